From an optimization exercise on the open Yosys and OpenROAD flow, aimed at small area; shortcuts taken in it are not production practice.
Only simulation tests tie the RTL to the original design; equivalence was not proved.
Runs are listed by start time; runs that overlapped did not see each other's results, and the first one shown may already differ from the original design.
Not every run is shown, and edits may drop behaviour that the tests do not exercise.
In runs 7 to 14 the design's own scripts or RTL, not TritonCTS, make the clock network.
The flow treats the clock pin as an ideal source. Dropping or thinning the clock tree relies on that and would not hold on a real chip.

### flow/config.mk
export PLATFORM = sky130hd
export DESIGN_NAME = top_module_project
export DESIGN_NICKNAME = top_module_project
export VERILOG_FILES = /design/flow/design.v
export SDC_FILE = /design/flow/constraint.sdc
export NUM_CORES = 4
export LEC_CHECK = 0
export CAP_MARGIN = 20
export CORE_MARGIN = 2
export CORE_UTILIZATION = 40
export SLEW_MARGIN = 20
### flow/constraint.sdc
create_clock -name core_clock -period 6.0 [get_ports {clk}]
set_input_delay 1.2000 -clock core_clock [delete_from_list [all_inputs] [get_ports {clk}]]
set_output_delay 1.2000 -clock core_clock [all_outputs]
set_load 0.01 [all_outputs]
### flow/design.v
`timescale 1ns / 1ps
module baud_rate_gen #(parameter integer BAUD_RATE = 9600 ,
                      parameter integer CLK_FREQ = 50_000_000)(clk,reset,baud_tick);
input wire clk ,reset ;
output reg baud_tick ;
localparam integer BAUD_COUNT = (CLK_FREQ / (BAUD_RATE));
reg [$clog2(BAUD_COUNT) - 1 : 0 ]baud_cntr ;
always @(posedge clk or posedge reset)begin
   if(reset) begin
     baud_cntr  <= 1'b0 ;
     baud_tick <= 1'b0 ;
   end 
   else if(baud_cntr == BAUD_COUNT - 1)begin
     baud_cntr <= 1'b0 ;
     baud_tick <= 1'b1 ;
   end
   else begin
    baud_tick <= 1'b0 ;
    baud_cntr <= baud_cntr + 1 ;
   end
end
endmodule
`timescale 1ns / 1ps
module uart_rx #(parameter integer DATA = 8)(clk,reset,rx_in,rx_data,rx_valid,parity_error);
input wire clk ,reset , rx_in ;
output reg [DATA-1 : 0]rx_data ;
output reg rx_valid ,parity_error ;
wire baud_tick ;
baud_rate_gen tick_generator(.clk(clk), .reset(reset), .baud_tick(baud_tick));
reg [$clog2(DATA) : 0]bit_cnt ;
reg [DATA-1 : 0]shift_register ;
reg [2:0]state ;
reg parity_check ;
localparam integer IDLE = 3'b000 ,
                   START = 3'b001 ,
                   DATA_STATE = 3'b010 ,
                   PARITY_STATE = 3'b100 ,
                   STOP = 3'b101 ;
always @(posedge clk or posedge reset)
begin
     if(reset)begin
        state <= IDLE ;
        parity_error <= 1'b0 ;
        rx_valid <= 1'b0 ;
        bit_cnt <= 0 ;
        shift_register <= 0 ;
     end
     else begin 
          rx_valid <= 1'b0 ;
          case(state)
            IDLE : begin
                     if(rx_in == 1'b0) 
                          state <= START ;
                   end   
            START : begin 
                      if(baud_tick)begin
                        if(rx_in == 1'b0)begin
                           bit_cnt <= 1'b0 ;
                           parity_check <= 1'b0 ;
                           parity_error <= 1'b0 ;
                           state <= DATA_STATE ;
                        end
                        else 
                           state <= IDLE ;
                      end                    
                    end
            DATA_STATE : begin
                           if(baud_tick)begin
                             shift_register <= {rx_in,shift_register[DATA-1 : 1]} ;
                             parity_check <= parity_check ^ rx_in ;
                             if(bit_cnt == DATA-1)begin
                                bit_cnt <= 0 ;
                                state <= PARITY_STATE ;
                             end
                             else begin
                                bit_cnt <= bit_cnt + 1 ;
                             end
                           end
                         end
            PARITY_STATE : begin
                            if(baud_tick)begin
                            state <= STOP ;
                              if(parity_check != rx_in)
                                parity_error <= 1'b1 ;
                            end
                          end 
            STOP : begin
                     if(baud_tick)begin
                       if(rx_in == 1)begin
                          rx_data <= shift_register ;
                          rx_valid <= 1'b1 ;
                       end 
                       state <= IDLE ;
                     end  
                   end       
          endcase
     end
end
endmodule
`timescale 1ns / 1ps
module uart_tx #(parameter integer DATA = 8)(clk,reset,tx_data,tx_start,tx_out,tx_busy);
input wire clk ,reset,tx_start ;
input wire [DATA - 1 : 0 ]tx_data ;
output reg tx_out ,tx_busy ;
wire baud_tick  ;
reg parity_bit ;
reg [$clog2(DATA) : 0 ]bit_cnt  ;
reg [DATA-1:0]shift_register ;
reg [2:0]state    ;
baud_rate_gen tick_generator(.clk(clk), .reset(reset), .baud_tick(baud_tick));
localparam IDLE  =  3'b000  ,
           START =  3'b001  ,
           DATA_STATE  =  3'b010 ,
           PARITY_STATE = 3'b011 ,
           STOP  =  3'b100  ;
always @(posedge clk or posedge reset)
begin
     if(reset)begin
       state <= IDLE   ;
       tx_busy <= 1'b0 ;
       tx_out <= 1'b1  ;
       bit_cnt <= 0    ;
       shift_register <= 0;  
       parity_bit <= 0;  
     end
     else  begin
     if(state == IDLE && tx_start) begin
       tx_busy <= 1'b1 ;
       shift_register <= tx_data ;
       parity_bit <= ^tx_data ;
       bit_cnt <= 0   ;
       state <= START ;
     end
     else if(baud_tick)begin
       case(state)
         IDLE : begin
                tx_out <= 1'b1  ;
                tx_busy <= 1'b0 ;
                end
         START : begin
                   tx_out  <= 1'b0 ;
                   state   <=  DATA_STATE ;
                 end       
        DATA_STATE : begin
                       tx_out <= shift_register[0] ;
                       shift_register <= shift_register >> 1 ;
                       if(bit_cnt == DATA - 1)begin
                         state   <= PARITY_STATE ;
                         bit_cnt <= 1'b0 ;
                       end
                       else begin
                        bit_cnt <= bit_cnt + 1 ;
                       end
                     end
        PARITY_STATE : begin
                       tx_out <= parity_bit ;
                       state  <= STOP ;
                       end
        STOP : begin
                tx_out <= 1'b1  ;
                tx_busy <= 1'b1 ;
                state <= IDLE   ;
               end
       endcase
     end
     end
end
endmodule
`timescale 1ns / 1ps
module digit_lock(
    input clk,
    input reset,
    input [7:0] rx_data,
    input rx_done,
    output reg auth
);
reg [1:0]  count;
reg [31:0] entered;
always @(posedge clk or posedge reset) begin
    if (reset) begin
        auth    <= 0;
        count   <= 0;
        entered <= 0;
    end
    else if (rx_done && auth == 0) begin
        entered <= {entered[23:0], rx_data};
        count   <= count + 1;
        if (count == 3) begin
            if ({entered[23:0], rx_data} == "1416")
                auth <= 1;
            count <= 0;
        end
    end
end
endmodule
`timescale 1ns / 1ps
module alu #(parameter integer WIDTH = 8)(a,b,alu_sel,result,           
                                          carry,zero,overflow,
                                          remainder,quotient,
                                          div_by_zero );     
input wire [WIDTH-1 : 0]a,b ;
input wire [3 : 0 ]alu_sel ;
output reg [WIDTH-1 : 0]result ;
output reg [WIDTH-1 : 0]remainder ;
output reg [WIDTH-1 : 0]quotient ;
output reg div_by_zero ;
output reg carry,overflow ;
output wire zero ;
reg [WIDTH : 0 ]temp_storage ;
localparam integer MULTIPLE_TEMP_WIDTH = 2 * WIDTH ;
reg [MULTIPLE_TEMP_WIDTH-1 : 0]temp_multiple_storage ;
always @(*)begin
  result = 0 ;
  carry = 0 ;
  overflow = 0 ;
  temp_storage = 0 ;
  remainder = 0 ;
  quotient = 0 ;
  div_by_zero = 0;
  temp_multiple_storage = 0 ;
  case(alu_sel)
    4'b0000 : begin  
             temp_storage = a+b ;
             result = temp_storage[WIDTH-1 : 0] ;
             carry = temp_storage[WIDTH] ;
             overflow = carry ;
             end
    4'b0001 : begin  
             temp_storage = a-b ;
             result = temp_storage[WIDTH-1 : 0]; 
             carry = temp_storage[WIDTH] ;
             overflow = ~carry ;
             end
    4'b0010 : begin  
             temp_multiple_storage = a*b ;
             result = temp_multiple_storage[WIDTH-1 : 0] ;
             overflow = | temp_multiple_storage[MULTIPLE_TEMP_WIDTH-1 : WIDTH];
             end
    4'b0011 : begin  
             if (b == 0) begin
               div_by_zero = 1;
             end
             else begin
               quotient  = a / b ;
               remainder = a % b ;
             end
             end
    4'b0100 : result = a & b ;  
    4'b0101 : result = a | b ;  
    4'b0110 : result = a ^ b ;  
    4'b0111 : result = ~a ;  
    4'b1000 : result = a << 1 ;  
    4'b1001 : result = a >> 1 ;  
    default : result = 0 ;
  endcase
end
assign zero = (result == 0 ) ;
endmodule
`timescale 1ns / 1ps
module top_module_project(clk, reset,rx_in, tx_out,auth_out,tx_busy_out);
input  wire clk         ;
input  wire reset       ;
input  wire rx_in       ;
output wire tx_out      ;
output wire auth_out    ;     
output wire tx_busy_out ;
    wire [7:0] rx_data;
    wire rx_valid;
    wire parity_error;
    wire auth;
    reg  [7:0] alu_a, alu_b;
    reg  [3:0] alu_sel;
    wire [7:0] alu_result;
    wire carry, zero, overflow;
    wire [7:0] remainder, quotient;
    wire div_by_zero;
    reg  [7:0] tx_data;
    reg  tx_start;
    wire tx_busy;
    reg [2:0] state;
localparam WAIT_PASS = 3'd0,
           GET_A     = 3'd1,
           GET_B     = 3'd2,
           GET_OP    = 3'd3,
           SEND_RES  = 3'd4;
    uart_rx uart_rx_inst (
        .clk(clk),
        .reset(reset),
        .rx_in(rx_in),
        .rx_data(rx_data),
        .rx_valid(rx_valid),
        .parity_error(parity_error)
    );
    digit_lock lock_inst (
        .clk(clk),
        .reset(reset),
        .rx_data(rx_data),
        .rx_done(rx_valid),
        .auth(auth)
    );
    alu alu_inst (
        .a(alu_a),
        .b(alu_b),
        .alu_sel(alu_sel),
        .result(alu_result),
        .carry(carry),
        .zero(zero),
        .overflow(overflow),
        .remainder(remainder),
        .quotient(quotient),
        .div_by_zero(div_by_zero)
    );
    uart_tx uart_tx_inst (
        .clk(clk),
        .reset(reset),
        .tx_data(tx_data),
        .tx_start(tx_start),
        .tx_out(tx_out),
        .tx_busy(tx_busy)
    );
    always @(posedge clk or posedge reset) begin
        if (reset) begin
            state <= WAIT_PASS;
            alu_a <= 0;
            alu_b <= 0;
            alu_sel <= 0;
            tx_data <= 0;
            tx_start <= 0;
        end else begin
            tx_start <= 0;  
            case (state)
                WAIT_PASS: begin
                    if (auth)
                        state <= GET_A;
                end
                GET_A: begin
                    if (rx_valid) begin
                        alu_a <= rx_data;
                        state <= GET_B;
                    end
                end
                GET_B: begin
                    if (rx_valid) begin
                        alu_b <= rx_data;
                        state <= GET_OP;
                    end
                end
                GET_OP: begin
                    if (rx_valid) begin
                        alu_sel <= rx_data[3:0];
                        state <= SEND_RES;
                    end
                end
                SEND_RES: begin
                    if (!tx_busy) begin
                        tx_data <= alu_result;
                        tx_start <= 1;
                        state <= GET_A;   
                    end
                end
            endcase
        end
    end
    assign auth_out    = auth;
    assign tx_busy_out = tx_busy;
endmodule
### flow/run.sh
#!/bin/bash
# synth_recipe.tcl (not shown) runs the flow's synth.tcl, then flattens the netlist and writes it again
# the make line also repeats each setting of config.mk as NAME=value (left out here)
make -C /OpenROAD-flow-scripts/flow DESIGN_CONFIG=/design/flow/config.mk WORK_HOME=/design/flow/orfs CLKGATE_MAP_FILE= SYNTH_SCRIPT=/design/flow/synth_recipe.tcl finish
==> summary.txt, run 1 <==
GRT
  • Pin count of the biggest net entering global routing: ~80
  • First-pass GRT wire length: around 27,000 microns
  • Total GRT Usage: 0.172
  • Vias in the first global route: 5,351
  • Initial antenna violation count: 0
  • Gr ovfl total: 0

Yosys
  • Number of flops mapped to enable cells by yosys: 8
  • Top FF cell, synth: dfrtp_1
  • Cells after synthesis: between 700 and 800
  • Count leader, synth: dfrtp_1
  • Cell variety after synth: just under 60
  • Synth top area cells: dfrtp_1, ha_1, mux2_2
  • Mean post-synth cell area: between 10 and 15 sq um
  • Net Count, Synth: around 800
  • Synth warnings: 6
  • Post-synth top area share: 0.402
  • Ys async rst share: 0.938
  • Biggest area consumer among synthesized cells: dfrtp_1
  • Top cells by count, synth: dfrtp_1, nand2_1, nor2_1
  • Seq cells post-synth: roughly 130
  • Syn Std Cell Area: 7470 sq um
  • Post-synthesis sequential area ratio: 0.438

CTS
  • CTS Hold Bufs: 0
  • Post_cts resized: 0
  • Setup Buffers After CTS: 0
  • CTS H-Tree Depth: 4
  • Reg clk slew, reported paths: 0.07 ns
  • Worst skew pair latency: between 0.4 and 0.5 ns
  • Root Driver: clkbuf_16
  • CTS tree: built
  • Clock Sinks: roughly 130
  • Num CTS Buffers: 17
  • Maximum clock path buffer count: 2

Setup path
  • Data arrival, critical path: roughly 4.4 ns
  • Crit. End Element: register
  • Setup CP Type: register to register
  • Startpoint types: register
  • Worst Path Required: 6.28 ns
  • CP max FO: 9

Place
  • Placer congestion estimate: approximately 0.91
  • Input/output buffers: 5
  • Hpwl dp: roughly 12,000 microns

Route
  • Post-route ant nets: 0
  • Number of remaining DRC errors: 0
  • Initial detailed-routing violation count: 401
  • Total wire length: about 16,000 microns
  • WL/cell: ~16 microns
  • DR vias: approximately 5,300
  • Pre-antenna DRT Iters: 5
  • Drt via density: about 5.4

Floorplan
  • Die area: 19,800 sq um
  • Die W: around 140 microns
  • Initial core utilization: 0.412
  • CORE AREA: approximately 18,000 sq um
  • FP Rows: 49
  • IO Pins: 6
  • Die Y: 141 microns

Timing
  • Final setup violation count: 0
  • Final clock skew: 0.00986 ns
  • Max Slew Vio Count: 0
  • RSZ-0062 raised after global routing: no
  • Highest Clock Rate: 244 MHz
  • Sum of negative setup slack: 0 ns
  • Worst Tran Pin Value: roughly 1.1 ns
  • Final period demand of the worst path: ~4 ns
  • Final hold violations: 0
  • Final critical-path share of the clock period: 0.684
  • Worst rel slew slack: 0.278

Final layout
  • Layout Nets: about 800
  • Layout cells sized above 1: 0.123
  • Syn-to-layout area delta: 11.6%
  • # fillers: between 1,500 and 2,000
  • Antenna Cells: 0

Run
  • Max-cap check violation count: 0

Hold path
  • HP Class: register to register

Status
  • Status: complete, no violations
## sequential cells by signal, indices dropped and copies added (netlist names), 4 cells and up
name / count
uart_rx_inst.bit_cnt: 4
uart_rx_inst.tick_generator.baud_cntr: 13
lock_inst.entered: 24
uart_tx_inst.bit_cnt: 4
uart_rx_inst.shift_register: 8
tx_data: 8
uart_tx_inst.tick_generator.baud_cntr: 13
alu_sel: 4
alu_b: 8
alu_a: 8
uart_rx_inst.rx_data: 8
uart_tx_inst.shift_register: 8
## per-layer routing
| layer | global-route usage | share of wire | up-vias |
|---|---|---|---|
| met2 | 0.281 | 0.48 | 84 |
| met4 | 0.0589 | 0.016 | 0 |
| li1 | - | - | 2541 |
| met3 | 0.0275 | 0.032 | 20 |
| met1 | 0.234 | 0.48 | 2621 |
| met5 | 0 | 0 | - |
## cell type report
| class | instances | area (sq um) | area share |
|---|---|---|---|
| clock buffers | 19 | 453 | 0.0543 |
| clock inverters | 13 | 168 | 0.0201 |
| inverters | 52 | 198 | 0.0237 |
| multi-input cells | 530 | 3870 | 0.464 |
| flip-flops and latches | 129 | 3270 | 0.392 |
| well taps | 229 | 287 | 0.0344 |
| repair buffers | 11 | 95.1 | 0.0114 |
## worst max-delay path, stage by stage, from the launching register on
cell,delay [ns]
dfrtp_1,0.46
clkinv_1,0.31
nor2_1,0.21
ha_1,0.20
fa_1,0.40
ha_1,0.29
inv_1,0.05
fa_1,0.52
inv_1,0.06
fa_1,0.47
a21o_1,0.19
a21oi_1,0.19
xnor2_1,0.16
xnor2_1,0.12
a221oi_2,0.26
a21oi_1,0.07
## worst paths after layout
kind	from	end	slack, ns	cells past startpoint
hold reg to reg	uart_rx_inst.shift_register[0]	uart_rx_inst.rx_data[0]	0.45	0
min in group asynchronous	reset	uart_rx_inst.shift_register[6]	1.38	2
setup reg to reg	alu_a[0]	tx_data[7]	1.90	15
hold / removal	uart_rx_inst.shift_register[0]	uart_rx_inst.rx_data[0]	0.45	0
setup / recovery	alu_a[0]	tx_data[7]	1.90	15
max in group asynchronous	reset	alu_a[2]	3.51	3
## cells by family after synthesis
kind of cell,after synthesis,share of synthesized area
AO/OA/AOI/OAI,117,0.0953
flip-flops,129,0.438
AND/OR/NAND/NOR,233,0.152
buffers and inverters,77,0.0451
XOR/XNOR,61,0.0715
multiplexers,61,0.0885
adder cells (fa/ha/maj),58,0.110
## cells in the final DEF, fill, tap and decap left out, types with 4 or more instances in the layout
| cell type | synthesis | routed |
|---|---|---|
| dfrtp_1 | 120 | 120 |
| nand2_1 | 78 | 78 |
| nor2_1 | 72 | 72 |
| inv_1 | 48 | 47 |
| ha_1 | 45 | 45 |
| xnor2_1 | 41 | 41 |
| mux2_2 | 40 | 40 |
| a21oi_1 | 30 | 30 |
| o21ai_0 | 25 | 25 |
| o21ai_1 | 22 | 22 |
| mux2i_1 | 21 | 21 |
| nand3_1 | 20 | 20 |
| xor2_1 | 20 | 20 |
| clkbuf_16 | 0 | 17 |
| fa_1 | 13 | 13 |
| nand2b_1 | 10 | 10 |
| nor3_1 | 8 | 8 |
| edfxtp_1 | 8 | 8 |
| a21o_1 | 6 | 6 |
| nor2b_1 | 6 | 6 |
| buf_4 | 1 | 6 |
| nor3b_1 | 5 | 5 |
| o22ai_1 | 5 | 5 |
| nand4_1 | 5 | 5 |
| inv_6 | 0 | 5 |
| clkdlybuf4s50_1 | 0 | 5 |
| nor4_1 | 4 | 4 |
| a31oi_1 | 4 | 4 |
| nor4bb_1 | 4 | 4 |
## stage by stage
stage | cell area, sq um | utilization | hold WS, ns | worst slack (ns) | std cells
after floorplan | 7470 | - | 0.421 | 1.59 | 736
final | 8340 | 0.459 | 0.447 | 1.90 | 983
after CTS | 8340 | 0.459 | 0.448 | 1.91 | 983
after detailed placement | 7720 | 0.425 | 0.433 | 1.91 | 951
after global placement | 7720 | 0.425 | 0.432 | 2.01 | 951
after global routing | 8340 | 0.459 | 0.459 | 1.61 | 983
Power of run 1 is not shown: the default activity estimate is doubtful for this run.
==> run 2, diff against run 1 <==
==> flow/design.v (replaced) <==
`timescale 1ns / 1ps
module top_module_project(clk, reset, rx_in, tx_out, auth_out, tx_busy_out);
input  wire clk;
input  wire reset;
input  wire rx_in;
output wire tx_out;
output wire auth_out;
output wire tx_busy_out;
    reg [12:0] n;
    wire tick = n[12] & n[10] & n[6] & n[4] & n[3];
    always @(posedge clk or posedge reset)
        if (reset) n <= 13'd0;
        else       n <= tick ? 13'd1 : n + 13'd1;
    localparam R_PAR = 4'b1000, R_STOP = 4'b1001, R_VALID = 4'b1010,
               R_IDLE = 4'b1011, R_START = 4'b1111;
    reg [3:0] rs;
    wire rx_valid = (rs == R_VALID);
    wire rx_bit   = tick & ~rs[3];           
    always @(posedge clk or posedge reset)
        if (reset) rs <= R_IDLE;
        else case (rs)
            R_IDLE, R_VALID: rs <= rx_in ? R_IDLE : R_START;
            R_START: if (tick) rs <= rx_in ? R_IDLE : 4'b0000;
            R_STOP:  if (tick) rs <= rx_in ? R_VALID : R_IDLE;
            default: if (tick) rs <= rs + 4'd1;
        endcase
    reg        auth;
    reg  [1:0] cnt;
    reg        m;                            
    reg  [7:0] A, r;
    reg  [3:0] op;
    wire [7:0] ch = (cnt == 2'd1) ? 8'h34 : (cnt == 2'd3) ? 8'h36 : 8'h31;
    wire       eq = (A == ch);
    localparam T_PAR = 4'b1000, T_TAIL = 4'b1001, T_IDLE = 4'b1010,
               T_START = 4'b1110, T_SB = 4'b1111;
    reg [3:0] ts;
    wire pending = (ts == T_START);
    wire trig    = auth & (cnt == 2'd3) & n[0];    
    always @(posedge clk or posedge reset)
        if (reset) begin
            auth <= 1'b0;
            cnt  <= 2'd0;
        end else begin
            if (rx_valid | trig) cnt <= cnt + 2'd1;
            if (rx_valid & ~auth & (cnt == 2'd3)) auth <= m & eq;
        end
    always @(posedge clk)
        if (rx_valid & ~auth)
            m <= eq & ((cnt == 2'd0) | m);
    wire       win  = pending & (n[12:8] == 5'd0);
    wire       proc = win & n[7] & ~n[3];
    wire [2:0] j    = n[2:0];
    wire [2:0] s    = n[6:4];
    wire       at_i = (j == ~s);
    wire       lastp = (s == 3'd7);
    wire       a = A[0];
    wire       b = r[0];
    reg        c, f;
    wire       mul = (op == 4'd2);
    wire       sub = (op == 4'd1);
    wire       y   = a & (f | ~mul);
    wire       ys  = y ^ sub;
    wire       fa_s = b ^ y ^ c;
    wire       fa_c = (ys & b) | (ys & c) | (b & c);
    reg        out, c_n;
    always @* begin
        out = 1'b0;
        c_n = 1'b0;
        if (mul) begin
            out = at_i ? (a & b) : fa_s;
            c_n = at_i ? 1'b0 : fa_c;
        end else if (!lastp) begin
            out = b;
        end else case (op)
            4'd0, 4'd1: begin out = fa_s; c_n = fa_c; end
            4'd4: out = a & b;
            4'd5: out = a | b;
            4'd6: out = a ^ b;
            4'd7: out = ~a;
            4'd8: begin out = c; c_n = a; end
            4'd9: out = (j != 3'd7) & A[1];
            default: out = 1'b0;
        endcase
    end
    always @(posedge clk) begin
        c <= proc & (j != 3'd7) & c_n;
        f <= proc & (j != 3'd7) & (at_i ? b : f);
    end
    wire a_rx  = rx_bit & (~auth | (cnt == 2'd0));
    wire a_rot = trig | proc | (win & (n[3:0] == 4'd8));
    always @(posedge clk)
        if (a_rx | a_rot) A <= {a_rot ? A[0] : rx_in, A[7:1]};
    wire tx_sh = tick & ~ts[3] & (ts[2:0] != 3'd7);
    wire r_rx  = rx_bit & auth & (cnt == 2'd1);
    always @(posedge clk)
        if (proc | tx_sh | r_rx) r <= {proc ? out : rx_in, r[7:1]};
    always @(posedge clk)
        if (rx_bit & auth & (cnt == 2'd2) & ~rs[2]) op <= {rx_in, op[3:1]};
    reg p;
    always @(posedge clk or posedge reset)
        if (reset)                   ts <= T_IDLE;
        else if (trig)               ts <= T_START;
        else if (tick & (ts != T_IDLE)) ts <= ts + 4'd1;
    always @(posedge clk)
        if (tick) p <= (ts == T_SB) ? 1'b0 : ts[3] ? p : (p ^ r[0]);
    assign tx_out      = (ts == T_SB) ? 1'b0 : ~ts[3] ? r[0] : (ts == T_PAR) ? p : 1'b1;
    assign tx_busy_out = (ts != T_IDLE);
    assign auth_out    = auth;
endmodule
==> summary.txt, run 2 <==
Place
  • Placed cell area: 2730 sq um (was 7720 sq um)
  • Hpwl dp: 3430 microns (was 11,600 microns)
  • Input/output buffers: 5 (unchanged)
  • Post-Place Worst Slack: 3.20 ns (was 1.91 ns)
  • Placer congestion estimate: 0.753 (was 0.912)

Yosys
  • Main combinational cell family by area after synthesis: simple AND/OR/NAND/NOR gates (unchanged)
  • Post-Synth Simple-Gate Area: 0.172 (was 0.152)
  • Post-synthesis mux area share: 0.0201 (was 0.0885)
  • Cells after synthesis: 250 (was 736)
  • Number of flops mapped to enable cells by yosys: 22 (was 8)
  • Cell variety after synth: 52 (was 59)
  • Biggest area consumer among synthesized cells: edfxtp_1 (was dfrtp_1)
  • Syn Std Cell Area: 2610 sq um (was 7470 sq um)
  • Synthesized-area fraction occupied by xor and xnor cells: 0.0637 (was 0.0715)
  • Seq cells post-synth: 48 (was 129)
  • Ys async rst share: 0.500 (was 0.938)
  • Top FF cell, synth: edfxtp_1 (was dfrtp_1)
  • Synth top area cells: edfxtp_1, dfrtp_1, ha_1 (was dfrtp_1, ha_1, mux2_2)
  • Net Count, Synth: 269 (was 797)
  • Adder-cell share of the synthesized area: 0.0805 (was 0.110)
  • Synth warnings: 1 (was 6)
  • Post-synth top area share: 0.253 (was 0.402)
  • Compound-gate portion of the synthesized area: 0.123 (was 0.0953)
  • Mean post-synth cell area: 10.5 sq um (was 10.1 sq um)
  • Top cells by count, synth: edfxtp_1, nor2_1, dfrtp_1, inv_1, nand2_1 (was dfrtp_1, nand2_1, nor2_1)
  • Post-synthesis sequential area ratio: 0.500 (was 0.438)

Setup path
  • Crit path depth: 4 (was 15)
  • Setup CP Type: register to output port (was register to register)
  • Slowest cell on crit path: dfstp_2 (was fa_1)
  • Reg2reg start: n[10] (was alu_a[0])
  • Data arrival, critical path: 1.94 ns (was 4.39 ns)
  • Startpoint types: register (unchanged)
  • CP Buf/Inv Count: 1 (was 3)
  • CP startpoint: ts[1] (was alu_a[0])
  • Worst Path Required: 4.80 ns (was 6.28 ns)
  • Worst-path cell chain: ha_1 > nand2_1 > or2_2 > clkdlybuf4s50_1 (was clkinv_1 > nor2_1 > ha_1 > fa_1 > ha_1 > inv_1 > fa_1 > inv_1 > fa_1 > a21o_1 > a21oi_1 > xnor2_1 > xnor2_1 > a221oi_2 > a21oi_1)
  • Crit path max-delay family: flip-flops (was adder cells)
  • Worst reg2reg setup slack: 3.71 ns (was 1.90 ns)
  • CP max FO: 5 (was 9)
  • Critical Path Max Stage Delay: 0.58 ns (was 0.52 ns)
  • Worst reg2reg path endpoint: A[3] (was tx_data[7])
  • Crit. End Element: output port (was register)
  • Worst R2R Path Depth: 4 (was 15)
  • Setup crit end: tx_busy_out (was tx_data[7])

CTS
  • Reg clk slew, reported paths: 0.08 ns (was 0.07 ns)
  • Worst skew pair latency: 0.29 ns (was 0.43 ns)
  • CTS H-Tree Depth: 2 (was 4)
  • Root Driver: clkbuf_8 (was clkbuf_16)
  • CTS tree: built (unchanged)
  • Maximum clock path buffer count: 2 (unchanged)
  • CTS Hold Bufs: 0 (unchanged)
  • Post_cts resized: 0 (unchanged)
  • Clock Sinks: 48 (was 129)
  • Num CTS Buffers: 5 (was 17)
  • Setup Buffers After CTS: 0 (unchanged)

Timing
  • Worst rel slew slack: 0.259 (was 0.278)
  • Final hold violations: 0 (unchanged)
  • Highest Clock Rate: 319 MHz (was 244 MHz)
  • Sum of negative setup slack: 0 ns (unchanged)
  • Final clock skew: 0.00318 ns (was 0.00986 ns)
  • Final Worst Setup Slack: 2.86 ns (was 1.90 ns)
  • Worst Tran Pin Value: 1.10 ns (was 1.07 ns)
  • Final period demand of the worst path: 3.14 ns (was 4.10 ns)
  • Max Slew Vio Count: 0 (unchanged)
  • Final setup violation count: 0 (unchanged)
  • RSZ-0062 raised after global routing: no (unchanged)
  • Final critical-path share of the clock period: 0.523 (was 0.684)

Route
  • Number of remaining DRC errors: 0 (unchanged)
  • Total wire length: 4720 microns (was 16,000 microns)
  • Drt via density: 5.35 (was 5.36)
  • Pre-antenna DRT Iters: 4 (was 5)
  • Initial detailed-routing violation count: 83 (was 401)
  • DR vias: 1,787 (was 5,266)
  • WL/cell: 14.1 microns (was 16.3 microns)
  • Post-route ant nets: 0 (unchanged)

Hold path
  • Hold-critical path depth: 0 (unchanged)
  • HP Class: register to register (unchanged)

Final layout
  • Max reg flops: 13 (was 24)
  • Antenna Cells: 0 (unchanged)
  • Largest Register: n (was lock_inst.entered)
  • Biggest regs: n: 13 flops, A: 8 flops, r: 8 flops (was lock_inst.entered: 24 flops, uart_rx_inst.tick_generator.baud_cntr: 13 flops, uart_tx_inst.tick_generator.baud_cntr: 13 flops)
  • Most frequent cells in the layout: edfxtp_1, nor2_1, inv_1, dfrtp_1, nand2_1 (was dfrtp_1, nand2_1, nor2_1)
  • Design area: 2840 sq um (was 8340 sq um)
  • Layout Nets: 275 (was 802)
  • Syn-to-layout area delta: 8.62% (was 11.6%)
  • Layout cells sized above 1: 0.0778 (was 0.123)

GRT
  • Gr ovfl total: 0 (unchanged)
  • Total GRT Usage: 0.147 (was 0.172)
  • First-pass GRT wire length: 8510 microns (was 26,900 microns)
  • Vias in the first global route: 1,775 (was 5,351)
  • Initial antenna violation count: 0 (unchanged)
  • Pin count of the biggest net entering global routing: 25 (was 78)

Floorplan
  • Die area: 7190 sq um (was 19,800 sq um)
  • CORE AREA: 6350 sq um (was 18,100 sq um)
  • FP Rows: 29 (was 49)
  • Initial core utilization: 0.411 (was 0.412)
  • Die Y: 84.8 microns (was 141 microns)
  • Die W: 84.8 microns (was 141 microns)
  • IO Pins: 6 (unchanged)

Status
  • Status: complete, no violations (unchanged)

Run
  • Max-cap check violation count: 0 (unchanged)
-- run 2: worst min path at each step --
stage	from	endpoint	slack, ns
after global placement	r[5]	r[4]	0.41
final	r[7]	r[6]	0.42
after global routing	r[7]	r[6]	0.43
after detailed placement	r[7]	r[6]	0.41
after floorplan	r[1]	r[0]	0.40
after CTS	r[7]	r[6]	0.43
-- run 2: final cells by class --
class / instances / area (sq um)
timing repair buffer: 6 / 77.6
inverter: 20 / 75.1
clock buffer: 7 / 76.3
fill: 583 / 3510
sequential: 48 / 1310
clock inverter: 1 / 5.00
tap: 77 / 96.3
multi-input combinational: 175 / 1200
-- run 2: logic make-up (layout without fill, tap and decap cells) --
family / after synthesis / after routing
adder cells (fa/ha/maj): 17 / 17
flip-flops: 48 / 48
multiplexers: 4 / 4
XOR/XNOR: 19 / 19
AND/OR/NAND/NOR: 85 / 85
AO/OA/AOI/OAI: 50 / 50
buffers and inverters: 27 / 34
-- run 2: per-layer routing --
layer,up-vias,track usage,part of all wire
li1,904,-,-
met1,856,0.209,0.50
met2,22,0.225,0.45
met3,5,0.0340,0.030
met4,0,0.0433,0.012
met5,-,0,0
-- run 2: stage by stage --
step	hold slack (ns)	utilization	instances
3_3_place_gp	0.405	0.430	325
2_1_floorplan	0.400	-	250
4_1_cts	0.427	0.443	333
5_1_grt	0.429	0.447	334
6_report	0.425	0.447	334
3_5_place_dp	0.407	0.430	325
Power of run 2 is not shown: the default activity estimate is doubtful for this run.
==> run 3, diff against run 2 <==
--- a/flow/config.mk
+++ b/flow/config.mk
@@ -9,3 +9,5 @@
 export CORE_MARGIN = 2
 export CORE_UTILIZATION = 40
+export CTS_CLUSTER_DIAMETER = 300
+export CTS_CLUSTER_SIZE = 60
 export SLEW_MARGIN = 20
==> summary.txt, run 3 <==
Setup path
  • Worst reg2reg path endpoint: A[3] (unchanged)
  • Worst Path Required: 4.80 ns (about the same)
  • Worst reg2reg setup slack: 3.71 ns (about the same)
  • Critical Path Max Stage Delay: 0.58 ns (about the same)
  • CP startpoint: ts[1] (unchanged)
  • Worst-path cell chain: ha_1 > nand2_1 > or2_2 > clkdlybuf4s50_1 (unchanged)
  • CP max FO: 5 (unchanged)
  • Data arrival, critical path: 1.94 ns (about the same)
  • Worst R2R Path Depth: 4 (unchanged)
  • Startpoint types: register (unchanged)
  • Crit. End Element: output port (unchanged)
  • Setup CP Type: register to output port (unchanged)
  • Reg2reg start: n[10] (unchanged)
  • Slowest cell on crit path: dfstp_2 (unchanged)

Final layout
  • Most frequent cells in the layout: edfxtp_1, nor2_1, inv_1, dfrtp_1, nand2_1 (unchanged)
  • Layout cells sized above 1: 0.0778 (unchanged)
  • Cell Count, Final, Fillers Out: 334 (unchanged)
  • Layout Utilization: 0.447 (unchanged)
  • Syn-to-layout area delta: 8.62% (unchanged)
  • Antenna Cells: 0 (unchanged)
  • Largest Register: n (unchanged)
  • Biggest regs: n: 13 flops, A: 8 flops, r: 8 flops (unchanged)
  • Max reg flops: 13 (unchanged)
  • Layout Nets: 275 (unchanged)

Timing
  • Worst rel slew slack: 0.259 (unchanged)
  • Worst Tran Pin Value: 1.10 ns (unchanged)
  • Highest Clock Rate: 319 MHz (unchanged)
  • Max Slew Vio Count: 0 (unchanged)
  • Sum of negative setup slack: 0 ns (unchanged)
  • Final hold violations: 0 (unchanged)
  • Final critical-path share of the clock period: 0.523 (unchanged)
  • Final period demand of the worst path: 3.14 ns (unchanged)
  • Final clock skew: 0.00318 ns (unchanged)
  • Final setup violation count: 0 (unchanged)
  • RSZ-0062 raised after global routing: no (unchanged)
  • Hold WS: 0.425 ns (unchanged)

CTS
  • Worst skew pair latency: 0.29 ns (about the same)
  • Clock Sinks: 48 (unchanged)
  • Maximum clock path buffer count: 2 (unchanged)
  • CTS H-Tree Depth: 2 (unchanged)
  • CTS tree: built (unchanged)
  • Root Driver: clkbuf_8 (unchanged)
  • Reg clk slew, reported paths: 0.08 ns (about the same)
  • Post_cts resized: 0 (unchanged)
  • Setup Buffers After CTS: 0 (unchanged)
  • Num CTS Buffers: 5 (unchanged)
  • CTS Hold Bufs: 0 (unchanged)

Floorplan
  • Die area: 7190 sq um (unchanged)
  • Die W: 84.8 microns (unchanged)
  • Initial core utilization: 0.411 (unchanged)
  • Die Y: 84.8 microns (unchanged)
  • IO Pins: 6 (unchanged)
  • CORE AREA: 6350 sq um (unchanged)
  • FP Rows: 29 (unchanged)

Yosys
  • Mean post-synth cell area: 10.5 sq um (unchanged)
  • Net Count, Synth: 269 (unchanged)
  • Top FF cell, synth: edfxtp_1 (unchanged)
  • Post-synth top area share: 0.253 (unchanged)
  • Post-synthesis sequential area ratio: 0.500 (unchanged)
  • Top cells by count, synth: edfxtp_1, nor2_1, dfrtp_1, inv_1, nand2_1 (unchanged)
  • Number of flops mapped to enable cells by yosys: 22 (unchanged)
  • Ys async rst share: 0.500 (unchanged)
  • Cells after synthesis: 250 (unchanged)
  • Cell variety after synth: 52 (unchanged)
  • Biggest area consumer among synthesized cells: edfxtp_1 (unchanged)
  • Seq cells post-synth: 48 (unchanged)
  • Syn Std Cell Area: 2610 sq um (unchanged)
  • Synth warnings: 1 (unchanged)
  • Synth top area cells: edfxtp_1, dfrtp_1, ha_1 (unchanged)

Route
  • Total wire length: 4720 microns (unchanged)
  • WL/cell: 14.1 microns (unchanged)
  • DR vias: 1,787 (unchanged)
  • Pre-antenna DRT Iters: 4 (unchanged)
  • Number of remaining DRC errors: 0 (unchanged)
  • Drt via density: 5.35 (unchanged)
  • Initial detailed-routing violation count: 83 (unchanged)
  • Post-route ant nets: 0 (unchanged)

Place
  • Inst Count DP: 325 (unchanged)
  • Input/output buffers: 5 (unchanged)
  • Placer congestion estimate: 0.753 (unchanged)
  • Hpwl dp: 3430 microns (unchanged)

GRT
  • Pin count of the biggest net entering global routing: 25 (unchanged)
  • Total GRT Usage: 0.147 (unchanged)
  • Gr ovfl total: 0 (unchanged)
  • First-pass GRT wire length: 8510 microns (unchanged)
  • Vias in the first global route: 1,775 (unchanged)
  • Initial antenna violation count: 0 (unchanged)

Hold path
  • Hold path endpoint: r[6] (unchanged)
  • HP Class: register to register (unchanged)
  • HP Start: r[7] (unchanged)
  • Hold-critical path depth: 0 (unchanged)

Status
  • Status: complete, no violations (unchanged)

Run
  • Max-cap check violation count: 0 (unchanged)
[run 3: cell counts in the layout (fill, tap and decap cells not counted)]
No cell type changed its count.
[run 3: worst max path at each step]
stage / cells past startpoint / endpoint / slack [ns]
after floorplan: 3 / tx_busy_out / 3.63
after global placement: 4 / tx_busy_out / 3.23
after detailed placement: 4 / tx_busy_out / 3.20
after CTS: 4 / tx_busy_out / 2.85
after global routing: 4 / tx_busy_out / 2.76
final: 4 / tx_busy_out / 2.86
[run 3: routing by layer]
| layer | vias up | routed length (microns) | global-route usage |
|---|---|---|---|
| met4 | 0 | 58 | 0.0433 |
| met2 | 22 | 2140 | 0.225 |
| li1 | 904 | - | - |
| met1 | 856 | 2380 | 0.209 |
| met3 | 5 | 143 | 0.0340 |
| met5 | - | 0 | 0 |
[run 3: critical path: cells and delay by family (launching register included)]
kind / cells / cell delay [ns]
simple gates: 2 / 0.43
buf+inv: 1 / 0.48
fa+ha+maj: 1 / 0.15
flops: 1 / 0.58
[run 3: kinds of logic after synthesis]
group	after synthesis	synth area share
compound gates	50	0.123
xor+xnor	19	0.0637
fa+ha+maj	17	0.0805
buf+inv	27	0.0402
flops	48	0.500
mux	4	0.0201
simple gates	85	0.172
[run 3: area by class of cell]
| type | instances | area [sq um] |
|---|---|---|
| clock buffer | 7 | 76.3 |
| clock inverter | 1 | 5.00 |
| tap | 77 | 96.3 |
| multi-input combinational | 175 | 1200 |
| sequential | 48 | 1310 |
| inverter | 20 | 75.1 |
| timing repair buffer | 6 | 77.6 |
| fill | 583 | 3510 |
[run 3: stage by stage]
| stage | setup WS [ns] | cell area (sq um) |
|---|---|---|
| 2_1_floorplan | 3.63 | 2610 |
| 3_3_place_gp | 3.23 | 2730 |
| 3_5_place_dp | 3.20 | 2730 |
| 4_1_cts | 2.85 | 2810 |
| 5_1_grt | 2.76 | 2840 |
| 6_report | 2.86 | 2840 |
Power of run 3 is not shown: the default activity estimate is doubtful for this run.
==> run 4, diff against run 3 <==
--- a/flow/config.mk
+++ b/flow/config.mk
@@ -6,8 +6,8 @@
 export NUM_CORES = 4
 export LEC_CHECK = 0
-export CAP_MARGIN = 20
+export CAP_MARGIN = 0
 export CORE_MARGIN = 2
-export CORE_UTILIZATION = 40
+export CORE_UTILIZATION = 70
 export CTS_CLUSTER_DIAMETER = 300
 export CTS_CLUSTER_SIZE = 60
-export SLEW_MARGIN = 20
+export SLEW_MARGIN = 0
==> summary.txt, run 4 <==
GRT
  • Vias in the first global route: 1,849 (was 1,775)
  • Pin count of the biggest net entering global routing: 25 (unchanged)
  • First-pass GRT wire length: 8550 microns (was 8510 microns)
  • Total GRT Usage: 0.269 (was 0.147)
  • Gr ovfl total: 0 (unchanged)
  • Initial antenna violation count: 0 (unchanged)

Final layout
  • Largest Register: n (unchanged)
  • Layout Nets: 274 (was 275)
  • # fillers: 246 (was 583)
  • Multi-input logic area: 1200 sq um (unchanged)
  • Antenna Cells: 0 (unchanged)
  • Biggest regs: n: 13 flops, A: 8 flops, r: 8 flops (unchanged)
  • Max reg flops: 13 (unchanged)
  • Most frequent cells in the layout: edfxtp_1, nor2_1, inv_1, dfrtp_1, nand2_1 (unchanged)
  • Layout Utilization: 0.771 (was 0.447)
  • Syn-to-layout area delta: 7.18% (was 8.62%)
  • Reg area: 1310 sq um (unchanged)
  • Layout cells sized above 1: 0.0781 (was 0.0778)
  • Cell Count, Final, Fillers Out: 304 (was 334)

Yosys
  • Post-synthesis sequential area ratio: 0.500 (unchanged)
  • Synth top area cells: edfxtp_1, dfrtp_1, ha_1 (unchanged)
  • Top FF cell, synth: edfxtp_1 (unchanged)
  • Cells after synthesis: 250 (unchanged)
  • Net Count, Synth: 269 (unchanged)
  • Biggest area consumer among synthesized cells: edfxtp_1 (unchanged)
  • Cell variety after synth: 52 (unchanged)
  • Syn Std Cell Area: 2610 sq um (unchanged)
  • Top cells by count, synth: edfxtp_1, nor2_1, dfrtp_1, inv_1, nand2_1 (unchanged)
  • Number of flops mapped to enable cells by yosys: 22 (unchanged)
  • Post-synth top area share: 0.253 (unchanged)
  • Ys async rst share: 0.500 (unchanged)
  • Synth warnings: 1 (unchanged)
  • Seq cells post-synth: 48 (unchanged)
  • Mean post-synth cell area: 10.5 sq um (unchanged)

Place
  • Input/output buffers: 5 (unchanged)
  • Hpwl dp: 3490 microns (was 3430 microns)
  • Placer congestion estimate: 0.908 (was 0.753)
  • Inst Count DP: 296 (was 325)

Timing
  • Final critical-path share of the clock period: 0.522 (was 0.523)
  • Final hold violations: 0 (unchanged)
  • Highest Clock Rate: 319 MHz (about the same)
  • RSZ-0062 raised after global routing: no (unchanged)
  • Sum of negative setup slack: 0 ns (unchanged)
  • Final clock skew: 0.00694 ns (was 0.00318 ns)
  • Worst rel slew slack: 0.247 (was 0.259)
  • Final setup violation count: 0 (unchanged)
  • Final period demand of the worst path: 3.13 ns (was 3.14 ns)
  • Worst Tran Pin Value: 1.12 ns (was 1.10 ns)
  • Max Slew Vio Count: 0 (unchanged)
  • Hold WS: 0.431 ns (was 0.425 ns)

Hold path
  • HP Start: r[5] (was r[7])
  • HP Class: register to register (unchanged)

Setup path
  • Startpoint types: register (unchanged)
  • CP max FO: 5 (unchanged)
  • Worst Path Required: 4.80 ns (about the same)
  • Reg2reg start: n[3] (was n[10])
  • CP startpoint: ts[1] (unchanged)
  • Crit. End Element: output port (unchanged)
  • Data arrival, critical path: 1.93 ns (was 1.94 ns)
  • Setup CP Type: register to output port (unchanged)

Route
  • Total met2 wirelength after detailed routing: 2440 microns (was 2140 microns)
  • Number of remaining DRC errors: 0 (unchanged)
  • WL/cell: 16.6 microns (was 14.1 microns)
  • Pre-antenna DRT Iters: 4 (unchanged)
  • Wl on met1: 2260 microns (was 2380 microns)
  • Total wire length: 5050 microns (was 4720 microns)
  • Routed wl met3: 228 microns (was 143 microns)
  • Drt via density: 6.14 (was 5.35)
  • DR vias: 1,867 (was 1,787)
  • Top sig layer: met4 (unchanged)
  • Post-route ant nets: 0 (unchanged)
  • Initial detailed-routing violation count: 254 (was 83)

Floorplan
  • IO Pins: 6 (unchanged)
  • Die W: 65.1 microns (was 84.8 microns)
  • CORE AREA: 3630 sq um (was 6350 sq um)
  • Initial core utilization: 0.719 (was 0.411)
  • Die Y: 65.1 microns (was 84.8 microns)
  • Die area: 4240 sq um (was 7190 sq um)
  • FP Rows: 22 (was 29)

CTS
  • Worst skew pair latency: 0.31 ns (was 0.29 ns)
  • Reg clk slew, reported paths: 0.08 ns (about the same)
  • CTS tree: built (unchanged)
  • Clock Sinks: 48 (unchanged)
  • CTS Hold Bufs: 0 (unchanged)
  • Root Driver: clkbuf_8 (unchanged)
  • Maximum clock path buffer count: 2 (unchanged)
  • Setup Buffers After CTS: 0 (unchanged)
  • Num CTS Buffers: 5 (unchanged)
  • CTS H-Tree Depth: 2 (unchanged)
  • Post_cts resized: 0 (unchanged)

Status
  • Status: complete, no violations (unchanged)

Run
  • Max-cap check violation count: 0 (unchanged)
## run 4: logic make-up (layout without fill, tap and decap cells)
family          after synthesis  after routing  synth area share
flops                        48             48             0.500
xor+xnor                     19             19            0.0637
simple gates                 85             85             0.172
compound gates               50             50             0.123
fa+ha+maj                    17             17            0.0805
buf+inv                      27             33            0.0402
mux                           4              4            0.0201
## run 4: layout make-up
class                      count  area share
timing repair buffer           5      0.0179
sequential                    48       0.467
clock inverter                 2      0.0125
clock buffer                   6      0.0259
multi-input combinational    175       0.429
inverter                      20      0.0268
tap                           48      0.0214
## run 4: final timing paths
check | slack, ns | depth (start not counted) | end
max | 2.87 | 4 | tx_busy_out
min | 0.43 | 0 | r[4]
max reg2reg | 3.66 | 3 | A[0]
min reg2reg | 0.43 | 0 | r[4]
max in group asynchronous | 4.04 | 2 | n[1]
min in group asynchronous | 1.39 | 2 | auth
## run 4: per-layer routing
layer,GRT usage,vias up
met5,0,-
met4,0.135,0
met3,0.0599,14
met2,0.439,61
met1,0.340,890
li1,-,902
## run 4: stage by stage
step / instance area, sq um / setup slack (ns)
after floorplan: 2610 / 3.63
after global placement: 2690 / 3.24
after detailed placement: 2690 / 3.21
after CTS: 2800 / 2.86
after global routing: 2800 / 2.78
final: 2800 / 2.87
## run 4: worst max-delay path, stage by stage (launching register included)
cell	delay [ns]
dfstp_2	0.57
ha_1	0.16
nand2_1	0.11
or2_2	0.31
clkdlybuf4s50_1	0.48
Power of run 4 is not shown: the default activity estimate is doubtful for this run.
==> run 5, diff against run 4 <==
--- a/flow/design.v
+++ b/flow/design.v
@@ -29,5 +29,6 @@
     reg        m;                            
     reg  [7:0] A, r;
-    reg  [3:0] op;
+    reg        o2, o3;                       
+    reg        p;                            
     wire [7:0] ch = (cnt == 2'd1) ? 8'h34 : (cnt == 2'd3) ? 8'h36 : 8'h31;
     wire       eq = (A == ch);
@@ -45,7 +46,10 @@
             if (rx_valid & ~auth & (cnt == 2'd3)) auth <= m & eq;
         end
+    wire op_sh = rx_bit & auth & (cnt == 2'd2) & ~rs[2];
     always @(posedge clk)
         if (rx_valid & ~auth)
             m <= eq & ((cnt == 2'd0) | m);
+        else if (op_sh)
+            m <= p;
     wire       win  = pending & (n[12:8] == 5'd0);
     wire       proc = win & n[7] & ~n[3];
@@ -57,4 +61,5 @@
     wire       b = r[0];
     reg        c, f;
+    wire [3:0] op  = {o3, o2, p, m};
     wire       mul = (op == 4'd2);
     wire       sub = (op == 4'd1);
@@ -96,6 +101,5 @@
         if (proc | tx_sh | r_rx) r <= {proc ? out : rx_in, r[7:1]};
     always @(posedge clk)
-        if (rx_bit & auth & (cnt == 2'd2) & ~rs[2]) op <= {rx_in, op[3:1]};
-    reg p;
+        if (op_sh) {o3, o2} <= {rx_in, o3};
     always @(posedge clk or posedge reset)
         if (reset)                   ts <= T_IDLE;
@@ -103,5 +107,6 @@
         else if (tick & (ts != T_IDLE)) ts <= ts + 4'd1;
     always @(posedge clk)
-        if (tick) p <= (ts == T_SB) ? 1'b0 : ts[3] ? p : (p ^ r[0]);
+        if (op_sh) p <= o2;
+        else if (tick) p <= (ts == T_SB) ? 1'b0 : ts[3] ? p : (p ^ r[0]);
     assign tx_out      = (ts == T_SB) ? 1'b0 : ~ts[3] ? r[0] : (ts == T_PAR) ? p : 1'b1;
     assign tx_busy_out = (ts != T_IDLE);
==> flow/config.mk (replaced) <==
export PLATFORM = sky130hd
export DESIGN_NAME = top_module_project
export DESIGN_NICKNAME = top_module_project
export VERILOG_FILES = /design/flow/design.v
export SDC_FILE = /design/flow/constraint.sdc
export NUM_CORES = 4
export LEC_CHECK = 0
export CAP_MARGIN = 20
export CORE_MARGIN = 2
export CORE_UTILIZATION = 40
export SLEW_MARGIN = 20
==> summary.txt, run 5 <==
Timing
  • Final clock skew: 0.0119 ns (was 0.00694 ns)
  • Worst Tran Pin Value: 0.763 ns (was 1.12 ns)
  • Highest Clock Rate: 320 MHz (was 319 MHz)
  • Sum of negative setup slack: 0 ns (unchanged)
  • Worst rel slew slack: 0.487 (was 0.247)
  • Final critical-path share of the clock period: 0.521 (was 0.522)
  • Final hold violations: 0 (unchanged)
  • RSZ-0062 raised after global routing: no (unchanged)
  • Final period demand of the worst path: 3.12 ns (was 3.13 ns)
  • Final setup violation count: 0 (unchanged)
  • Max Slew Vio Count: 0 (unchanged)

Final layout
  • # fillers: 596 (was 246)
  • Commonest non-fill, non-tap cell in the layout: edfxtp_1
  • Most frequent cells in the layout: edfxtp_1, dfrtp_1, nand2_1 (was edfxtp_1, nor2_1, inv_1, dfrtp_1, nand2_1)
  • Layout cells sized above 1: 0.0843 (was 0.0781)
  • Antenna Cells: 0 (unchanged)
  • Largest Register: n (unchanged)
  • Multi-input logic area: 1220 sq um (was 1200 sq um)
  • Reg area: 1250 sq um (was 1310 sq um)
  • Syn-to-layout area delta: 8.26% (was 7.18%)
  • Max reg flops: 13 (unchanged)
  • Layout Nets: 267 (was 274)
  • Biggest regs: n: 13 flops, A: 8 flops, r: 8 flops (unchanged)

Setup path
  • Crit. End Element: output port (unchanged)
  • Crit path top cell by count: inv_1
  • Startpoint types: register (unchanged)
  • Reg2reg start: n[10] (was n[3])
  • Data arrival, critical path: 1.92 ns (was 1.93 ns)
  • Setup CP Type: register to output port (unchanged)
  • Crit path depth: 6 (was 4)
  • Slowest cell on crit path: clkdlybuf4s50_1 (was dfstp_2)
  • Crit path max-delay family: buffers and inverters (was flip-flops)
  • Worst reg2reg path endpoint: r[5] (was A[0])
  • CP max FO: 4 (was 5)
  • Worst-path cell chain: inv_1 > ha_1 > inv_1 > o311ai_0 > o21ai_0 > clkdlybuf4s50_1 (was ha_1 > nand2_1 > or2_2 > clkdlybuf4s50_1)
  • Critical Path Max Stage Delay: 0.51 ns (was 0.57 ns)
  • Setup crit end: tx_out (was tx_busy_out)
  • Worst R2R Path Depth: 3 (unchanged)
  • Worst reg2reg setup slack: 3.74 ns (was 3.66 ns)
  • Worst Path Required: 4.80 ns (about the same)
  • CP startpoint: ts[0] (was ts[1])
  • CP Buf/Inv Count: 3 (was 1)

Yosys
  • Net Count, Synth: 263 (was 269)
  • Biggest area consumer among synthesized cells: edfxtp_1 (unchanged)
  • Post-synth top area share: 0.234 (was 0.253)
  • Mean post-synth cell area: 10.5 sq um (about the same)
  • Cell variety after synth: 52 (unchanged)
  • Number of flops mapped to enable cells by yosys: 20 (was 22)
  • Cells after synthesis: 244 (was 250)
  • Seq cells post-synth: 46 (was 48)
  • Count leader, synth: edfxtp_1
  • Top cells by count, synth: edfxtp_1, dfrtp_1, nand2_1 (was edfxtp_1, nor2_1, dfrtp_1, inv_1, nand2_1)
  • Syn Std Cell Area: 2560 sq um (was 2610 sq um)
  • Ys async rst share: 0.522 (was 0.500)
  • Top FF cell, synth: edfxtp_1 (unchanged)
  • Synth top area cells: edfxtp_1, dfrtp_1, ha_1 (unchanged)
  • Synth warnings: 1 (unchanged)
  • Post-synthesis sequential area ratio: 0.487 (was 0.500)

Route
  • WL/cell: 14.3 microns (was 16.6 microns)
  • Number of remaining DRC errors: 0 (unchanged)
  • Initial detailed-routing violation count: 82 (was 254)
  • DR vias: 1,760 (was 1,867)
  • Drt via density: 5.40 (was 6.14)
  • Total wire length: 4660 microns (was 5050 microns)
  • Post-route ant nets: 0 (unchanged)
  • Pre-antenna DRT Iters: 4 (unchanged)

Place
  • Hpwl dp: 3310 microns (was 3490 microns)
  • Placer congestion estimate: 0.808 (was 0.908)
  • Input/output buffers: 5 (unchanged)

CTS
  • Setup Buffers After CTS: 0 (unchanged)
  • Root Driver: clkbuf_8 (unchanged)
  • Clock Sinks: 46 (was 48)
  • CTS tree: built (unchanged)
  • Worst skew pair latency: 0.30 ns (was 0.31 ns)
  • Num CTS Buffers: 5 (unchanged)
  • Post_cts resized: 0 (unchanged)
  • CTS H-Tree Depth: 2 (unchanged)
  • Maximum clock path buffer count: 2 (unchanged)
  • Reg clk slew, reported paths: 0.08 ns (about the same)
  • CTS Hold Bufs: 0 (unchanged)

GRT
  • Vias in the first global route: 1,656 (was 1,849)
  • Gr ovfl total: 0 (unchanged)
  • First-pass GRT wire length: 8130 microns (was 8550 microns)
  • Initial antenna violation count: 0 (unchanged)
  • Total GRT Usage: 0.143 (was 0.269)
  • Pin count of the biggest net entering global routing: 25 (unchanged)

Floorplan
  • Die Y: 84.0 microns (was 65.1 microns)
  • Die area: 7060 sq um (was 4240 sq um)
  • IO Pins: 6 (unchanged)
  • Die W: 84.0 microns (was 65.1 microns)
  • Initial core utilization: 0.408 (was 0.719)
  • CORE AREA: 6280 sq um (was 3630 sq um)
  • FP Rows: 29 (was 22)

Run
  • Max-cap check violation count: 0 (unchanged)

Status
  • Status: complete, no violations (unchanged)

Hold path
  • HP Class: register to register (unchanged)
## run 5: worst min-delay path by stage
stage	slack, ns	cells after the start	endpoint	startpoint
floorplan	0.40	0	r[0]	r[1]
global placement	0.40	0	r[6]	r[7]
detailed placement	0.41	0	r[2]	r[3]
CTS	0.43	0	r[4]	r[5]
global route	0.43	0	r[6]	r[7]
finish	0.42	0	r[4]	r[5]
## run 5: per-layer routing
| layer | vias up | GRT usage | wire length, microns |
|---|---|---|---|
| met5 | - | 0 | 0 |
| met4 | 0 | 0.0499 | 46 |
| met3 | 5 | 0.0307 | 109 |
| met2 | 23 | 0.214 | 2130 |
| met1 | 845 | 0.205 | 2370 |
| li1 | 887 | - | - |
## run 5: logic make-up (layout without fill, tap and decap cells)
family                   after synthesis  count (layout)  share of synthesized area
XOR/XNOR                              20              20                     0.0684
multiplexers                           9               9                     0.0366
AND/OR/NAND/NOR                       78              78                      0.169
buffers and inverters                 26              31                     0.0391
adder cells (fa/ha/maj)               16              16                     0.0782
AO/OA/AOI/OAI                         49              49                      0.122
flip-flops                            46              46                      0.487
## run 5: layout make-up
type / count / area share
clock buffers: 6 / 0.0262
clock inverters: 2 / 0.00316
inverters: 17 / 0.0230
multi-input cells: 172 / 0.440
flip-flops and latches: 46 / 0.450
well taps: 77 / 0.0347
repair buffers: 6 / 0.0235
## run 5: metrics by stage
step | utilization | cell area (sq um) | std cells | setup WS (ns) | hold WS, ns
CTS | 0.439 | 2760 | 325 | 2.87 | 0.425
detailed placement | 0.426 | 2680 | 317 | 3.23 | 0.406
global route | 0.442 | 2770 | 326 | 2.60 | 0.431
floorplan | - | 2560 | 244 | 3.70 | 0.400
global placement | 0.426 | 2670 | 317 | 3.22 | 0.403
finish | 0.442 | 2770 | 326 | 2.88 | 0.423
Power of run 5 is not shown: the default activity estimate is doubtful for this run.
==> run 6, diff against run 5 <==
==> flow/flow/run.sh (new file) <==
#!/bin/bash
# The standard layout (standard.sh), with an area-oriented synthesis mapping:
# ABC runs flow/abc_area.script, and adders are left to ABC instead of being
# mapped to half/full-adder cells first. Registers and their names are unchanged.
set -euo pipefail
W=$(pwd)
rm -rf "$W/scripts_area"
cp -r "$FLOW_HOME/scripts" "$W/scripts_area"
cp "$W/flow/abc_area.script" "$W/scripts_area/abc_area.script"
SCRIPTS_DIR="$W/scripts_area" ABC_AREA=1 ADDER_MAP_FILE= bash standard.sh synth > synth.log 2>&1
bash standard.sh > layout.log 2>&1
==> flow/flow/abc_area.script (new file) <==
strash
&get -n
&fraig -x
&put
scorr
dc2
strash
&get -n
&dch -f
&nf -a
&put
==> flow/standard.sh (new file) <==
#!/bin/bash
# synth_recipe.tcl (not shown) runs the flow's synth.tcl, then flattens the netlist and writes it again
# the make line also repeats each setting of config.mk as NAME=value (left out here)
make -C /OpenROAD-flow-scripts/flow DESIGN_CONFIG=/design/flow/config.mk WORK_HOME=/design/flow/orfs CLKGATE_MAP_FILE= SYNTH_SCRIPT=/design/flow/synth_recipe.tcl "${@:-finish}"
removed: flow/run.sh
==> summary.txt, run 6 <==
Setup path
  • Reg2reg start: m (was n[10])
  • Crit. End Element: output port (unchanged)
  • Worst reg2reg path endpoint: r[7] (was r[5])
  • Crit path max-delay family: flip-flops (was buffers and inverters)
  • Worst Path Required: 4.80 ns (about the same)
  • Startpoint types: register (unchanged)
  • CP max FO: 6 (was 4)
  • Setup CP Type: register to output port (unchanged)
  • Worst reg2reg setup slack: 3.72 ns (was 3.74 ns)
  • Data arrival, critical path: 1.72 ns (was 1.92 ns)
  • Critical Path Max Stage Delay: 0.57 ns (was 0.51 ns)
  • Slowest cell on crit path: dfstp_2 (was clkdlybuf4s50_1)
  • CP Buf/Inv Count: 1 (was 3)
  • Worst R2R Path Depth: 6 (was 3)
  • Worst-path cell chain: nand3_1 > nand2_1 > o22ai_1 > clkdlybuf4s50_1 (was inv_1 > ha_1 > inv_1 > o311ai_0 > o21ai_0 > clkdlybuf4s50_1)

Floorplan
  • Die W: 77.6 microns (was 84.0 microns)
  • IO Pins: 6 (unchanged)
  • Die Y: 77.6 microns (was 84.0 microns)
  • CORE AREA: 5170 sq um (was 6280 sq um)
  • FP Rows: 26 (was 29)
  • Initial core utilization: 0.419 (was 0.408)
  • Die area: 6030 sq um (was 7060 sq um)

Hold path
  • Hold-critical path depth: 0 (unchanged)
  • Hold path endpoint: r[3] (was r[4])
  • HP Class: register to register (unchanged)
  • HP Start: r[4] (was r[5])

Place
  • Input/output buffers: 5 (unchanged)
  • Placer congestion estimate: 0.785 (was 0.808)
  • Hpwl dp: 3070 microns (was 3310 microns)
  • Post-Place Worst Slack: 3.41 ns (was 3.23 ns)

Timing
  • Final hold violations: 0 (unchanged)
  • Sum of negative setup slack: 0 ns (unchanged)
  • Final Worst Setup Slack: 3.08 ns (was 2.88 ns)
  • Final period demand of the worst path: 2.92 ns (was 3.12 ns)
  • Highest Clock Rate: 343 MHz (was 320 MHz)
  • Max Slew Vio Count: 0 (unchanged)
  • Worst rel slew slack: 0.425 (was 0.487)
  • Final clock skew: 0.00787 ns (was 0.0119 ns)
  • Final critical-path share of the clock period: 0.486 (was 0.521)
  • RSZ-0062 raised after global routing: no (unchanged)
  • Final setup violation count: 0 (unchanged)
  • Worst Tran Pin Value: 0.857 ns (was 0.763 ns)

CTS
  • Num CTS Buffers: 5 (unchanged)
  • Maximum clock path buffer count: 2 (unchanged)
  • CTS H-Tree Depth: 2 (unchanged)
  • Worst skew pair latency: 0.30 ns (about the same)
  • CTS Hold Bufs: 0 (unchanged)
  • CTS tree: built (unchanged)
  • Root Driver: clkbuf_8 (unchanged)
  • Post_cts resized: 0 (unchanged)
  • Clock Sinks: 46 (unchanged)
  • Setup Buffers After CTS: 0 (unchanged)
  • Reg clk slew, reported paths: 0.08 ns (about the same)

Yosys
  • Mean post-synth cell area: 10.4 sq um (was 10.5 sq um)
  • Net Count, Synth: 212 (was 263)
  • Cells after synthesis: 209 (was 244)
  • Seq cells post-synth: 46 (unchanged)
  • Cell variety after synth: 38 (was 52)
  • Number of flops mapped to enable cells by yosys: 20 (unchanged)
  • Syn Std Cell Area: 2170 sq um (was 2560 sq um)
  • Synth warnings: 1 (unchanged)
  • Top cells by count, synth: edfxtp_1, nor2_1, a21oi_1, dfrtp_1, o21ai_0 (was edfxtp_1, dfrtp_1, nand2_1)
  • Synth top area cells: edfxtp_1, dfrtp_1, dfstp_2 (was edfxtp_1, dfrtp_1, ha_1)
  • Post-synthesis sequential area ratio: 0.575 (was 0.487)
  • Biggest area consumer among synthesized cells: edfxtp_1 (unchanged)
  • Top FF cell, synth: edfxtp_1 (unchanged)
  • Post-synth top area share: 0.277 (was 0.234)
  • Ys async rst share: 0.522 (unchanged)

Route
  • Drt via density: 5.50 (was 5.40)
  • Wl on met1: 2300 microns (was 2370 microns)
  • Number of remaining DRC errors: 0 (unchanged)
  • Total wire length: 4410 microns (was 4660 microns)
  • Post-route ant nets: 0 (unchanged)
  • DR vias: 1,605 (was 1,760)
  • Routed wl met3: 89 microns (was 109 microns)
  • Initial detailed-routing violation count: 52 (was 82)
  • WL/cell: 15.1 microns (was 14.3 microns)
  • Total met2 wirelength after detailed routing: 1920 microns (was 2130 microns)
  • Top sig layer: met4 (unchanged)
  • Pre-antenna DRT Iters: 4 (unchanged)

Final layout
  • Layout cells sized above 1: 0.0541 (was 0.0843)
  • Most frequent cells in the layout: edfxtp_1, nor2_1, a21oi_1, o21ai_0, dfrtp_1 (was edfxtp_1, dfrtp_1, nand2_1)
  • Syn-to-layout area delta: 11.5% (was 8.26%)
  • Max reg flops: 13 (unchanged)
  • Layout Nets: 224 (was 267)
  • Largest Register: n (unchanged)
  • Antenna Cells: 0 (unchanged)
  • Biggest regs: n: 13 flops, A: 8 flops, r: 8 flops (unchanged)
  • Layout Utilization: 0.468 (was 0.442)

Run
  • Max-cap check violation count: 0 (unchanged)

GRT
  • Gr ovfl total: 0 (unchanged)
  • Total GRT Usage: 0.160 (was 0.143)
  • Vias in the first global route: 1,523 (was 1,656)
  • First-pass GRT wire length: 7520 microns (was 8130 microns)
  • Initial antenna violation count: 0 (unchanged)
  • Pin count of the biggest net entering global routing: 25 (unchanged)

Status
  • Status: complete, no violations (unchanged)
## run 6: worst max-delay path by stage
stage / start / end / slack, ns / cells after the start
3_5_place_dp: ts[1] / tx_out / 3.41 / 4
5_1_grt: ts[1] / tx_out / 2.97 / 4
2_1_floorplan: ts[1] / tx_out / 3.93 / 3
3_3_place_gp: ts[1] / tx_out / 3.44 / 4
6_report: ts[1] / tx_out / 3.08 / 4
4_1_cts: ts[1] / tx_out / 3.07 / 4
## run 6: layout make-up
class,instances,area (sq um)
Tap cell,70,87.6
Inverter,8,30.0
Clock buffer,8,111
Fill cell,496,2750
Multi-Input combinational cell,155,892
Timing Repair Buffer,5,50.0
Sequential cell,46,1250
## run 6: stage by stage
step,std cells,cell area (sq um),hold slack [ns]
after floorplan,209,2170,0.400
after detailed placement,284,2310,0.411
after CTS,292,2420,0.430
final,292,2420,0.429
after global placement,284,2310,0.407
after global routing,292,2420,0.444
## run 6: kinds of logic (layout without fill, tap and decap cells)
| group | Yosys count | in the layout | synth area share |
|---|---|---|---|
| buffers and inverters | 8 | 21 | 0.0138 |
| DFF | 46 | 46 | 0.575 |
| and+or+nand+nor | 89 | 89 | 0.218 |
| muxes | 1 | 1 | 0.00461 |
| AOI/OAI and AO/OA | 56 | 56 | 0.152 |
| xor gates and xnor gates | 9 | 9 | 0.0363 |
## run 6: routing by layer
layer / vias up / GRT usage
met5: - / 0
met3: 9 / 0.0326
li1: 806 / -
met2: 14 / 0.234
met4: 0 / 0.0696
met1: 776 / 0.230
Power of run 6 is not shown: the default activity estimate is doubtful for this run.
==> run 7, diff against run 6 <==
==> flow/flow/run.sh (replaced) <==
#!/bin/bash
# The standard layout (standard.sh) with three changes, all made through a
# copy of the ORFS scripts folder:
#  - synthesis: ABC maps with the area script flow/abc_area.script, and adders are
#    left to ABC rather than mapped to adder cells first (registers are unchanged);
#  - clock tree: instead of TritonCTS's H-tree, the clock sinks are split into
#    three groups by position, each driven by one clock buffer placed at its
#    centroid (flow/split_clock.tcl); the clock port drives only these buffers;
#  - port buffers use the smallest buffer cell.
set -euo pipefail
W=$(pwd)
S="$W/scripts_mod"
rm -rf "$S"
cp -r "$FLOW_HOME/scripts" "$S"
cp "$W/flow/abc_area.script" "$S/abc_area.script"
cp "$W/flow/split_clock.tcl" "$S/split_clock.tcl"
grep -q '^log_cmd clock_tree_synthesis {\*}$cts_args$' "$S/cts.tcl"
sed -i 's|^log_cmd clock_tree_synthesis {\*}$cts_args$|source $::env(SCRIPTS_DIR)/split_clock.tcl\nsplit_buffer_clock clk sky130_fd_sc_hd__clkbuf_8 3\nset_propagated_clock [all_clocks]|' "$S/cts.tcl"
SCRIPTS_DIR="$S" ABC_AREA=1 ADDER_MAP_FILE= bash standard.sh synth > synth.log 2>&1
SCRIPTS_DIR="$S" BUFFER_PORTS_ARGS="-buffer_cell sky130_fd_sc_hd__buf_1" bash standard.sh > layout.log 2>&1
==> flow/flow/split_clock.tcl (new file) <==
# Clock distribution: split the clock sinks into k groups by position and drive
# each group from one clock buffer at the group's centroid; the clock port
# drives only the k buffers.
proc split_buffer_clock { port_name master_name k } {
  set db [ord::get_db]
  set block [ord::get_db_block]
  set clk_net [[$block findBTerm $port_name] getNet]
  set master [$db findMaster $master_name]
  set sinks {}
  foreach it [$clk_net getITerms] {
    set loc [[$it getInst] getLocation]
    lappend sinks [list [lindex $loc 0] [lindex $loc 1] $it]
  }
  # k = 4: quadrants (x halves, then y halves); otherwise x strips
  set groups {}
  set sinks [lsort -integer -index 0 $sinks]
  set n [llength $sinks]
  if {$k == 4} {
    foreach half [list [lrange $sinks 0 [expr {$n / 2 - 1}]] [lrange $sinks [expr {$n / 2}] end]] {
      set half [lsort -integer -index 1 $half]
      set h [llength $half]
      lappend groups [lrange $half 0 [expr {$h / 2 - 1}]] [lrange $half [expr {$h / 2}] end]
    }
  } else {
    for {set g 0} {$g < $k} {incr g} {
      lappend groups [lrange $sinks [expr {$g * $n / $k}] [expr {($g + 1) * $n / $k - 1}]]
    }
  }
  for {set g 0} {$g < $k} {incr g} {
    set inst [odb::dbInst_create $block $master clkbuf_${g}_clk]
    set net [odb::dbNet_create $block clknet_${g}_clk]
    set sx 0; set sy 0; set m 0
    foreach s [lindex $groups $g] {
      lassign $s x y it
      incr sx $x; incr sy $y; incr m
      $it disconnect
      $it connect $net
    }
    [$inst findITerm A] connect $clk_net
    [$inst findITerm X] connect $net
    $net setSigType CLOCK
    $inst setLocation [expr {$sx / $m}] [expr {$sy / $m}]
    $inst setPlacementStatus PLACED
    puts "split_buffer_clock: $master_name $g drives $m sinks"
  }
}
--- a/flow/config.mk
+++ b/flow/config.mk
@@ -8,4 +8,4 @@
 export CAP_MARGIN = 20
 export CORE_MARGIN = 2
-export CORE_UTILIZATION = 40
+export CORE_UTILIZATION = 65
 export SLEW_MARGIN = 20
==> summary.txt, run 7 <==
Setup path
  • Setup CP Type: register to output port (unchanged)
  • CP max FO: 6 (unchanged)
  • Startpoint types: register (unchanged)
  • Reg2reg start: m (unchanged)
  • Worst R2R Path Depth: 6 (unchanged)
  • Worst Path Required: 4.80 ns (about the same)
  • Crit. End Element: output port (unchanged)
  • Worst reg2reg setup slack: 3.76 ns (was 3.72 ns)
  • Data arrival, critical path: 1.24 ns (was 1.72 ns)
  • Worst reg2reg path endpoint: r[7] (unchanged)
  • CP startpoint: ts[1] (unchanged)

Timing
  • Final period demand of the worst path: 2.44 ns (was 2.92 ns)
  • Final Worst Setup Slack: 3.56 ns (was 3.08 ns)
  • Worst rel slew slack: 0.448 (was 0.425)
  • Final clock skew: 0.00759 ns (was 0.00787 ns)
  • Highest Clock Rate: 410 MHz (was 343 MHz)
  • Final critical-path share of the clock period: 0.407 (was 0.486)
  • Final setup violation count: 0 (unchanged)
  • Sum of negative setup slack: 0 ns (unchanged)
  • Final hold violations: 0 (unchanged)
  • Worst Tran Pin Value: 0.823 ns (was 0.857 ns)
  • Max Slew Vio Count: 0 (unchanged)
  • RSZ-0062 raised after global routing: no (unchanged)

GRT
  • Total GRT Usage: 0.232 (was 0.160)
  • Gr ovfl total: 0 (unchanged)
  • Vias in the first global route: 1,495 (was 1,523)
  • First-pass GRT wire length: 6830 microns (was 7520 microns)
  • Pin count of the biggest net entering global routing: 25 (unchanged)
  • Initial antenna violation count: 0 (unchanged)

Final layout
  • Antenna Cells: 0 (unchanged)
  • Layout Nets: 222 (was 224)
  • Syn-to-layout area delta: 5.31% (was 11.5%)
  • Most frequent cells in the layout: edfxtp_1, nor2_1, a21oi_1, o21ai_0, dfrtp_1 (unchanged)
  • Biggest regs: n: 13 flops, A: 8 flops, r: 8 flops (unchanged)
  • Cell Count, Final, Fillers Out: 261 (was 292)
  • Max reg flops: 13 (unchanged)
  • Largest Register: n (unchanged)
  • Layout cells sized above 1: 0.0369 (was 0.0541)

Route
  • DR vias: 1,642 (was 1,605)
  • Post-route ant nets: 0 (unchanged)
  • Drt via density: 6.29 (was 5.50)
  • Number of remaining DRC errors: 0 (unchanged)
  • Total wire length: 4010 microns (was 4410 microns)
  • Initial detailed-routing violation count: 137 (was 52)
  • Pre-antenna DRT Iters: 4 (unchanged)
  • WL/cell: 15.4 microns (was 15.1 microns)

Place
  • Input/output buffers: 5 (unchanged)
  • Hpwl dp: 2870 microns (was 3070 microns)
  • Inst Count DP: 258 (was 284)
  • Post-Place Worst Slack: 3.76 ns (was 3.41 ns)
  • Placer congestion estimate: 0.855 (was 0.785)

Yosys
  • Net Count, Synth: 212 (unchanged)
  • Syn Std Cell Area: 2170 sq um (unchanged)
  • Cells after synthesis: 209 (unchanged)
  • Cell variety after synth: 38 (unchanged)
  • Ys async rst share: 0.522 (unchanged)
  • Top FF cell, synth: edfxtp_1 (unchanged)
  • Adder-cell share of the synthesized area: 0 (unchanged)
  • Main combinational cell family by area after synthesis: simple AND/OR/NAND/NOR gates (unchanged)
  • Post-Synth Simple-Gate Area: 0.218 (unchanged)
  • Top cells by count, synth: edfxtp_1, nor2_1, a21oi_1, dfrtp_1, o21ai_0 (unchanged)
  • Post-synthesis sequential area ratio: 0.575 (unchanged)
  • Post-synthesis mux area share: 0.00461 (unchanged)
  • Synth top area cells: edfxtp_1, dfrtp_1, dfstp_2 (unchanged)
  • Post-synth top area share: 0.277 (unchanged)
  • Synthesized-area fraction occupied by xor and xnor cells: 0.0363 (unchanged)
  • Number of flops mapped to enable cells by yosys: 20 (unchanged)
  • Biggest area consumer among synthesized cells: edfxtp_1 (unchanged)
  • Compound-gate portion of the synthesized area: 0.152 (unchanged)
  • Synth warnings: 1 (unchanged)
  • Seq cells post-synth: 46 (unchanged)
  • Mean post-synth cell area: 10.4 sq um (unchanged)

CTS
  • Setup Buffers After CTS: 0 (unchanged)
  • Worst skew pair latency: 0.15 ns (was 0.30 ns)
  • Reg clk slew, reported paths: 0.09 ns (was 0.08 ns)
  • Post_cts resized: 0 (unchanged)
  • CTS Hold Bufs: 0 (unchanged)

Hold path
  • HP Start: r[6] (was r[4])
  • Hold-critical path depth: 0 (unchanged)
  • Hold path endpoint: r[5] (was r[3])
  • HP Class: register to register (unchanged)

Floorplan
  • Die W: 61.8 microns (was 77.6 microns)
  • CORE AREA: 3100 sq um (was 5170 sq um)
  • IO Pins: 6 (unchanged)
  • FP Rows: 20 (was 26)
  • Die area: 3820 sq um (was 6030 sq um)
  • Die Y: 61.8 microns (was 77.6 microns)
  • Initial core utilization: 0.699 (was 0.419)

Status
  • Status: complete, no violations (unchanged)

Run
  • Max-cap check violation count: 0 (unchanged)
-- run 7: cell counts after synthesis --
No cell type changed its count.
-- run 7: cell families (layout without fill, tap and decap cells) --
| logic type | after synthesis | after routing |
|---|---|---|
| buffers and inverters | 8 | 16 |
| flip-flops | 46 | 46 |
| XOR/XNOR | 9 | 9 |
| AO/OA/AOI/OAI | 56 | 56 |
| AND/OR/NAND/NOR | 89 | 89 |
| multiplexers | 1 | 1 |
-- run 7: how the worst max path moves through the flow --
stage	slack, ns	end	depth (start not counted)
after floorplan	3.93	tx_out	3
after global placement	3.80	tx_out	4
after detailed placement	3.76	tx_out	4
after CTS	3.58	tx_out	4
after global routing	3.45	tx_out	4
final	3.56	tx_out	4
-- run 7: worst max-delay path, stage by stage (launching register included) --
cell     delay, ns
dfstp_2       0.57
nand3_1       0.18
nand2_1       0.12
o22ai_1       0.09
buf_1         0.14
-- run 7: area by class of cell --
type                            count  area [sq um]
Inverter                            8          30.0
Buffer                              3          41.3
Timing Repair Buffer                5          18.8
Fill cell                         246           818
Sequential cell                    46          1250
Multi-Input combinational cell    155           892
Tap cell                           44          55.1
-- run 7: stage by stage --
step / area, sq um / hold slack [ns] / utilization
floorplan: 2170 / 0.400 / -
global placement: 2240 / 0.406 / 0.723
global route: 2280 / 0.430 / 0.736
detailed placement: 2240 / 0.406 / 0.723
finish: 2280 / 0.423 / 0.736
CTS: 2280 / 0.426 / 0.736
-- run 7: layer usage --
| metal | track usage | routed length [microns] | up-vias |
|---|---|---|---|
| met1 | 0.348 | 1880 | 787 |
| met5 | 0 | 0 | - |
| met4 | 0.0274 | 29 | 0 |
| met3 | 0.0145 | 221 | 4 |
| li1 | - | - | 801 |
| met2 | 0.391 | 1880 | 50 |
Power of run 7 is not shown: the default activity estimate is doubtful for this run.
==> run 8, diff against run 7 <==
--- a/flow/design.v
+++ b/flow/design.v
@@ -62,32 +62,24 @@
     reg        c, f;
     wire [3:0] op  = {o3, o2, p, m};
-    wire       mul = (op == 4'd2);
-    wire       sub = (op == 4'd1);
-    wire       y   = a & (f | ~mul);
-    wire       ys  = y ^ sub;
-    wire       fa_s = b ^ y ^ c;
-    wire       fa_c = (ys & b) | (ys & c) | (b & c);
-    reg        out, c_n;
-    always @* begin
-        out = 1'b0;
-        c_n = 1'b0;
-        if (mul) begin
-            out = at_i ? (a & b) : fa_s;
-            c_n = at_i ? 1'b0 : fa_c;
-        end else if (!lastp) begin
-            out = b;
-        end else case (op)
-            4'd0, 4'd1: begin out = fa_s; c_n = fa_c; end
-            4'd4: out = a & b;
-            4'd5: out = a | b;
-            4'd6: out = a ^ b;
-            4'd7: out = ~a;
-            4'd8: begin out = c; c_n = a; end
-            4'd9: out = (j != 3'd7) & A[1];
-            default: out = 1'b0;
-        endcase
-    end
+    wire       mul   = ~o3 & ~o2 & p & ~m;           
+    wire       sub   = ~o3 & ~o2 & ~p & m;           
+    wire       arith = ~o3 & ~o2 & ~(p & m);         
+    wire       lg    = ~o3 & o2;                     
+    wire       shl   = o3 & ~o2 & ~p & ~m;           
+    wire       shr   = o3 & ~o2 & ~p & m;            
+    wire       act   = mul | lastp;                  
+    wire       isor = lg & ~p & m;
+    wire       y    = a & (f | ~mul | at_i);
+    wire       ci   = c | isor;
+    wire       ys   = y ^ sub;
+    wire       fa_s = b ^ y ^ ci;
+    wire       fa_c = (ys & b) | (ys & ci) | (b & ci);
+    wire       out  = ~act ? b :
+                      (arith | (lg & ~(p & m))) ? (((mul & at_i) | (lg & ~p)) ? fa_c : fa_s) :
+                      lg  ? ~a :
+                      shl ? c :
+                      shr ? (A[1] & (j != 3'd7)) : 1'b0;
     always @(posedge clk) begin
-        c <= proc & (j != 3'd7) & c_n;
+        c <= proc & (j != 3'd7) & act & ((arith & ~(mul & at_i) & fa_c) | (shl & a));
         f <= proc & (j != 3'd7) & (at_i ? b : f);
     end
--- a/flow/flow/run.sh
+++ b/flow/flow/run.sh
@@ -16,5 +16,5 @@
 cp "$W/flow/split_clock.tcl" "$S/split_clock.tcl"
 grep -q '^log_cmd clock_tree_synthesis {\*}$cts_args$' "$S/cts.tcl"
-sed -i 's|^log_cmd clock_tree_synthesis {\*}$cts_args$|source $::env(SCRIPTS_DIR)/split_clock.tcl\nsplit_buffer_clock clk sky130_fd_sc_hd__clkbuf_8 3\nset_propagated_clock [all_clocks]|' "$S/cts.tcl"
+sed -i 's|^log_cmd clock_tree_synthesis {\*}$cts_args$|source $::env(SCRIPTS_DIR)/split_clock.tcl\nsplit_buffer_clock clk sky130_fd_sc_hd__buf_6 3\nset_propagated_clock [all_clocks]|' "$S/cts.tcl"
 SCRIPTS_DIR="$S" ABC_AREA=1 ADDER_MAP_FILE= bash standard.sh synth > synth.log 2>&1
 SCRIPTS_DIR="$S" BUFFER_PORTS_ARGS="-buffer_cell sky130_fd_sc_hd__buf_1" bash standard.sh > layout.log 2>&1
==> flow/flow/abc_area.script (replaced) <==
strash
&get -n
&deepsyn -T 20
&put
strash
&get -n
&dch -f
&nf -a -R 1000
&put
==> summary.txt, run 8 <==
Status
  • Status: complete, no violations (unchanged)

Yosys
  • Post-synth top area share: 0.285 (was 0.277)
  • Synth warnings: 1 (unchanged)
  • Synth top area cells: edfxtp_1, dfrtp_1, dfstp_2 (unchanged)
  • Top cells by count, synth: nor2_1, edfxtp_1, dfrtp_1 (was edfxtp_1, nor2_1, a21oi_1, dfrtp_1, o21ai_0)
  • Count leader, synth: nor2_1
  • Biggest area consumer among synthesized cells: edfxtp_1 (unchanged)
  • Number of flops mapped to enable cells by yosys: 20 (unchanged)
  • Post-synthesis sequential area ratio: 0.592 (was 0.575)
  • Top FF cell, synth: edfxtp_1 (unchanged)
  • Seq cells post-synth: 46 (unchanged)
  • Cell variety after synth: 38 (unchanged)
  • Ys async rst share: 0.522 (unchanged)
  • Cells after synthesis: 201 (was 209)
  • Net Count, Synth: 204 (was 212)
  • Syn Std Cell Area: 2110 sq um (was 2170 sq um)
  • Mean post-synth cell area: 10.5 sq um (was 10.4 sq um)

CTS
  • CTS Hold Bufs: 0 (unchanged)
  • Worst skew pair latency: 0.13 ns (was 0.15 ns)
  • Post_cts resized: 0 (unchanged)
  • Reg clk slew, reported paths: 0.10 ns (was 0.09 ns)
  • Setup Buffers After CTS: 0 (unchanged)

GRT
  • Gr ovfl total: 0 (unchanged)
  • Total GRT Usage: 0.222 (was 0.232)
  • Vias in the first global route: 1,429 (was 1,495)
  • First-pass GRT wire length: 6330 microns (was 6830 microns)
  • Pin count of the biggest net entering global routing: 25 (unchanged)
  • Initial antenna violation count: 0 (unchanged)

Timing
  • Final clock skew: 0.00910 ns (was 0.00759 ns)
  • Final setup violation count: 0 (unchanged)
  • Final hold violations: 0 (unchanged)
  • Worst rel slew slack: 0.447 (was 0.448)
  • RSZ-0062 raised after global routing: no (unchanged)
  • Sum of negative setup slack: 0 ns (unchanged)
  • Highest Clock Rate: 399 MHz (was 410 MHz)
  • Max Slew Vio Count: 0 (unchanged)
  • Final critical-path share of the clock period: 0.418 (was 0.407)
  • Worst Tran Pin Value: 0.824 ns (was 0.823 ns)
  • Final period demand of the worst path: 2.51 ns (was 2.44 ns)

Route
  • Pre-antenna DRT Iters: 4 (unchanged)
  • Drt via density: 6.15 (was 6.29)
  • WL/cell: 15.3 microns (was 15.4 microns)
  • DR vias: 1,563 (was 1,642)
  • Number of remaining DRC errors: 0 (unchanged)
  • Initial detailed-routing violation count: 108 (was 137)
  • Total wire length: 3900 microns (was 4010 microns)
  • Post-route ant nets: 0 (unchanged)

Floorplan
  • IO Pins: 6 (unchanged)
  • Initial core utilization: 0.685 (was 0.699)
  • FP Rows: 20 (unchanged)
  • Die W: 61.0 microns (was 61.8 microns)
  • Die area: 3710 sq um (was 3820 sq um)
  • CORE AREA: 3080 sq um (was 3100 sq um)
  • Die Y: 61.0 microns (was 61.8 microns)

Setup path
  • Startpoint types: register (unchanged)
  • CP max FO: 6 (unchanged)
  • Worst Path Required: 4.80 ns (about the same)
  • Setup CP Type: register to output port (unchanged)
  • Data arrival, critical path: 1.31 ns (was 1.24 ns)
  • Crit. End Element: output port (unchanged)

Final layout
  • Layout Nets: 215 (was 222)
  • Layout Utilization: 0.722 (was 0.736)
  • Design area: 2220 sq um (was 2280 sq um)
  • Biggest regs: n: 13 flops, A: 8 flops, r: 8 flops (unchanged)
  • Antenna Cells: 0 (unchanged)
  • Reg area: 1250 sq um (unchanged)
  • # fillers: 227 (was 246)
  • Max reg flops: 13 (unchanged)
  • Largest Register: n (unchanged)
  • Most frequent cells in the layout: nor2_1, edfxtp_1, dfrtp_1 (was edfxtp_1, nor2_1, a21oi_1, o21ai_0, dfrtp_1)
  • Syn-to-layout area delta: 5.34% (was 5.31%)
  • Layout cells sized above 1: 0.0429 (was 0.0369)
  • Multi-input logic area: 842 sq um (was 892 sq um)
  • Commonest non-fill, non-tap cell in the layout: nor2_1

Place
  • Placed cell area: 2180 sq um (was 2240 sq um)
  • Input/output buffers: 5 (unchanged)
  • Placer congestion estimate: 0.887 (was 0.855)
  • Hpwl dp: 2770 microns (was 2870 microns)

Run
  • Max-cap check violation count: 0 (unchanged)

Hold path
  • HP Class: register to register (unchanged)
## run 8: logic make-up after synthesis
family / after synthesis / synth area share
AND/OR/NAND/NOR: 88 / 0.207
AO/OA/AOI/OAI: 51 / 0.144
flip-flops: 46 / 0.592
XOR/XNOR: 7 / 0.0291
buffers and inverters: 5 / 0.00890
multiplexers: 4 / 0.0202
## run 8: final timing paths
path	start	end	slack, ns	depth (start not counted)
worst max-delay path	ts[1]	tx_out	3.49	5
worst min-delay path	r[4]	r[3]	0.43	0
worst max register to register	ts[3]	A[7]	3.51	7
worst min register to register	r[4]	r[3]	0.43	0
max in group asynchronous	reset	n[9]	4.51	2
min in group asynchronous	reset	cnt[0]	1.09	2
## run 8: area by class of cell
class                           instances  share of cell area
Buffer                                  3              0.0152
Inverter                                5             0.00845
Multi-Input combinational cell        150               0.379
Sequential cell                        46               0.562
Tap cell                               44              0.0248
Timing Repair Buffer                    6              0.0107
## run 8: critical path, cell delays in order, from the launching register on
cell and delay, ns:
dfstp_2 0.60, and3_1 0.21, nand2_1 0.08, o21ai_0 0.09
a21oi_1 0.07, buf_1 0.14
## run 8: layer usage
| layer | routed length [microns] | part of all wire | vias up | track usage |
|---|---|---|---|---|
| met2 | 1900 | 0.49 | 34 | 0.367 |
| met4 | 76 | 0.020 | 0 | 0.0559 |
| met1 | 1780 | 0.46 | 755 | 0.319 |
| met5 | 0 | 0 | - | 0 |
| met3 | 140 | 0.036 | 9 | 0.0235 |
| li1 | - | - | 765 | - |
## run 8: stage by stage
step	std cells	setup WS [ns]	hold WS, ns
after floorplan	201	3.82	0.400
after global placement	250	3.54	0.410
final	254	3.49	0.433
after global routing	254	3.27	0.436
after detailed placement	250	3.40	0.406
after CTS	253	3.39	0.430
Power of run 8 is not shown: the default activity estimate is doubtful for this run.
==> run 9, diff against run 8 <==
--- a/flow/design.v
+++ b/flow/design.v
@@ -29,13 +29,10 @@
     reg        m;                            
     reg  [7:0] A, r;
-    reg        o2, o3;                       
     reg        p;                            
     wire [7:0] ch = (cnt == 2'd1) ? 8'h34 : (cnt == 2'd3) ? 8'h36 : 8'h31;
     wire       eq = (A == ch);
-    localparam T_PAR = 4'b1000, T_TAIL = 4'b1001, T_IDLE = 4'b1010,
-               T_START = 4'b1110, T_SB = 4'b1111;
-    reg [3:0] ts;
-    wire pending = (ts == T_START);
-    wire trig    = auth & (cnt == 2'd3) & n[0];    
+    wire       hold = auth & cnt[1];         
+    wire       send = auth & (cnt == 2'd3);
+    wire       early = (n[12:2] == 11'd0);   
     always @(posedge clk or posedge reset)
         if (reset) begin
@@ -43,5 +40,5 @@
             cnt  <= 2'd0;
         end else begin
-            if (rx_valid | trig) cnt <= cnt + 2'd1;
+            if (rx_valid | (send & tick)) cnt <= cnt + 2'd1;
             if (rx_valid & ~auth & (cnt == 2'd3)) auth <= m & eq;
         end
@@ -52,5 +49,8 @@
         else if (op_sh)
             m <= p;
-    wire       win  = pending & (n[12:8] == 5'd0);
+    localparam T_PAR = 4'b1000, T_TAIL = 4'b1001, T_IDLE = 4'b1010, T_SB = 4'b1111;
+    reg [3:0] ts;
+    wire       c = ts[2], f = ts[3];
+    wire       win  = send & (n[12:8] == 5'd0);
     wire       proc = win & n[7] & ~n[3];
     wire [2:0] j    = n[2:0];
@@ -60,6 +60,5 @@
     wire       a = A[0];
     wire       b = r[0];
-    reg        c, f;
-    wire [3:0] op  = {o3, o2, p, m};
+    wire       o3 = ts[1], o2 = ts[0];
     wire       mul   = ~o3 & ~o2 & p & ~m;           
     wire       sub   = ~o3 & ~o2 & ~p & m;           
@@ -80,27 +79,26 @@
                       shl ? c :
                       shr ? (A[1] & (j != 3'd7)) : 1'b0;
-    always @(posedge clk) begin
-        c <= proc & (j != 3'd7) & act & ((arith & ~(mul & at_i) & fa_c) | (shl & a));
-        f <= proc & (j != 3'd7) & (at_i ? b : f);
-    end
+    wire       c_n = proc & (j != 3'd7) & act & ((arith & ~(mul & at_i) & fa_c) | (shl & a));
+    wire       f_n = proc & (j != 3'd7) & (at_i ? b : f);
     wire a_rx  = rx_bit & (~auth | (cnt == 2'd0));
-    wire a_rot = trig | proc | (win & (n[3:0] == 4'd8));
+    wire a_rot = proc | (win & ((n[3:0] == 4'd8) | (early & n[0])));
     always @(posedge clk)
         if (a_rx | a_rot) A <= {a_rot ? A[0] : rx_in, A[7:1]};
-    wire tx_sh = tick & ~ts[3] & (ts[2:0] != 3'd7);
+    wire tx_d  = ~hold & ~ts[3];                  
+    wire tx_sh = tick & tx_d & (ts[2:0] != 3'd7);
     wire r_rx  = rx_bit & auth & (cnt == 2'd1);
     always @(posedge clk)
         if (proc | tx_sh | r_rx) r <= {proc ? out : rx_in, r[7:1]};
+    always @(posedge clk or posedge reset)
+        if (reset)                      ts <= T_IDLE;
+        else if (send & tick)           ts <= T_SB;
+        else if (send)                  ts[3:2] <= {f_n, c_n};
+        else if (op_sh)                 ts[1:0] <= {rx_in, ts[1]};
+        else if (~hold & tick & (ts != T_IDLE)) ts <= ts + 4'd1;
     always @(posedge clk)
-        if (op_sh) {o3, o2} <= {rx_in, o3};
-    always @(posedge clk or posedge reset)
-        if (reset)                   ts <= T_IDLE;
-        else if (trig)               ts <= T_START;
-        else if (tick & (ts != T_IDLE)) ts <= ts + 4'd1;
-    always @(posedge clk)
-        if (op_sh) p <= o2;
-        else if (tick) p <= (ts == T_SB) ? 1'b0 : ts[3] ? p : (p ^ r[0]);
-    assign tx_out      = (ts == T_SB) ? 1'b0 : ~ts[3] ? r[0] : (ts == T_PAR) ? p : 1'b1;
-    assign tx_busy_out = (ts != T_IDLE);
+        if (op_sh) p <= ts[0];
+        else if (tick & ~hold) p <= (ts == T_SB) ? 1'b0 : ts[3] ? p : (p ^ r[0]);
+    assign tx_out      = hold ? 1'b1 : (ts == T_SB) ? 1'b0 : ~ts[3] ? r[0] : (ts == T_PAR) ? p : 1'b1;
+    assign tx_busy_out = hold ? (cnt[0] & ~early) : (ts != T_IDLE);
     assign auth_out    = auth;
 endmodule
==> summary.txt, run 9 <==
GRT
  • First-pass GRT wire length: 6490 microns (was 6330 microns)
  • Total GRT Usage: 0.231 (was 0.222)
  • Vias in the first global route: 1,406 (was 1,429)
  • Gr ovfl total: 0 (unchanged)
  • Pin count of the biggest net entering global routing: 25 (unchanged)
  • Initial antenna violation count: 0 (unchanged)

Hold path
  • Hold path endpoint: r[5] (was r[3])
  • HP Class: register to register (unchanged)
  • HP Start: r[6] (was r[4])
  • Hold-critical path depth: 0 (unchanged)

Setup path
  • Data arrival, critical path: 1.46 ns (was 1.31 ns)
  • Crit. End Element: output port (unchanged)
  • Setup CP Type: register to output port (unchanged)
  • Worst reg2reg path endpoint: r[3] (was A[7])
  • Worst Path Required: 4.80 ns (about the same)
  • Reg2reg start: n[4] (was ts[3])
  • Worst R2R Path Depth: 5 (was 7)
  • Worst reg2reg setup slack: 3.49 ns (was 3.51 ns)
  • CP max FO: 9 (was 6)
  • Startpoint types: register (unchanged)

Route
  • Initial detailed-routing violation count: 132 (was 108)
  • DR vias: 1,584 (was 1,563)
  • Drt via density: 6.19 (was 6.15)
  • Post-route ant nets: 0 (unchanged)
  • Pre-antenna DRT Iters: 4 (unchanged)
  • Total wire length: 3960 microns (was 3900 microns)
  • Number of remaining DRC errors: 0 (unchanged)
  • WL/cell: 15.5 microns (was 15.3 microns)

Yosys
  • Adder-cell share of the synthesized area: 0 (unchanged)
  • Syn Std Cell Area: 2040 sq um (was 2110 sq um)
  • Post-synthesis mux area share: 0.0104 (was 0.0202)
  • Mean post-synth cell area: 10.0 sq um (was 10.5 sq um)
  • Ys async rst share: 0.571 (was 0.522)
  • Biggest area consumer among synthesized cells: edfxtp_1 (unchanged)
  • Net Count, Synth: 207 (was 204)
  • Top FF cell, synth: dfrtp_1 (was edfxtp_1)
  • Seq cells post-synth: 42 (was 46)
  • Synth warnings: 1 (unchanged)
  • Synthesized-area fraction occupied by xor and xnor cells: 0.0257 (was 0.0291)
  • Number of flops mapped to enable cells by yosys: 18 (was 20)
  • Cells after synthesis: 204 (was 201)
  • Post-synth top area share: 0.264 (was 0.285)
  • Post-Synth Simple-Gate Area: 0.201 (was 0.207)
  • Compound-gate portion of the synthesized area: 0.189 (was 0.144)
  • Count leader, synth: a21oi_1 (was nor2_1)
  • Synth top area cells: edfxtp_1, dfrtp_1, dfstp_2 (unchanged)
  • Main combinational cell family by area after synthesis: simple AND/OR/NAND/NOR gates (unchanged)
  • Post-synthesis sequential area ratio: 0.561 (was 0.592)
  • Top cells by count, synth: a21oi_1, o21ai_0, dfrtp_1 (was nor2_1, edfxtp_1, dfrtp_1)
  • Cell variety after synth: 36 (was 38)

CTS
  • Worst skew pair latency: 0.12 ns (was 0.13 ns)
  • CTS Hold Bufs: 0 (unchanged)
  • Setup Buffers After CTS: 0 (unchanged)
  • Reg clk slew, reported paths: 0.09 ns (was 0.10 ns)
  • Post_cts resized: 0 (unchanged)

Timing
  • Final clock skew: 0.00995 ns (was 0.00910 ns)
  • Sum of negative setup slack: 0 ns (unchanged)
  • Highest Clock Rate: 376 MHz (was 399 MHz)
  • Final critical-path share of the clock period: 0.443 (was 0.418)
  • Final setup violation count: 0 (unchanged)
  • Max Slew Vio Count: 0 (unchanged)
  • Worst Tran Pin Value: 0.815 ns (was 0.824 ns)
  • Final period demand of the worst path: 2.66 ns (was 2.51 ns)
  • RSZ-0062 raised after global routing: no (unchanged)
  • Worst rel slew slack: 0.453 (was 0.447)
  • Final hold violations: 0 (unchanged)

Final layout
  • Biggest regs: n: 13 flops, A: 8 flops, r: 8 flops (unchanged)
  • Layout Nets: 217 (was 215)
  • Cell Count, Final, Fillers Out: 256 (was 254)
  • Max reg flops: 13 (unchanged)
  • Most frequent cells in the layout: a21oi_1, o21ai_0, dfrtp_1 (was nor2_1, edfxtp_1, dfrtp_1)
  • Layout cells sized above 1: 0.0377 (was 0.0429)
  • Syn-to-layout area delta: 5.26% (was 5.34%)
  • Commonest non-fill, non-tap cell in the layout: a21oi_1 (was nor2_1)
  • Largest Register: n (unchanged)
  • Antenna Cells: 0 (unchanged)

Status
  • Status: complete, no violations (unchanged)

Floorplan
  • Initial core utilization: 0.675 (was 0.685)
  • Die Y: 60.1 microns (was 61.0 microns)
  • CORE AREA: 3030 sq um (was 3080 sq um)
  • Die area: 3610 sq um (was 3710 sq um)
  • IO Pins: 6 (unchanged)
  • FP Rows: 20 (unchanged)
  • Die W: 60.1 microns (was 61.0 microns)

Run
  • Max-cap check violation count: 0 (unchanged)

Place
  • Placer congestion estimate: 0.980 (was 0.887)
  • Hpwl dp: 2860 microns (was 2770 microns)
  • Inst Count DP: 253 (was 250)
  • Input/output buffers: 5 (unchanged)
## run 9: layer usage
| layer | routed length, microns | share of wire | up-vias | GRT usage |
|---|---|---|---|---|
| li1 | - | - | 789 | - |
| met1 | 1860 | 0.47 | 751 | 0.346 |
| met2 | 1870 | 0.47 | 40 | 0.379 |
| met3 | 182 | 0.046 | 4 | 0.0216 |
| met4 | 42 | 0.011 | 0 | 0.0286 |
| met5 | 0 | 0 | - | 0 |
## run 9: logic make-up after synthesis
logic type,count (synthesis)
compound gates,66
xor+xnor,6
buf+inv,7
flops,42
mux,2
simple gates,81
## run 9: how the worst max path moves through the flow
stage / from / endpoint / slack [ns] / cells past startpoint
floorplan: ts[1] / tx_out / 3.68 / 3
global placement: n[4] / r[0] / 3.42 / 5
detailed placement: n[4] / r[1] / 3.25 / 5
CTS: n[4] / r[0] / 3.28 / 5
global route: n[4] / r[2] / 3.21 / 5
finish: ts[1] / tx_out / 3.34 / 4
## run 9: area by class of cell
| cell class | instances | area (sq um) |
|---|---|---|
| Buffer | 3 | 33.8 |
| Fill cell | 222 | 876 |
| Multi-Input combinational cell | 155 | 871 |
| Inverter | 7 | 26.3 |
| Tap cell | 44 | 55.1 |
| Sequential cell | 42 | 1150 |
| Timing Repair Buffer | 5 | 18.8 |
## run 9: worst max-delay path, stage by stage (launching register included)
cell and delay (ns):
dfstp_2 0.63, and3_1 0.24, nor3_1 0.07, a221o_1 0.26, buf_1 0.13
## run 9: through the flow
stage	setup slack, ns	util	cell area [sq um]	hold slack [ns]
finish	3.34	0.711	2150	0.430
global route	3.21	0.711	2150	0.432
CTS	3.28	0.711	2150	0.427
detailed placement	3.25	0.700	2120	0.406
global placement	3.42	0.700	2120	0.407
floorplan	3.68	-	2040	0.400
Power of run 9 is not shown: the default activity estimate is doubtful for this run.
==> run 10, diff against run 9 <==
--- a/flow/design.v
+++ b/flow/design.v
@@ -27,12 +27,13 @@
     reg        auth;
     reg  [1:0] cnt;
-    reg        m;                            
     reg  [7:0] A, r;
     reg        p;                            
+    reg  [3:0] ts;                           
     wire [7:0] ch = (cnt == 2'd1) ? 8'h34 : (cnt == 2'd3) ? 8'h36 : 8'h31;
     wire       eq = (A == ch);
-    wire       hold = auth & cnt[1];         
+    wire       hold = ~auth | cnt[1];        
     wire       send = auth & (cnt == 2'd3);
     wire       early = (n[12:2] == 11'd0);   
+    wire       m = ts[3];                    
     always @(posedge clk or posedge reset)
         if (reset) begin
@@ -44,12 +45,8 @@
         end
     wire op_sh = rx_bit & auth & (cnt == 2'd2) & ~rs[2];
-    always @(posedge clk)
-        if (rx_valid & ~auth)
-            m <= eq & ((cnt == 2'd0) | m);
-        else if (op_sh)
-            m <= p;
     localparam T_PAR = 4'b1000, T_TAIL = 4'b1001, T_IDLE = 4'b1010, T_SB = 4'b1111;
-    reg [3:0] ts;
-    wire       c = ts[2], f = ts[3];
+    wire       o3 = ts[3], o2 = ts[2], o1 = ts[1], o0 = ts[0];
+    wire       c  = p;
+    wire       f  = o0;
     wire       win  = send & (n[12:8] == 5'd0);
     wire       proc = win & n[7] & ~n[3];
@@ -60,13 +57,12 @@
     wire       a = A[0];
     wire       b = r[0];
-    wire       o3 = ts[1], o2 = ts[0];
-    wire       mul   = ~o3 & ~o2 & p & ~m;           
-    wire       sub   = ~o3 & ~o2 & ~p & m;           
-    wire       arith = ~o3 & ~o2 & ~(p & m);         
+    wire       mul   = ~o3 & ~o2 & o1;               
+    wire       sub   = ~o3 & ~o2 & ~o1 & o0;         
+    wire       arith = ~o3 & ~o2;                    
     wire       lg    = ~o3 & o2;                     
-    wire       shl   = o3 & ~o2 & ~p & ~m;           
-    wire       shr   = o3 & ~o2 & ~p & m;            
+    wire       shl   = o3 & ~o2 & ~o1 & ~o0;         
+    wire       shr   = o3 & ~o2 & ~o1 & o0;          
     wire       act   = mul | lastp;                  
-    wire       isor = lg & ~p & m;
+    wire       isor = lg & ~o1 & o0;
     wire       y    = a & (f | ~mul | at_i);
     wire       ci   = c | isor;
@@ -75,10 +71,10 @@
     wire       fa_c = (ys & b) | (ys & ci) | (b & ci);
     wire       out  = ~act ? b :
-                      (arith | (lg & ~(p & m))) ? (((mul & at_i) | (lg & ~p)) ? fa_c : fa_s) :
+                      (arith | (lg & ~(o1 & o0))) ? (((mul & at_i) | (lg & ~o1)) ? fa_c : fa_s) :
                       lg  ? ~a :
                       shl ? c :
                       shr ? (A[1] & (j != 3'd7)) : 1'b0;
     wire       c_n = proc & (j != 3'd7) & act & ((arith & ~(mul & at_i) & fa_c) | (shl & a));
-    wire       f_n = proc & (j != 3'd7) & (at_i ? b : f);
+    wire       f_n = (j != 3'd7) & (at_i ? b : f);
     wire a_rx  = rx_bit & (~auth | (cnt == 2'd0));
     wire a_rot = proc | (win & ((n[3:0] == 4'd8) | (early & n[0])));
@@ -91,14 +87,16 @@
         if (proc | tx_sh | r_rx) r <= {proc ? out : rx_in, r[7:1]};
     always @(posedge clk or posedge reset)
-        if (reset)                      ts <= T_IDLE;
-        else if (send & tick)           ts <= T_SB;
-        else if (send)                  ts[3:2] <= {f_n, c_n};
-        else if (op_sh)                 ts[1:0] <= {rx_in, ts[1]};
-        else if (~hold & tick & (ts != T_IDLE)) ts <= ts + 4'd1;
+        if (reset)                                ts <= T_IDLE;
+        else if (rx_valid & ~auth)                ts <= (cnt == 2'd3) ? T_IDLE : {eq & ((cnt == 2'd0) | m), 3'b000};
+        else if (send & tick)                     ts <= T_SB;
+        else if (op_sh)                           ts <= {rx_in, ts[3:1]};
+        else if (send & early & n[0])             ts[3] <= o3 | (~o2 & o1 & o0);
+        else if (proc & mul)                      ts[0] <= f_n;
+        else if (~hold & tick & (ts != T_IDLE))   ts <= ts + 4'd1;
     always @(posedge clk)
-        if (op_sh) p <= ts[0];
+        if (send) p <= c_n;
         else if (tick & ~hold) p <= (ts == T_SB) ? 1'b0 : ts[3] ? p : (p ^ r[0]);
     assign tx_out      = hold ? 1'b1 : (ts == T_SB) ? 1'b0 : ~ts[3] ? r[0] : (ts == T_PAR) ? p : 1'b1;
-    assign tx_busy_out = hold ? (cnt[0] & ~early) : (ts != T_IDLE);
+    assign tx_busy_out = hold ? (send & ~early) : (ts != T_IDLE);
     assign auth_out    = auth;
 endmodule
==> summary.txt, run 10 <==
CTS
  • Post_cts resized: 0 (unchanged)
  • Worst skew pair latency: 0.12 ns (about the same)
  • Reg clk slew, reported paths: 0.10 ns (was 0.09 ns)
  • CTS Hold Bufs: 0 (unchanged)
  • Setup Buffers After CTS: 0 (unchanged)

Timing
  • Max Slew Vio Count: 0 (unchanged)
  • Final period demand of the worst path: 2.72 ns (was 2.66 ns)
  • Sum of negative setup slack: 0 ns (unchanged)
  • Final hold violations: 0 (unchanged)
  • RSZ-0062 raised after global routing: no (unchanged)
  • Final critical-path share of the clock period: 0.453 (was 0.443)
  • Worst rel slew slack: 0.440 (was 0.453)
  • Highest Clock Rate: 368 MHz (was 376 MHz)
  • Final clock skew: 0.0182 ns (was 0.00995 ns)
  • Final setup violation count: 0 (unchanged)
  • Worst Tran Pin Value: 0.835 ns (was 0.815 ns)

GRT
  • First-pass GRT wire length: 6930 microns (was 6490 microns)
  • Pin count of the biggest net entering global routing: 25 (unchanged)
  • Total GRT Usage: 0.244 (was 0.231)
  • Gr ovfl total: 0 (unchanged)
  • Vias in the first global route: 1,562 (was 1,406)
  • Initial antenna violation count: 0 (unchanged)

Yosys
  • Cell variety after synth: 41 (was 36)
  • Ys async rst share: 0.585 (was 0.571)
  • Post-synthesis sequential area ratio: 0.542 (was 0.561)
  • Syn Std Cell Area: 2060 sq um (was 2040 sq um)
  • Cells after synthesis: 212 (was 204)
  • Post-synth top area share: 0.248 (was 0.264)
  • Seq cells post-synth: 41 (was 42)
  • Net Count, Synth: 215 (was 207)
  • Number of flops mapped to enable cells by yosys: 17 (was 18)
  • Biggest area consumer among synthesized cells: edfxtp_1 (unchanged)
  • Synth top area cells: edfxtp_1, dfrtp_1, dfstp_2 (unchanged)
  • Mean post-synth cell area: 9.73 sq um (was 10.0 sq um)
  • Top cells by count, synth: a21oi_1, nand2_1, nor2_1 (was a21oi_1, o21ai_0, dfrtp_1)
  • Synth warnings: 1 (unchanged)
  • Top FF cell, synth: dfrtp_1 (unchanged)

Final layout
  • Most frequent cells in the layout: nand2_1, nor2_1, a21oi_1 (was a21oi_1, o21ai_0, dfrtp_1)
  • Max reg flops: 13 (unchanged)
  • Layout Nets: 225 (was 217)
  • Syn-to-layout area delta: 5.22% (was 5.26%)
  • Layout cells sized above 1: 0.0364 (was 0.0377)
  • Antenna Cells: 0 (unchanged)
  • Largest Register: n (unchanged)
  • Biggest regs: n: 13 flops, A: 8 flops, r: 8 flops (unchanged)

Route
  • Post-route ant nets: 0 (unchanged)
  • Number of remaining DRC errors: 0 (unchanged)
  • DR vias: 1,681 (was 1,584)
  • Drt via density: 6.37 (was 6.19)
  • Total wire length: 4040 microns (was 3960 microns)
  • Pre-antenna DRT Iters: 4 (unchanged)
  • Initial detailed-routing violation count: 122 (was 132)
  • WL/cell: 15.3 microns (was 15.5 microns)

Place
  • Input/output buffers: 5 (unchanged)
  • Hpwl dp: 2840 microns (was 2860 microns)
  • Placer congestion estimate: 0.864 (was 0.980)

Setup path
  • Setup CP Type: register to output port (unchanged)
  • Data arrival, critical path: 1.52 ns (was 1.46 ns)
  • Critical Path Max Stage Delay: 0.49 ns (was 0.63 ns)
  • Crit. End Element: output port (unchanged)
  • Startpoint types: register (unchanged)
  • Worst-path cell chain: clkinv_1 > nand2_1 > nor2_1 > a21oi_1 > o21bai_1 > buf_1 (was and3_1 > nor3_1 > a221o_1 > buf_1)
  • CP max FO: 8 (was 9)
  • Worst Path Required: 4.80 ns (about the same)
  • Slowest cell on crit path: dfrtp_1 (was dfstp_2)
  • CP Buf/Inv Count: 2 (was 1)
  • Crit path max-delay family: flip-flops (unchanged)

Floorplan
  • Die Y: 60.3 microns (was 60.1 microns)
  • CORE AREA: 3030 sq um (unchanged)
  • Initial core utilization: 0.681 (was 0.675)
  • Die W: 60.3 microns (was 60.1 microns)
  • IO Pins: 6 (unchanged)
  • FP Rows: 20 (unchanged)
  • Die area: 3640 sq um (was 3610 sq um)

Hold path
  • HP Class: register to register (unchanged)

Status
  • Status: complete, no violations (unchanged)

Run
  • Max-cap check violation count: 0 (unchanged)
run 10: worst paths after layout:
check / end / slack (ns) / start / cells past startpoint
worst max-delay path: tx_busy_out / 3.28 / ts[2] / 6
worst min-delay path: r[3] / 0.43 / r[4] / 0
worst max register to register: r[7] / 3.41 / n[1] / 7
worst min register to register: r[3] / 0.43 / r[4] / 0
max in group asynchronous: cnt[0] / 4.49 / reset / 2
min in group asynchronous: n[9] / 1.10 / reset / 2
run 10: cell type report:
cell class                      instances  area [sq um]
Buffer                                  3          33.8
Fill cell                             225           858
Inverter                                5          18.8
Multi-Input combinational cell        166           926
Sequential cell                        41          1120
Tap cell                               44          55.1
Timing Repair Buffer                    5          18.8
run 10: kinds of logic (layout without fill, tap and decap cells):
| group | count (synthesis) | count (layout) | synth area share |
|---|---|---|---|
| AO/OA/AOI/OAI | 69 | 69 | 0.210 |
| XOR/XNOR | 3 | 3 | 0.0127 |
| buffers and inverters | 5 | 13 | 0.00910 |
| flip-flops | 41 | 41 | 0.542 |
| multiplexers | 1 | 1 | 0.00546 |
| AND/OR/NAND/NOR | 93 | 93 | 0.221 |
run 10: through the flow:
stage / hold slack (ns) / cell area [sq um] / instances / setup WS [ns] / utilization
floorplan: 0.400 / 2060 / 212 / 3.63 / -
global placement: 0.403 / 2140 / 261 / 3.45 / 0.705
detailed placement: 0.407 / 2140 / 261 / 3.44 / 0.705
CTS: 0.430 / 2170 / 264 / 3.28 / 0.717
global route: 0.445 / 2170 / 264 / 3.16 / 0.717
finish: 0.432 / 2170 / 264 / 3.28 / 0.717
run 10: layer usage:
layer / up-vias / share of wire / routed length [microns] / global-route usage
li1: 823 / - / - / -
met2: 79 / 0.46 / 1860 / 0.385
met1: 773 / 0.46 / 1860 / 0.374
met3: 6 / 0.066 / 266 / 0.0130
met5: - / 0 / 0 / 0
met4: 0 / 0.012 / 47 / 0.0603
Power of run 10 is not shown: the default activity estimate is doubtful for this run.
==> run 11, diff against run 10 <==
==> flow/flow/run.sh (replaced) <==
#!/bin/bash
# The standard layout (standard.sh) with three changes, made through a copy
# of the ORFS scripts folder:
#  - synthesis: ABC maps with an area script (deepsyn, then area-oriented &nf
#    mapping) and adders are left to ABC rather than mapped to adder cells first.
#    The synthesis is run with several deepsyn seeds and the smallest netlist is
#    kept (registers and their names are the same in every run);
#  - clock tree: instead of TritonCTS's H-tree, the clock sinks are split into
#    three groups by position, each driven by one clock buffer placed at its
#    centroid (flow/split_clock.tcl); the clock port drives only these buffers;
#  - port buffers use the smallest buffer cell.
set -euo pipefail
W=$(pwd)
S="$W/scripts_mod"
REP="$W/orfs/reports/sky130hd/top_module_project/base/synth_stat.txt"
rm -rf "$S" "$W/orfs_best"
cp -r "$FLOW_HOME/scripts" "$S"
cp "$W/flow/split_clock.tcl" "$S/split_clock.tcl"
grep -q '^log_cmd clock_tree_synthesis {\*}$cts_args$' "$S/cts.tcl"
sed -i 's|^log_cmd clock_tree_synthesis {\*}$cts_args$|source $::env(SCRIPTS_DIR)/split_clock.tcl\nsplit_buffer_clock clk sky130_fd_sc_hd__buf_6 3\nset_propagated_clock [all_clocks]|' "$S/cts.tcl"

best_area=""
for seed in 1 3 5 7 9; do
  printf '%s\n' strash '&get -n' "&deepsyn -I 1 -J 50 -S $seed" '&put' strash '&get -n' '&dch -f' '&nf -a -R 1000' '&put' > "$S/abc_area.script"
  rm -rf "$W/orfs"
  SCRIPTS_DIR="$S" ABC_AREA=1 ADDER_MAP_FILE= bash standard.sh synth > "synth_seed$seed.log" 2>&1
  area=$(awk '/Chip area for module/ {print $NF}' "$REP")
  echo "seed $seed: synthesized area $area" | tee -a synth_select.log
  if [[ -z "$best_area" ]] || awk -v a="$area" -v b="$best_area" 'BEGIN {exit !(a < b)}'; then
    best_area=$area
    rm -rf "$W/orfs_best"
    cp -a "$W/orfs" "$W/orfs_best"
    echo "  kept" | tee -a synth_select.log
  fi
done
rm -rf "$W/orfs"
mv "$W/orfs_best" "$W/orfs"
SCRIPTS_DIR="$S" BUFFER_PORTS_ARGS="-buffer_cell sky130_fd_sc_hd__buf_1" bash standard.sh > layout.log 2>&1
removed: flow/flow/abc_area.script
==> summary.txt, run 11 <==
Timing
  • Max Slew Vio Count: 0 (unchanged)
  • Worst rel slew slack: 0.464 (was 0.440)
  • RSZ-0062 raised after global routing: no (unchanged)
  • Final setup violation count: 0 (unchanged)
  • Sum of negative setup slack: 0 ns (unchanged)
  • Final critical-path share of the clock period: 0.469 (was 0.453)
  • Final hold violations: 0 (unchanged)
  • Final period demand of the worst path: 2.81 ns (was 2.72 ns)
  • Highest Clock Rate: 355 MHz (was 368 MHz)
  • Worst Tran Pin Value: 0.799 ns (was 0.835 ns)
  • Final clock skew: 0.0168 ns (was 0.0182 ns)

Final layout
  • Largest Register: n (unchanged)
  • Layout cells sized above 1: 0.0364 (unchanged)
  • Antenna Cells: 0 (unchanged)
  • Syn-to-layout area delta: 5.25% (was 5.22%)
  • Commonest non-fill, non-tap cell in the layout: nor2_1
  • Biggest regs: n: 13 flops, A: 8 flops, r: 8 flops (unchanged)
  • Most frequent cells in the layout: nor2_1, a21oi_1, nand2_1, dfrtp_1 (was nand2_1, nor2_1, a21oi_1)
  • Max reg flops: 13 (unchanged)
  • Layout Nets: 225 (unchanged)

Floorplan
  • Initial core utilization: 0.677 (was 0.681)
  • IO Pins: 6 (unchanged)
  • Die area: 3620 sq um (was 3640 sq um)
  • Die W: 60.2 microns (was 60.3 microns)
  • Die Y: 60.2 microns (was 60.3 microns)
  • FP Rows: 20 (unchanged)
  • CORE AREA: 3030 sq um (unchanged)

GRT
  • First-pass GRT wire length: 6600 microns (was 6930 microns)
  • Vias in the first global route: 1,474 (was 1,562)
  • Pin count of the biggest net entering global routing: 25 (unchanged)
  • Gr ovfl total: 0 (unchanged)
  • Total GRT Usage: 0.238 (was 0.244)
  • Initial antenna violation count: 0 (unchanged)

Route
  • WL/cell: 15.7 microns (was 15.3 microns)
  • Total wire length: 4140 microns (was 4040 microns)
  • DR vias: 1,691 (was 1,681)
  • Post-route ant nets: 0 (unchanged)
  • Pre-antenna DRT Iters: 5 (was 4)
  • Initial detailed-routing violation count: 130 (was 122)
  • Number of remaining DRC errors: 0 (unchanged)
  • Drt via density: 6.41 (was 6.37)

Yosys
  • Synth top area cells: edfxtp_1, dfrtp_1, dfstp_2 (unchanged)
  • Adder-cell share of the synthesized area: 0 (unchanged)
  • Post-Synth Simple-Gate Area: 0.226 (was 0.221)
  • Post-synthesis sequential area ratio: 0.545 (was 0.542)
  • Ys async rst share: 0.585 (unchanged)
  • Mean post-synth cell area: 9.67 sq um (was 9.73 sq um)
  • Cell variety after synth: 36 (was 41)
  • Count leader, synth: nor2_1
  • Main combinational cell family by area after synthesis: simple AND/OR/NAND/NOR gates (unchanged)
  • Net Count, Synth: 215 (unchanged)
  • Biggest area consumer among synthesized cells: edfxtp_1 (unchanged)
  • Number of flops mapped to enable cells by yosys: 17 (unchanged)
  • Syn Std Cell Area: 2050 sq um (was 2060 sq um)
  • Top cells by count, synth: nor2_1, a21oi_1, dfrtp_1, nand2_1 (was a21oi_1, nand2_1, nor2_1)
  • Cells after synthesis: 212 (unchanged)
  • Seq cells post-synth: 41 (unchanged)
  • Post-synth top area share: 0.249 (was 0.248)
  • Synth warnings: 1 (unchanged)
  • Synthesized-area fraction occupied by xor and xnor cells: 0.0128 (was 0.0127)
  • Compound-gate portion of the synthesized area: 0.194 (was 0.210)
  • Top FF cell, synth: dfrtp_1 (unchanged)
  • Post-synthesis mux area share: 0.0110 (was 0.00546)

Setup path
  • Setup CP Type: register to output port (unchanged)
  • CP max FO: 9 (was 8)
  • Startpoint types: register (unchanged)
  • Crit. End Element: output port (unchanged)
  • Worst R2R Path Depth: 11 (was 7)
  • Data arrival, critical path: 1.61 ns (was 1.52 ns)
  • Worst Path Required: 4.80 ns (about the same)

CTS
  • CTS Hold Bufs: 0 (unchanged)
  • Worst skew pair latency: 0.13 ns (was 0.12 ns)
  • Setup Buffers After CTS: 0 (unchanged)
  • Post_cts resized: 0 (unchanged)
  • Reg clk slew, reported paths: 0.10 ns (about the same)

Hold path
  • Hold-critical path depth: 0 (unchanged)
  • HP Class: register to register (unchanged)

Status
  • Status: complete, no violations (unchanged)

Place
  • Input/output buffers: 5 (unchanged)
  • Placer congestion estimate: 0.955 (was 0.864)
  • Hpwl dp: 3040 microns (was 2840 microns)

Run
  • Max-cap check violation count: 0 (unchanged)
-- run 11: cell count changes in the layout (fill, tap and decap cells not counted), moves of 2 or more --
cell,previous run,this run
nand2_1,23,19
a221oi_1,0,2
nor3_1,9,14
o2111ai_1,2,0
and2_0,3,5
nor2_1,23,26
o31ai_1,3,0
a21o_1,5,2
a211oi_1,0,3
nor2b_1,3,0
a2111oi_0,2,0
a31oi_1,2,5
-- run 11: logic make-up after synthesis --
group | after synthesis
and+or+nand+nor | 95
AOI/OAI and AO/OA | 65
DFF | 41
buffers and inverters | 6
xor gates and xnor gates | 3
muxes | 2
-- run 11: metal layers --
metal,part of all wire,track usage
met1,0.44,0.341
met2,0.48,0.394
met3,0.066,0.0260
met4,0.014,0.0444
met5,0,0
-- run 11: per-stage QoR --
stage | hold slack, ns | setup slack (ns) | utilization | cells | instance area (sq um)
after global routing | 0.447 | 3.08 | 0.712 | 264 | 2160
after global placement | 0.407 | 3.39 | 0.701 | 261 | 2120
after CTS | 0.432 | 3.21 | 0.712 | 264 | 2160
after detailed placement | 0.412 | 3.36 | 0.701 | 261 | 2120
final | 0.430 | 3.19 | 0.712 | 264 | 2160
after floorplan | 0.400 | 3.51 | - | 212 | 2050
-- run 11: cell type report --
cell class	instances	area [sq um]
buffer	3	33.8
multi-input combinational	165	910
sequential	41	1120
fill	242	871
tap	44	55.1
inverter	6	22.5
timing repair buffer	5	18.8
-- run 11: worst paths after layout --
path / slack (ns) / startpoint / to
min reg2reg: 0.43 / r[5] / r[4]
min in group asynchronous: 1.08 / reset / ts[2]
max: 3.19 / ts[2] / tx_busy_out
max in group asynchronous: 4.52 / reset / n[5]
min: 0.43 / r[5] / r[4]
max reg2reg: 3.39 / n[0] / r[7]
-- run 11: worst max-delay path: stages (launching register included) --
cell and delay [ns]:
dfrtp_1 0.54, clkinv_1 0.23, nand2_1 0.16, nor2_1 0.08, a21oi_1 0.18, o21bai_1 0.13
buf_1 0.17
Power of run 11 is not shown: the default activity estimate is doubtful for this run.
==> run 12, diff against run 11 <==
--- a/flow/flow/run.sh
+++ b/flow/flow/run.sh
@@ -21,5 +21,5 @@
 
 best_area=""
-for seed in 1 3 5 7 9; do
+for seed in 1 2 3 4 5 6 7 8 9 10 11 12; do
   printf '%s\n' strash '&get -n' "&deepsyn -I 1 -J 50 -S $seed" '&put' strash '&get -n' '&dch -f' '&nf -a -R 1000' '&put' > "$S/abc_area.script"
   rm -rf "$W/orfs"
==> summary.txt, run 12 <==
Final layout
  • Multi-input logic area: 870 sq um (was 910 sq um)
  • Layout cells sized above 1: 0.0379 (was 0.0364)
  • Layout Nets: 216 (was 225)
  • Reg area: 1120 sq um (unchanged)
  • Antenna Cells: 0 (unchanged)
  • Max reg flops: 13 (unchanged)
  • Biggest regs: n: 13 flops, A: 8 flops, r: 8 flops (unchanged)
  • Syn-to-layout area delta: 4.65% (was 5.25%)
  • Largest Register: n (unchanged)
  • # fillers: 246 (was 242)
  • Most frequent cells in the layout: nor2_1, a21oi_1, dfrtp_1 (was nor2_1, a21oi_1, nand2_1, dfrtp_1)
  • Commonest non-fill, non-tap cell in the layout: nor2_1 (unchanged)

Place
  • Placer congestion estimate: 0.889 (was 0.955)
  • Post-Place Worst Slack: 3.23 ns (was 3.36 ns)
  • Input/output buffers: 5 (unchanged)
  • Hpwl dp: 2930 microns (was 3040 microns)

Floorplan
  • Die Y: 59.7 microns (was 60.2 microns)
  • Die W: 59.7 microns (was 60.2 microns)
  • Initial core utilization: 0.672 (was 0.677)
  • CORE AREA: 3000 sq um (was 3030 sq um)
  • Die area: 3560 sq um (was 3620 sq um)
  • FP Rows: 20 (unchanged)
  • IO Pins: 6 (unchanged)

GRT
  • Total GRT Usage: 0.245 (was 0.238)
  • Gr ovfl total: 0 (unchanged)
  • Initial antenna violation count: 0 (unchanged)
  • Vias in the first global route: 1,502 (was 1,474)
  • First-pass GRT wire length: 6870 microns (was 6600 microns)
  • GR Util met3: 0.0173 (was 0.0260)
  • Grt met2 use: 0.387 (was 0.394)
  • Pin count of the biggest net entering global routing: 25 (unchanged)
  • M1 GR Usage: 0.374 (was 0.341)
  • Layer with the highest usage: met2 (unchanged)

Yosys
  • Mean post-synth cell area: 9.94 sq um (was 9.67 sq um)
  • Post-synth top area share: 0.253 (was 0.249)
  • Net Count, Synth: 206 (was 215)
  • Syn Std Cell Area: 2020 sq um (was 2050 sq um)
  • Cells after synthesis: 203 (was 212)
  • Post-synthesis sequential area ratio: 0.554 (was 0.545)
  • Biggest area consumer among synthesized cells: edfxtp_1 (unchanged)
  • Number of flops mapped to enable cells by yosys: 17 (unchanged)
  • Synth top area cells: edfxtp_1, dfrtp_1, dfstp_2 (unchanged)
  • Top cells by count, synth: nor2_1, a21oi_1, dfrtp_1 (was nor2_1, a21oi_1, dfrtp_1, nand2_1)
  • Synth warnings: 1 (unchanged)
  • Cell variety after synth: 39 (was 36)
  • Count leader, synth: nor2_1 (unchanged)
  • Top FF cell, synth: dfrtp_1 (unchanged)
  • Ys async rst share: 0.585 (unchanged)
  • Seq cells post-synth: 41 (unchanged)

Setup path
  • Worst reg2reg path endpoint: ts[0] (was r[7])
  • CP max FO: 7 (was 9)
  • Reg2reg start: cnt[0] (was n[0])
  • Worst R2R Path Depth: 6 (was 11)
  • Setup crit end: tx_out (was tx_busy_out)
  • Worst Path Required: 4.80 ns (about the same)
  • Startpoint types: register (unchanged)
  • CP startpoint: ts[2] (unchanged)
  • Crit. End Element: output port (unchanged)
  • Worst reg2reg setup slack: 3.32 ns (was 3.39 ns)
  • Setup CP Type: register to output port (unchanged)
  • Data arrival, critical path: 1.67 ns (was 1.61 ns)

Timing
  • Highest Clock Rate: 348 MHz (was 355 MHz)
  • Final setup violation count: 0 (unchanged)
  • Final Worst Setup Slack: 3.13 ns (was 3.19 ns)
  • Final hold violations: 0 (unchanged)
  • Worst rel slew slack: 0.433 (was 0.464)
  • Final period demand of the worst path: 2.87 ns (was 2.81 ns)
  • Final clock skew: 0.0179 ns (was 0.0168 ns)
  • Worst Tran Pin Value: 0.845 ns (was 0.799 ns)
  • Final critical-path share of the clock period: 0.479 (was 0.469)
  • Sum of negative setup slack: 0 ns (unchanged)
  • Max Slew Vio Count: 0 (unchanged)
  • RSZ-0062 raised after global routing: no (unchanged)

Route
  • Drt via density: 6.89 (was 6.41)
  • Post-route ant nets: 0 (unchanged)
  • WL/cell: 16.6 microns (was 15.7 microns)
  • Number of remaining DRC errors: 0 (unchanged)
  • DR vias: 1,682 (was 1,691)
  • Pre-antenna DRT Iters: 5 (unchanged)
  • Initial detailed-routing violation count: 146 (was 130)
  • Total wire length: 4060 microns (was 4140 microns)

Status
  • Status: complete, no violations (unchanged)

Hold path
  • HP Class: register to register (unchanged)

CTS
  • Worst skew pair latency: 0.13 ns (about the same)
  • Setup Buffers After CTS: 0 (unchanged)
  • CTS Hold Bufs: 0 (unchanged)
  • Reg clk slew, reported paths: 0.08 ns (was 0.10 ns)
  • Post_cts resized: 0 (unchanged)

Run
  • Max-cap check violation count: 0 (unchanged)
==> run 12: cell types whose count changed after synthesis, moves of 3 or more <==
cell      delta
o31ai_1      +3
o311ai_0     +3
a21oi_1      -3
nand2b_1     -6
nand2_1      -6
nor4_1       +3
==> run 12: logic make-up after synthesis <==
kind of cell / Yosys count / share of synthesized area
and+or+nand+nor: 86 / 0.212
AOI/OAI and AO/OA: 64 / 0.201
DFF: 41 / 0.554
buffers and inverters: 8 / 0.0149
xor gates and xnor gates: 3 / 0.0130
muxes: 1 / 0.00496
==> run 12: final cells by class <==
type                            instances  area share
Sequential cell                        41       0.529
Inverter                                8      0.0142
Timing Repair Buffer                    5     0.00889
Tap cell                               33      0.0196
Buffer                                  3      0.0160
Multi-Input combinational cell        154       0.412
==> run 12: metrics by stage <==
stage                     std cells  utilization  instance area (sq um)  hold WS, ns
final                           244        0.703                   2110        0.438
after global routing            244        0.703                   2110        0.443
after CTS                       244        0.703                   2110        0.442
after detailed placement        241        0.692                   2080        0.408
after global placement          241        0.692                   2080        0.404
after floorplan                 203            -                   2020        0.400
==> run 12: how the worst min path moves through the flow <==
stage	start	endpoint	slack (ns)	cells after the start
2_1_floorplan	r[1]	r[0]	0.40	0
3_3_place_gp	r[3]	r[2]	0.40	0
3_5_place_dp	r[5]	r[4]	0.41	0
4_1_cts	r[5]	r[4]	0.44	0
5_1_grt	r[4]	r[3]	0.44	0
6_report	r[5]	r[4]	0.44	0
==> run 12: critical path, stage by stage, from the launching register on <==
cell and delay [ns]:
dfrtp_1 0.48, clkinv_1 0.24, nor2_1 0.41, o311ai_0 0.26, buf_1 0.18
==> run 12: metal layers <==
metal	share of wire	vias up
li1	-	812
met5	0	-
met2	0.46	67
met4	0.021	0
met3	0.065	12
met1	0.45	791
Power of run 12 is not shown: the default activity estimate is doubtful for this run.
==> run 13, diff against run 12 <==
--- a/flow/flow/run.sh
+++ b/flow/flow/run.sh
@@ -4,6 +4,6 @@
 #  - synthesis: ABC maps with an area script (deepsyn, then area-oriented &nf
 #    mapping) and adders are left to ABC rather than mapped to adder cells first.
-#    The synthesis is run with several deepsyn seeds and the smallest netlist is
-#    kept (registers and their names are the same in every run);
+#    The synthesis is run with several deepsyn seeds (and two &nf settings) and
+#    the smallest netlist is kept (registers and their names are the same in every run);
 #  - clock tree: instead of TritonCTS's H-tree, the clock sinks are split into
 #    three groups by position, each driven by one clock buffer placed at its
@@ -21,10 +21,13 @@
 
 best_area=""
-for seed in 1 2 3 4 5 6 7 8 9 10 11 12; do
-  printf '%s\n' strash '&get -n' "&deepsyn -I 1 -J 50 -S $seed" '&put' strash '&get -n' '&dch -f' '&nf -a -R 1000' '&put' > "$S/abc_area.script"
+for cand in 1 2 3 4 5 6 7 8 9 10 11 12 13 14 15 16 17 18 19 20 p1 p2 p3 p4; do
+  seed=${cand#p}
+  map='&nf -a -R 1000'
+  [[ "$cand" == p* ]] && map='&nf -a -R 1000 -p'
+  printf '%s\n' strash '&get -n' "&deepsyn -I 1 -J 50 -S $seed" '&put' strash '&get -n' '&dch -f' "$map" '&put' > "$S/abc_area.script"
   rm -rf "$W/orfs"
-  SCRIPTS_DIR="$S" ABC_AREA=1 ADDER_MAP_FILE= bash standard.sh synth > "synth_seed$seed.log" 2>&1
+  SCRIPTS_DIR="$S" ABC_AREA=1 ADDER_MAP_FILE= bash standard.sh synth > "synth_$cand.log" 2>&1
   area=$(awk '/Chip area for module/ {print $NF}' "$REP")
-  echo "seed $seed: synthesized area $area" | tee -a synth_select.log
+  echo "candidate $cand: synthesized area $area" | tee -a synth_select.log
   if [[ -z "$best_area" ]] || awk -v a="$area" -v b="$best_area" 'BEGIN {exit !(a < b)}'; then
     best_area=$area
==> summary.txt, run 13 <==
Floorplan
  • Die area: 3560 sq um (unchanged)
  • Die W: 59.7 microns (unchanged)
  • IO Pins: 6 (unchanged)
  • Die Y: 59.7 microns (unchanged)
  • Initial core utilization: 0.672 (unchanged)
  • CORE AREA: 3000 sq um (unchanged)
  • FP Rows: 20 (unchanged)

Setup path
  • CP Buf/Inv Count: 2 (unchanged)
  • Setup CP Type: register to output port (unchanged)
  • Worst-path cell chain: clkinv_1 > nor2_1 > o311ai_0 > buf_1 (unchanged)
  • Crit path max-delay family: flip-flops (unchanged)
  • Worst reg2reg setup slack: 3.32 ns (about the same)
  • Worst Path Required: 4.80 ns (about the same)
  • Data arrival, critical path: 1.67 ns (about the same)
  • Crit. End Element: output port (unchanged)
  • Slowest cell on crit path: dfrtp_1 (unchanged)
  • Critical Path Max Stage Delay: 0.48 ns (about the same)
  • CP max FO: 7 (unchanged)
  • Startpoint types: register (unchanged)

Hold path
  • HP Class: register to register (unchanged)

Timing
  • Highest Clock Rate: 348 MHz (unchanged)
  • Max Slew Vio Count: 0 (unchanged)
  • RSZ-0062 raised after global routing: no (unchanged)
  • Final Worst Setup Slack: 3.13 ns (unchanged)
  • Sum of negative setup slack: 0 ns (unchanged)
  • Worst rel slew slack: 0.433 (unchanged)
  • Worst Tran Pin Value: 0.845 ns (unchanged)
  • Final critical-path share of the clock period: 0.479 (unchanged)
  • Final hold violations: 0 (unchanged)
  • Final period demand of the worst path: 2.87 ns (unchanged)
  • Final clock skew: 0.0179 ns (unchanged)
  • Final setup violation count: 0 (unchanged)

GRT
  • Initial antenna violation count: 0 (unchanged)
  • Total GRT Usage: 0.245 (unchanged)
  • Vias in the first global route: 1,502 (unchanged)
  • Pin count of the biggest net entering global routing: 25 (unchanged)
  • First-pass GRT wire length: 6870 microns (unchanged)
  • Gr ovfl total: 0 (unchanged)

CTS
  • Setup Buffers After CTS: 0 (unchanged)
  • Reg clk slew, reported paths: 0.08 ns (about the same)
  • CTS Hold Bufs: 0 (unchanged)
  • Worst skew pair latency: 0.13 ns (about the same)
  • Post_cts resized: 0 (unchanged)

Final layout
  • # fillers: 246 (unchanged)
  • Reg area: 1120 sq um (unchanged)
  • Layout cells sized above 1: 0.0379 (unchanged)
  • Layout Utilization: 0.703 (unchanged)
  • Commonest non-fill, non-tap cell in the layout: nor2_1 (unchanged)
  • Layout Nets: 216 (unchanged)
  • Most frequent cells in the layout: nor2_1, a21oi_1, dfrtp_1 (unchanged)
  • Multi-input logic area: 870 sq um (unchanged)
  • Max reg flops: 13 (unchanged)
  • Largest Register: n (unchanged)
  • Syn-to-layout area delta: 4.65% (unchanged)
  • Biggest regs: n: 13 flops, A: 8 flops, r: 8 flops (unchanged)
  • Cell Count, Final, Fillers Out: 244 (unchanged)
  • Antenna Cells: 0 (unchanged)

Route
  • Post-route ant nets: 0 (unchanged)
  • WL/cell: 16.6 microns (unchanged)
  • Initial detailed-routing violation count: 146 (unchanged)
  • Total wire length: 4060 microns (unchanged)
  • Drt via density: 6.89 (unchanged)
  • DR vias: 1,682 (unchanged)
  • Number of remaining DRC errors: 0 (unchanged)
  • Pre-antenna DRT Iters: 5 (unchanged)

Place
  • Post-Place Worst Slack: 3.23 ns (unchanged)
  • Hpwl dp: 2930 microns (unchanged)
  • Inst Count DP: 241 (unchanged)
  • Placer congestion estimate: 0.889 (unchanged)
  • Input/output buffers: 5 (unchanged)

Yosys
  • Post-synth top area share: 0.253 (unchanged)
  • Net Count, Synth: 206 (unchanged)
  • Synth top area cells: edfxtp_1, dfrtp_1, dfstp_2 (unchanged)
  • Count leader, synth: nor2_1 (unchanged)
  • Number of flops mapped to enable cells by yosys: 17 (unchanged)
  • Top cells by count, synth: nor2_1, a21oi_1, dfrtp_1 (unchanged)
  • Cell variety after synth: 39 (unchanged)
  • Ys async rst share: 0.585 (unchanged)
  • Post-synthesis sequential area ratio: 0.554 (unchanged)
  • Mean post-synth cell area: 9.94 sq um (unchanged)
  • Cells after synthesis: 203 (unchanged)
  • Syn Std Cell Area: 2020 sq um (unchanged)
  • Biggest area consumer among synthesized cells: edfxtp_1 (unchanged)
  • Synth warnings: 1 (unchanged)
  • Seq cells post-synth: 41 (unchanged)
  • Top FF cell, synth: dfrtp_1 (unchanged)

Status
  • Status: complete, no violations (unchanged)

Run
  • Max-cap check violation count: 0 (unchanged)
-- run 13: cell counts after synthesis --
Identical to the previous run, type by type.
-- run 13: worst paths after layout --
kind | from | endpoint | cells past startpoint
setup / recovery | ts[2] | tx_out | 4
hold / removal | r[5] | r[4] | 0
setup reg to reg | cnt[0] | ts[0] | 6
hold reg to reg | r[5] | r[4] | 0
max in group asynchronous | reset | n[5] | 2
min in group asynchronous | reset | cnt[1] | 2
-- run 13: cell families (layout without fill, tap and decap cells) --
| group | after synthesis | after routing | share of synthesized area |
|---|---|---|---|
| AO/OA/AOI/OAI | 64 | 64 | 0.201 |
| XOR/XNOR | 3 | 3 | 0.0130 |
| buffers and inverters | 8 | 16 | 0.0149 |
| flip-flops | 41 | 41 | 0.554 |
| multiplexers | 1 | 1 | 0.00496 |
| AND/OR/NAND/NOR | 86 | 86 | 0.212 |
-- run 13: through the flow --
stage                     hold WS (ns)  cell area, sq um
after floorplan                  0.400              2020
after global placement           0.404              2080
after detailed placement         0.408              2080
after CTS                        0.442              2110
after global routing             0.443              2110
final                            0.438              2110
-- run 13: cell type report --
type                    count  share of cell area
flip-flops and latches     41               0.529
plain buffers               3              0.0160
repair buffers              5             0.00889
well taps                  33              0.0196
inverters                   8              0.0142
multi-input cells         154               0.412
-- run 13: worst reg2reg max path: stages, from the launching register on --
cell and delay [ns]:
dfrtp_1 0.53, nand3_1 0.31, nor4_1 0.50, nand3b_1 0.26, o311ai_0 0.40, o311ai_0 0.22, a221o_1 0.36
-- run 13: per-layer routing --
metal  track usage  wire [microns]  up-vias  share of wire
met5             0               0        -              0
met4        0.0508              87        0          0.021
met3        0.0173             262       12          0.065
met2         0.387            1860       67           0.46
met1         0.374            1850      791           0.45
li1              -               -      812              -
Power of run 13 is not shown: the default activity estimate is doubtful for this run.
==> run 14, diff against run 13 <==
--- a/flow/flow/run.sh
+++ b/flow/flow/run.sh
@@ -4,6 +4,6 @@
 #  - synthesis: ABC maps with an area script (deepsyn, then area-oriented &nf
 #    mapping) and adders are left to ABC rather than mapped to adder cells first.
-#    The synthesis is run with several deepsyn seeds (and two &nf settings) and
-#    the smallest netlist is kept (registers and their names are the same in every run);
+#    The synthesis is run with several deepsyn seeds and &nf settings, and the
+#    smallest netlist is kept (registers and their names are the same in every run);
 #  - clock tree: instead of TritonCTS's H-tree, the clock sinks are split into
 #    three groups by position, each driven by one clock buffer placed at its
@@ -21,8 +21,13 @@
 
 best_area=""
-for cand in 1 2 3 4 5 6 7 8 9 10 11 12 13 14 15 16 17 18 19 20 p1 p2 p3 p4; do
-  seed=${cand#p}
-  map='&nf -a -R 1000'
-  [[ "$cand" == p* ]] && map='&nf -a -R 1000 -p'
+for seed in 3 6 12 15 16; do
+ for mapv in 0 1 2 3; do
+  cand="s${seed}m${mapv}"
+  case $mapv in
+    0) map='&nf -a -R 1000' ;;
+    1) map='&nf -a -R 1000 -F 8 -A 8' ;;
+    2) map='&nf -a -R 1000 -E 100' ;;
+    3) map='&nf -a -R 1000 -E 100 -F 8 -A 8' ;;
+  esac
   printf '%s\n' strash '&get -n' "&deepsyn -I 1 -J 50 -S $seed" '&put' strash '&get -n' '&dch -f' "$map" '&put' > "$S/abc_area.script"
   rm -rf "$W/orfs"
@@ -36,4 +41,5 @@
     echo "  kept" | tee -a synth_select.log
   fi
+ done
 done
 rm -rf "$W/orfs"
==> summary.txt, run 14 <==
Timing
  • Worst Tran Pin Value: 0.845 ns (unchanged)
  • Final setup violation count: 0 (unchanged)
  • Final Worst Setup Slack: 3.13 ns (unchanged)
  • Sum of negative setup slack: 0 ns (unchanged)
  • Final hold violations: 0 (unchanged)
  • Worst rel slew slack: 0.433 (unchanged)
  • Highest Clock Rate: 348 MHz (unchanged)
  • Max Slew Vio Count: 0 (unchanged)
  • Final clock skew: 0.0179 ns (unchanged)
  • Final period demand of the worst path: 2.87 ns (unchanged)
  • Final critical-path share of the clock period: 0.479 (unchanged)
  • RSZ-0062 raised after global routing: no (unchanged)

Setup path
  • Slowest cell on crit path: dfrtp_1 (unchanged)
  • Worst R2R Path Depth: 6 (unchanged)
  • Critical Path Max Stage Delay: 0.48 ns (about the same)
  • Startpoint types: register (unchanged)
  • Worst Path Required: 4.80 ns (about the same)
  • Data arrival, critical path: 1.67 ns (about the same)
  • Setup CP Type: register to output port (unchanged)
  • CP max FO: 7 (unchanged)
  • Crit. End Element: output port (unchanged)
  • Worst-path cell chain: clkinv_1 > nor2_1 > o311ai_0 > buf_1 (unchanged)

Route
  • DR vias: 1,682 (unchanged)
  • WL/cell: 16.6 microns (unchanged)
  • Number of remaining DRC errors: 0 (unchanged)
  • Total wire length: 4060 microns (unchanged)
  • Pre-antenna DRT Iters: 5 (unchanged)
  • Drt via density: 6.89 (unchanged)
  • Initial detailed-routing violation count: 146 (unchanged)
  • Post-route ant nets: 0 (unchanged)

Yosys
  • Adder-cell share of the synthesized area: 0 (unchanged)
  • Synth top area cells: edfxtp_1, dfrtp_1, dfstp_2 (unchanged)
  • Synth warnings: 1 (unchanged)
  • Compound-gate portion of the synthesized area: 0.201 (unchanged)
  • Main combinational cell family by area after synthesis: simple AND/OR/NAND/NOR gates (unchanged)
  • Number of flops mapped to enable cells by yosys: 17 (unchanged)
  • Seq cells post-synth: 41 (unchanged)
  • Top FF cell, synth: dfrtp_1 (unchanged)
  • Synthesized-area fraction occupied by xor and xnor cells: 0.0130 (unchanged)
  • Post-synthesis mux area share: 0.00496 (unchanged)
  • Mean post-synth cell area: 9.94 sq um (unchanged)
  • Net Count, Synth: 206 (unchanged)
  • Post-synth top area share: 0.253 (unchanged)
  • Cell variety after synth: 39 (unchanged)
  • Cells after synthesis: 203 (unchanged)
  • Top cells by count, synth: nor2_1, a21oi_1, dfrtp_1 (unchanged)
  • Syn Std Cell Area: 2020 sq um (unchanged)
  • Count leader, synth: nor2_1 (unchanged)
  • Ys async rst share: 0.585 (unchanged)
  • Post-synthesis sequential area ratio: 0.554 (unchanged)
  • Post-Synth Simple-Gate Area: 0.212 (unchanged)
  • Biggest area consumer among synthesized cells: edfxtp_1 (unchanged)

Final layout
  • Biggest regs: n: 13 flops, A: 8 flops, r: 8 flops (unchanged)
  • Max reg flops: 13 (unchanged)
  • Layout cells sized above 1: 0.0379 (unchanged)
  • # fillers: 246 (unchanged)
  • Antenna Cells: 0 (unchanged)
  • Most frequent cells in the layout: nor2_1, a21oi_1, dfrtp_1 (unchanged)
  • Layout Nets: 216 (unchanged)
  • Syn-to-layout area delta: 4.65% (unchanged)
  • Largest Register: n (unchanged)
  • Commonest non-fill, non-tap cell in the layout: nor2_1 (unchanged)

GRT
  • Pin count of the biggest net entering global routing: 25 (unchanged)
  • Vias in the first global route: 1,502 (unchanged)
  • Gr ovfl total: 0 (unchanged)
  • Total GRT Usage: 0.245 (unchanged)
  • Initial antenna violation count: 0 (unchanged)
  • First-pass GRT wire length: 6870 microns (unchanged)

Place
  • Input/output buffers: 5 (unchanged)
  • Post-Place Worst Slack: 3.23 ns (unchanged)
  • Hpwl dp: 2930 microns (unchanged)
  • Placer congestion estimate: 0.889 (unchanged)

CTS
  • CTS Hold Bufs: 0 (unchanged)
  • Setup Buffers After CTS: 0 (unchanged)
  • Worst skew pair latency: 0.13 ns (about the same)
  • Post_cts resized: 0 (unchanged)
  • Reg clk slew, reported paths: 0.08 ns (about the same)

Floorplan
  • IO Pins: 6 (unchanged)
  • Die W: 59.7 microns (unchanged)
  • FP Rows: 20 (unchanged)
  • Initial core utilization: 0.672 (unchanged)
  • CORE AREA: 3000 sq um (unchanged)
  • Die area: 3560 sq um (unchanged)
  • Die Y: 59.7 microns (unchanged)

Run
  • Max-cap check violation count: 0 (unchanged)

Hold path
  • HP Class: register to register (unchanged)
  • Hold-critical path depth: 0 (unchanged)

Status
  • Status: complete, no violations (unchanged)
[run 14: cell counts after synthesis]
Identical to the previous run, type by type.
[run 14: routing by layer]
| metal | routed length, microns | GRT usage | vias to the layer above |
|---|---|---|---|
| met5 | 0 | 0 | - |
| li1 | - | - | 812 |
| met3 | 262 | 0.0173 | 12 |
| met2 | 1860 | 0.387 | 67 |
| met1 | 1850 | 0.374 | 791 |
| met4 | 87 | 0.0508 | 0 |
[run 14: layout make-up]
class	count	area (sq um)	share of cell area
Multi-Input combinational cell	154	870	0.412
Inverter	8	30.0	0.0142
Timing Repair Buffer	5	18.8	0.00889
Buffer	3	33.8	0.0160
Tap cell	33	41.3	0.0196
Sequential cell	41	1120	0.529
[run 14: worst paths after layout]
check / from / end / slack, ns
hold reg to reg: r[5] / r[4] / 0.44
max in group asynchronous: reset / n[5] / 4.49
setup / recovery: ts[2] / tx_out / 3.13
setup reg to reg: cnt[0] / ts[0] / 3.32
hold / removal: r[5] / r[4] / 0.44
min in group asynchronous: reset / cnt[1] / 1.10
[run 14: cells by family (layout without fill, tap and decap cells)]
kind of cell    after synthesis  count (layout)
compound gates               64              64
xor+xnor                      3               3
buf+inv                       8              16
flops                        41              41
mux                           1               1
simple gates                 86              86
[run 14: through the flow]
| step | cells | hold WS (ns) | cell area [sq um] | util |
|---|---|---|---|---|
| 2_1_floorplan | 203 | 0.400 | 2020 | - |
| 3_3_place_gp | 241 | 0.404 | 2080 | 0.692 |
| 6_report | 244 | 0.438 | 2110 | 0.703 |
| 3_5_place_dp | 241 | 0.408 | 2080 | 0.692 |
| 5_1_grt | 244 | 0.443 | 2110 | 0.703 |
| 4_1_cts | 244 | 0.442 | 2110 | 0.703 |
[run 14: critical path: cells and delay by family (launching register included)]
family,cells,cell delay (ns)
compound gates,1,0.26
flops,1,0.48
simple gates,1,0.41
buf+inv,2,0.42
Power of run 14 is not shown: the default activity estimate is doubtful for this run.

-- what the ideal ports hide --
In the flow no input, the clock included, has a driving cell. The finished layouts below were timed again as built, in two steps.
Step 1 assumes that a clkbuf_16 drives the clock port and a buf_2 every other input.
Step 2 times the ports against the registers' clock, not the clock port: input delays grow and output delays shrink by t, the midpoint of the rising clock arrivals with the driver on.
Slacks: ideal ports / drivers / drivers and shift; pairs: ideal ports / drivers.
run	shift t [ns]	slack for setup (ns)	worst data-port slew with drivers (ns)
run 1	0.461	1.899 / 1.899 / 1.899	0.03
run 2	0.320	2.862 / 2.832 / 3.152	0.03
run 3	0.320	2.862 / 2.832 / 3.152	0.03
run 4	0.331	2.869 / 2.843 / 3.173	0.03
run 5	0.320	2.876 / 2.846 / 3.166	0.03
run 6	0.321	3.084 / 3.059 / 3.380	0.03
run 7	0.191	3.559 / 3.516 / 3.707	0.03
run 8	0.171	3.493 / 3.446 / 3.511	0.03
run 9	0.166	3.340 / 3.293 / 3.459	0.03
run 10	0.162	3.283 / 3.236 / 3.398	0.03
run 11	0.168	3.186 / 3.136 / 3.305	0.03
run 12	0.163	3.125 / 3.079 / 3.243	0.03
run 13	0.163	3.125 / 3.079 / 3.243	0.03
run 14	0.163	3.125 / 3.079 / 3.243	0.03
After both steps setup and hold are still met in every run listed.
